Context: an optimization exercise on an open-source flow, tuned for small area and a short achievable clock period. The choices shown serve that exercise and are no tape-out recipe. Where RTL was checked, it was by simulation tests only, not by an equivalence proof against the original. The runs stand in the order in which they began. Some may have run side by side, so a run need not build on the results above it, and the first need not be the original design. The series may have gaps, and a smaller design here may also do less where the tests do not look. Only the layout flow was run in runs 1 to 3; the RTL was not checked for function there. Power is estimated from default activity; no workload was simulated.

<file path="design.v">
module fulladder(
  input      a,  
  input      b,
  input     Pin,
  output     S,    
  output     Pout
  );
      assign Pout = ((a & b) | (a & Pin)) | (b & Pin);
      assign S =  (a ^ b) ^ Pin;
  endmodule
module fulladder4(
  input [3:0]   a,  
  input [3:0]   b,
  input         Pin,
  output [3:0]  S,    
  output        Pout
  );
    wire [2:0] P;
    fulladder a0 (
        .a(a[0]),
        .b(b[0]),
        .Pin(Pin),
        .S(S[0]),
        .Pout(P[0])
    );
        fulladder a1 (
        .a(a[1]),
        .b(b[1]),
        .Pin(P[0]),
        .S(S[1]),
        .Pout(P[1])
    );
        fulladder a2 (
        .a(a[2]),
        .b(b[2]),
        .Pin(P[1]),
        .S(S[2]),
        .Pout(P[2])
    );
        fulladder a3 (
        .a(a[3]),
        .b(b[3]),
        .Pin(P[2]),
        .S(S[3]),
        .Pout(Pout)
    );
  endmodule
module fulladder16(
    input [15:0]   a,  
    input [15:0]   b,
    input         Pin,
    output [15:0]  S,    
    output        Pout
);
        wire [2:0] P;
        fulladder4 a0 (
        .a(a[3:0]),
        .b(b[3:0]),
        .Pin(Pin),
        .S(S[3:0]),
        .Pout(P[0])
    );
        fulladder4 a1 (
        .a(a[7:4]),
        .b(b[7:4]),
        .Pin(P[0]),
        .S(S[7:4]),
        .Pout(P[1])
    );
        fulladder4 a2 (
        .a(a[11:8]),
        .b(b[11:8]),
        .Pin(P[1]),
        .S(S[11:8]),
        .Pout(P[2])
    );
        fulladder4 a3 (
        .a(a[15:12]),
        .b(b[15:12]),
        .Pin(P[2]),
        .S(S[15:12]),
        .Pout(Pout)
    );
  endmodule
  module fulladder32(
      input [31:0]  A,  
      input [31:0]  B,
      input         Pin,
      output [31:0] S,    
      output        Pout
  );
    wire P;
    fulladder16 a0 (
        .a(A[15:0]),
        .b(B[15:0]),
        .Pin(Pin),
        .S(S[15:0]),
        .Pout(P)
    );
        fulladder16 a1 (
        .a(A[31:16]),
        .b(B[31:16]),
        .Pin(P),
        .S(S[31:16]),
        .Pout(Pout)
    );
  endmodule
module alu_riscv(
    input [31:0] A,
    input [31:0] B,
    input [4:0] ALUOp,
    output reg Flag,
    output reg [31:0] Result
);
    wire [31:0] S;
    fulladder32 a0(
                .A(A), 
                .B(ALUOp[3] ? ~B + 1'b1 : B), 
                .Pin(0),
                .S(S),
                .Pout()
            );
    always @(*) begin
        case(ALUOp)
        5'b00000: begin Result = S; Flag = 0; end
        5'b01000: begin Result = S; Flag = 0; end
        5'b00001: begin 
            Result = A << B[4:0]; 
            Flag = 0; 
        end
        5'b00010: begin Result = $signed(A) <  $signed(B); Flag = 0; end
        5'b00011: begin Result = $unsigned(A) <  $unsigned(B); Flag = 0; end
        5'b00100: begin Result = A ^ B; Flag = 0; end
        5'b00101: begin Result = A >> B[4:0]; Flag = 0; end
        5'b01101: begin Result = $signed(A) >>> B[4:0]; Flag = 0; end
        5'b00110: begin Result = A | B; Flag = 0; end
        5'b00111: begin Result = A & B; Flag = 0; end
        5'b11000: begin Result = 0; Flag = A == B; end
        5'b11001: begin Result = 0; Flag = A != B; end
        5'b11100: begin Result = 0; Flag = $signed(A) <  $signed(B); end
        5'b11101: begin Result = 0; Flag = $signed(A) >=  $signed(B); end
        5'b11110: begin Result = 0; Flag = $unsigned(A) <  $unsigned(B); end
        5'b11111: begin Result = 0; Flag = $unsigned(A) >=  $unsigned(B); end
        default: begin Result = 0; Flag = 0; end
        endcase
    end 
endmodule
module decoder_riscv (
  input       [31:0]  fetched_instr_i,       
  output  reg [1:0]   ex_op_a_sel_o,         
  output  reg [2:0]   ex_op_b_sel_o,         
  output  reg [4:0]   alu_op_o,              
  output  reg         mem_req_o,             
  output  reg         mem_we_o,              
  output  reg [2:0]   mem_size_o,            
  output  reg         gpr_we_a_o,            
  output  reg         wb_src_sel_o,          
  output  reg         illegal_instr_o,       
  output  reg         branch_o,              
  output  reg         jal_o,                 
  output  reg         jalr_o               
);
    wire [1:0]opcode_d = fetched_instr_i[1:0];
    wire [4:0]opcode = fetched_instr_i[6:2];
    wire [2:0]func3 = fetched_instr_i[14:12];
    wire [6:0]func7 = fetched_instr_i[31:25];
    always @(*) begin
        illegal_instr_o = 0;
        ex_op_a_sel_o = 0;
        ex_op_b_sel_o = 0;
        alu_op_o = 0;
        mem_size_o = 0;
        mem_req_o = 0;
        mem_we_o = 0;
        gpr_we_a_o = 0;
        wb_src_sel_o = 0;
        branch_o = 0;
        jal_o = 0;
        jalr_o = 0;
        if(opcode_d != 2'b11)
            illegal_instr_o = 1;
        else begin
            case(opcode)  
            5'b01100:begin  
                if ((func7 == 7'h00) | ((func7 == 7'h20) & 
                    ((func3 == 3'b000) | (func3 == 3'b101)))) begin
                    ex_op_a_sel_o = 0;
                    ex_op_b_sel_o = 0;
                    alu_op_o = {func7[6:5], func3};
                    wb_src_sel_o = 0;
                    gpr_we_a_o = 1;
                end else begin 
                    illegal_instr_o = 1;
                end
            end
            5'b00100:begin  
                if ( ((func3 == 3'h1) & (func7 != 7'h00)) | 
                    ((func3 == 3'h5) & (func7 != 7'h00) & (func7 != 7'h20)) ) begin
                        illegal_instr_o = 1;
                end else begin
                    ex_op_a_sel_o = 0;
                    ex_op_b_sel_o = 1;
                    if(func3 == 3'h5) begin 
                        alu_op_o = {func7[6:5], func3};
                    end else begin 
                        alu_op_o = {2'b00, func3};
                    end
                    wb_src_sel_o = 0;
                    gpr_we_a_o = 1;
                end
            end
            5'b00000:begin  
                if((func3 <= 3'h5) & (func3 != 3'h3)) begin 
                    ex_op_a_sel_o = 0;
                    ex_op_b_sel_o = 1;
                    alu_op_o = 5'b00000;
                    mem_req_o = 1;
                    mem_size_o = func3;
                    wb_src_sel_o = 1;
                    gpr_we_a_o = 1;
                end else begin 
                    illegal_instr_o = 1;
                end                
            end
            5'b01000:begin  
                if(func3 <= 3'h2) begin 
                    ex_op_a_sel_o = 0;
                    ex_op_b_sel_o = 3;
                    alu_op_o = 5'b00000;
                    mem_req_o = 1;
                    mem_we_o = 1;
                    mem_size_o = func3;
                end else begin 
                    illegal_instr_o = 1;
                end    
            end
            5'b11000:begin  
                if((func3 != 3'h2) & (func3 != 3'h3)) begin                
                    branch_o = 1;
                    ex_op_a_sel_o = 0;
                    ex_op_b_sel_o = 0;
                    alu_op_o = {2'b11, func3};
                end else begin 
                    illegal_instr_o = 1;
                end
            end
            5'b11011:begin  
                jal_o = 1;
                ex_op_a_sel_o = 1;
                ex_op_b_sel_o = 4;
                alu_op_o = 5'b00000;
                wb_src_sel_o = 0;
                gpr_we_a_o = 1;            
            end
            5'b11001:begin  
                if(func3 == 3'h0) begin
                jalr_o = 1;
                ex_op_a_sel_o = 1;
                ex_op_b_sel_o = 4;
                alu_op_o = 5'b00000;
                wb_src_sel_o = 0;
                gpr_we_a_o = 1; 
                end else begin 
                    illegal_instr_o = 1;
                end
            end
            5'b01101:begin  
                ex_op_a_sel_o = 2;
                ex_op_b_sel_o = 2;
                alu_op_o = 5'b00000;
                wb_src_sel_o = 0;
                gpr_we_a_o = 1;
            end 
            5'b00101:begin  
                ex_op_a_sel_o = 1;
                ex_op_b_sel_o = 2;
                alu_op_o = 5'b00000;
                wb_src_sel_o = 0;
                gpr_we_a_o = 1;
            end
            5'b00011:begin  
                if(func3 != 0) begin
                    illegal_instr_o = 1;
                end else begin
                end
            end
            5'b11100: begin  
                if(!((fetched_instr_i[31:7] == 0) | 
                ((fetched_instr_i[31:20] == 1) & (fetched_instr_i[19:7] == 0)))) begin
                    illegal_instr_o = 1;
                end else begin 
                end
            end
            default: begin
                illegal_instr_o = 1;
                ex_op_a_sel_o = 0;
                ex_op_b_sel_o = 0;
                alu_op_o = 0;
                mem_req_o = 0;
                mem_we_o = 0;
                gpr_we_a_o = 0;
                wb_src_sel_o = 0;
                branch_o = 0;
                jal_o = 0;
                jalr_o = 0;
                mem_size_o = 0;
            end
            endcase
        end       
    end
endmodule
module rf_riscv(
        input           clk,
        input           WE,
        input [4:0]    A1,
        input [4:0]    A2,
        input [4:0]    A3,
        input   [31:0]    WD3,
        output  [31:0]    RD1,
        output  [31:0]    RD2
    );
    reg [31:0] REGS [0:31];
    assign RD1 = A1 == 5'b0 ? 32'b0 : REGS[A1];
    assign RD2 = A2 == 5'b0 ? 32'b0 : REGS[A2];
    always @ (posedge clk) begin
        if (WE && (A3 != 5'b0)) begin
            REGS[A3] <= WD3;
        end
    end 
endmodule
module PC (
    input               clk_i,
    input               rst_i,
    input       [31:0]  d_i,
    output  reg [31:0] addr_o
);
    always @(posedge clk_i) begin
        if(rst_i) addr_o <= 0;
        else addr_o <= d_i;
    end
endmodule
module riscv_core(
    input clk_i,
    input rst_i,
    input   [31:0] instr_i,
    input   [31:0] RD_i,
    output  WE_o,
    output  [31:0] WD_o,
    output  [31:0] instr_addr_o,
    output  [31:0] data_addr_o,
    output  [2:0] size_o
);     
    wire [1:0]   srcA;      
    wire [2:0]   srcB;       
    wire [4:0]   alu_op;                  
    wire         gpr_we_a;           
    wire         wb_src_sel;         
    wire         illegal_instr;     
    wire         branch;      
    wire         jal;             
    wire         jalr;  
    wire         mem_req;
    wire [31:0]  aluResult;
    wire         comp;
    decoder_riscv decoder (
        .fetched_instr_i  (instr_i),
        .ex_op_a_sel_o    (srcA),
        .ex_op_b_sel_o    (srcB),
        .alu_op_o         (alu_op),
        .mem_req_o        (mem_req),
        .mem_we_o         (WE_o),
        .mem_size_o       (size_o),
        .gpr_we_a_o       (gpr_we_a),
        .wb_src_sel_o     (wb_src_sel),
        .illegal_instr_o  (illegal_instr),
        .branch_o         (branch),
        .jal_o            (jal),
        .jalr_o           (jalr)
    );
    wire [31:0] ReadData1;
    wire [31:0] ReadData2;
    reg [31:0] WriteData;
    assign WD_o = ReadData2; 
    rf_riscv reg_file(
        .clk(clk_i),
        .WE(gpr_we_a),
        .A1(instr_i[19:15]),
        .A2(instr_i[24:20]),
        .A3(instr_i[11:7]),
        .WD3(WriteData),
        .RD1(ReadData1),
        .RD2(ReadData2)
    );
    wire [31:0] se_imm_I = {{20{instr_i[31]}}, instr_i[31:20]};
    wire [31:0] se_imm_U = {instr_i[31:12], {12{1'b0}}};
    wire [31:0] se_imm_S = {{20{instr_i[31]}}, instr_i[31:25], instr_i[11:7]};
    wire [31:0] se_imm_J = {{12{instr_i[31]}}, instr_i[19:12], instr_i[20], instr_i[30:21], 1'b0};
    wire [31:0] se_imm_B = {{19{instr_i[31]}}, instr_i[31], instr_i[7], instr_i[30:25], instr_i[11:8], 1'b0};
    reg [31:0] alu_A;
    reg [31:0] alu_B;
    always @(*) begin
           case(srcA) 
            0: alu_A <= ReadData1;
            1: alu_A <= instr_addr_o;
            2: alu_A <= 0;
            default: alu_A <= 0;
        endcase
        case(srcB) 
            0: alu_B <= ReadData2;
            1: alu_B <= se_imm_I;
            2: alu_B <= se_imm_U;
            3: alu_B <= se_imm_S;
            4: alu_B <= 4;
            default: alu_B <= 0;
        endcase
        case(wb_src_sel) 
            0: WriteData <= aluResult;
            1: WriteData <= RD_i;
        endcase
    end
    assign data_addr_o = aluResult;
    alu_riscv alu(
        .A(alu_A),
        .B(alu_B),
        .ALUOp(alu_op),
        .Flag(comp),
        .Result(aluResult)
    );
    wire [31:0] branchAddr;
    wire [31:0] immAddr;
    reg [31:0] branchImm;
    reg [31:0] branchOut;
    reg [31:0] nextAddr;
    wire jumpComp = (comp & branch) | jal;
    always @(*) begin
        case(branch)
            0: branchImm <= se_imm_J;
            1: branchImm <= se_imm_B;
        endcase
        case(jumpComp)
            0: branchOut <= 4;
            1: branchOut <= branchImm;
        endcase
        case(jalr)
            0: nextAddr <= branchAddr;
            1: nextAddr <= {immAddr[31:1], 1'b0};
        endcase
    end
    fulladder32 branchAddr_adder(
        .A(instr_addr_o),  
        .B(branchOut),
        .Pin(1'b0),
        .S(branchAddr) 
    );
    fulladder32 immAddr_adder(
        .A(ReadData1),  
        .B(se_imm_I),
        .Pin(1'b0),
        .S(immAddr) 
    );
    PC pc(
        .clk_i(clk_i),
        .rst_i(rst_i),
        .d_i(nextAddr),
        .addr_o(instr_addr_o)
    );
endmodule
</file>
<file path="constraint.sdc">
create_clock -name core_clock -period 26.0 [get_ports {clk_i}]
set_input_delay 5.2000 -clock core_clock [delete_from_list [all_inputs] [get_ports {clk_i}]]
set_output_delay 5.2000 -clock core_clock [all_outputs]
set_load 0.01 [all_outputs]
</file>
<file path="config.mk">
export PLATFORM = sky130hd
export DESIGN_NAME = riscv_core
export DESIGN_NICKNAME = riscv_core
export VERILOG_FILES = /design/flow/design.v
export SDC_FILE = /design/flow/constraint.sdc
export NUM_CORES = 4
export LEC_CHECK = 0
export CAP_MARGIN = 20
export CORE_MARGIN = 2
export CORE_UTILIZATION = 40
export PLACE_DENSITY = 0.6
export SETUP_SLACK_MARGIN = 0.8
export SLEW_MARGIN = 20
</file>
<file path="run.sh">
#!/bin/bash
# synth_recipe.tcl (not shown) runs the flow's synth.tcl, then flattens the netlist and writes it again
# the make line also repeats each setting of config.mk as NAME=value (left out here)
make -C /OpenROAD-flow-scripts/flow DESIGN_CONFIG=/design/flow/config.mk WORK_HOME=/design/flow/orfs CLKGATE_MAP_FILE= SYNTH_SCRIPT=/design/flow/synth_recipe.tcl finish
</file>
==> results.tsv, run 1 <==
metric	value	unit
sink of the worst hold path	pc.addr_o[31]$_SDFF_PP0_	
Post-Syn Area	61000	um2
status	timing/DRC/antenna clean	
Die Wd	394	um
R2R cell count	57	
Final Slew Violations	0	
initial antenna violation count	13	
Yosys cell types	106	
worst min-delay path class	register to register	
CP endpoint kind	output pin	
initial DRC count	7175	
CTS buffer count	110	
worst-skew pair later-pin latency	0.77	ns
CTS H-tree depth	3	
Initial Util	40.2	%
R2R Path End	pc.addr_o[31]$_SDFF_PP0_	
P_int	3470	uW
# nets final	5104	
Slowest-stage cell, CP	or4_4	
total power	5150	uW
Clk pwr share	30.8	%
I/O Pins	166	
fin crit share	95.8	%
Final Hold Slack	0.732	ns
Post-synth EDFFs	1024	
Reg power frac	41.9	%
root buf cell	clkbuf_16	
Num Clock Sinks	1055	
Sw Share	32.7	%
TNS Setup	0	ns
gr usage total	32.8	%
Post-synth ARST share	0	%
drt drc	0	
Port Buffers	164	
CP most frequent cell	fa_2	
total of max-cap violations	0	
core area	152000	um2
pwr dens	72.8	nW/um2
minimum clock period	24.91	ns
Via density	6.68	
worst vdd ir	0.0000658	V
NetSw	1680	uW
row count	143	
Syn Inst Count	4481	
full die area	156000	um2
slew at the pin closest to its max-slew limit	1.11	ns
layout cell share with drive strength beyond 1	22.2	%
WHS Path Cells	3	
total grt overflow	0	
first-pass GRT wire length	358	mm
final cell count without fillers	6982	
Layout area overhead	16.2	%
Slew HR	25.6	%
Worst Skew	0.0554	ns
TritonRoute pass-1 iters	6	
vias in the first global route	44500	
dpl cells	6758	
largest net degree at the start of global routing	101	
Setup violations, final	0	
final hold violations	0	
Die Y	394	um
synthesis warning total	6	
Max Fclk	40.1	MHz
Leak Pwr	0.0249	uW
element type at the critical path start	input pin	
type of the worst setup path	input pin to output pin	
HP Start	pc.addr_o[31]$_SDFF_PP0_	
Placer Congestion	1.01	
ANT nets after route	0	
Finished Core Util	46.7	%
combinational share of power	27.3	%
vias post-DR	46600	
crit path max fanout	5	
CTS max path bufs	3	
reg2reg setup slack	6.91	ns
Synth Register Bits	1055	
Post-DP HPWL	179	mm
Most used DFF post-synth	edfxtp_1	
Clock transition at path regs	0.06	ns
Req. time, crit path	20.80	ns
drt total wl	262	mm
DR WL/cell	37.5	um
crit path DAT	19.71	ns
Worst R2R Start	reg_file.REGS[29][0]$_DFFE_PP_	
Post-Synthesis Mean Instance Area	13.6	um2
TritonCTS clock tree	done	
RSZ-0062 raised after global routing	no	
post-synthesis sequential area ratio	51.5	%
CP peak stage delay	0.53	ns
==> registers in the layout, summed over array words and instances (netlist names) <==
| register | count |
|---|---|
| reg_file.REGS | 1024 |
| pc.addr_o | 31 |
==> placed cells by master (no fill, tap or decap), types with 116 or more instances in the layout <==
master / count
nor2_1: 198
buf_4: 405
edfxtp_1: 1024
a22oi_1: 210
mux4_2: 277
nand2_1: 248
clkdlybuf4s50_1: 149
o22ai_1: 116
mux2i_1: 605
a21oi_1: 129
==> stage by stage <==
step           setup WS [ns]  instance area (um2)
6_report                1.09                70800
5_1_grt                0.782                70800
4_1_cts                0.810                70700
3_5_place_dp          -0.236                67100
3_3_place_gp          -0.338                67100
2_1_floorplan          0.806                61200
==> synthesized netlist by cell type (8+ instances only) <==
cell type  number  area share (%)
o221ai_1       42            0.60
fa_1           89             2.9
nor2b_1        17            0.17
a32oi_1        10            0.14
edfxtp_1     1024              50
or2_2           9           0.092
o21ai_0        70            0.57
a2111oi_0      11            0.16
nand4_1        25            0.26
a22o_1         26            0.37
o32ai_1         8            0.11
a21oi_1       132             1.1
nand2b_1       16            0.16
o211ai_1       43            0.53
a211oi_1       39            0.48
a221o_1         9            0.15
nand3b_1        8           0.099
buf_2          79            0.65
nand2_1       249             1.5
and2_1         26            0.27
mux2_2         58             1.1
o22a_1         16            0.23
nor2_1        236             1.5
clkbuf_1      149            0.92
or4_1           8           0.099
and3_1         28            0.29
dfxtp_1        31             1.0
nor3_1         57            0.47
a221oi_1       27            0.39
inv_1          88            0.54
mux2i_1       605             9.9
a22oi_1       210             2.6
a31oi_1        56            0.57
buf_6          22            0.41
nor4_1         41            0.42
xnor2_1        36            0.52
o31ai_1        12            0.15
ha_1          101             2.1
mux4_2        277              10
buf_4          63            0.78
o22ai_1       117             1.2
or3_1           9           0.092
buf_1          39            0.24
nand3_1        87            0.71
==> cells by family after synthesis <==
family	count (synthesis)	share of synthesized area [%]
AOI/OAI and AO/OA	931	11.0
xor gates and xnor gates	38	0.546
adders and majority gates	190	5.00
buffers and inverters	459	3.84
DFF	1055	51.5
muxes	943	21.3
other	1	0.00615
and+or+nand+nor	864	6.88
==> what timing repair did <==
item | in CTS | in global routing
pin swaps | 22 | 36
endpoints found under the setup margin | 5 | 6
setup buffers | 3 | 5
resized for setup | 18 | 25
hold buffers | 0 | 0
==> how the worst max path moves through the flow <==
stage / startpoint / end / slack [ns] / cells after the start
3_3_place_gp: instr_i[6] / data_addr_o[30] / -0.34 / 49
6_report: instr_i[3] / data_addr_o[30] / 1.09 / 47
4_1_cts: instr_i[3] / data_addr_o[31] / 0.81 / 47
2_1_floorplan: instr_i[20] / data_addr_o[30] / 0.81 / 52
5_1_grt: instr_i[3] / data_addr_o[30] / 0.78 / 49
3_5_place_dp: instr_i[6] / data_addr_o[30] / -0.24 / 49
==> worst max-delay path: cells and delay by family <==
kind	cells	cell delay (ns)
buf+inv	6	0.83
simple gates	3	0.70
fa+ha+maj	31	11.41
compound gates	7	1.55
==> routing by layer <==
metal	global-route usage, %	vias to the layer above	wire length [um]
met2	50.5	3197	118000
met1	44.3	24100	100000
met4	15.1	10	14100
li1	-	18700	-
met5	0	-	67
met3	7.35	629	29700
==> power by group through the flow <==
stage               clock network [uW]  registers (uW)  logic [uW]
finish                            1590            2160        1410
global route                      1660            2160        1470
CTS                               1600            2160        1380
detailed placement                   0            2190        1370
global placement                     0            2190        1370
floorplan                            0            2190         699
==> final cells by class <==
| class | instances | area (um2) |
|---|---|---|
| Fill cell | 13600 | 80900 |
| Tap cell | 2030 | 2540 |
| Multi-Input combinational cell | 2999 | 28000 |
| Timing Repair Buffer | 584 | 4940 |
| Clock buffer | 136 | 2870 |
| Inverter | 98 | 375 |
| Clock inverter | 69 | 698 |
| Antenna cell | 11 | 27.5 |
| Sequential cell | 1055 | 31400 |
==> run 2: changes to the inputs <==
==> design.v (replaced) <==
module add32 (
    input  [31:0] a,
    input  [31:0] b,
    output [31:0] s
);
    assign s = a + b;
endmodule
module alu_riscv (
    input  [31:0] a,
    input  [31:0] b,
    input  [2:0]  f3,
    input         sub,       
    input         arith,     
    output reg [31:0] y,
    output        eq,
    output        lts,
    output        ltu
);
    wire [31:0] bx = b ^ {32{sub}};
    wire [32:0] sum1 = {a, 1'b1} + {bx, sub};
    wire [31:0] sum = sum1[32:1];
    wire [31:0] x = a ^ b;
    assign eq  = ~|x;
    assign ltu = (a[31] ^ b[31]) ? b[31] : sum[31];
    assign lts = (a[31] ^ b[31]) ? a[31] : sum[31];
    wire left = ~f3[2];
    reg  [31:0] a_rev, shr_rev;
    integer k;
    always @(*) begin
        for (k = 0; k < 32; k = k + 1) a_rev[k] = a[31-k];
    end
    wire [31:0] shin = left ? a_rev : a;
    wire fill = arith & a[31] & ~left;
    wire [32:0] shx = $signed({fill, shin}) >>> b[4:0];
    wire [31:0] shr = shx[31:0];
    always @(*) begin
        for (k = 0; k < 32; k = k + 1) shr_rev[k] = shr[31-k];
    end
    wire [31:0] shres = left ? shr_rev : shr;
    always @(*) begin
        case (f3)
            3'd0: y = sum;
            3'd1: y = shres;
            3'd2: y = {31'd0, lts};
            3'd3: y = {31'd0, ltu};
            3'd4: y = x;
            3'd5: y = shres;
            3'd6: y = a | b;
            default: y = a & b;
        endcase
    end
endmodule
module dec5 (
    input  [4:0]  a,
    output [31:0] y
);
    genvar g;
    generate for (g = 0; g < 32; g = g + 1) begin : g_dec
        assign y[g] = (a == g);
    end endgenerate
endmodule
module rdmux (
    input      [31:0]      sel,
    input      [31*32-1:0] d,
    output reg [31:0]      y
);
    integer k;
    always @(*) begin
        y = 32'd0;
        for (k = 1; k < 32; k = k + 1)
            y = y | ({32{sel[k]}} & d[(k-1)*32 +: 32]);
    end
endmodule
module pc_add (
    input  [31:0] pc,
    input  [31:0] imm,
    output [31:0] pc4,
    output [31:0] pcimm
);
    assign pc4   = {pc[31:2] + 30'd1, pc[1:0]};
    assign pcimm = pc + imm;
endmodule
module riscv_core(
    input clk_i,
    input rst_i,
    input   [31:0] instr_i,
    input   [31:0] RD_i,
    output  WE_o,
    output  [31:0] WD_o,
    output  [31:0] instr_addr_o,
    output  [31:0] data_addr_o,
    output  [2:0] size_o
);
    wire [6:0] opc  = instr_i[6:0];
    wire [2:0] f3   = instr_i[14:12];
    wire [6:0] f7   = instr_i[31:25];
    wire [4:0] rs1a = instr_i[19:15];
    wire [4:0] rs2a = instr_i[24:20];
    wire [4:0] rda  = instr_i[11:7];
    wire f7z  = (f7 == 7'h00);
    wire f7s  = (f7 == 7'h20);
    wire is_op    = (opc == 7'b0110011) & (f7z | (f7s & (f3 == 3'd0 | f3 == 3'd5)));
    wire is_opimm = (opc == 7'b0010011) & ~((f3 == 3'd1) & ~f7z) & ~((f3 == 3'd5) & ~f7z & ~f7s);
    wire is_load  = (opc == 7'b0000011) & (f3 != 3'd3) & (f3 != 3'd6) & (f3 != 3'd7);
    wire is_store = (opc == 7'b0100011) & ~f3[2] & ~(f3[1] & f3[0]);
    wire is_br    = (opc == 7'b1100011) & (f3[2:1] != 2'b01);
    wire is_jal   = (opc == 7'b1101111);
    wire is_jalr  = (opc == 7'b1100111) & (f3 == 3'd0);
    wire is_lui   = (opc == 7'b0110111);
    wire is_auipc = (opc == 7'b0010111);
    assign WE_o   = is_store;
    assign size_o = f3;
    wire [31:0] imm_i = {{20{instr_i[31]}}, instr_i[31:20]};
    reg  [31:0] regs [1:31];
    wire [31:0] dec1, dec2, decw;
    wire [31*32-1:0] regs_flat;
    wire [31:0] rs1, rs2;
    genvar g;
    dec5 u_dec1 (.a(rs1a), .y(dec1));
    dec5 u_dec2 (.a(rs2a), .y(dec2));
    dec5 u_decw (.a(rda),  .y(decw));
    generate for (g = 1; g < 32; g = g + 1) begin : g_flat
        assign regs_flat[(g-1)*32 +: 32] = regs[g];
    end endgenerate
    rdmux u_rd1 (.sel(dec1), .d(regs_flat), .y(rs1));
    rdmux u_rd2 (.sel(dec2), .d(regs_flat), .y(rs2));
    wire sel_s = ~instr_i[6] & instr_i[5];
    wire [31:0] imm_ls = {imm_i[31:5], sel_s ? instr_i[11:7] : instr_i[24:20]};
    wire [31:0] addr;
    add32 u_addr (.a(rs1), .b(imm_ls), .s(addr));
    assign data_addr_o = addr;
    assign WD_o = rs2;
    wire [31:0] opb = instr_i[5] ? rs2 : imm_i;
    wire sub = ~(f3 == 3'd0) | (instr_i[5] & (instr_i[30] | instr_i[6]));
    wire [31:0] alu;
    wire eq, lts, ltu;
    alu_riscv u_alu (.a(rs1), .b(opb), .f3(f3), .sub(sub), .arith(instr_i[30]),
                     .y(alu), .eq(eq), .lts(lts), .ltu(ltu));
    reg  [31:0] pc;
    assign instr_addr_o = pc;
    wire [31:0] imm_b = {{20{instr_i[31]}}, instr_i[7], instr_i[30:25], instr_i[11:8], 1'b0};
    wire [31:0] imm_j = {{12{instr_i[31]}}, instr_i[19:12], instr_i[20], instr_i[30:21], 1'b0};
    wire [31:0] imm_u = {instr_i[31:12], 12'd0};
    wire [31:0] imm_pc = ~instr_i[2] ? imm_b : (instr_i[3] ? imm_j : imm_u);
    wire [31:0] pc4, pcimm;
    pc_add u_pc (.pc(pc), .imm(imm_pc), .pc4(pc4), .pcimm(pcimm));
    reg taken;
    always @(*) begin
        case (f3)
            3'd0: taken = eq;
            3'd1: taken = ~eq;
            3'd4: taken = lts;
            3'd5: taken = ~lts;
            3'd6: taken = ltu;
            default: taken = ~ltu;
        endcase
    end
    wire [31:0] pc_next = is_jalr ? {addr[31:1], 1'b0} :
                          ((is_br & taken) | is_jal) ? pcimm : pc4;
    always @(posedge clk_i) begin
        if (rst_i) pc <= 32'd0;
        else       pc <= pc_next;
    end
    wire [31:0] wd = is_load ? RD_i :
                     is_lui ? imm_u :
                     is_auipc ? pcimm :
                     (is_jal | is_jalr) ? pc4 : alu;
    wire we = is_op | is_opimm | is_load | is_jal | is_jalr | is_lui | is_auipc;
    generate for (g = 1; g < 32; g = g + 1) begin : g_rf
        always @(posedge clk_i) begin
            if (we & decw[g]) regs[g] <= wd;
        end
    end endgenerate
endmodule
==> flow/run.sh (new file) <==
#!/bin/bash
# Layout flow: the standard flow (standard.sh), with the extra ORFS make
# variables listed in flow/extra.mk (one NAME=VALUE per line) added on the make
# command line, where they override the same settings from config.mk.
cd "$(dirname "$0")/.."
extra=$(grep -v '^#' flow/extra.mk | xargs)
echo "extra make variables: $extra" > run.log
bash standard.sh $extra finish > standard.log 2>&1
echo "standard.sh exit $?" >> run.log
==> flow/extra.mk (new file) <==
SETUP_SLACK_MARGIN=12
TNS_END_PERCENT=5
==> standard.sh (new file) <==
#!/bin/bash
# synth_recipe.tcl (not shown) runs the flow's synth.tcl, then flattens the netlist and writes it again
# the make line also repeats each setting of config.mk as NAME=value (left out here)
make -C /OpenROAD-flow-scripts/flow DESIGN_CONFIG=/design/flow/config.mk WORK_HOME=/design/flow/orfs CLKGATE_MAP_FILE= SYNTH_SCRIPT=/design/flow/synth_recipe.tcl "${@:-finish}"
--- a/config.mk
+++ b/config.mk
@@ -12,2 +12,3 @@
 export SETUP_SLACK_MARGIN = 0.8
 export SLEW_MARGIN = 20
+export SYNTH_HIERARCHICAL = 1
removed: run.sh
==> results.tsv, run 2 <==
metric	value	unit	change
most frequent cells in the layout	edfxtp_1, a22oi_1, nand2_1		was edfxtp_1, mux2i_1, buf_4
RSZ-0062 raised after global routing	yes		was no
met3 usage	10.9	%	was 7.35%
met2 Usage GRT	51.1	%	was 50.5%
Layout area overhead	18.4	%	was 16.2%
CP peak stage delay	0.79	ns	was 0.53 ns
core area	140000	um2	was 152000 um2
full die area	144000	um2	was 156000 um2
Req. time, crit path	20.80	ns	about the same
TNS Setup	0	ns	unchanged
ANT nets after route	0		unchanged
Slowest-stage cell, CP	nor2_4		was or4_4
crit path DAT	9.44	ns	was 19.71 ns
minimum clock period	14.64	ns	was 24.91 ns
drt total wl	259	mm	was 262 mm
reg2reg setup slack	19.05	ns	was 6.91 ns
kind of cell adding the most delay to the critical path	simple AND/OR/NAND/NOR gates		was adder cells
sink of the worst hold path	pc[0]$_SDFF_PP0_		was pc.addr_o[31]$_SDFF_PP0_
Post-Syn Area	56200	um2	was 61000 um2
grt met1 use	44.7	%	was 44.3%
final hold violations	0		unchanged
total of max-cap violations	0		unchanged
initial DRC count	8700		was 7175
element type at the critical path start	input pin		unchanged
TritonRoute pass-1 iters	7		was 6
slew at the pin closest to its max-slew limit	1.19	ns	was 1.11 ns
Via density	7.10		was 6.68
crit path max fanout	17		was 5
Post-Synthesis Mean Instance Area	12.0	um2	was 13.6 um2
final worst setup slack	11.36	ns	was 1.09 ns
Worst Skew	0.0413	ns	was 0.0554 ns
worst-skew pair later-pin latency	0.73	ns	was 0.77 ns
gr usage total	34.8	%	was 32.8%
GRT Max-Usage Layer	met2		unchanged
total power	4590	uW	was 5150 uW
root buf cell	clkbuf_16		unchanged
Syn Inst Count	4693		was 4481
Die Y	379	um	was 394 um
Final Slew Violations	0		unchanged
Buf/Inv on CP	4		was 6
max reg flops	992		was 1024
Num Clock Sinks	1024		was 1055
largest reg by FF count	regs		was reg_file.REGS
Slew HR	21.0	%	was 25.6%
first-pass GRT wire length	352	mm	was 358 mm
Port Buffers	165		was 164
drt drc	0		unchanged
hold_buf cts	0		unchanged
HP Start	pc[0]$_SDFF_PP0_		was pc.addr_o[31]$_SDFF_PP0_
DR WL/cell	37.6	um	was 37.5 um
vias in the first global route	45100		was 44500
# nets final	5141		was 5104
total grt overflow	0		unchanged
worst vdd ir	0.0000564	V	was 0.0000658 V
Placer Congestion	0.993		was 1.01
worst min-delay path class	register to register		unchanged
most common cell after layout, fill and taps aside	edfxtp_1		unchanged
CTS max path bufs	3		unchanged
fin crit share	56.3	%	was 95.8%
vias post-DR	49000		was 46600
Leak Pwr	0.0225	uW	was 0.0249 uW
TritonCTS clock tree	done		unchanged
synthesis warning total	10		was 6
crit-path cells	clkdlybuf4s50_1 > buf_4 > nand2_1 > nor2_4 > buf_4 > a22oi_1 > nand4_1 > or4_1 > clkdlybuf4s50_1		
Die Wd	379	um	was 394 um
number of fill cells	12500		was 13600
type of the worst setup path	input pin to output pin		unchanged
post-place setup slack	9.27	ns	was -0.236 ns
area post-placement	60600	um2	was 67100 um2
CP endpoint kind	output pin		unchanged
layout cell share with drive strength beyond 1	19.2	%	was 22.2%
I/O Pins	166		unchanged
Setup violations, final	0		unchanged
Finished Core Util	47.7	%	was 46.7%
Worst R2R Start	regs[2][4]$_DFFE_PP_		was reg_file.REGS[29][0]$_DFFE_PP_
Initial Util	40.3	%	was 40.2%
CTS H-tree depth	3		unchanged
initial antenna violation count	24		was 13
Post-DP HPWL	165	mm	was 179 mm
biggest regs	regs: 992 flops, pc: 32 flops		was reg_file.REGS: 1024 flops, pc.addr_o: 31 flops
row count	137		was 143
CTS buffer count	107		was 110
final instance area	66600	um2	was 70800 um2
pwr dens	69.0	nW/um2	was 72.8 nW/um2
Clock transition at path regs	0.06	ns	about the same
largest net degree at the start of global routing	64		was 101
R2R cell count	19		was 57
Max Fclk	68.3	MHz	was 40.1 MHz
status	timing/DRC/antenna clean		unchanged
R2R Path End	regs[24][30]$_DFFE_PP_		was pc.addr_o[31]$_SDFF_PP0_
WHS Path Cells	2		was 3
==> run 2: worst max-delay path by stage <==
stage / from / to / slack, ns / cells past startpoint
after floorplan: instr_i[19] / data_addr_o[31] / 12.00 / 16
after global placement: instr_i[19] / data_addr_o[31] / 9.27 / 17
after detailed placement: instr_i[19] / data_addr_o[18] / 9.27 / 16
after CTS: instr_i[15] / data_addr_o[31] / 11.61 / 17
after global routing: instr_i[18] / data_addr_o[18] / 11.50 / 19
final: instr_i[22] / WD_o[29] / 11.36 / 9
==> run 2: per-stage QoR <==
stage / std cells / hold WS, ns
floorplan: 4693 / 0.610
global placement: 6547 / 0.507
detailed placement: 6547 / 0.519
CTS: 6836 / 0.528
global route: 6880 / 0.588
finish: 6893 / 0.532
==> run 2: timing repair <==
item / CTS / global route
pin swaps: 74 / 51
buffers inserted: 84 / 38
cloned: 3 / 6
endpoints found under the setup margin: 64 / 62
resized for setup: 279 / 53
==> run 2: power breakdown <==
| group | switching [uW] | internal, uW |
|---|---|---|
| Clock | 687 | 858 |
| Sequential | 2.34 | 1900 |
| Combinational | 755 | 393 |
==> run 2: per-layer routing <==
| metal | part of all wire, % | vias up |
|---|---|---|
| met2 | 43 | 4227 |
| li1 | - | 19600 |
| met3 | 14 | 973 |
| met5 | 0.047 | - |
| met4 | 7.3 | 16 |
| met1 | 36 | 24100 |
==> run 2: tightest hold or removal path: cells and delay by family (launching register included) <==
family | cells | cell delay, ns
AO/OA/AOI/OAI | 2 | 0.14
flip-flops | 1 | 0.34
==> run 2: layout make-up <==
class / instances / area [um2] / share of cell area [%]
tap: 1876 / 2350 / 3.53
multi-input combinational: 3216 / 25500 / 38.3
timing repair buffer: 467 / 4430 / 6.65
clock buffer: 118 / 2720 / 4.08
clock inverter: 84 / 777 / 1.17
sequential: 1024 / 30400 / 45.7
inverter: 95 / 357 / 0.536
antenna: 13 / 32.5 / 0.0489
==> run 3: changes to the inputs <==
==> flow/extra.mk (replaced) <==
SETUP_SLACK_MARGIN=12
TNS_END_PERCENT=5
CTS_CLUSTER_SIZE=30
CTS_CLUSTER_DIAMETER=100
==> results.tsv, run 3 <==
metric	value	unit	change
synthesis warning total	10		unchanged
initial DRC count	8848		was 8700
TNS Setup	0	ns	unchanged
combinational share of power	29.3	%	was 25.0%
TritonRoute pass-1 iters	10		was 7
TritonCTS clock tree	done		unchanged
layout cell share with drive strength beyond 1	17.3	%	was 19.2%
Req. time, crit path	20.80	ns	about the same
max reg flops	992		unchanged
largest reg by FF count	regs		unchanged
worst min-delay path class	register to register		unchanged
total of max-cap violations	0		unchanged
P_int	2620	uW	was 3150 uW
full die area	144000	um2	unchanged
Max Fclk	68.8	MHz	was 68.3 MHz
Final Slew Violations	0		unchanged
gr usage total	34.3	%	was 34.8%
CTS max path bufs	3		unchanged
number of fill cells	12700		was 12500
NetSw	1290	uW	was 1440 uW
largest net degree at the start of global routing	64		unchanged
Leak Pwr	0.0213	uW	was 0.0225 uW
Syn Inst Count	4693		unchanged
Post-Syn Area	56200	um2	unchanged
CTS buffer count	43		was 107
Post-DP HPWL	165	mm	unchanged
Die Y	379	um	unchanged
R2R cell count	20		was 19
drt drc	0		unchanged
Post-Synthesis Mean Instance Area	12.0	um2	unchanged
post-place setup slack	9.27	ns	unchanged
hold_buf cts	0		unchanged
Sw Share	33.0	%	was 31.4%
CP endpoint kind	output pin		unchanged
DR WL/cell	37.8	um	was 37.6 um
# nets final	5062		was 5141
Reg power frac	48.5	%	was 41.4%
minimum clock period	14.54	ns	was 14.64 ns
RSZ-0062 raised after global routing	yes		unchanged
crit path DAT	9.34	ns	was 9.44 ns
most frequent cells in the layout	edfxtp_1, a22oi_1, nand2_1		unchanged
status	timing/DRC/antenna clean		unchanged
fin crit share	55.9	%	was 56.3%
Layout area overhead	14.1	%	was 18.4%
Num Clock Sinks	1024		unchanged
type of the worst setup path	input pin to output pin		unchanged
biggest regs	regs: 992 flops, pc: 32 flops		unchanged
WHS Path Cells	2		unchanged
first-pass GRT wire length	346	mm	was 352 mm
final hold violations	0		unchanged
CTS H-tree depth	2		was 3
Worst R2R Start	regs[2][4]$_DFFE_PP_		unchanged
core area	140000	um2	unchanged
most common cell after layout, fill and taps aside	edfxtp_1		unchanged
Setup violations, final	0		unchanged
element type at the critical path start	input pin		unchanged
HP Start	pc[0]$_SDFF_PP0_		unchanged
Via density	7.15		was 7.10
root buf cell	clkbuf_16		unchanged
row count	137		unchanged
Slew HR	17.8	%	was 21.0%
initial antenna violation count	27		was 24
vias in the first global route	44300		was 45100
drt total wl	254	mm	was 259 mm
crit path max fanout	22		was 17
sink of the worst hold path	pc[0]$_SDFF_PP0_		unchanged
total grt overflow	0		unchanged
reg2reg setup slack	19.00	ns	was 19.05 ns
I/O Pins	166		unchanged
Clock transition at path regs	0.10	ns	was 0.06 ns
worst-skew pair later-pin latency	0.71	ns	was 0.73 ns
Die Wd	379	um	unchanged
pwr dens	61.0	nW/um2	was 69.0 nW/um2
worst vdd ir	0.0000527	V	was 0.0000564 V
Initial Util	40.3	%	unchanged
final worst setup slack	11.46	ns	was 11.36 ns
slew at the pin closest to its max-slew limit	1.22	ns	was 1.19 ns
Worst Skew	0.0478	ns	was 0.0413 ns
R2R Path End	regs[1][0]$_DFFE_PP_		was regs[24][30]$_DFFE_PP_
Clk pwr share	22.2	%	was 33.6%
Placer Congestion	0.993		unchanged
ANT nets after route	0		unchanged
vias post-DR	48100		was 49000
Port Buffers	165		unchanged
==> run 3: final cells by class <==
type,count,area (um2),area share [%]
clock buffers,49,1120,1.74
multi-input cells,3216,25500,39.7
diodes,9,22.5,0.0351
clock inverters,12,185,0.289
inverters,95,357,0.556
well taps,1876,2350,3.66
flip-flops and latches,1024,30400,47.4
repair buffers,452,4220,6.57
==> run 3: power by group through the flow <==
stage          clock (uW)  sequential (uW)  combinational, uW
6_report              871             1900               1150
5_1_grt               924             1900               1190
4_1_cts               872             1900               1090
3_5_place_dp            0             1940               1020
3_3_place_gp            0             1940               1020
2_1_floorplan           0             1940                564
==> run 3: how the worst max path moves through the flow <==
stage | start | slack [ns] | end | depth (start not counted)
after floorplan | instr_i[19] | 12.00 | data_addr_o[31] | 16
after global placement | instr_i[19] | 9.27 | data_addr_o[31] | 17
after detailed placement | instr_i[19] | 9.27 | data_addr_o[18] | 16
after CTS | instr_i[16] | 11.66 | data_addr_o[28] | 18
after global routing | instr_i[17] | 11.53 | data_addr_o[31] | 18
final | instr_i[24] | 11.46 | WD_o[22] | 9
==> run 3: stage by stage <==
stage / instances / hold slack, ns / area (um2) / power, uW / utilization, %
2_1_floorplan: 4693 / 0.610 / 56300 / 2500 / -
3_3_place_gp: 6547 / 0.507 / 60600 / 2960 / 43.5
3_5_place_dp: 6547 / 0.519 / 60600 / 2960 / 43.5
4_1_cts: 6699 / 0.533 / 63700 / 3860 / 45.7
5_1_grt: 6724 / 0.593 / 64200 / 4010 / 46.0
6_report: 6733 / 0.538 / 64200 / 3920 / 46.0
==> run 3: repair_timing <==
action,CTS,global route
buffers inserted,89,22
setup endpoints to repair,64,62
cloned,2,3
pin swaps,87,63
resized for setup,281,60
==> run 3: routing by layer <==
metal | vias up | part of all wire (%) | GRT usage, %
met2 | 4053 | 43 | 50.7
met1 | 23800 | 36 | 44.0
met5 | - | 0.085 | 0.172
met3 | 879 | 14 | 10.6
li1 | 19400 | - | -
met4 | 30 | 7.0 | 20.2
==> run 3: worst max-delay path, cell delays in order <==
cell             delay, ns
clkdlybuf4s50_1       0.46
buf_4                 0.24
nand2_1               0.49
nor2_4                0.63
buf_4                 0.51
a22oi_1               0.14
nand3_1               0.21
or4_1                 0.65
clkdlybuf4s50_1       0.68
==> run 4: changes to the inputs <==
==> design.v (replaced) <==
module ks_nand2 (input a, input b, output y);
    assign y = ~(a & b);
endmodule
module ks_nor2 (input a, input b, output y);
    assign y = ~(a | b);
endmodule
module ks_xor2 (input a, input b, output y);
    assign y = a ^ b;
endmodule
module ks_xnor2 (input a, input b, output y);
    assign y = ~(a ^ b);
endmodule
module ks_inv (input a, output y);
    assign y = ~a;
endmodule
module ks_o21ai (input a1, input a2, input b1, output y);
    assign y = ~((a1 | a2) & b1);
endmodule
module ks_a21oi (input a1, input a2, input b1, output y);
    assign y = ~((a1 & a2) | b1);
endmodule
module add32 (
    input  [31:0] a,
    input  [31:0] b,
    output [31:0] s
);
    wire g1;
    wire t2;
    wire p3;
    wire g7;
    wire t8;
    wire p9;
    wire g13;
    wire t14;
    wire p15;
    wire g19;
    wire t20;
    wire p21;
    wire g25;
    wire t26;
    wire p27;
    wire g31;
    wire t32;
    wire p33;
    wire g37;
    wire t38;
    wire p39;
    wire g43;
    wire t44;
    wire p45;
    wire g49;
    wire t50;
    wire p51;
    wire g55;
    wire t56;
    wire p57;
    wire g61;
    wire t62;
    wire p63;
    wire g67;
    wire t68;
    wire p69;
    wire g73;
    wire t74;
    wire p75;
    wire g79;
    wire t80;
    wire p81;
    wire g85;
    wire t86;
    wire p87;
    wire g91;
    wire t92;
    wire p93;
    wire g97;
    wire t98;
    wire p99;
    wire g103;
    wire t104;
    wire p105;
    wire g109;
    wire t110;
    wire p111;
    wire g115;
    wire t116;
    wire p117;
    wire g121;
    wire t122;
    wire p123;
    wire g127;
    wire t128;
    wire p129;
    wire g133;
    wire t134;
    wire p135;
    wire g139;
    wire t140;
    wire p141;
    wire g145;
    wire t146;
    wire p147;
    wire g151;
    wire t152;
    wire p153;
    wire g157;
    wire t158;
    wire p159;
    wire g163;
    wire t164;
    wire p165;
    wire g169;
    wire t170;
    wire p171;
    wire g175;
    wire t176;
    wire p177;
    wire g181;
    wire t182;
    wire p183;
    wire g187;
    wire t188;
    wire p189;
    wire g193;
    wire g195;
    wire t197;
    wire g199;
    wire t201;
    wire g203;
    wire t205;
    wire g207;
    wire t209;
    wire g211;
    wire t213;
    wire g215;
    wire t217;
    wire g219;
    wire t221;
    wire g223;
    wire t225;
    wire g227;
    wire t229;
    wire g231;
    wire t233;
    wire g235;
    wire t237;
    wire g239;
    wire t241;
    wire g243;
    wire t245;
    wire g247;
    wire t249;
    wire g251;
    wire t253;
    wire g255;
    wire t257;
    wire g259;
    wire t261;
    wire g263;
    wire t265;
    wire g267;
    wire t269;
    wire g271;
    wire t273;
    wire g275;
    wire t277;
    wire g279;
    wire t281;
    wire g283;
    wire t285;
    wire g287;
    wire t289;
    wire g291;
    wire t293;
    wire g295;
    wire t297;
    wire g299;
    wire t301;
    wire g303;
    wire t305;
    wire g307;
    wire t309;
    wire g311;
    wire t313;
    wire g315;
    wire n316;
    wire g319;
    wire g321;
    wire t323;
    wire g325;
    wire t327;
    wire g329;
    wire t331;
    wire g333;
    wire t335;
    wire g337;
    wire t339;
    wire g341;
    wire t343;
    wire g345;
    wire t347;
    wire g349;
    wire t351;
    wire g353;
    wire t355;
    wire g357;
    wire t359;
    wire g361;
    wire t363;
    wire g365;
    wire t367;
    wire g369;
    wire t371;
    wire g373;
    wire t375;
    wire g377;
    wire t379;
    wire g381;
    wire t383;
    wire g385;
    wire t387;
    wire g389;
    wire t391;
    wire g393;
    wire t395;
    wire g397;
    wire t399;
    wire g401;
    wire t403;
    wire g405;
    wire t407;
    wire g409;
    wire t411;
    wire g413;
    wire t415;
    wire g417;
    wire t419;
    wire g421;
    wire t423;
    wire g425;
    wire t427;
    wire g429;
    wire t431;
    wire g433;
    wire g435;
    wire n436;
    wire g439;
    wire g441;
    wire g443;
    wire t445;
    wire g447;
    wire t449;
    wire g451;
    wire t453;
    wire g455;
    wire t457;
    wire g459;
    wire t461;
    wire g463;
    wire t465;
    wire g467;
    wire t469;
    wire g471;
    wire t473;
    wire g475;
    wire t477;
    wire g479;
    wire t481;
    wire g483;
    wire t485;
    wire g487;
    wire t489;
    wire g491;
    wire t493;
    wire g495;
    wire t497;
    wire g499;
    wire t501;
    wire g503;
    wire t505;
    wire g507;
    wire t509;
    wire g511;
    wire t513;
    wire g515;
    wire t517;
    wire g519;
    wire t521;
    wire g523;
    wire t525;
    wire g527;
    wire t529;
    wire g531;
    wire t533;
    wire g535;
    wire t537;
    wire g539;
    wire g541;
    wire g543;
    wire n544;
    wire g547;
    wire n548;
    wire g551;
    wire g553;
    wire g555;
    wire g557;
    wire g559;
    wire t561;
    wire g563;
    wire t565;
    wire g567;
    wire t569;
    wire g571;
    wire t573;
    wire g575;
    wire t577;
    wire g579;
    wire t581;
    wire g583;
    wire t585;
    wire g587;
    wire t589;
    wire g591;
    wire t593;
    wire g595;
    wire t597;
    wire g599;
    wire t601;
    wire g603;
    wire t605;
    wire g607;
    wire t609;
    wire g611;
    wire t613;
    wire g615;
    wire t617;
    wire g619;
    wire t621;
    wire g623;
    wire g625;
    wire g627;
    wire g629;
    wire g631;
    wire n632;
    wire g635;
    wire n636;
    wire g639;
    wire n640;
    wire g643;
    wire n644;
    wire g647;
    wire g649;
    wire g651;
    wire g653;
    wire g655;
    wire g657;
    wire g659;
    wire g661;
    ks_nand2 c4 (.a(a[0]), .b(b[0]), .y(g1));
    ks_nor2 c5 (.a(a[0]), .b(b[0]), .y(t2));
    ks_xor2 c6 (.a(a[0]), .b(b[0]), .y(p3));
    ks_nand2 c10 (.a(a[1]), .b(b[1]), .y(g7));
    ks_nor2 c11 (.a(a[1]), .b(b[1]), .y(t8));
    ks_xor2 c12 (.a(a[1]), .b(b[1]), .y(p9));
    ks_nand2 c16 (.a(a[2]), .b(b[2]), .y(g13));
    ks_nor2 c17 (.a(a[2]), .b(b[2]), .y(t14));
    ks_xor2 c18 (.a(a[2]), .b(b[2]), .y(p15));
    ks_nand2 c22 (.a(a[3]), .b(b[3]), .y(g19));
    ks_nor2 c23 (.a(a[3]), .b(b[3]), .y(t20));
    ks_xor2 c24 (.a(a[3]), .b(b[3]), .y(p21));
    ks_nand2 c28 (.a(a[4]), .b(b[4]), .y(g25));
    ks_nor2 c29 (.a(a[4]), .b(b[4]), .y(t26));
    ks_xor2 c30 (.a(a[4]), .b(b[4]), .y(p27));
    ks_nand2 c34 (.a(a[5]), .b(b[5]), .y(g31));
    ks_nor2 c35 (.a(a[5]), .b(b[5]), .y(t32));
    ks_xor2 c36 (.a(a[5]), .b(b[5]), .y(p33));
    ks_nand2 c40 (.a(a[6]), .b(b[6]), .y(g37));
    ks_nor2 c41 (.a(a[6]), .b(b[6]), .y(t38));
    ks_xor2 c42 (.a(a[6]), .b(b[6]), .y(p39));
    ks_nand2 c46 (.a(a[7]), .b(b[7]), .y(g43));
    ks_nor2 c47 (.a(a[7]), .b(b[7]), .y(t44));
    ks_xor2 c48 (.a(a[7]), .b(b[7]), .y(p45));
    ks_nand2 c52 (.a(a[8]), .b(b[8]), .y(g49));
    ks_nor2 c53 (.a(a[8]), .b(b[8]), .y(t50));
    ks_xor2 c54 (.a(a[8]), .b(b[8]), .y(p51));
    ks_nand2 c58 (.a(a[9]), .b(b[9]), .y(g55));
    ks_nor2 c59 (.a(a[9]), .b(b[9]), .y(t56));
    ks_xor2 c60 (.a(a[9]), .b(b[9]), .y(p57));
    ks_nand2 c64 (.a(a[10]), .b(b[10]), .y(g61));
    ks_nor2 c65 (.a(a[10]), .b(b[10]), .y(t62));
    ks_xor2 c66 (.a(a[10]), .b(b[10]), .y(p63));
    ks_nand2 c70 (.a(a[11]), .b(b[11]), .y(g67));
    ks_nor2 c71 (.a(a[11]), .b(b[11]), .y(t68));
    ks_xor2 c72 (.a(a[11]), .b(b[11]), .y(p69));
    ks_nand2 c76 (.a(a[12]), .b(b[12]), .y(g73));
    ks_nor2 c77 (.a(a[12]), .b(b[12]), .y(t74));
    ks_xor2 c78 (.a(a[12]), .b(b[12]), .y(p75));
    ks_nand2 c82 (.a(a[13]), .b(b[13]), .y(g79));
    ks_nor2 c83 (.a(a[13]), .b(b[13]), .y(t80));
    ks_xor2 c84 (.a(a[13]), .b(b[13]), .y(p81));
    ks_nand2 c88 (.a(a[14]), .b(b[14]), .y(g85));
    ks_nor2 c89 (.a(a[14]), .b(b[14]), .y(t86));
    ks_xor2 c90 (.a(a[14]), .b(b[14]), .y(p87));
    ks_nand2 c94 (.a(a[15]), .b(b[15]), .y(g91));
    ks_nor2 c95 (.a(a[15]), .b(b[15]), .y(t92));
    ks_xor2 c96 (.a(a[15]), .b(b[15]), .y(p93));
    ks_nand2 c100 (.a(a[16]), .b(b[16]), .y(g97));
    ks_nor2 c101 (.a(a[16]), .b(b[16]), .y(t98));
    ks_xor2 c102 (.a(a[16]), .b(b[16]), .y(p99));
    ks_nand2 c106 (.a(a[17]), .b(b[17]), .y(g103));
    ks_nor2 c107 (.a(a[17]), .b(b[17]), .y(t104));
    ks_xor2 c108 (.a(a[17]), .b(b[17]), .y(p105));
    ks_nand2 c112 (.a(a[18]), .b(b[18]), .y(g109));
    ks_nor2 c113 (.a(a[18]), .b(b[18]), .y(t110));
    ks_xor2 c114 (.a(a[18]), .b(b[18]), .y(p111));
    ks_nand2 c118 (.a(a[19]), .b(b[19]), .y(g115));
    ks_nor2 c119 (.a(a[19]), .b(b[19]), .y(t116));
    ks_xor2 c120 (.a(a[19]), .b(b[19]), .y(p117));
    ks_nand2 c124 (.a(a[20]), .b(b[20]), .y(g121));
    ks_nor2 c125 (.a(a[20]), .b(b[20]), .y(t122));
    ks_xor2 c126 (.a(a[20]), .b(b[20]), .y(p123));
    ks_nand2 c130 (.a(a[21]), .b(b[21]), .y(g127));
    ks_nor2 c131 (.a(a[21]), .b(b[21]), .y(t128));
    ks_xor2 c132 (.a(a[21]), .b(b[21]), .y(p129));
    ks_nand2 c136 (.a(a[22]), .b(b[22]), .y(g133));
    ks_nor2 c137 (.a(a[22]), .b(b[22]), .y(t134));
    ks_xor2 c138 (.a(a[22]), .b(b[22]), .y(p135));
    ks_nand2 c142 (.a(a[23]), .b(b[23]), .y(g139));
    ks_nor2 c143 (.a(a[23]), .b(b[23]), .y(t140));
    ks_xor2 c144 (.a(a[23]), .b(b[23]), .y(p141));
    ks_nand2 c148 (.a(a[24]), .b(b[24]), .y(g145));
    ks_nor2 c149 (.a(a[24]), .b(b[24]), .y(t146));
    ks_xor2 c150 (.a(a[24]), .b(b[24]), .y(p147));
    ks_nand2 c154 (.a(a[25]), .b(b[25]), .y(g151));
    ks_nor2 c155 (.a(a[25]), .b(b[25]), .y(t152));
    ks_xor2 c156 (.a(a[25]), .b(b[25]), .y(p153));
    ks_nand2 c160 (.a(a[26]), .b(b[26]), .y(g157));
    ks_nor2 c161 (.a(a[26]), .b(b[26]), .y(t158));
    ks_xor2 c162 (.a(a[26]), .b(b[26]), .y(p159));
    ks_nand2 c166 (.a(a[27]), .b(b[27]), .y(g163));
    ks_nor2 c167 (.a(a[27]), .b(b[27]), .y(t164));
    ks_xor2 c168 (.a(a[27]), .b(b[27]), .y(p165));
    ks_nand2 c172 (.a(a[28]), .b(b[28]), .y(g169));
    ks_nor2 c173 (.a(a[28]), .b(b[28]), .y(t170));
    ks_xor2 c174 (.a(a[28]), .b(b[28]), .y(p171));
    ks_nand2 c178 (.a(a[29]), .b(b[29]), .y(g175));
    ks_nor2 c179 (.a(a[29]), .b(b[29]), .y(t176));
    ks_xor2 c180 (.a(a[29]), .b(b[29]), .y(p177));
    ks_nand2 c184 (.a(a[30]), .b(b[30]), .y(g181));
    ks_nor2 c185 (.a(a[30]), .b(b[30]), .y(t182));
    ks_xor2 c186 (.a(a[30]), .b(b[30]), .y(p183));
    ks_nand2 c190 (.a(a[31]), .b(b[31]), .y(g187));
    ks_nor2 c191 (.a(a[31]), .b(b[31]), .y(t188));
    ks_xor2 c192 (.a(a[31]), .b(b[31]), .y(p189));
    ks_o21ai c194 (.a1(t8), .a2(g1), .b1(g7), .y(g193));
    ks_o21ai c196 (.a1(t14), .a2(g7), .b1(g13), .y(g195));
    ks_nor2 c198 (.a(t14), .b(t8), .y(t197));
    ks_o21ai c200 (.a1(t20), .a2(g13), .b1(g19), .y(g199));
    ks_nor2 c202 (.a(t20), .b(t14), .y(t201));
    ks_o21ai c204 (.a1(t26), .a2(g19), .b1(g25), .y(g203));
    ks_nor2 c206 (.a(t26), .b(t20), .y(t205));
    ks_o21ai c208 (.a1(t32), .a2(g25), .b1(g31), .y(g207));
    ks_nor2 c210 (.a(t32), .b(t26), .y(t209));
    ks_o21ai c212 (.a1(t38), .a2(g31), .b1(g37), .y(g211));
    ks_nor2 c214 (.a(t38), .b(t32), .y(t213));
    ks_o21ai c216 (.a1(t44), .a2(g37), .b1(g43), .y(g215));
    ks_nor2 c218 (.a(t44), .b(t38), .y(t217));
    ks_o21ai c220 (.a1(t50), .a2(g43), .b1(g49), .y(g219));
    ks_nor2 c222 (.a(t50), .b(t44), .y(t221));
    ks_o21ai c224 (.a1(t56), .a2(g49), .b1(g55), .y(g223));
    ks_nor2 c226 (.a(t56), .b(t50), .y(t225));
    ks_o21ai c228 (.a1(t62), .a2(g55), .b1(g61), .y(g227));
    ks_nor2 c230 (.a(t62), .b(t56), .y(t229));
    ks_o21ai c232 (.a1(t68), .a2(g61), .b1(g67), .y(g231));
    ks_nor2 c234 (.a(t68), .b(t62), .y(t233));
    ks_o21ai c236 (.a1(t74), .a2(g67), .b1(g73), .y(g235));
    ks_nor2 c238 (.a(t74), .b(t68), .y(t237));
    ks_o21ai c240 (.a1(t80), .a2(g73), .b1(g79), .y(g239));
    ks_nor2 c242 (.a(t80), .b(t74), .y(t241));
    ks_o21ai c244 (.a1(t86), .a2(g79), .b1(g85), .y(g243));
    ks_nor2 c246 (.a(t86), .b(t80), .y(t245));
    ks_o21ai c248 (.a1(t92), .a2(g85), .b1(g91), .y(g247));
    ks_nor2 c250 (.a(t92), .b(t86), .y(t249));
    ks_o21ai c252 (.a1(t98), .a2(g91), .b1(g97), .y(g251));
    ks_nor2 c254 (.a(t98), .b(t92), .y(t253));
    ks_o21ai c256 (.a1(t104), .a2(g97), .b1(g103), .y(g255));
    ks_nor2 c258 (.a(t104), .b(t98), .y(t257));
    ks_o21ai c260 (.a1(t110), .a2(g103), .b1(g109), .y(g259));
    ks_nor2 c262 (.a(t110), .b(t104), .y(t261));
    ks_o21ai c264 (.a1(t116), .a2(g109), .b1(g115), .y(g263));
    ks_nor2 c266 (.a(t116), .b(t110), .y(t265));
    ks_o21ai c268 (.a1(t122), .a2(g115), .b1(g121), .y(g267));
    ks_nor2 c270 (.a(t122), .b(t116), .y(t269));
    ks_o21ai c272 (.a1(t128), .a2(g121), .b1(g127), .y(g271));
    ks_nor2 c274 (.a(t128), .b(t122), .y(t273));
    ks_o21ai c276 (.a1(t134), .a2(g127), .b1(g133), .y(g275));
    ks_nor2 c278 (.a(t134), .b(t128), .y(t277));
    ks_o21ai c280 (.a1(t140), .a2(g133), .b1(g139), .y(g279));
    ks_nor2 c282 (.a(t140), .b(t134), .y(t281));
    ks_o21ai c284 (.a1(t146), .a2(g139), .b1(g145), .y(g283));
    ks_nor2 c286 (.a(t146), .b(t140), .y(t285));
    ks_o21ai c288 (.a1(t152), .a2(g145), .b1(g151), .y(g287));
    ks_nor2 c290 (.a(t152), .b(t146), .y(t289));
    ks_o21ai c292 (.a1(t158), .a2(g151), .b1(g157), .y(g291));
    ks_nor2 c294 (.a(t158), .b(t152), .y(t293));
    ks_o21ai c296 (.a1(t164), .a2(g157), .b1(g163), .y(g295));
    ks_nor2 c298 (.a(t164), .b(t158), .y(t297));
    ks_o21ai c300 (.a1(t170), .a2(g163), .b1(g169), .y(g299));
    ks_nor2 c302 (.a(t170), .b(t164), .y(t301));
    ks_o21ai c304 (.a1(t176), .a2(g169), .b1(g175), .y(g303));
    ks_nor2 c306 (.a(t176), .b(t170), .y(t305));
    ks_o21ai c308 (.a1(t182), .a2(g175), .b1(g181), .y(g307));
    ks_nor2 c310 (.a(t182), .b(t176), .y(t309));
    ks_o21ai c312 (.a1(t188), .a2(g181), .b1(g187), .y(g311));
    ks_nor2 c314 (.a(t188), .b(t182), .y(t313));
    ks_inv c317 (.a(g1), .y(n316));
    ks_a21oi c318 (.a1(t197), .a2(n316), .b1(g195), .y(g315));
    ks_a21oi c320 (.a1(t201), .a2(g193), .b1(g199), .y(g319));
    ks_a21oi c322 (.a1(t205), .a2(g195), .b1(g203), .y(g321));
    ks_nand2 c324 (.a(t205), .b(t197), .y(t323));
    ks_a21oi c326 (.a1(t209), .a2(g199), .b1(g207), .y(g325));
    ks_nand2 c328 (.a(t209), .b(t201), .y(t327));
    ks_a21oi c330 (.a1(t213), .a2(g203), .b1(g211), .y(g329));
    ks_nand2 c332 (.a(t213), .b(t205), .y(t331));
    ks_a21oi c334 (.a1(t217), .a2(g207), .b1(g215), .y(g333));
    ks_nand2 c336 (.a(t217), .b(t209), .y(t335));
    ks_a21oi c338 (.a1(t221), .a2(g211), .b1(g219), .y(g337));
    ks_nand2 c340 (.a(t221), .b(t213), .y(t339));
    ks_a21oi c342 (.a1(t225), .a2(g215), .b1(g223), .y(g341));
    ks_nand2 c344 (.a(t225), .b(t217), .y(t343));
    ks_a21oi c346 (.a1(t229), .a2(g219), .b1(g227), .y(g345));
    ks_nand2 c348 (.a(t229), .b(t221), .y(t347));
    ks_a21oi c350 (.a1(t233), .a2(g223), .b1(g231), .y(g349));
    ks_nand2 c352 (.a(t233), .b(t225), .y(t351));
    ks_a21oi c354 (.a1(t237), .a2(g227), .b1(g235), .y(g353));
    ks_nand2 c356 (.a(t237), .b(t229), .y(t355));
    ks_a21oi c358 (.a1(t241), .a2(g231), .b1(g239), .y(g357));
    ks_nand2 c360 (.a(t241), .b(t233), .y(t359));
    ks_a21oi c362 (.a1(t245), .a2(g235), .b1(g243), .y(g361));
    ks_nand2 c364 (.a(t245), .b(t237), .y(t363));
    ks_a21oi c366 (.a1(t249), .a2(g239), .b1(g247), .y(g365));
    ks_nand2 c368 (.a(t249), .b(t241), .y(t367));
    ks_a21oi c370 (.a1(t253), .a2(g243), .b1(g251), .y(g369));
    ks_nand2 c372 (.a(t253), .b(t245), .y(t371));
    ks_a21oi c374 (.a1(t257), .a2(g247), .b1(g255), .y(g373));
    ks_nand2 c376 (.a(t257), .b(t249), .y(t375));
    ks_a21oi c378 (.a1(t261), .a2(g251), .b1(g259), .y(g377));
    ks_nand2 c380 (.a(t261), .b(t253), .y(t379));
    ks_a21oi c382 (.a1(t265), .a2(g255), .b1(g263), .y(g381));
    ks_nand2 c384 (.a(t265), .b(t257), .y(t383));
    ks_a21oi c386 (.a1(t269), .a2(g259), .b1(g267), .y(g385));
    ks_nand2 c388 (.a(t269), .b(t261), .y(t387));
    ks_a21oi c390 (.a1(t273), .a2(g263), .b1(g271), .y(g389));
    ks_nand2 c392 (.a(t273), .b(t265), .y(t391));
    ks_a21oi c394 (.a1(t277), .a2(g267), .b1(g275), .y(g393));
    ks_nand2 c396 (.a(t277), .b(t269), .y(t395));
    ks_a21oi c398 (.a1(t281), .a2(g271), .b1(g279), .y(g397));
    ks_nand2 c400 (.a(t281), .b(t273), .y(t399));
    ks_a21oi c402 (.a1(t285), .a2(g275), .b1(g283), .y(g401));
    ks_nand2 c404 (.a(t285), .b(t277), .y(t403));
    ks_a21oi c406 (.a1(t289), .a2(g279), .b1(g287), .y(g405));
    ks_nand2 c408 (.a(t289), .b(t281), .y(t407));
    ks_a21oi c410 (.a1(t293), .a2(g283), .b1(g291), .y(g409));
    ks_nand2 c412 (.a(t293), .b(t285), .y(t411));
    ks_a21oi c414 (.a1(t297), .a2(g287), .b1(g295), .y(g413));
    ks_nand2 c416 (.a(t297), .b(t289), .y(t415));
    ks_a21oi c418 (.a1(t301), .a2(g291), .b1(g299), .y(g417));
    ks_nand2 c420 (.a(t301), .b(t293), .y(t419));
    ks_a21oi c422 (.a1(t305), .a2(g295), .b1(g303), .y(g421));
    ks_nand2 c424 (.a(t305), .b(t297), .y(t423));
    ks_a21oi c426 (.a1(t309), .a2(g299), .b1(g307), .y(g425));
    ks_nand2 c428 (.a(t309), .b(t301), .y(t427));
    ks_a21oi c430 (.a1(t313), .a2(g303), .b1(g311), .y(g429));
    ks_nand2 c432 (.a(t313), .b(t305), .y(t431));
    ks_o21ai c434 (.a1(t323), .a2(g1), .b1(g321), .y(g433));
    ks_inv c437 (.a(g193), .y(n436));
    ks_o21ai c438 (.a1(t327), .a2(n436), .b1(g325), .y(g435));
    ks_o21ai c440 (.a1(t331), .a2(g315), .b1(g329), .y(g439));
    ks_o21ai c442 (.a1(t335), .a2(g319), .b1(g333), .y(g441));
    ks_o21ai c444 (.a1(t339), .a2(g321), .b1(g337), .y(g443));
    ks_nor2 c446 (.a(t339), .b(t323), .y(t445));
    ks_o21ai c448 (.a1(t343), .a2(g325), .b1(g341), .y(g447));
    ks_nor2 c450 (.a(t343), .b(t327), .y(t449));
    ks_o21ai c452 (.a1(t347), .a2(g329), .b1(g345), .y(g451));
    ks_nor2 c454 (.a(t347), .b(t331), .y(t453));
    ks_o21ai c456 (.a1(t351), .a2(g333), .b1(g349), .y(g455));
    ks_nor2 c458 (.a(t351), .b(t335), .y(t457));
    ks_o21ai c460 (.a1(t355), .a2(g337), .b1(g353), .y(g459));
    ks_nor2 c462 (.a(t355), .b(t339), .y(t461));
    ks_o21ai c464 (.a1(t359), .a2(g341), .b1(g357), .y(g463));
    ks_nor2 c466 (.a(t359), .b(t343), .y(t465));
    ks_o21ai c468 (.a1(t363), .a2(g345), .b1(g361), .y(g467));
    ks_nor2 c470 (.a(t363), .b(t347), .y(t469));
    ks_o21ai c472 (.a1(t367), .a2(g349), .b1(g365), .y(g471));
    ks_nor2 c474 (.a(t367), .b(t351), .y(t473));
    ks_o21ai c476 (.a1(t371), .a2(g353), .b1(g369), .y(g475));
    ks_nor2 c478 (.a(t371), .b(t355), .y(t477));
    ks_o21ai c480 (.a1(t375), .a2(g357), .b1(g373), .y(g479));
    ks_nor2 c482 (.a(t375), .b(t359), .y(t481));
    ks_o21ai c484 (.a1(t379), .a2(g361), .b1(g377), .y(g483));
    ks_nor2 c486 (.a(t379), .b(t363), .y(t485));
    ks_o21ai c488 (.a1(t383), .a2(g365), .b1(g381), .y(g487));
    ks_nor2 c490 (.a(t383), .b(t367), .y(t489));
    ks_o21ai c492 (.a1(t387), .a2(g369), .b1(g385), .y(g491));
    ks_nor2 c494 (.a(t387), .b(t371), .y(t493));
    ks_o21ai c496 (.a1(t391), .a2(g373), .b1(g389), .y(g495));
    ks_nor2 c498 (.a(t391), .b(t375), .y(t497));
    ks_o21ai c500 (.a1(t395), .a2(g377), .b1(g393), .y(g499));
    ks_nor2 c502 (.a(t395), .b(t379), .y(t501));
    ks_o21ai c504 (.a1(t399), .a2(g381), .b1(g397), .y(g503));
    ks_nor2 c506 (.a(t399), .b(t383), .y(t505));
    ks_o21ai c508 (.a1(t403), .a2(g385), .b1(g401), .y(g507));
    ks_nor2 c510 (.a(t403), .b(t387), .y(t509));
    ks_o21ai c512 (.a1(t407), .a2(g389), .b1(g405), .y(g511));
    ks_nor2 c514 (.a(t407), .b(t391), .y(t513));
    ks_o21ai c516 (.a1(t411), .a2(g393), .b1(g409), .y(g515));
    ks_nor2 c518 (.a(t411), .b(t395), .y(t517));
    ks_o21ai c520 (.a1(t415), .a2(g397), .b1(g413), .y(g519));
    ks_nor2 c522 (.a(t415), .b(t399), .y(t521));
    ks_o21ai c524 (.a1(t419), .a2(g401), .b1(g417), .y(g523));
    ks_nor2 c526 (.a(t419), .b(t403), .y(t525));
    ks_o21ai c528 (.a1(t423), .a2(g405), .b1(g421), .y(g527));
    ks_nor2 c530 (.a(t423), .b(t407), .y(t529));
    ks_o21ai c532 (.a1(t427), .a2(g409), .b1(g425), .y(g531));
    ks_nor2 c534 (.a(t427), .b(t411), .y(t533));
    ks_o21ai c536 (.a1(t431), .a2(g413), .b1(g429), .y(g535));
    ks_nor2 c538 (.a(t431), .b(t415), .y(t537));
    ks_a21oi c540 (.a1(t445), .a2(n316), .b1(g443), .y(g539));
    ks_a21oi c542 (.a1(t449), .a2(g193), .b1(g447), .y(g541));
    ks_inv c545 (.a(g315), .y(n544));
    ks_a21oi c546 (.a1(t453), .a2(n544), .b1(g451), .y(g543));
    ks_inv c549 (.a(g319), .y(n548));
    ks_a21oi c550 (.a1(t457), .a2(n548), .b1(g455), .y(g547));
    ks_a21oi c552 (.a1(t461), .a2(g433), .b1(g459), .y(g551));
    ks_a21oi c554 (.a1(t465), .a2(g435), .b1(g463), .y(g553));
    ks_a21oi c556 (.a1(t469), .a2(g439), .b1(g467), .y(g555));
    ks_a21oi c558 (.a1(t473), .a2(g441), .b1(g471), .y(g557));
    ks_a21oi c560 (.a1(t477), .a2(g443), .b1(g475), .y(g559));
    ks_nand2 c562 (.a(t477), .b(t445), .y(t561));
    ks_a21oi c564 (.a1(t481), .a2(g447), .b1(g479), .y(g563));
    ks_nand2 c566 (.a(t481), .b(t449), .y(t565));
    ks_a21oi c568 (.a1(t485), .a2(g451), .b1(g483), .y(g567));
    ks_nand2 c570 (.a(t485), .b(t453), .y(t569));
    ks_a21oi c572 (.a1(t489), .a2(g455), .b1(g487), .y(g571));
    ks_nand2 c574 (.a(t489), .b(t457), .y(t573));
    ks_a21oi c576 (.a1(t493), .a2(g459), .b1(g491), .y(g575));
    ks_nand2 c578 (.a(t493), .b(t461), .y(t577));
    ks_a21oi c580 (.a1(t497), .a2(g463), .b1(g495), .y(g579));
    ks_nand2 c582 (.a(t497), .b(t465), .y(t581));
    ks_a21oi c584 (.a1(t501), .a2(g467), .b1(g499), .y(g583));
    ks_nand2 c586 (.a(t501), .b(t469), .y(t585));
    ks_a21oi c588 (.a1(t505), .a2(g471), .b1(g503), .y(g587));
    ks_nand2 c590 (.a(t505), .b(t473), .y(t589));
    ks_a21oi c592 (.a1(t509), .a2(g475), .b1(g507), .y(g591));
    ks_nand2 c594 (.a(t509), .b(t477), .y(t593));
    ks_a21oi c596 (.a1(t513), .a2(g479), .b1(g511), .y(g595));
    ks_nand2 c598 (.a(t513), .b(t481), .y(t597));
    ks_a21oi c600 (.a1(t517), .a2(g483), .b1(g515), .y(g599));
    ks_nand2 c602 (.a(t517), .b(t485), .y(t601));
    ks_a21oi c604 (.a1(t521), .a2(g487), .b1(g519), .y(g603));
    ks_nand2 c606 (.a(t521), .b(t489), .y(t605));
    ks_a21oi c608 (.a1(t525), .a2(g491), .b1(g523), .y(g607));
    ks_nand2 c610 (.a(t525), .b(t493), .y(t609));
    ks_a21oi c612 (.a1(t529), .a2(g495), .b1(g527), .y(g611));
    ks_nand2 c614 (.a(t529), .b(t497), .y(t613));
    ks_a21oi c616 (.a1(t533), .a2(g499), .b1(g531), .y(g615));
    ks_nand2 c618 (.a(t533), .b(t501), .y(t617));
    ks_a21oi c620 (.a1(t537), .a2(g503), .b1(g535), .y(g619));
    ks_nand2 c622 (.a(t537), .b(t505), .y(t621));
    ks_o21ai c624 (.a1(t561), .a2(g1), .b1(g559), .y(g623));
    ks_o21ai c626 (.a1(t565), .a2(n436), .b1(g563), .y(g625));
    ks_o21ai c628 (.a1(t569), .a2(g315), .b1(g567), .y(g627));
    ks_o21ai c630 (.a1(t573), .a2(g319), .b1(g571), .y(g629));
    ks_inv c633 (.a(g433), .y(n632));
    ks_o21ai c634 (.a1(t577), .a2(n632), .b1(g575), .y(g631));
    ks_inv c637 (.a(g435), .y(n636));
    ks_o21ai c638 (.a1(t581), .a2(n636), .b1(g579), .y(g635));
    ks_inv c641 (.a(g439), .y(n640));
    ks_o21ai c642 (.a1(t585), .a2(n640), .b1(g583), .y(g639));
    ks_inv c645 (.a(g441), .y(n644));
    ks_o21ai c646 (.a1(t589), .a2(n644), .b1(g587), .y(g643));
    ks_o21ai c648 (.a1(t593), .a2(g539), .b1(g591), .y(g647));
    ks_o21ai c650 (.a1(t597), .a2(g541), .b1(g595), .y(g649));
    ks_o21ai c652 (.a1(t601), .a2(g543), .b1(g599), .y(g651));
    ks_o21ai c654 (.a1(t605), .a2(g547), .b1(g603), .y(g653));
    ks_o21ai c656 (.a1(t609), .a2(g551), .b1(g607), .y(g655));
    ks_o21ai c658 (.a1(t613), .a2(g553), .b1(g611), .y(g657));
    ks_o21ai c660 (.a1(t617), .a2(g555), .b1(g615), .y(g659));
    ks_o21ai c662 (.a1(t621), .a2(g557), .b1(g619), .y(g661));
    ks_xnor2 c663 (.a(p9), .b(g1), .y(s[1]));
    ks_xor2 c664 (.a(p15), .b(g193), .y(s[2]));
    ks_xnor2 c665 (.a(p21), .b(g315), .y(s[3]));
    ks_xnor2 c666 (.a(p27), .b(g319), .y(s[4]));
    ks_xor2 c667 (.a(p33), .b(g433), .y(s[5]));
    ks_xor2 c668 (.a(p39), .b(g435), .y(s[6]));
    ks_xor2 c669 (.a(p45), .b(g439), .y(s[7]));
    ks_xor2 c670 (.a(p51), .b(g441), .y(s[8]));
    ks_xnor2 c671 (.a(p57), .b(g539), .y(s[9]));
    ks_xnor2 c672 (.a(p63), .b(g541), .y(s[10]));
    ks_xnor2 c673 (.a(p69), .b(g543), .y(s[11]));
    ks_xnor2 c674 (.a(p75), .b(g547), .y(s[12]));
    ks_xnor2 c675 (.a(p81), .b(g551), .y(s[13]));
    ks_xnor2 c676 (.a(p87), .b(g553), .y(s[14]));
    ks_xnor2 c677 (.a(p93), .b(g555), .y(s[15]));
    ks_xnor2 c678 (.a(p99), .b(g557), .y(s[16]));
    ks_xor2 c679 (.a(p105), .b(g623), .y(s[17]));
    ks_xor2 c680 (.a(p111), .b(g625), .y(s[18]));
    ks_xor2 c681 (.a(p117), .b(g627), .y(s[19]));
    ks_xor2 c682 (.a(p123), .b(g629), .y(s[20]));
    ks_xor2 c683 (.a(p129), .b(g631), .y(s[21]));
    ks_xor2 c684 (.a(p135), .b(g635), .y(s[22]));
    ks_xor2 c685 (.a(p141), .b(g639), .y(s[23]));
    ks_xor2 c686 (.a(p147), .b(g643), .y(s[24]));
    ks_xor2 c687 (.a(p153), .b(g647), .y(s[25]));
    ks_xor2 c688 (.a(p159), .b(g649), .y(s[26]));
    ks_xor2 c689 (.a(p165), .b(g651), .y(s[27]));
    ks_xor2 c690 (.a(p171), .b(g653), .y(s[28]));
    ks_xor2 c691 (.a(p177), .b(g655), .y(s[29]));
    ks_xor2 c692 (.a(p183), .b(g657), .y(s[30]));
    ks_xor2 c693 (.a(p189), .b(g659), .y(s[31]));
    assign s[0] = p3;
endmodule
module add32bk (
    input  [31:0] a,
    input  [31:0] b,
    input         ci,
    output [31:0] s
);
    wire g1;
    wire t2;
    wire p3;
    wire g7;
    wire t8;
    wire p9;
    wire g13;
    wire t14;
    wire p15;
    wire g19;
    wire t20;
    wire p21;
    wire g25;
    wire t26;
    wire p27;
    wire g31;
    wire t32;
    wire p33;
    wire g37;
    wire t38;
    wire p39;
    wire g43;
    wire t44;
    wire p45;
    wire g49;
    wire t50;
    wire p51;
    wire g55;
    wire t56;
    wire p57;
    wire g61;
    wire t62;
    wire p63;
    wire g67;
    wire t68;
    wire p69;
    wire g73;
    wire t74;
    wire p75;
    wire g79;
    wire t80;
    wire p81;
    wire g85;
    wire t86;
    wire p87;
    wire g91;
    wire t92;
    wire p93;
    wire g97;
    wire t98;
    wire p99;
    wire g103;
    wire t104;
    wire p105;
    wire g109;
    wire t110;
    wire p111;
    wire g115;
    wire t116;
    wire p117;
    wire g121;
    wire t122;
    wire p123;
    wire g127;
    wire t128;
    wire p129;
    wire g133;
    wire t134;
    wire p135;
    wire g139;
    wire t140;
    wire p141;
    wire g145;
    wire t146;
    wire p147;
    wire g151;
    wire t152;
    wire p153;
    wire g157;
    wire t158;
    wire p159;
    wire g163;
    wire t164;
    wire p165;
    wire g169;
    wire t170;
    wire p171;
    wire g175;
    wire t176;
    wire p177;
    wire g181;
    wire t182;
    wire p183;
    wire g187;
    wire t188;
    wire p189;
    wire g193;
    wire n194;
    wire g197;
    wire n198;
    wire g201;
    wire t203;
    wire g205;
    wire t207;
    wire g209;
    wire t211;
    wire g213;
    wire t215;
    wire g217;
    wire t219;
    wire g221;
    wire t223;
    wire g225;
    wire t227;
    wire g229;
    wire t231;
    wire g233;
    wire t235;
    wire g237;
    wire t239;
    wire g241;
    wire t243;
    wire g245;
    wire t247;
    wire g249;
    wire t251;
    wire g253;
    wire t255;
    wire g257;
    wire t259;
    wire g261;
    wire g263;
    wire t265;
    wire g267;
    wire t269;
    wire g271;
    wire t273;
    wire g275;
    wire t277;
    wire g279;
    wire t281;
    wire g283;
    wire t285;
    wire g287;
    wire t289;
    wire g291;
    wire g293;
    wire t295;
    wire g297;
    wire t299;
    wire g301;
    wire t303;
    wire g305;
    wire g307;
    wire t309;
    wire g311;
    wire g313;
    wire n314;
    wire g317;
    wire n318;
    wire g321;
    wire g323;
    wire g325;
    wire n326;
    wire g329;
    wire g331;
    wire g333;
    wire g335;
    wire g337;
    wire n338;
    wire g341;
    wire g343;
    wire n344;
    wire g347;
    wire g349;
    wire g351;
    wire g353;
    wire g355;
    wire n356;
    wire g359;
    wire g361;
    wire g363;
    wire g365;
    wire n366;
    wire g369;
    wire g371;
    wire g373;
    wire g375;
    wire n376;
    wire g379;
    ks_nand2 c4 (.a(a[0]), .b(b[0]), .y(g1));
    ks_nor2 c5 (.a(a[0]), .b(b[0]), .y(t2));
    ks_xor2 c6 (.a(a[0]), .b(b[0]), .y(p3));
    ks_nand2 c10 (.a(a[1]), .b(b[1]), .y(g7));
    ks_nor2 c11 (.a(a[1]), .b(b[1]), .y(t8));
    ks_xor2 c12 (.a(a[1]), .b(b[1]), .y(p9));
    ks_nand2 c16 (.a(a[2]), .b(b[2]), .y(g13));
    ks_nor2 c17 (.a(a[2]), .b(b[2]), .y(t14));
    ks_xor2 c18 (.a(a[2]), .b(b[2]), .y(p15));
    ks_nand2 c22 (.a(a[3]), .b(b[3]), .y(g19));
    ks_nor2 c23 (.a(a[3]), .b(b[3]), .y(t20));
    ks_xor2 c24 (.a(a[3]), .b(b[3]), .y(p21));
    ks_nand2 c28 (.a(a[4]), .b(b[4]), .y(g25));
    ks_nor2 c29 (.a(a[4]), .b(b[4]), .y(t26));
    ks_xor2 c30 (.a(a[4]), .b(b[4]), .y(p27));
    ks_nand2 c34 (.a(a[5]), .b(b[5]), .y(g31));
    ks_nor2 c35 (.a(a[5]), .b(b[5]), .y(t32));
    ks_xor2 c36 (.a(a[5]), .b(b[5]), .y(p33));
    ks_nand2 c40 (.a(a[6]), .b(b[6]), .y(g37));
    ks_nor2 c41 (.a(a[6]), .b(b[6]), .y(t38));
    ks_xor2 c42 (.a(a[6]), .b(b[6]), .y(p39));
    ks_nand2 c46 (.a(a[7]), .b(b[7]), .y(g43));
    ks_nor2 c47 (.a(a[7]), .b(b[7]), .y(t44));
    ks_xor2 c48 (.a(a[7]), .b(b[7]), .y(p45));
    ks_nand2 c52 (.a(a[8]), .b(b[8]), .y(g49));
    ks_nor2 c53 (.a(a[8]), .b(b[8]), .y(t50));
    ks_xor2 c54 (.a(a[8]), .b(b[8]), .y(p51));
    ks_nand2 c58 (.a(a[9]), .b(b[9]), .y(g55));
    ks_nor2 c59 (.a(a[9]), .b(b[9]), .y(t56));
    ks_xor2 c60 (.a(a[9]), .b(b[9]), .y(p57));
    ks_nand2 c64 (.a(a[10]), .b(b[10]), .y(g61));
    ks_nor2 c65 (.a(a[10]), .b(b[10]), .y(t62));
    ks_xor2 c66 (.a(a[10]), .b(b[10]), .y(p63));
    ks_nand2 c70 (.a(a[11]), .b(b[11]), .y(g67));
    ks_nor2 c71 (.a(a[11]), .b(b[11]), .y(t68));
    ks_xor2 c72 (.a(a[11]), .b(b[11]), .y(p69));
    ks_nand2 c76 (.a(a[12]), .b(b[12]), .y(g73));
    ks_nor2 c77 (.a(a[12]), .b(b[12]), .y(t74));
    ks_xor2 c78 (.a(a[12]), .b(b[12]), .y(p75));
    ks_nand2 c82 (.a(a[13]), .b(b[13]), .y(g79));
    ks_nor2 c83 (.a(a[13]), .b(b[13]), .y(t80));
    ks_xor2 c84 (.a(a[13]), .b(b[13]), .y(p81));
    ks_nand2 c88 (.a(a[14]), .b(b[14]), .y(g85));
    ks_nor2 c89 (.a(a[14]), .b(b[14]), .y(t86));
    ks_xor2 c90 (.a(a[14]), .b(b[14]), .y(p87));
    ks_nand2 c94 (.a(a[15]), .b(b[15]), .y(g91));
    ks_nor2 c95 (.a(a[15]), .b(b[15]), .y(t92));
    ks_xor2 c96 (.a(a[15]), .b(b[15]), .y(p93));
    ks_nand2 c100 (.a(a[16]), .b(b[16]), .y(g97));
    ks_nor2 c101 (.a(a[16]), .b(b[16]), .y(t98));
    ks_xor2 c102 (.a(a[16]), .b(b[16]), .y(p99));
    ks_nand2 c106 (.a(a[17]), .b(b[17]), .y(g103));
    ks_nor2 c107 (.a(a[17]), .b(b[17]), .y(t104));
    ks_xor2 c108 (.a(a[17]), .b(b[17]), .y(p105));
    ks_nand2 c112 (.a(a[18]), .b(b[18]), .y(g109));
    ks_nor2 c113 (.a(a[18]), .b(b[18]), .y(t110));
    ks_xor2 c114 (.a(a[18]), .b(b[18]), .y(p111));
    ks_nand2 c118 (.a(a[19]), .b(b[19]), .y(g115));
    ks_nor2 c119 (.a(a[19]), .b(b[19]), .y(t116));
    ks_xor2 c120 (.a(a[19]), .b(b[19]), .y(p117));
    ks_nand2 c124 (.a(a[20]), .b(b[20]), .y(g121));
    ks_nor2 c125 (.a(a[20]), .b(b[20]), .y(t122));
    ks_xor2 c126 (.a(a[20]), .b(b[20]), .y(p123));
    ks_nand2 c130 (.a(a[21]), .b(b[21]), .y(g127));
    ks_nor2 c131 (.a(a[21]), .b(b[21]), .y(t128));
    ks_xor2 c132 (.a(a[21]), .b(b[21]), .y(p129));
    ks_nand2 c136 (.a(a[22]), .b(b[22]), .y(g133));
    ks_nor2 c137 (.a(a[22]), .b(b[22]), .y(t134));
    ks_xor2 c138 (.a(a[22]), .b(b[22]), .y(p135));
    ks_nand2 c142 (.a(a[23]), .b(b[23]), .y(g139));
    ks_nor2 c143 (.a(a[23]), .b(b[23]), .y(t140));
    ks_xor2 c144 (.a(a[23]), .b(b[23]), .y(p141));
    ks_nand2 c148 (.a(a[24]), .b(b[24]), .y(g145));
    ks_nor2 c149 (.a(a[24]), .b(b[24]), .y(t146));
    ks_xor2 c150 (.a(a[24]), .b(b[24]), .y(p147));
    ks_nand2 c154 (.a(a[25]), .b(b[25]), .y(g151));
    ks_nor2 c155 (.a(a[25]), .b(b[25]), .y(t152));
    ks_xor2 c156 (.a(a[25]), .b(b[25]), .y(p153));
    ks_nand2 c160 (.a(a[26]), .b(b[26]), .y(g157));
    ks_nor2 c161 (.a(a[26]), .b(b[26]), .y(t158));
    ks_xor2 c162 (.a(a[26]), .b(b[26]), .y(p159));
    ks_nand2 c166 (.a(a[27]), .b(b[27]), .y(g163));
    ks_nor2 c167 (.a(a[27]), .b(b[27]), .y(t164));
    ks_xor2 c168 (.a(a[27]), .b(b[27]), .y(p165));
    ks_nand2 c172 (.a(a[28]), .b(b[28]), .y(g169));
    ks_nor2 c173 (.a(a[28]), .b(b[28]), .y(t170));
    ks_xor2 c174 (.a(a[28]), .b(b[28]), .y(p171));
    ks_nand2 c178 (.a(a[29]), .b(b[29]), .y(g175));
    ks_nor2 c179 (.a(a[29]), .b(b[29]), .y(t176));
    ks_xor2 c180 (.a(a[29]), .b(b[29]), .y(p177));
    ks_nand2 c184 (.a(a[30]), .b(b[30]), .y(g181));
    ks_nor2 c185 (.a(a[30]), .b(b[30]), .y(t182));
    ks_xor2 c186 (.a(a[30]), .b(b[30]), .y(p183));
    ks_nand2 c190 (.a(a[31]), .b(b[31]), .y(g187));
    ks_nor2 c191 (.a(a[31]), .b(b[31]), .y(t188));
    ks_xor2 c192 (.a(a[31]), .b(b[31]), .y(p189));
    ks_inv c195 (.a(ci), .y(n194));
    ks_o21ai c196 (.a1(t2), .a2(n194), .b1(g1), .y(g193));
    ks_inv c199 (.a(g193), .y(n198));
    ks_o21ai c200 (.a1(t8), .a2(n198), .b1(g7), .y(g197));
    ks_o21ai c202 (.a1(t20), .a2(g13), .b1(g19), .y(g201));
    ks_nor2 c204 (.a(t20), .b(t14), .y(t203));
    ks_o21ai c206 (.a1(t32), .a2(g25), .b1(g31), .y(g205));
    ks_nor2 c208 (.a(t32), .b(t26), .y(t207));
    ks_o21ai c210 (.a1(t44), .a2(g37), .b1(g43), .y(g209));
    ks_nor2 c212 (.a(t44), .b(t38), .y(t211));
    ks_o21ai c214 (.a1(t56), .a2(g49), .b1(g55), .y(g213));
    ks_nor2 c216 (.a(t56), .b(t50), .y(t215));
    ks_o21ai c218 (.a1(t68), .a2(g61), .b1(g67), .y(g217));
    ks_nor2 c220 (.a(t68), .b(t62), .y(t219));
    ks_o21ai c222 (.a1(t80), .a2(g73), .b1(g79), .y(g221));
    ks_nor2 c224 (.a(t80), .b(t74), .y(t223));
    ks_o21ai c226 (.a1(t92), .a2(g85), .b1(g91), .y(g225));
    ks_nor2 c228 (.a(t92), .b(t86), .y(t227));
    ks_o21ai c230 (.a1(t104), .a2(g97), .b1(g103), .y(g229));
    ks_nor2 c232 (.a(t104), .b(t98), .y(t231));
    ks_o21ai c234 (.a1(t116), .a2(g109), .b1(g115), .y(g233));
    ks_nor2 c236 (.a(t116), .b(t110), .y(t235));
    ks_o21ai c238 (.a1(t128), .a2(g121), .b1(g127), .y(g237));
    ks_nor2 c240 (.a(t128), .b(t122), .y(t239));
    ks_o21ai c242 (.a1(t140), .a2(g133), .b1(g139), .y(g241));
    ks_nor2 c244 (.a(t140), .b(t134), .y(t243));
    ks_o21ai c246 (.a1(t152), .a2(g145), .b1(g151), .y(g245));
    ks_nor2 c248 (.a(t152), .b(t146), .y(t247));
    ks_o21ai c250 (.a1(t164), .a2(g157), .b1(g163), .y(g249));
    ks_nor2 c252 (.a(t164), .b(t158), .y(t251));
    ks_o21ai c254 (.a1(t176), .a2(g169), .b1(g175), .y(g253));
    ks_nor2 c256 (.a(t176), .b(t170), .y(t255));
    ks_o21ai c258 (.a1(t188), .a2(g181), .b1(g187), .y(g257));
    ks_nor2 c260 (.a(t188), .b(t182), .y(t259));
    ks_a21oi c262 (.a1(t203), .a2(g197), .b1(g201), .y(g261));
    ks_a21oi c264 (.a1(t211), .a2(g205), .b1(g209), .y(g263));
    ks_nand2 c266 (.a(t211), .b(t207), .y(t265));
    ks_a21oi c268 (.a1(t219), .a2(g213), .b1(g217), .y(g267));
    ks_nand2 c270 (.a(t219), .b(t215), .y(t269));
    ks_a21oi c272 (.a1(t227), .a2(g221), .b1(g225), .y(g271));
    ks_nand2 c274 (.a(t227), .b(t223), .y(t273));
    ks_a21oi c276 (.a1(t235), .a2(g229), .b1(g233), .y(g275));
    ks_nand2 c278 (.a(t235), .b(t231), .y(t277));
    ks_a21oi c280 (.a1(t243), .a2(g237), .b1(g241), .y(g279));
    ks_nand2 c282 (.a(t243), .b(t239), .y(t281));
    ks_a21oi c284 (.a1(t251), .a2(g245), .b1(g249), .y(g283));
    ks_nand2 c286 (.a(t251), .b(t247), .y(t285));
    ks_a21oi c288 (.a1(t259), .a2(g253), .b1(g257), .y(g287));
    ks_nand2 c290 (.a(t259), .b(t255), .y(t289));
    ks_o21ai c292 (.a1(t265), .a2(g261), .b1(g263), .y(g291));
    ks_o21ai c294 (.a1(t273), .a2(g267), .b1(g271), .y(g293));
    ks_nor2 c296 (.a(t273), .b(t269), .y(t295));
    ks_o21ai c298 (.a1(t281), .a2(g275), .b1(g279), .y(g297));
    ks_nor2 c300 (.a(t281), .b(t277), .y(t299));
    ks_o21ai c302 (.a1(t289), .a2(g283), .b1(g287), .y(g301));
    ks_nor2 c304 (.a(t289), .b(t285), .y(t303));
    ks_a21oi c306 (.a1(t295), .a2(g291), .b1(g293), .y(g305));
    ks_a21oi c308 (.a1(t303), .a2(g297), .b1(g301), .y(g307));
    ks_nand2 c310 (.a(t303), .b(t299), .y(t309));
    ks_o21ai c312 (.a1(t309), .a2(g305), .b1(g307), .y(g311));
    ks_inv c315 (.a(g305), .y(n314));
    ks_a21oi c316 (.a1(t299), .a2(n314), .b1(g297), .y(g313));
    ks_inv c319 (.a(g291), .y(n318));
    ks_o21ai c320 (.a1(t269), .a2(n318), .b1(g267), .y(g317));
    ks_o21ai c322 (.a1(t277), .a2(g305), .b1(g275), .y(g321));
    ks_o21ai c324 (.a1(t285), .a2(g313), .b1(g283), .y(g323));
    ks_inv c327 (.a(g261), .y(n326));
    ks_a21oi c328 (.a1(t207), .a2(n326), .b1(g205), .y(g325));
    ks_a21oi c330 (.a1(t215), .a2(g291), .b1(g213), .y(g329));
    ks_a21oi c332 (.a1(t223), .a2(g317), .b1(g221), .y(g331));
    ks_a21oi c334 (.a1(t231), .a2(n314), .b1(g229), .y(g333));
    ks_a21oi c336 (.a1(t239), .a2(g321), .b1(g237), .y(g335));
    ks_inv c339 (.a(g313), .y(n338));
    ks_a21oi c340 (.a1(t247), .a2(n338), .b1(g245), .y(g337));
    ks_a21oi c342 (.a1(t255), .a2(g323), .b1(g253), .y(g341));
    ks_inv c345 (.a(g197), .y(n344));
    ks_o21ai c346 (.a1(t14), .a2(n344), .b1(g13), .y(g343));
    ks_o21ai c348 (.a1(t26), .a2(g261), .b1(g25), .y(g347));
    ks_o21ai c350 (.a1(t38), .a2(g325), .b1(g37), .y(g349));
    ks_o21ai c352 (.a1(t50), .a2(n318), .b1(g49), .y(g351));
    ks_o21ai c354 (.a1(t62), .a2(g329), .b1(g61), .y(g353));
    ks_inv c357 (.a(g317), .y(n356));
    ks_o21ai c358 (.a1(t74), .a2(n356), .b1(g73), .y(g355));
    ks_o21ai c360 (.a1(t86), .a2(g331), .b1(g85), .y(g359));
    ks_o21ai c362 (.a1(t98), .a2(g305), .b1(g97), .y(g361));
    ks_o21ai c364 (.a1(t110), .a2(g333), .b1(g109), .y(g363));
    ks_inv c367 (.a(g321), .y(n366));
    ks_o21ai c368 (.a1(t122), .a2(n366), .b1(g121), .y(g365));
    ks_o21ai c370 (.a1(t134), .a2(g335), .b1(g133), .y(g369));
    ks_o21ai c372 (.a1(t146), .a2(g313), .b1(g145), .y(g371));
    ks_o21ai c374 (.a1(t158), .a2(g337), .b1(g157), .y(g373));
    ks_inv c377 (.a(g323), .y(n376));
    ks_o21ai c378 (.a1(t170), .a2(n376), .b1(g169), .y(g375));
    ks_o21ai c380 (.a1(t182), .a2(g341), .b1(g181), .y(g379));
    ks_xor2 c381 (.a(p3), .b(ci), .y(s[0]));
    ks_xor2 c382 (.a(p9), .b(g193), .y(s[1]));
    ks_xor2 c383 (.a(p15), .b(g197), .y(s[2]));
    ks_xor2 c384 (.a(p21), .b(g343), .y(s[3]));
    ks_xnor2 c385 (.a(p27), .b(g261), .y(s[4]));
    ks_xor2 c386 (.a(p33), .b(g347), .y(s[5]));
    ks_xnor2 c387 (.a(p39), .b(g325), .y(s[6]));
    ks_xor2 c388 (.a(p45), .b(g349), .y(s[7]));
    ks_xor2 c389 (.a(p51), .b(g291), .y(s[8]));
    ks_xor2 c390 (.a(p57), .b(g351), .y(s[9]));
    ks_xnor2 c391 (.a(p63), .b(g329), .y(s[10]));
    ks_xor2 c392 (.a(p69), .b(g353), .y(s[11]));
    ks_xor2 c393 (.a(p75), .b(g317), .y(s[12]));
    ks_xor2 c394 (.a(p81), .b(g355), .y(s[13]));
    ks_xnor2 c395 (.a(p87), .b(g331), .y(s[14]));
    ks_xor2 c396 (.a(p93), .b(g359), .y(s[15]));
    ks_xnor2 c397 (.a(p99), .b(g305), .y(s[16]));
    ks_xor2 c398 (.a(p105), .b(g361), .y(s[17]));
    ks_xnor2 c399 (.a(p111), .b(g333), .y(s[18]));
    ks_xor2 c400 (.a(p117), .b(g363), .y(s[19]));
    ks_xor2 c401 (.a(p123), .b(g321), .y(s[20]));
    ks_xor2 c402 (.a(p129), .b(g365), .y(s[21]));
    ks_xnor2 c403 (.a(p135), .b(g335), .y(s[22]));
    ks_xor2 c404 (.a(p141), .b(g369), .y(s[23]));
    ks_xnor2 c405 (.a(p147), .b(g313), .y(s[24]));
    ks_xor2 c406 (.a(p153), .b(g371), .y(s[25]));
    ks_xnor2 c407 (.a(p159), .b(g337), .y(s[26]));
    ks_xor2 c408 (.a(p165), .b(g373), .y(s[27]));
    ks_xor2 c409 (.a(p171), .b(g323), .y(s[28]));
    ks_xor2 c410 (.a(p177), .b(g375), .y(s[29]));
    ks_xnor2 c411 (.a(p183), .b(g341), .y(s[30]));
    ks_xor2 c412 (.a(p189), .b(g379), .y(s[31]));
endmodule
module add32bkn (
    input  [31:0] a,
    input  [31:0] b,
    output [31:0] s
);
    wire g1;
    wire t2;
    wire p3;
    wire g7;
    wire t8;
    wire p9;
    wire g13;
    wire t14;
    wire p15;
    wire g19;
    wire t20;
    wire p21;
    wire g25;
    wire t26;
    wire p27;
    wire g31;
    wire t32;
    wire p33;
    wire g37;
    wire t38;
    wire p39;
    wire g43;
    wire t44;
    wire p45;
    wire g49;
    wire t50;
    wire p51;
    wire g55;
    wire t56;
    wire p57;
    wire g61;
    wire t62;
    wire p63;
    wire g67;
    wire t68;
    wire p69;
    wire g73;
    wire t74;
    wire p75;
    wire g79;
    wire t80;
    wire p81;
    wire g85;
    wire t86;
    wire p87;
    wire g91;
    wire t92;
    wire p93;
    wire g97;
    wire t98;
    wire p99;
    wire g103;
    wire t104;
    wire p105;
    wire g109;
    wire t110;
    wire p111;
    wire g115;
    wire t116;
    wire p117;
    wire g121;
    wire t122;
    wire p123;
    wire g127;
    wire t128;
    wire p129;
    wire g133;
    wire t134;
    wire p135;
    wire g139;
    wire t140;
    wire p141;
    wire g145;
    wire t146;
    wire p147;
    wire g151;
    wire t152;
    wire p153;
    wire g157;
    wire t158;
    wire p159;
    wire g163;
    wire t164;
    wire p165;
    wire g169;
    wire t170;
    wire p171;
    wire g175;
    wire t176;
    wire p177;
    wire g181;
    wire t182;
    wire p183;
    wire g187;
    wire t188;
    wire p189;
    wire g193;
    wire g195;
    wire t197;
    wire g199;
    wire t201;
    wire g203;
    wire t205;
    wire g207;
    wire t209;
    wire g211;
    wire t213;
    wire g215;
    wire t217;
    wire g219;
    wire t221;
    wire g223;
    wire t225;
    wire g227;
    wire t229;
    wire g231;
    wire t233;
    wire g235;
    wire t237;
    wire g239;
    wire t241;
    wire g243;
    wire t245;
    wire g247;
    wire t249;
    wire g251;
    wire t253;
    wire g255;
    wire g257;
    wire t259;
    wire g261;
    wire t263;
    wire g265;
    wire t267;
    wire g269;
    wire t271;
    wire g273;
    wire t275;
    wire g277;
    wire t279;
    wire g281;
    wire t283;
    wire g285;
    wire g287;
    wire t289;
    wire g291;
    wire t293;
    wire g295;
    wire t297;
    wire g299;
    wire g301;
    wire t303;
    wire g305;
    wire g307;
    wire n308;
    wire g311;
    wire n312;
    wire g315;
    wire g317;
    wire g319;
    wire n320;
    wire g323;
    wire g325;
    wire g327;
    wire g329;
    wire g331;
    wire n332;
    wire g335;
    wire g337;
    wire n338;
    wire g341;
    wire g343;
    wire g345;
    wire g347;
    wire g349;
    wire n350;
    wire g353;
    wire g355;
    wire g357;
    wire g359;
    wire n360;
    wire g363;
    wire g365;
    wire g367;
    wire g369;
    wire n370;
    wire g373;
    ks_nand2 c4 (.a(a[0]), .b(b[0]), .y(g1));
    ks_nor2 c5 (.a(a[0]), .b(b[0]), .y(t2));
    ks_xor2 c6 (.a(a[0]), .b(b[0]), .y(p3));
    ks_nand2 c10 (.a(a[1]), .b(b[1]), .y(g7));
    ks_nor2 c11 (.a(a[1]), .b(b[1]), .y(t8));
    ks_xor2 c12 (.a(a[1]), .b(b[1]), .y(p9));
    ks_nand2 c16 (.a(a[2]), .b(b[2]), .y(g13));
    ks_nor2 c17 (.a(a[2]), .b(b[2]), .y(t14));
    ks_xor2 c18 (.a(a[2]), .b(b[2]), .y(p15));
    ks_nand2 c22 (.a(a[3]), .b(b[3]), .y(g19));
    ks_nor2 c23 (.a(a[3]), .b(b[3]), .y(t20));
    ks_xor2 c24 (.a(a[3]), .b(b[3]), .y(p21));
    ks_nand2 c28 (.a(a[4]), .b(b[4]), .y(g25));
    ks_nor2 c29 (.a(a[4]), .b(b[4]), .y(t26));
    ks_xor2 c30 (.a(a[4]), .b(b[4]), .y(p27));
    ks_nand2 c34 (.a(a[5]), .b(b[5]), .y(g31));
    ks_nor2 c35 (.a(a[5]), .b(b[5]), .y(t32));
    ks_xor2 c36 (.a(a[5]), .b(b[5]), .y(p33));
    ks_nand2 c40 (.a(a[6]), .b(b[6]), .y(g37));
    ks_nor2 c41 (.a(a[6]), .b(b[6]), .y(t38));
    ks_xor2 c42 (.a(a[6]), .b(b[6]), .y(p39));
    ks_nand2 c46 (.a(a[7]), .b(b[7]), .y(g43));
    ks_nor2 c47 (.a(a[7]), .b(b[7]), .y(t44));
    ks_xor2 c48 (.a(a[7]), .b(b[7]), .y(p45));
    ks_nand2 c52 (.a(a[8]), .b(b[8]), .y(g49));
    ks_nor2 c53 (.a(a[8]), .b(b[8]), .y(t50));
    ks_xor2 c54 (.a(a[8]), .b(b[8]), .y(p51));
    ks_nand2 c58 (.a(a[9]), .b(b[9]), .y(g55));
    ks_nor2 c59 (.a(a[9]), .b(b[9]), .y(t56));
    ks_xor2 c60 (.a(a[9]), .b(b[9]), .y(p57));
    ks_nand2 c64 (.a(a[10]), .b(b[10]), .y(g61));
    ks_nor2 c65 (.a(a[10]), .b(b[10]), .y(t62));
    ks_xor2 c66 (.a(a[10]), .b(b[10]), .y(p63));
    ks_nand2 c70 (.a(a[11]), .b(b[11]), .y(g67));
    ks_nor2 c71 (.a(a[11]), .b(b[11]), .y(t68));
    ks_xor2 c72 (.a(a[11]), .b(b[11]), .y(p69));
    ks_nand2 c76 (.a(a[12]), .b(b[12]), .y(g73));
    ks_nor2 c77 (.a(a[12]), .b(b[12]), .y(t74));
    ks_xor2 c78 (.a(a[12]), .b(b[12]), .y(p75));
    ks_nand2 c82 (.a(a[13]), .b(b[13]), .y(g79));
    ks_nor2 c83 (.a(a[13]), .b(b[13]), .y(t80));
    ks_xor2 c84 (.a(a[13]), .b(b[13]), .y(p81));
    ks_nand2 c88 (.a(a[14]), .b(b[14]), .y(g85));
    ks_nor2 c89 (.a(a[14]), .b(b[14]), .y(t86));
    ks_xor2 c90 (.a(a[14]), .b(b[14]), .y(p87));
    ks_nand2 c94 (.a(a[15]), .b(b[15]), .y(g91));
    ks_nor2 c95 (.a(a[15]), .b(b[15]), .y(t92));
    ks_xor2 c96 (.a(a[15]), .b(b[15]), .y(p93));
    ks_nand2 c100 (.a(a[16]), .b(b[16]), .y(g97));
    ks_nor2 c101 (.a(a[16]), .b(b[16]), .y(t98));
    ks_xor2 c102 (.a(a[16]), .b(b[16]), .y(p99));
    ks_nand2 c106 (.a(a[17]), .b(b[17]), .y(g103));
    ks_nor2 c107 (.a(a[17]), .b(b[17]), .y(t104));
    ks_xor2 c108 (.a(a[17]), .b(b[17]), .y(p105));
    ks_nand2 c112 (.a(a[18]), .b(b[18]), .y(g109));
    ks_nor2 c113 (.a(a[18]), .b(b[18]), .y(t110));
    ks_xor2 c114 (.a(a[18]), .b(b[18]), .y(p111));
    ks_nand2 c118 (.a(a[19]), .b(b[19]), .y(g115));
    ks_nor2 c119 (.a(a[19]), .b(b[19]), .y(t116));
    ks_xor2 c120 (.a(a[19]), .b(b[19]), .y(p117));
    ks_nand2 c124 (.a(a[20]), .b(b[20]), .y(g121));
    ks_nor2 c125 (.a(a[20]), .b(b[20]), .y(t122));
    ks_xor2 c126 (.a(a[20]), .b(b[20]), .y(p123));
    ks_nand2 c130 (.a(a[21]), .b(b[21]), .y(g127));
    ks_nor2 c131 (.a(a[21]), .b(b[21]), .y(t128));
    ks_xor2 c132 (.a(a[21]), .b(b[21]), .y(p129));
    ks_nand2 c136 (.a(a[22]), .b(b[22]), .y(g133));
    ks_nor2 c137 (.a(a[22]), .b(b[22]), .y(t134));
    ks_xor2 c138 (.a(a[22]), .b(b[22]), .y(p135));
    ks_nand2 c142 (.a(a[23]), .b(b[23]), .y(g139));
    ks_nor2 c143 (.a(a[23]), .b(b[23]), .y(t140));
    ks_xor2 c144 (.a(a[23]), .b(b[23]), .y(p141));
    ks_nand2 c148 (.a(a[24]), .b(b[24]), .y(g145));
    ks_nor2 c149 (.a(a[24]), .b(b[24]), .y(t146));
    ks_xor2 c150 (.a(a[24]), .b(b[24]), .y(p147));
    ks_nand2 c154 (.a(a[25]), .b(b[25]), .y(g151));
    ks_nor2 c155 (.a(a[25]), .b(b[25]), .y(t152));
    ks_xor2 c156 (.a(a[25]), .b(b[25]), .y(p153));
    ks_nand2 c160 (.a(a[26]), .b(b[26]), .y(g157));
    ks_nor2 c161 (.a(a[26]), .b(b[26]), .y(t158));
    ks_xor2 c162 (.a(a[26]), .b(b[26]), .y(p159));
    ks_nand2 c166 (.a(a[27]), .b(b[27]), .y(g163));
    ks_nor2 c167 (.a(a[27]), .b(b[27]), .y(t164));
    ks_xor2 c168 (.a(a[27]), .b(b[27]), .y(p165));
    ks_nand2 c172 (.a(a[28]), .b(b[28]), .y(g169));
    ks_nor2 c173 (.a(a[28]), .b(b[28]), .y(t170));
    ks_xor2 c174 (.a(a[28]), .b(b[28]), .y(p171));
    ks_nand2 c178 (.a(a[29]), .b(b[29]), .y(g175));
    ks_nor2 c179 (.a(a[29]), .b(b[29]), .y(t176));
    ks_xor2 c180 (.a(a[29]), .b(b[29]), .y(p177));
    ks_nand2 c184 (.a(a[30]), .b(b[30]), .y(g181));
    ks_nor2 c185 (.a(a[30]), .b(b[30]), .y(t182));
    ks_xor2 c186 (.a(a[30]), .b(b[30]), .y(p183));
    ks_nand2 c190 (.a(a[31]), .b(b[31]), .y(g187));
    ks_nor2 c191 (.a(a[31]), .b(b[31]), .y(t188));
    ks_xor2 c192 (.a(a[31]), .b(b[31]), .y(p189));
    ks_o21ai c194 (.a1(t8), .a2(g1), .b1(g7), .y(g193));
    ks_o21ai c196 (.a1(t20), .a2(g13), .b1(g19), .y(g195));
    ks_nor2 c198 (.a(t20), .b(t14), .y(t197));
    ks_o21ai c200 (.a1(t32), .a2(g25), .b1(g31), .y(g199));
    ks_nor2 c202 (.a(t32), .b(t26), .y(t201));
    ks_o21ai c204 (.a1(t44), .a2(g37), .b1(g43), .y(g203));
    ks_nor2 c206 (.a(t44), .b(t38), .y(t205));
    ks_o21ai c208 (.a1(t56), .a2(g49), .b1(g55), .y(g207));
    ks_nor2 c210 (.a(t56), .b(t50), .y(t209));
    ks_o21ai c212 (.a1(t68), .a2(g61), .b1(g67), .y(g211));
    ks_nor2 c214 (.a(t68), .b(t62), .y(t213));
    ks_o21ai c216 (.a1(t80), .a2(g73), .b1(g79), .y(g215));
    ks_nor2 c218 (.a(t80), .b(t74), .y(t217));
    ks_o21ai c220 (.a1(t92), .a2(g85), .b1(g91), .y(g219));
    ks_nor2 c222 (.a(t92), .b(t86), .y(t221));
    ks_o21ai c224 (.a1(t104), .a2(g97), .b1(g103), .y(g223));
    ks_nor2 c226 (.a(t104), .b(t98), .y(t225));
    ks_o21ai c228 (.a1(t116), .a2(g109), .b1(g115), .y(g227));
    ks_nor2 c230 (.a(t116), .b(t110), .y(t229));
    ks_o21ai c232 (.a1(t128), .a2(g121), .b1(g127), .y(g231));
    ks_nor2 c234 (.a(t128), .b(t122), .y(t233));
    ks_o21ai c236 (.a1(t140), .a2(g133), .b1(g139), .y(g235));
    ks_nor2 c238 (.a(t140), .b(t134), .y(t237));
    ks_o21ai c240 (.a1(t152), .a2(g145), .b1(g151), .y(g239));
    ks_nor2 c242 (.a(t152), .b(t146), .y(t241));
    ks_o21ai c244 (.a1(t164), .a2(g157), .b1(g163), .y(g243));
    ks_nor2 c246 (.a(t164), .b(t158), .y(t245));
    ks_o21ai c248 (.a1(t176), .a2(g169), .b1(g175), .y(g247));
    ks_nor2 c250 (.a(t176), .b(t170), .y(t249));
    ks_o21ai c252 (.a1(t188), .a2(g181), .b1(g187), .y(g251));
    ks_nor2 c254 (.a(t188), .b(t182), .y(t253));
    ks_a21oi c256 (.a1(t197), .a2(g193), .b1(g195), .y(g255));
    ks_a21oi c258 (.a1(t205), .a2(g199), .b1(g203), .y(g257));
    ks_nand2 c260 (.a(t205), .b(t201), .y(t259));
    ks_a21oi c262 (.a1(t213), .a2(g207), .b1(g211), .y(g261));
    ks_nand2 c264 (.a(t213), .b(t209), .y(t263));
    ks_a21oi c266 (.a1(t221), .a2(g215), .b1(g219), .y(g265));
    ks_nand2 c268 (.a(t221), .b(t217), .y(t267));
    ks_a21oi c270 (.a1(t229), .a2(g223), .b1(g227), .y(g269));
    ks_nand2 c272 (.a(t229), .b(t225), .y(t271));
    ks_a21oi c274 (.a1(t237), .a2(g231), .b1(g235), .y(g273));
    ks_nand2 c276 (.a(t237), .b(t233), .y(t275));
    ks_a21oi c278 (.a1(t245), .a2(g239), .b1(g243), .y(g277));
    ks_nand2 c280 (.a(t245), .b(t241), .y(t279));
    ks_a21oi c282 (.a1(t253), .a2(g247), .b1(g251), .y(g281));
    ks_nand2 c284 (.a(t253), .b(t249), .y(t283));
    ks_o21ai c286 (.a1(t259), .a2(g255), .b1(g257), .y(g285));
    ks_o21ai c288 (.a1(t267), .a2(g261), .b1(g265), .y(g287));
    ks_nor2 c290 (.a(t267), .b(t263), .y(t289));
    ks_o21ai c292 (.a1(t275), .a2(g269), .b1(g273), .y(g291));
    ks_nor2 c294 (.a(t275), .b(t271), .y(t293));
    ks_o21ai c296 (.a1(t283), .a2(g277), .b1(g281), .y(g295));
    ks_nor2 c298 (.a(t283), .b(t279), .y(t297));
    ks_a21oi c300 (.a1(t289), .a2(g285), .b1(g287), .y(g299));
    ks_a21oi c302 (.a1(t297), .a2(g291), .b1(g295), .y(g301));
    ks_nand2 c304 (.a(t297), .b(t293), .y(t303));
    ks_o21ai c306 (.a1(t303), .a2(g299), .b1(g301), .y(g305));
    ks_inv c309 (.a(g299), .y(n308));
    ks_a21oi c310 (.a1(t293), .a2(n308), .b1(g291), .y(g307));
    ks_inv c313 (.a(g285), .y(n312));
    ks_o21ai c314 (.a1(t263), .a2(n312), .b1(g261), .y(g311));
    ks_o21ai c316 (.a1(t271), .a2(g299), .b1(g269), .y(g315));
    ks_o21ai c318 (.a1(t279), .a2(g307), .b1(g277), .y(g317));
    ks_inv c321 (.a(g255), .y(n320));
    ks_a21oi c322 (.a1(t201), .a2(n320), .b1(g199), .y(g319));
    ks_a21oi c324 (.a1(t209), .a2(g285), .b1(g207), .y(g323));
    ks_a21oi c326 (.a1(t217), .a2(g311), .b1(g215), .y(g325));
    ks_a21oi c328 (.a1(t225), .a2(n308), .b1(g223), .y(g327));
    ks_a21oi c330 (.a1(t233), .a2(g315), .b1(g231), .y(g329));
    ks_inv c333 (.a(g307), .y(n332));
    ks_a21oi c334 (.a1(t241), .a2(n332), .b1(g239), .y(g331));
    ks_a21oi c336 (.a1(t249), .a2(g317), .b1(g247), .y(g335));
    ks_inv c339 (.a(g193), .y(n338));
    ks_o21ai c340 (.a1(t14), .a2(n338), .b1(g13), .y(g337));
    ks_o21ai c342 (.a1(t26), .a2(g255), .b1(g25), .y(g341));
    ks_o21ai c344 (.a1(t38), .a2(g319), .b1(g37), .y(g343));
    ks_o21ai c346 (.a1(t50), .a2(n312), .b1(g49), .y(g345));
    ks_o21ai c348 (.a1(t62), .a2(g323), .b1(g61), .y(g347));
    ks_inv c351 (.a(g311), .y(n350));
    ks_o21ai c352 (.a1(t74), .a2(n350), .b1(g73), .y(g349));
    ks_o21ai c354 (.a1(t86), .a2(g325), .b1(g85), .y(g353));
    ks_o21ai c356 (.a1(t98), .a2(g299), .b1(g97), .y(g355));
    ks_o21ai c358 (.a1(t110), .a2(g327), .b1(g109), .y(g357));
    ks_inv c361 (.a(g315), .y(n360));
    ks_o21ai c362 (.a1(t122), .a2(n360), .b1(g121), .y(g359));
    ks_o21ai c364 (.a1(t134), .a2(g329), .b1(g133), .y(g363));
    ks_o21ai c366 (.a1(t146), .a2(g307), .b1(g145), .y(g365));
    ks_o21ai c368 (.a1(t158), .a2(g331), .b1(g157), .y(g367));
    ks_inv c371 (.a(g317), .y(n370));
    ks_o21ai c372 (.a1(t170), .a2(n370), .b1(g169), .y(g369));
    ks_o21ai c374 (.a1(t182), .a2(g335), .b1(g181), .y(g373));
    ks_xnor2 c375 (.a(p9), .b(g1), .y(s[1]));
    ks_xor2 c376 (.a(p15), .b(g193), .y(s[2]));
    ks_xor2 c377 (.a(p21), .b(g337), .y(s[3]));
    ks_xnor2 c378 (.a(p27), .b(g255), .y(s[4]));
    ks_xor2 c379 (.a(p33), .b(g341), .y(s[5]));
    ks_xnor2 c380 (.a(p39), .b(g319), .y(s[6]));
    ks_xor2 c381 (.a(p45), .b(g343), .y(s[7]));
    ks_xor2 c382 (.a(p51), .b(g285), .y(s[8]));
    ks_xor2 c383 (.a(p57), .b(g345), .y(s[9]));
    ks_xnor2 c384 (.a(p63), .b(g323), .y(s[10]));
    ks_xor2 c385 (.a(p69), .b(g347), .y(s[11]));
    ks_xor2 c386 (.a(p75), .b(g311), .y(s[12]));
    ks_xor2 c387 (.a(p81), .b(g349), .y(s[13]));
    ks_xnor2 c388 (.a(p87), .b(g325), .y(s[14]));
    ks_xor2 c389 (.a(p93), .b(g353), .y(s[15]));
    ks_xnor2 c390 (.a(p99), .b(g299), .y(s[16]));
    ks_xor2 c391 (.a(p105), .b(g355), .y(s[17]));
    ks_xnor2 c392 (.a(p111), .b(g327), .y(s[18]));
    ks_xor2 c393 (.a(p117), .b(g357), .y(s[19]));
    ks_xor2 c394 (.a(p123), .b(g315), .y(s[20]));
    ks_xor2 c395 (.a(p129), .b(g359), .y(s[21]));
    ks_xnor2 c396 (.a(p135), .b(g329), .y(s[22]));
    ks_xor2 c397 (.a(p141), .b(g363), .y(s[23]));
    ks_xnor2 c398 (.a(p147), .b(g307), .y(s[24]));
    ks_xor2 c399 (.a(p153), .b(g365), .y(s[25]));
    ks_xnor2 c400 (.a(p159), .b(g331), .y(s[26]));
    ks_xor2 c401 (.a(p165), .b(g367), .y(s[27]));
    ks_xor2 c402 (.a(p171), .b(g317), .y(s[28]));
    ks_xor2 c403 (.a(p177), .b(g369), .y(s[29]));
    ks_xnor2 c404 (.a(p183), .b(g335), .y(s[30]));
    ks_xor2 c405 (.a(p189), .b(g373), .y(s[31]));
    assign s[0] = p3;
endmodule
module alu_riscv (
    input  [31:0] a,
    input  [31:0] b,
    input  [2:0]  f3,
    input         sub,       
    input         arith,     
    output reg [31:0] y,
    output        eq,
    output        lts,
    output        ltu
);
    wire [31:0] bx = b ^ {32{sub}};
    wire [31:0] sum;
    add32bk u_add (.a(a), .b(bx), .ci(sub), .s(sum));
    wire [31:0] x = a ^ b;
    assign eq  = ~|x;
    assign ltu = (a[31] ^ b[31]) ? b[31] : sum[31];
    assign lts = (a[31] ^ b[31]) ? a[31] : sum[31];
    wire [31:0] shres_n;
    shifter u_sh (.a(a), .sh(b[4:0]), .left(~f3[2]), .arith(arith), .yn(shres_n));
    wire [31:0] shres = ~shres_n;
    always @(*) begin
        case (f3)
            3'd0: y = sum;
            3'd1: y = shres;
            3'd2: y = {31'd0, lts};
            3'd3: y = {31'd0, ltu};
            3'd4: y = x;
            3'd5: y = shres;
            3'd6: y = a | b;
            default: y = a & b;
        endcase
    end
endmodule
module sh_a222oi (input a1, input a2, input b1, input b2, input c1, input c2, output y);
    assign y = ~((a1 & a2) | (b1 & b2) | (c1 & c2));
endmodule
module shifter (
    input  [31:0] a,
    input  [4:0]  sh,
    input         left,
    input         arith,
    output [31:0] yn
);
    wire [31:0] d0 = a;         
    wire [31:0] d1, d2, d3, d4, d5;
    sh_stage #(.S(1),  .INV(0)) s0 (.d(d0), .amt(sh[0]), .left(left), .arith(arith), .q(d1));
    sh_stage #(.S(16), .INV(1)) s1 (.d(d1), .amt(sh[4]), .left(left), .arith(arith), .q(d2));
    sh_stage #(.S(2),  .INV(0)) s2 (.d(d2), .amt(sh[1]), .left(left), .arith(arith), .q(d3));
    sh_stage #(.S(8),  .INV(1)) s3 (.d(d3), .amt(sh[3]), .left(left), .arith(arith), .q(d4));
    sh_stage #(.S(4),  .INV(0)) s4 (.d(d4), .amt(sh[2]), .left(left), .arith(arith), .q(d5));
    assign yn = d5;
endmodule
module sh_stage #(parameter S = 1, parameter INV = 0) (
    input  [31:0] d,
    input         amt,
    input         left,
    input         arith,
    output [31:0] q
);
    wire n = ~amt;
    wire l = amt & left;
    wire r = amt & ~left;
    wire fill_r = INV ? (~arith | d[31]) : (arith & d[31]);
    wire fill_l = INV ? 1'b1 : 1'b0;
    genvar i;
    generate for (i = 0; i < 32; i = i + 1) begin : g_bit
        wire from_l = (i - S >= 0) ? d[(i - S >= 0) ? i - S : 0] : fill_l;
        wire from_r = (i + S <= 31) ? d[(i + S <= 31) ? i + S : 31] : fill_r;
        sh_a222oi c (.a1(n), .a2(d[i]), .b1(l), .b2(from_l), .c1(r), .c2(from_r), .y(q[i]));
    end endgenerate
endmodule
module dec5n (
    input  [4:0]  a,
    output [31:0] yn
);
    genvar g;
    generate for (g = 0; g < 32; g = g + 1) begin : g_dec
        assign yn[g] = ~(a == g);
    end endgenerate
endmodule
module rf_o22ai (input a1, input a2, input b1, input b2, output y);
    assign y = ~((a1 | a2) & (b1 | b2));
endmodule
module rf_o21ai (input a1, input a2, input b1, output y);
    assign y = ~((a1 | a2) & b1);
endmodule
module rf_nor2 (input a, input b, output y);
    assign y = ~(a | b);
endmodule
module rf_nand4 (input a, input b, input c, input d, output y);
    assign y = ~(a & b & c & d);
endmodule
module rf_or4 (input a, input b, input c, input d, output y);
    assign y = a | b | c | d;
endmodule
module rf_nor4 (input a, input b, input c, input d, output y);
    assign y = ~(a | b | c | d);
endmodule
module rdbit (
    input  [30:0] q,
    input  [31:0] seln,
    output        y
);
    wire [15:0] t;
    wire [3:0]  u;
    genvar p;
    generate for (p = 0; p < 15; p = p + 1) begin : g_pair
        rf_o22ai c (.a1(q[2*p]), .a2(seln[2*p+1]), .b1(q[2*p+1]), .b2(seln[2*p+2]), .y(t[p]));
    end endgenerate
    rf_o21ai c31 (.a1(q[30]), .a2(seln[31]), .b1(seln[0]), .y(t[15]));
    generate for (p = 0; p < 4; p = p + 1) begin : g_or
        rf_or4 c (.a(t[4*p]), .b(t[4*p+1]), .c(t[4*p+2]), .d(t[4*p+3]), .y(u[p]));
    end endgenerate
    rf_nor4 c_out (.a(u[0]), .b(u[1]), .c(u[2]), .d(u[3]), .y(y));
endmodule
module rdbit_fast (
    input  [30:0] q,
    input  [31:0] seln,
    output        y
);
    wire [15:0] t;
    wire [7:0]  u;
    wire [1:0]  v;
    genvar p;
    generate for (p = 0; p < 15; p = p + 1) begin : g_pair
        rf_o22ai c (.a1(q[2*p]), .a2(seln[2*p+1]), .b1(q[2*p+1]), .b2(seln[2*p+2]), .y(t[p]));
    end endgenerate
    rf_o21ai c31 (.a1(q[30]), .a2(seln[31]), .b1(seln[0]), .y(t[15]));
    generate for (p = 0; p < 8; p = p + 1) begin : g_nor
        rf_nor2 c (.a(t[2*p]), .b(t[2*p+1]), .y(u[p]));
    end endgenerate
    generate for (p = 0; p < 2; p = p + 1) begin : g_nand
        rf_nand4 c (.a(u[4*p]), .b(u[4*p+1]), .c(u[4*p+2]), .d(u[4*p+3]), .y(v[p]));
    end endgenerate
    rf_nor2 c_out (.a(v[0]), .b(v[1]), .y(y));
endmodule
module rdmux #(parameter FAST = 0) (
    input  [31:0]      seln,
    input  [31*32-1:0] d,
    output [31:0]      y
);
    genvar b, k;
    generate for (b = 0; b < 32; b = b + 1) begin : g_bit
        wire [30:0] q;
        for (k = 0; k < 31; k = k + 1) begin : g_q
            assign q[k] = d[k*32 + b];
        end
        if (FAST) begin : g_fast
            rdbit_fast u (.q(q), .seln(seln), .y(y[b]));
        end else begin : g_small
            rdbit u (.q(q), .seln(seln), .y(y[b]));
        end
    end endgenerate
endmodule
module pc_add (
    input  [31:0] pc,
    input  [31:0] imm,
    output [31:0] pc4,
    output [31:0] pcimm
);
    assign pc4   = {pc[31:2] + 30'd1, pc[1:0]};
    add32bkn u_add (.a(pc), .b(imm), .s(pcimm));
endmodule
module riscv_core(
    input clk_i,
    input rst_i,
    input   [31:0] instr_i,
    input   [31:0] RD_i,
    output  WE_o,
    output  [31:0] WD_o,
    output  [31:0] instr_addr_o,
    output  [31:0] data_addr_o,
    output  [2:0] size_o
);
    wire [6:0] opc  = instr_i[6:0];
    wire [2:0] f3   = instr_i[14:12];
    wire [6:0] f7   = instr_i[31:25];
    wire [4:0] rs1a = instr_i[19:15];
    wire [4:0] rs2a = instr_i[24:20];
    wire [4:0] rda  = instr_i[11:7];
    wire f7z  = (f7 == 7'h00);
    wire f7s  = (f7 == 7'h20);
    wire is_op    = (opc == 7'b0110011) & (f7z | (f7s & (f3 == 3'd0 | f3 == 3'd5)));
    wire is_opimm = (opc == 7'b0010011) & ~((f3 == 3'd1) & ~f7z) & ~((f3 == 3'd5) & ~f7z & ~f7s);
    wire is_load  = (opc == 7'b0000011) & (f3 != 3'd3) & (f3 != 3'd6) & (f3 != 3'd7);
    wire is_store = (opc == 7'b0100011) & ~f3[2] & ~(f3[1] & f3[0]);
    wire is_br    = (opc == 7'b1100011) & (f3[2:1] != 2'b01);
    wire is_jal   = (opc == 7'b1101111);
    wire is_jalr  = (opc == 7'b1100111) & (f3 == 3'd0);
    wire is_lui   = (opc == 7'b0110111);
    wire is_auipc = (opc == 7'b0010111);
    assign WE_o   = is_store;
    assign size_o = f3;
    wire [31:0] imm_i = {{20{instr_i[31]}}, instr_i[31:20]};
    reg  [31:0] regs [1:31];
    wire [31:0] dec1n, dec2n, decw;
    wire [31*32-1:0] regs_flat;
    wire [31:0] rs1, rs2;
    genvar g;
    dec5n u_dec1 (.a(rs1a), .yn(dec1n));
    dec5n u_dec2 (.a(rs2a), .yn(dec2n));
    generate for (g = 0; g < 32; g = g + 1) begin : g_decw
        assign decw[g] = (rda == g);
    end endgenerate
    generate for (g = 1; g < 32; g = g + 1) begin : g_flat
        assign regs_flat[(g-1)*32 +: 32] = regs[g];
    end endgenerate
    rdmux #(.FAST(1)) u_rd1 (.seln(dec1n), .d(regs_flat), .y(rs1));
    rdmux u_rd2 (.seln(dec2n), .d(regs_flat), .y(rs2));
    wire sel_s = ~instr_i[6] & instr_i[5];
    wire [31:0] imm_ls = {imm_i[31:5], sel_s ? instr_i[11:7] : instr_i[24:20]};
    wire [31:0] addr;
    add32 u_addr (.a(rs1), .b(imm_ls), .s(addr));
    assign data_addr_o = addr;
    assign WD_o = rs2;
    wire [31:0] opb = instr_i[5] ? rs2 : imm_i;
    wire sub = ~(f3 == 3'd0) | (instr_i[5] & (instr_i[30] | instr_i[6]));
    wire [31:0] alu;
    wire eq, lts, ltu;
    alu_riscv u_alu (.a(rs1), .b(opb), .f3(f3), .sub(sub), .arith(instr_i[30]),
                     .y(alu), .eq(eq), .lts(lts), .ltu(ltu));
    reg  [31:1] pc_q;
    wire [31:0] pc = {pc_q, 1'b0};
    assign instr_addr_o = pc;
    wire [31:0] imm_b = {{20{instr_i[31]}}, instr_i[7], instr_i[30:25], instr_i[11:8], 1'b0};
    wire [31:0] imm_j = {{12{instr_i[31]}}, instr_i[19:12], instr_i[20], instr_i[30:21], 1'b0};
    wire [31:0] imm_u = {instr_i[31:12], 12'd0};
    wire [31:0] imm_pc = ~instr_i[2] ? imm_b : (instr_i[3] ? imm_j : imm_u);
    wire [31:0] pc4, pcimm;
    pc_add u_pc (.pc(pc), .imm(imm_pc), .pc4(pc4), .pcimm(pcimm));
    reg taken;
    always @(*) begin
        case (f3)
            3'd0: taken = eq;
            3'd1: taken = ~eq;
            3'd4: taken = lts;
            3'd5: taken = ~lts;
            3'd6: taken = ltu;
            default: taken = ~ltu;
        endcase
    end
    wire [31:0] pc_next = is_jalr ? {addr[31:1], 1'b0} :
                          ((is_br & taken) | is_jal) ? pcimm : pc4;
    always @(posedge clk_i) begin
        if (rst_i) pc_q <= 31'd0;
        else       pc_q <= pc_next[31:1];
    end
    wire [31:0] wd = is_load ? RD_i :
                     is_lui ? imm_u :
                     is_auipc ? pcimm :
                     (is_jal | is_jalr) ? pc4 : alu;
    wire we = is_op | is_opimm | is_load | is_jal | is_jalr | is_lui | is_auipc;
    generate for (g = 1; g < 32; g = g + 1) begin : g_rf
        always @(posedge clk_i) begin
            if (we & decw[g]) regs[g] <= wd;
        end
    end endgenerate
endmodule
==> flow/run.sh (replaced) <==
#!/bin/bash
cd "$(dirname "$0")/.."
source flow/extra.sh
{
  printf 'through cts:\n'; printf '  %s\n' "${CTS_EXTRA[@]}"
  printf 'route and finish:\n'; printf '  %s\n' "${ROUTE_EXTRA[@]}"
} > run.log
bash standard.sh "${CTS_EXTRA[@]}" cts > standard_cts.log 2>&1
echo "standard.sh cts exit $?" >> run.log
bash standard.sh "${ROUTE_EXTRA[@]}" finish > standard_finish.log 2>&1
echo "standard.sh finish exit $?" >> run.log
==> flow/extra.sh (new file) <==
# Port buffers: buf_2 cells.
PORTS="BUFFER_PORTS_ARGS=-buffer_cell sky130_fd_sc_hd__buf_2"
# Through clock tree synthesis: timing repair aims for 12.2 ns of setup slack,
# working on the worst 5% of the failing endpoints.
CTS_EXTRA=(
  "SETUP_SLACK_MARGIN=12.2"
  "TNS_END_PERCENT=5"
  "$PORTS"
)
# After global routing: repair only up to 12 ns of setup slack.
ROUTE_EXTRA=(
  "SETUP_SLACK_MARGIN=12"
  "TNS_END_PERCENT=5"
  "$PORTS"
)
--- a/config.mk
+++ b/config.mk
@@ -8,6 +8,8 @@
 export CAP_MARGIN = 20
 export CORE_MARGIN = 2
-export CORE_UTILIZATION = 40
-export PLACE_DENSITY = 0.6
+export CORE_UTILIZATION = 50
+export CTS_CLUSTER_DIAMETER = 60
+export CTS_CLUSTER_SIZE = 20
+export PLACE_DENSITY = 0.65
 export SETUP_SLACK_MARGIN = 0.8
 export SLEW_MARGIN = 20
removed: flow/extra.mk
==> results.tsv, run 4 <==
metric	value	unit	change
Post-synth ARST share	0	%	
Worst Skew	0.0661	ns	was 0.0478 ns
most common cell after layout, fill and taps aside	edfxtp_1		unchanged
Max Fclk	69.4	MHz	was 68.8 MHz
total of max-cap violations	0		unchanged
DR top layer	met5		unchanged
Syn Inst Count	4553		was 4693
TritonCTS clock tree	done		unchanged
Post-synth EDFFs	992		
core area	105000	um2	was 140000 um2
Initial Util	50.2	%	was 40.3%
Leak Pwr	0.0214	uW	was 0.0213 uW
full die area	108000	um2	was 144000 um2
CTS buffer count	83		was 43
Post-Syn Area	52600	um2	was 56200 um2
final worst setup slack	11.59	ns	was 11.46 ns
I/O Pins	166		unchanged
post-place setup slack	10.95	ns	was 9.27 ns
gr usage total	40.2	%	was 34.3%
Die Wd	328	um	was 379 um
met3 wire length	35.4	mm	was 35.7 mm
TNS Setup	0	ns	unchanged
crit-path cells	buf_2 > nor3b_2 > nand2_1 > buf_4 > o22ai_1 > or4_1 > nor4_2 > buf_2		was clkdlybuf4s50_1 > buf_4 > nand2_1 > nor2_4 > buf_4 > a22oi_1 > nand3_1 > or4_1 > clkdlybuf4s50_1
Synth Register Bits	1023		
drt drc	0		unchanged
final hold violations	0		unchanged
most instantiated cells after synthesis	edfxtp_1, o22ai_1, nor2_1, nand2_1, o21ai_1		
Buf/Inv on CP	3		was 4
reg2reg setup slack	18.15	ns	was 19.00 ns
drt total wl	225	mm	was 254 mm
Post-DP HPWL	143	mm	was 165 mm
Slew HR	13.5	%	was 17.8%
Setup violations, final	0		unchanged
Clock transition at path regs	0.05	ns	was 0.10 ns
Final Hold Slack	0.663	ns	was 0.538 ns
status	timing/DRC/antenna clean		unchanged
initial antenna violation count	15		was 27
dpl cells	6225		was 6547
initial DRC count	10100		was 8848
first-pass GRT wire length	308	mm	was 346 mm
vias in the first global route	42000		was 44300
Most used DFF post-synth	edfxtp_1		
Layout area overhead	13.8	%	was 14.1%
most numerous cell in the Yosys netlist	edfxtp_1		
ANT nets after route	0		unchanged
post-synthesis sequential area ratio	57.8	%	
CP peak stage delay	1.10	ns	was 0.68 ns
row count	119		was 137
met1 wire length	77.3	mm	was 92.0 mm
most frequent cells in the layout	edfxtp_1, o22ai_1, nor2_1		was edfxtp_1, a22oi_1, nand2_1
worst min-delay path class	register to register		unchanged
CP endpoint kind	output pin		unchanged
Placer Congestion	1.04		was 0.993
type of the worst setup path	input pin to output pin		unchanged
DR WL/cell	35.2	um	was 37.8 um
Final Slew Violations	0		unchanged
layout cell share with drive strength beyond 1	15.0	%	was 17.3%
RSZ-0062 raised after global routing	yes		unchanged
CP most frequent cell	buf_2		
CTS max path bufs	3		unchanged
max reg flops	992		unchanged
wire length on met2	93.8	mm	was 109 mm
total grt overflow	0		unchanged
Yosys cell types	68		
area share of the largest cell type after synthesis	56.6	%	
vias post-DR	47400		was 48100
biggest regs	regs: 992 flops, pc_q: 31 flops		was regs: 992 flops, pc: 32 flops
synthesis warning total	9		was 10
largest reg by FF count	regs		unchanged
crit path max fanout	21		was 22
final cell count without fillers	6390		was 6733
Port Buffers	164		was 165
element type at the critical path start	input pin		unchanged
Die Y	328	um	was 379 um
TritonRoute pass-1 iters	22		was 10
minimum clock period	14.41	ns	was 14.54 ns
largest cells by area after synthesis	edfxtp_1, o22ai_1, nor2_1, xor2_1, a222oi_1		
CTS H-tree depth	3		was 2
# nets final	5062		unchanged
crit path DAT	9.21	ns	was 9.34 ns
Req. time, crit path	20.80	ns	about the same
Synth area leader	edfxtp_1		
kind of cell adding the most delay to the critical path	simple AND/OR/NAND/NOR gates		unchanged
fin crit share	55.4	%	was 55.9%
Num Clock Sinks	1023		was 1024
worst vdd ir	0.0000679	V	was 0.0000527 V
root buf cell	clkbuf_16		unchanged
Slowest-stage cell, CP	nor4_2		was clkdlybuf4s50_1
pwr dens	70.3	nW/um2	was 61.0 nW/um2
worst-skew pair later-pin latency	0.70	ns	was 0.71 ns
Post-Synthesis Mean Instance Area	11.6	um2	was 12.0 um2
largest net degree at the start of global routing	68		was 64
Via density	7.42		was 7.15
slew at the pin closest to its max-slew limit	1.29	ns	was 1.22 ns
## run 4: timing repair
action / in CTS / in global routing
gates resized for setup: 123 / 14
pin swaps: 22 / 6
buffers inserted: 8 / 1
gates cloned: 3 / 0
hold buffers: 0 / 0
endpoints found under the setup margin: 43 / 30
## run 4: worst paths after layout
check                                      startpoint                      to  cells after the start
worst max-delay path                      instr_i[24]                WD_o[27]                      8
worst min-delay path               pc_q[1]$_SDFF_PP0_      pc_q[1]$_SDFF_PP0_                      2
worst min register to register     pc_q[1]$_SDFF_PP0_      pc_q[1]$_SDFF_PP0_                      2
worst max register to register  regs[12][0]$_DFFE_PP_  regs[28][30]$_DFFE_PP_                     19
## run 4: logic make-up after synthesis
group	Yosys count	synth area share [%]
xor+xnor	252	4.19
mux	100	1.94
buf+inv	197	1.66
fa+ha+maj	65	1.55
simple gates	1242	11.6
other cells	6	0.0428
flops	1023	57.8
compound gates	1668	21.2
## run 4: layout make-up
cell class / instances / area, um2
Antenna cell: 5 / 12.5
Clock buffer: 87 / 2110
Clock inverter: 61 / 704
Fill cell: 8775 / 44900
Inverter: 105 / 394
Multi-Input combinational cell: 3364 / 21800
Sequential cell: 1023 / 30400
Tap cell: 1391 / 1740
Timing Repair Buffer: 354 / 2670
## run 4: routing by layer
| layer | global-route usage (%) | vias up |
|---|---|---|
| met5 | 0 | - |
| met4 | 26.2 | 10 |
| met3 | 13.2 | 815 |
| met2 | 57.8 | 4157 |
| met1 | 52.0 | 23000 |
| li1 | - | 19400 |
## run 4: worst reg2reg max path, delay by kind of cell (launching register included)
kind	cells	cell delay (ns)
flip-flops	1	0.37
AO/OA/AOI/OAI	9	3.12
multiplexers	2	0.54
AND/OR/NAND/NOR	8	3.40
## run 4: metrics by stage
stage / power, uW / utilization, % / instance area [um2]
2_1_floorplan: 2470 / - / 52700
3_3_place_gp: 2840 / 53.8 / 56400
3_5_place_dp: 2850 / 53.8 / 56400
4_1_cts: 4160 / 57.1 / 59800
5_1_grt: 4300 / 57.1 / 59900
6_report: 4210 / 57.1 / 59900
## run 4: modules after synthesis, one instance, submodules excluded, excerpt
module	flip-flops and latches	times used	cells
rf_o21ai	0	64	1
ks_xnor2	0	32	1
ks_nand2	0	147	1
rf_nor2	0	288	1
rf_or4	0	128	1
ks_a21oi	0	84	1
ks_inv	0	26	1
ks_o21ai	0	145	1
add32bkn	0	1	1
riscv_core	1023	1	1509
pc_add	0	1	83
rf_o22ai	0	960	1
ks_nor2	0	175	1
rf_nand4	0	64	1
alu_riscv	0	1	377
## run 4: power by group
group          switching [uW]  leakage [uW]  total (uW)  internal (uW)
sequential               2.80       0.00926        1900           1890
combinational             708        0.0108         995            287
clock                     657       0.00137        1320            664
total                    1370        0.0214        4210           2840
==> run 5: changes to the inputs <==
--- a/design.v
+++ b/design.v
@@ -1554,8 +1554,9 @@
     input  [31:0] a,
     input  [31:0] b,
-    input  [2:0]  f3,
+    input         left,      
     input         sub,       
     input         arith,     
-    output reg [31:0] y,
+    output [31:0] sum,
+    output [31:0] shres_n,   
     output        eq,
     output        lts,
@@ -1563,25 +1564,67 @@
 );
     wire [31:0] bx = b ^ {32{sub}};
-    wire [31:0] sum;
     add32bk u_add (.a(a), .b(bx), .ci(sub), .s(sum));
-    wire [31:0] x = a ^ b;
-    assign eq  = ~|x;
+    assign eq  = ~|sum;      
     assign ltu = (a[31] ^ b[31]) ? b[31] : sum[31];
     assign lts = (a[31] ^ b[31]) ? a[31] : sum[31];
-    wire [31:0] shres_n;
-    shifter u_sh (.a(a), .sh(b[4:0]), .left(~f3[2]), .arith(arith), .yn(shres_n));
-    wire [31:0] shres = ~shres_n;
-    always @(*) begin
-        case (f3)
-            3'd0: y = sum;
-            3'd1: y = shres;
-            3'd2: y = {31'd0, lts};
-            3'd3: y = {31'd0, ltu};
-            3'd4: y = x;
-            3'd5: y = shres;
-            3'd6: y = a | b;
-            default: y = a & b;
-        endcase
-    end
+    shifter u_sh (.a(a), .sh(b[4:0]), .left(left), .arith(arith), .yn(shres_n));
+endmodule
+module wb_logic (input a, input b, input s_xor, input s_or, input s_and_n, output l);
+    wire n, o, kn;
+    wb_nand2  c0 (.a(a), .b(b), .y(n));
+    wb_nor2   c1 (.a(a), .b(b), .y(o));
+    wb_a21oi  c2 (.a1(s_xor), .a2(n), .b1(s_or), .y(kn));
+    wb_o22ai  c3 (.a1(n), .a2(s_and_n), .b1(o), .b2(kn), .y(l));
+endmodule
+module wb_nand2 (input a, input b, output y);
+    assign y = ~(a & b);
+endmodule
+module wb_a21oi (input a1, input a2, input b1, output y);
+    assign y = ~((a1 & a2) | b1);
+endmodule
+module wb_o22ai (input a1, input a2, input b1, input b2, output y);
+    assign y = ~((a1 | a2) & (b1 | b2));
+endmodule
+module wb_nand3b (input a_n, input b, input c, output y);
+    assign y = ~(~a_n & b & c);
+endmodule
+module wb_nand4b (input a_n, input b, input c, input d, output y);
+    assign y = ~(~a_n & b & c & d);
+endmodule
+module wb_a2bb2oi (input a1_n, input a2_n, input b1, input b2, output y);
+    assign y = ~((~a1_n & ~a2_n) | (b1 & b2));
+endmodule
+module wb_nor2 (input a, input b, output y);
+    assign y = ~(a | b);
+endmodule
+module wb_bit #(parameter LO = 0, parameter BIT0 = 0) (
+    input  sum, input sh_n, input a, input b, input rd, input u, input pcimm, input pc4,
+    input  ext_n,
+    input  s_sum, input s_sh_n, input s_xor, input s_or, input s_and_n,
+    input  s_ld, input s_lui, input s_auipc, input s_link,
+    output y
+);
+    wire t0, t1, l, un;
+    wb_a2bb2oi c0 (.a1_n(s_sh_n), .a2_n(sh_n), .b1(s_sum), .b2(sum), .y(t0));
+    sh_a222oi  c1 (.a1(s_ld), .a2(rd), .b1(s_auipc), .b2(pcimm), .c1(s_link), .c2(pc4), .y(t1));
+    wb_logic   c2 (.a(a), .b(b), .s_xor(s_xor), .s_or(s_or), .s_and_n(s_and_n), .l(l));
+    generate
+        if (BIT0) begin : g_b0
+            wb_nand4b c3 (.a_n(l), .b(t0), .c(t1), .d(ext_n), .y(y));
+        end else if (LO) begin : g_lo
+            wb_nand3b c3 (.a_n(l), .b(t0), .c(t1), .y(y));
+        end else begin : g_hi
+            wb_nand2  c4 (.a(s_lui), .b(u), .y(un));
+            wb_nand4b c3 (.a_n(l), .b(t0), .c(t1), .d(un), .y(y));
+        end
+    endgenerate
+endmodule
+module pc_bit (
+    input rst, input s_jalr, input jalr_t, input s_tk, input tgt, input s_nx, input pc4,
+    output d
+);
+    wire t;
+    sh_a222oi c0 (.a1(s_jalr), .a2(jalr_t), .b1(s_tk), .b2(tgt), .c1(s_nx), .c2(pc4), .y(t));
+    wb_nor2   c1 (.a(rst), .b(t), .y(d));
 endmodule
 module sh_a222oi (input a1, input a2, input b1, input b2, input c1, input c2, output y);
@@ -1769,8 +1812,8 @@
     wire [31:0] opb = instr_i[5] ? rs2 : imm_i;
     wire sub = ~(f3 == 3'd0) | (instr_i[5] & (instr_i[30] | instr_i[6]));
-    wire [31:0] alu;
+    wire [31:0] sum, shres_n;
     wire eq, lts, ltu;
-    alu_riscv u_alu (.a(rs1), .b(opb), .f3(f3), .sub(sub), .arith(instr_i[30]),
-                     .y(alu), .eq(eq), .lts(lts), .ltu(ltu));
+    alu_riscv u_alu (.a(rs1), .b(opb), .left(~f3[2]), .sub(sub), .arith(instr_i[30]),
+                     .sum(sum), .shres_n(shres_n), .eq(eq), .lts(lts), .ltu(ltu));
     reg  [31:1] pc_q;
     wire [31:0] pc = {pc_q, 1'b0};
@@ -1793,14 +1836,33 @@
         endcase
     end
-    wire [31:0] pc_next = is_jalr ? {addr[31:1], 1'b0} :
-                          ((is_br & taken) | is_jal) ? pcimm : pc4;
+    wire jump = (is_br & taken) | is_jal;
+    wire s_jalr = is_jalr;
+    wire s_tk = ~is_jalr & jump;
+    wire s_nx = ~is_jalr & ~jump;
+    wire [31:1] pc_d;
+    generate for (g = 1; g < 32; g = g + 1) begin : g_pc
+        pc_bit u (.rst(rst_i), .s_jalr(s_jalr), .jalr_t(addr[g]), .s_tk(s_tk), .tgt(pcimm[g]),
+                  .s_nx(s_nx), .pc4(pc4[g]), .d(pc_d[g]));
+    end endgenerate
     always @(posedge clk_i) begin
-        if (rst_i) pc_q <= 31'd0;
-        else       pc_q <= pc_next[31:1];
+        pc_q <= pc_d;
     end
-    wire [31:0] wd = is_load ? RD_i :
-                     is_lui ? imm_u :
-                     is_auipc ? pcimm :
-                     (is_jal | is_jalr) ? pc4 : alu;
+    wire alu_op  = is_op | is_opimm;
+    wire s_sum   = alu_op & (f3 == 3'd0);
+    wire s_sh_n  = ~(alu_op & (f3[1:0] == 2'd1));
+    wire s_slt   = alu_op & (f3[2:1] == 2'd1);
+    wire s_xor   = alu_op & (f3 == 3'd4);
+    wire s_or    = alu_op & (f3 == 3'd6);
+    wire s_and_n = ~(alu_op & (f3 == 3'd7));
+    wire s_link  = is_jal | is_jalr;
+    wire slt_n   = ~(s_slt & (f3[0] ? ltu : lts));
+    wire [31:0] wd;
+    generate for (g = 0; g < 32; g = g + 1) begin : g_wb
+        wb_bit #(.LO(g < 12), .BIT0(g == 0)) u (
+            .sum(sum[g]), .sh_n(shres_n[g]), .a(rs1[g]), .b(opb[g]), .rd(RD_i[g]), .u(imm_u[g]),
+            .pcimm(pcimm[g]), .pc4(pc4[g]), .ext_n(slt_n),
+            .s_sum(s_sum), .s_sh_n(s_sh_n), .s_xor(s_xor), .s_or(s_or), .s_and_n(s_and_n),
+            .s_ld(is_load), .s_lui(is_lui), .s_auipc(is_auipc), .s_link(s_link), .y(wd[g]));
+    end endgenerate
     wire we = is_op | is_opimm | is_load | is_jal | is_jalr | is_lui | is_auipc;
     generate for (g = 1; g < 32; g = g + 1) begin : g_rf
--- a/config.mk
+++ b/config.mk
@@ -9,6 +9,6 @@
 export CORE_MARGIN = 2
 export CORE_UTILIZATION = 50
-export CTS_CLUSTER_DIAMETER = 60
-export CTS_CLUSTER_SIZE = 20
+export CTS_CLUSTER_DIAMETER = 70
+export CTS_CLUSTER_SIZE = 26
 export PLACE_DENSITY = 0.65
 export SETUP_SLACK_MARGIN = 0.8
==> results.tsv, run 5 <==
metric	value	unit	change
total grt overflow	0		unchanged
Most used DFF post-synth	edfxtp_1		unchanged
Worst Skew	0.0686	ns	was 0.0661 ns
status	timing/DRC/antenna clean		unchanged
Setup violations, final	0		unchanged
RSZ-0062 raised after global routing	yes		unchanged
Num Clock Sinks	1023		unchanged
Post-Synthesis Mean Instance Area	11.9	um2	was 11.6 um2
Port Buffers	164		unchanged
vias in the first global route	40900		was 42000
element type at the critical path start	input pin		unchanged
post-synthesis sequential area ratio	59.8	%	was 57.8%
Post-DP HPWL	139	mm	was 143 mm
minimum clock period	14.16	ns	was 14.41 ns
Placer Congestion	1.01		was 1.04
core area	101000	um2	was 105000 um2
Post-synth ARST share	0	%	unchanged
fin crit share	54.5	%	was 55.4%
footprint of the multi-input gates	21000	um2	was 21800 um2
Syn Inst Count	4283		was 4553
GRT Max-Usage Layer	met2		unchanged
pwr dens	63.2	nW/um2	was 70.3 nW/um2
ANT nets after route	0		unchanged
most instantiated cells after synthesis	edfxtp_1, o22ai_1, nor2_1, nand2_1, a222oi_1		was edfxtp_1, o22ai_1, nor2_1, nand2_1, o21ai_1
Finished Core Util	57.5	%	was 57.1%
Die Wd	323	um	was 328 um
layout cell share with drive strength beyond 1	18.0	%	was 15.0%
met2 Usage GRT	59.5	%	was 57.8%
Via density	7.52		was 7.42
initial antenna violation count	9		was 15
Post-synth EDFFs	992		unchanged
root buf cell	clkbuf_16		unchanged
first-pass GRT wire length	299	mm	was 308 mm
Yosys cell types	58		was 68
crit path max fanout	25		was 21
total of max-cap violations	0		unchanged
# nets final	4777		was 5062
TritonRoute pass-1 iters	14		was 22
Req. time, crit path	20.80	ns	about the same
grt met1 use	52.1	%	was 52.0%
TritonCTS clock tree	done		unchanged
row count	117		was 119
Slew HR	14.6	%	was 13.5%
biggest regs	regs: 992 flops, pc_q: 31 flops		unchanged
full die area	104000	um2	was 108000 um2
Layout area overhead	14.5	%	was 13.8%
most frequent cells in the layout	o22ai_1, edfxtp_1, nor2_1		was edfxtp_1, o22ai_1, nor2_1
initial DRC count	9555		was 10100
I/O Pins	166		unchanged
Max Fclk	70.6	MHz	was 69.4 MHz
worst vdd ir	0.0000793	V	was 0.0000679 V
worst-skew pair later-pin latency	0.74	ns	was 0.70 ns
Final Slew Violations	0		unchanged
Post-Syn Area	50900	um2	was 52600 um2
gr usage total	40.2	%	about the same
largest reg by FF count	regs		unchanged
reg2reg setup slack	17.41	ns	was 18.15 ns
Clock transition at path regs	0.07	ns	was 0.05 ns
largest cells by area after synthesis	edfxtp_1, o22ai_1, a222oi_1, nor2_1, xor2_1		was edfxtp_1, o22ai_1, nor2_1, xor2_1, a222oi_1
largest net degree at the start of global routing	68		unchanged
area share of the largest cell type after synthesis	58.5	%	was 56.6%
DR WL/cell	35.8	um	was 35.2 um
TNS Setup	0	ns	unchanged
max reg flops	992		unchanged
vias post-DR	46100		was 47400
Synth area leader	edfxtp_1		unchanged
CP endpoint kind	output pin		unchanged
CTS max path bufs	3		unchanged
met3 usage	14.1	%	was 13.2%
type of the worst setup path	input pin to output pin		unchanged
number of fill cells	8366		was 8775
final hold violations	0		unchanged
Initial Util	50.2	%	about the same
synthesis warning total	8		was 9
register area	30400	um2	unchanged
Synth Register Bits	1023		unchanged
worst min-delay path class	register to register		unchanged
slew at the pin closest to its max-slew limit	1.28	ns	was 1.29 ns
drt drc	0		unchanged
drt total wl	220	mm	was 225 mm
crit path DAT	8.96	ns	was 9.21 ns
Leak Pwr	0.0203	uW	was 0.0214 uW
CTS H-tree depth	2		was 3
Die Y	323	um	was 328 um
CTS buffer count	60		was 83
-- run 5: modules after synthesis (local to each module, per instance), excerpt --
module	flip-flops and latches	cell area (um2)	copies in the design
rf_or4	0	7.51	128
ks_xor2	0	8.76	158
rf_nand4	0	6.26	64
wb_a21oi	0	8.76	32
ks_a21oi	0	8.76	84
add32	0	7.51	1
wb_nand4b	0	8.76	21
pc_add	0	581	1
-- run 5: per-layer routing --
metal  wire [um]  vias to the layer above
li1            -                    18800
met1       76500                    22500
met2       93400                     4035
met3       34600                      789
met4       15100                       12
met5          97                        -
-- run 5: logic make-up (layout without fill, tap and decap cells) --
group                      after synthesis  after routing  synth area share (%)
AOI/OAI and AO/OA                     1603           1603                  22.0
and+or+nand+nor                       1308           1308                  12.7
DFF                                   1023           1023                  59.8
xor gates and xnor gates               252            252                  4.34
buffers and inverters                   77            517                 0.802
muxes                                   13             13                 0.283
other                                    6             48                0.0443
adders and majority gates                1              1                0.0246
-- run 5: through the flow --
step	instances	hold WS [ns]	cell area (um2)	power [uW]	setup WS (ns)
after global placement	5983	0.670	54800	2540	11.20
after floorplan	4314	0.665	51000	2270	12.58
after CTS	6095	0.703	57600	3630	12.09
after global routing	6123	0.758	58200	3770	11.93
final	6133	0.733	58300	3680	11.84
after detailed placement	5985	0.686	54900	2540	11.16
-- run 5: path summary, 6_finish.rpt --
| kind | start | endpoint | cells past startpoint |
|---|---|---|---|
| max reg2reg | regs[28][0]$_DFFE_PP_ | pc_q[15]$_DFF_P_ | 29 |
| max | instr_i[23] | WD_o[14] | 8 |
| min | pc_q[1]$_DFF_P_ | pc_q[1]$_DFF_P_ | 2 |
| min reg2reg | pc_q[1]$_DFF_P_ | pc_q[1]$_DFF_P_ | 2 |
-- run 5: worst max-delay path, cell delays in order --
cell and delay [ns]:
buf_2 0.50, and3b_1 0.29, nand2_1 0.36, buf_4 0.54, o22ai_1 0.16, or4_1 0.74, nor4_2 0.87, buf_2 0.28
-- run 5: what timing repair did --
action | 4_1_cts | 5_1_grt
setup endpoints to repair | 40 | 32
hold buffers | 0 | 0
gates resized for setup | 132 | 91
pin swaps | 19 | 37
setup buffers | 3 | 21
gates cloned | 1 | 6
-- run 5: cell type report --
| cell class | count | area share, % |
|---|---|---|
| multi-input combinational | 3214 | 36.0 |
| antenna | 11 | 0.0472 |
| clock inverter | 41 | 1.01 |
| inverter | 40 | 0.258 |
| timing repair buffer | 371 | 4.95 |
| clock buffer | 65 | 2.61 |
| tap | 1368 | 2.94 |
| sequential | 1023 | 52.2 |
-- run 5: report_power, final --
group | total, uW | internal, uW | switching (uW)
logic | 793 | 254 | 540
clock network | 1100 | 494 | 610
registers | 1790 | 1780 | 3.16
total | 3680 | 2530 | 1150
==> run 6: changes to the inputs <==
--- a/design.v
+++ b/design.v
@@ -1803,5 +1803,5 @@
     end endgenerate
     rdmux #(.FAST(1)) u_rd1 (.seln(dec1n), .d(regs_flat), .y(rs1));
-    rdmux u_rd2 (.seln(dec2n), .d(regs_flat), .y(rs2));
+    rdmux #(.FAST(1)) u_rd2 (.seln(dec2n), .d(regs_flat), .y(rs2));
     wire sel_s = ~instr_i[6] & instr_i[5];
     wire [31:0] imm_ls = {imm_i[31:5], sel_s ? instr_i[11:7] : instr_i[24:20]};
==> results.tsv, run 6 <==
metric	value	unit	change
status	timing/DRC/antenna clean		unchanged
Sw Share	31.4	%	was 31.3%
crit path max fanout	16		was 25
type of the worst setup path	input pin to output pin		unchanged
worst-skew pair later-pin latency	0.72	ns	was 0.74 ns
Most used DFF post-synth	edfxtp_1		unchanged
crit-path cells	buf_4 > and3b_2 > nand2_4 > buf_12 > o22ai_1 > nor2_1 > nand4_1 > nor2_2 > buf_6 > nor2_1 > nor2_2 > nand2_2 > o21ai_1 > a21oi_2 > xnor2_1 > buf_2		was buf_2 > and3b_1 > nand2_1 > buf_4 > o22ai_1 > or4_1 > nor4_2 > buf_2
CTS buffer count	55		was 60
max reg flops	992		unchanged
Setup violations, final	0		unchanged
Post-Syn Area	51000	um2	was 50900 um2
Max Fclk	70.9	MHz	was 70.6 MHz
mux share of post-synthesis cell area	0.282	%	was 0.283%
XOR/XNOR Fraction of Synth Area	4.33	%	was 4.34%
Post-synth EDFFs	992		unchanged
DR WL/cell	33.9	um	was 35.8 um
area share of the largest cell type after synthesis	58.4	%	was 58.5%
largest cells by area after synthesis	edfxtp_1, o22ai_1, nor2_1, a222oi_1, xor2_1		was edfxtp_1, o22ai_1, a222oi_1, nor2_1, xor2_1
Synth area leader	edfxtp_1		unchanged
# nets final	4955		was 4777
Post-DP HPWL	131	mm	was 139 mm
Num Clock Sinks	1023		unchanged
hold_buf cts	0		unchanged
full die area	105000	um2	was 104000 um2
Synth Register Bits	1023		unchanged
final cell count without fillers	6297		was 6133
most frequent cells in the layout	o22ai_1, edfxtp_1, nor2_1		unchanged
most instantiated cells after synthesis	edfxtp_1, o22ai_1, nor2_1, nand2_1, a222oi_1		unchanged
first-pass GRT wire length	290	mm	was 299 mm
CTS H-tree depth	2		unchanged
layout cell share with drive strength beyond 1	15.8	%	was 18.0%
Initial Util	50.3	%	was 50.2%
CP peak stage delay	0.51	ns	was 0.87 ns
TritonCTS clock tree	done		unchanged
Final Slew Violations	0		unchanged
Placer Congestion	0.992		was 1.01
Post-Synthesis Mean Instance Area	11.4	um2	was 11.9 um2
total grt overflow	0		unchanged
Die Wd	323	um	about the same
P_int	2490	uW	was 2530 uW
worst min-delay path class	register to register		unchanged
root buf cell	clkbuf_16		unchanged
gr usage total	38.9	%	was 40.2%
Port Buffers	164		unchanged
Simple-Gate Fraction of Synth Area	12.9	%	was 12.7%
Via density	7.31		was 7.52
RSZ-0062 raised after global routing	yes		unchanged
Compound-Gate Fraction of Synth Area	22.0	%	about the same
row count	117		unchanged
Yosys cell types	58		unchanged
number of fill cells	8374		was 8366
dpl cells	6171		was 5985
Die Y	323	um	about the same
CP endpoint kind	output pin		unchanged
reg2reg setup slack	18.23	ns	was 17.41 ns
initial DRC count	9476		was 9555
Post-Synth Adder-Cell Area	0.0245	%	was 0.0246%
drt total wl	213	mm	was 220 mm
vias post-DR	46000		was 46100
largest net degree at the start of global routing	68		unchanged
Worst Skew	0.0392	ns	was 0.0686 ns
TritonRoute pass-1 iters	20		was 14
TNS Setup	0	ns	unchanged
Layout area overhead	13.7	%	was 14.5%
Reg power frac	49.3	%	was 48.5%
core area	101000	um2	about the same
worst vdd ir	0.0000784	V	was 0.0000793 V
synthesis warning total	8		unchanged
fin crit share	54.2	%	was 54.5%
post-place setup slack	11.34	ns	was 11.16 ns
I/O Pins	166		unchanged
Leak Pwr	0.0202	uW	was 0.0203 uW
vias in the first global route	41400		was 40900
Syn Inst Count	4475		was 4283
post-synthesis sequential area ratio	59.6	%	was 59.8%
pwr dens	62.4	nW/um2	was 63.2 nW/um2
initial antenna violation count	15		was 9
largest family of logic cells by synthesized area	compound AO/OA/AOI/OAI gates		unchanged
Slew HR	27.3	%	was 14.6%
Post-synth ARST share	0	%	unchanged
largest reg by FF count	regs		unchanged
slew at the pin closest to its max-slew limit	1.09	ns	was 1.28 ns
crit path DAT	8.90	ns	was 8.96 ns
final worst setup slack	11.90	ns	was 11.84 ns
total of max-cap violations	0		unchanged
drt drc	0		unchanged
minimum clock period	14.10	ns	was 14.16 ns
CTS max path bufs	3		unchanged
Clk pwr share	28.3	%	was 30.0%
element type at the critical path start	input pin		unchanged
ANT nets after route	0		unchanged
Finished Core Util	57.2	%	was 57.5%
final hold violations	0		unchanged
Req. time, crit path	20.80	ns	about the same
Clock transition at path regs	0.10	ns	was 0.07 ns
biggest regs	regs: 992 flops, pc_q: 31 flops		unchanged
NetSw	1140	uW	was 1150 uW
Slowest-stage cell, CP	nand4_1		was nor4_2
combinational share of power	22.4	%	was 21.5%
==> run 6: changes by cell type after synthesis <==
cell,change
nand4_1,+64
nor2_1,+288
nor4_2,-32
or4_1,-128
==> run 6: per-module statistics from Yosys (local to each module, per instance), a selection <==
module      copies in the design  flops+latches  cells inside
wb_a21oi                      32              0             1
rf_o22ai                     960              0             1
wb_nand2                      52              0             1
riscv_core                     1           1023          1257
wb_nand3b                     11              0             1
ks_inv                        26              0             1
ks_xnor2                      32              0             1
==> run 6: what timing repair did <==
item | 4_1_cts | 5_1_grt
hold endpoints to repair | 0 | 0
pin swaps | 21 | 24
setup buffers | 3 | 12
resized for setup | 154 | 57
cloned | 4 | 8
endpoints found under the setup margin | 30 | 24
==> run 6: area by class of cell <==
type	instances	area, um2	area share, %
clock buffers	60	1420	2.44
multi-input cells	3406	20900	36.1
clock inverters	32	453	0.781
repair buffers	362	2930	5.06
diodes	6	15.0	0.0259
inverters	40	150	0.259
flip-flops and latches	1023	30400	52.4
well taps	1368	1710	2.95
==> run 6: path summary, 6_finish.rpt <==
path,startpoint,to,depth (start not counted)
max,instr_i[18],data_addr_o[16],16
min,pc_q[1]$_DFF_P_,pc_q[1]$_DFF_P_,2
max reg2reg,regs[21][3]$_DFFE_PP_,pc_q[14]$_DFF_P_,27
min reg2reg,pc_q[1]$_DFF_P_,pc_q[1]$_DFF_P_,2
==> run 6: metrics by stage <==
stage	cell area, um2	hold WS [ns]	power, uW
floorplan	51100	0.665	2270
global placement	54900	0.700	2560
detailed placement	54900	0.711	2560
CTS	57500	0.722	3580
global route	58000	0.771	3720
finish	58000	0.731	3620
==> run 6: critical path, delay by kind of cell <==
kind / cells / cell delay (ns)
simple gates: 8 / 1.98
buf+inv: 4 / 0.82
xor+xnor: 1 / 0.39
compound gates: 3 / 0.44
==> run 6: power groups by stage <==
stage / combinational, uW / sequential [uW] / clock [uW]
floorplan: 448 / 1820 / 0
global placement: 735 / 1820 / 0
detailed placement: 737 / 1820 / 0
CTS: 761 / 1790 / 1030
global route: 845 / 1790 / 1090
finish: 813 / 1790 / 1020
==> run 6: kinds of logic after synthesis <==
family          count (synthesis)
compound gates               1603
simple gates                 1500
xor+xnor                      252
other cells                     6
fa+ha+maj                       1
flops                        1023
mux                            13
buf+inv                        77
==> run 6: routing by layer <==
layer / GRT usage [%] / part of all wire [%] / vias up
li1: - / - / 19100
met4: 20.7 / 6.2 / 14
met5: 0.648 / 0.075 / -
met2: 56.6 / 43 / 3934
met1: 52.4 / 36 / 22300
met3: 11.9 / 15 / 669
==> run 7: changes to the inputs <==
--- a/config.mk
+++ b/config.mk
@@ -8,8 +8,8 @@
 export CAP_MARGIN = 20
 export CORE_MARGIN = 2
-export CORE_UTILIZATION = 50
+export CORE_UTILIZATION = 55
 export CTS_CLUSTER_DIAMETER = 70
 export CTS_CLUSTER_SIZE = 26
-export PLACE_DENSITY = 0.65
+export PLACE_DENSITY = 0.7
 export SETUP_SLACK_MARGIN = 0.8
 export SLEW_MARGIN = 20
==> results.tsv, run 7 <==
metric	value	unit	change
Max Fclk	70.9	MHz	about the same
TNS Setup	0	ns	unchanged
Worst R2R Start	regs[19][3]$_DFFE_PP_		was regs[21][3]$_DFFE_PP_
hold_buf cts	0		unchanged
slew at the pin closest to its max-slew limit	1.10	ns	was 1.09 ns
Num Clock Sinks	1023		unchanged
Synth area leader	edfxtp_1		unchanged
CP endpoint kind	output pin		unchanged
worst min-delay path class	register to register		unchanged
Post-Syn Area	51000	um2	unchanged
Clock transition at path regs	0.08	ns	was 0.10 ns
crit path DAT	8.90	ns	about the same
Slew HR	26.8	%	was 27.3%
Die Wd	309	um	was 323 um
DR WL/cell	33.4	um	was 33.9 um
layout cell share with drive strength beyond 1	15.2	%	was 15.8%
Req. time, crit path	20.80	ns	about the same
post-synthesis sequential area ratio	59.6	%	unchanged
TritonRoute pass-1 iters	19		was 20
largest reg by FF count	regs		unchanged
initial antenna violation count	17		was 15
Setup violations, final	0		unchanged
worst vdd ir	0.0000630	V	was 0.0000784 V
Worst Skew	0.0566	ns	was 0.0392 ns
Post-synth EDFFs	992		unchanged
status	timing/DRC/antenna clean		unchanged
worst-skew pair later-pin latency	0.73	ns	was 0.72 ns
core area	91800	um2	was 101000 um2
Die Y	309	um	was 323 um
area share of the largest cell type after synthesis	58.4	%	unchanged
ANT nets after route	0		unchanged
post-place setup slack	11.47	ns	was 11.34 ns
largest cells by area after synthesis	edfxtp_1, o22ai_1, nor2_1, a222oi_1, xor2_1		unchanged
Most used DFF post-synth	edfxtp_1		unchanged
Post-synth ARST share	0	%	unchanged
most frequent cells in the layout	o22ai_1, edfxtp_1, nor2_1		unchanged
row count	111		was 117
CTS H-tree depth	2		unchanged
first-pass GRT wire length	281	mm	was 290 mm
TritonCTS clock tree	done		unchanged
max reg flops	992		unchanged
initial DRC count	11200		was 9476
Post-Synthesis Mean Instance Area	11.4	um2	unchanged
drt total wl	206	mm	was 213 mm
Final Slew Violations	0		unchanged
# nets final	4956		was 4955
number of fill cells	7229		was 8374
full die area	95200	um2	was 105000 um2
CTS buffer count	55		unchanged
type of the worst setup path	input pin to output pin		unchanged
vias post-DR	46200		was 46000
Syn Inst Count	4475		unchanged
R2R Path End	pc_q[10]$_DFF_P_		was pc_q[14]$_DFF_P_
gr usage total	41.1	%	was 38.9%
Initial Util	55.6	%	was 50.3%
synthesis warning total	8		unchanged
RSZ-0062 raised after global routing	yes		unchanged
Setup crit start	instr_i[16]		was instr_i[18]
drt drc	0		unchanged
Yosys cell types	58		unchanged
final hold violations	0		unchanged
R2R cell count	28		was 27
total grt overflow	0		unchanged
Leak Pwr	0.0197	uW	was 0.0202 uW
element type at the critical path start	input pin		unchanged
total of max-cap violations	0		unchanged
vias in the first global route	41100		was 41400
crit path to	data_addr_o[29]		was data_addr_o[16]
Port Buffers	164		unchanged
largest net degree at the start of global routing	68		unchanged
final worst setup slack	11.90	ns	about the same
reg2reg setup slack	18.33	ns	was 18.23 ns
CTS max path bufs	3		unchanged
biggest regs	regs: 992 flops, pc_q: 31 flops		unchanged
Post-DP HPWL	128	mm	was 131 mm
fin crit share	54.2	%	about the same
WHS Path Cells	3		was 2
Layout area overhead	12.9	%	was 13.7%
Via density	7.48		was 7.31
root buf cell	clkbuf_16		unchanged
crit path max fanout	32		was 16
pwr dens	62.3	nW/um2	was 62.4 nW/um2
minimum clock period	14.10	ns	about the same
Placer Congestion	1.04		was 0.992
most instantiated cells after synthesis	edfxtp_1, o22ai_1, nor2_1, nand2_1, a222oi_1		unchanged
Synth Register Bits	1023		unchanged
I/O Pins	166		unchanged
[run 7: logic make-up after synthesis]
kind of cell / Yosys count / share of synthesized area, %
buffers and inverters: 77 / 0.800
xor gates and xnor gates: 252 / 4.33
other: 6 / 0.0442
DFF: 1023 / 59.6
and+or+nand+nor: 1500 / 12.9
AOI/OAI and AO/OA: 1603 / 22.0
muxes: 13 / 0.282
adders and majority gates: 1 / 0.0245
[run 7: repair_timing]
action | in CTS | in global routing
pin swaps | 23 | 23
endpoints found under the setup margin | 29 | 26
resized for setup | 130 | 66
setup buffers | 8 | 13
gates cloned | 0 | 5
[run 7: how the worst min path moves through the flow]
stage / startpoint / endpoint / slack (ns)
after floorplan: pc_q[2]$_DFF_P_ / pc_q[2]$_DFF_P_ / 0.66
after global placement: pc_q[1]$_DFF_P_ / pc_q[1]$_DFF_P_ / 0.69
final: pc_q[2]$_DFF_P_ / pc_q[2]$_DFF_P_ / 0.75
after CTS: pc_q[2]$_DFF_P_ / pc_q[2]$_DFF_P_ / 0.74
after global routing: pc_q[2]$_DFF_P_ / pc_q[2]$_DFF_P_ / 0.79
after detailed placement: pc_q[1]$_DFF_P_ / pc_q[1]$_DFF_P_ / 0.71
[run 7: layer usage]
| metal | routed length [um] | up-vias | GRT usage, % |
|---|---|---|---|
| met5 | 259 | - | 1.47 |
| met3 | 33500 | 760 | 12.9 |
| met2 | 88000 | 4137 | 60.4 |
| met1 | 71200 | 22100 | 54.5 |
| li1 | - | 19100 | - |
| met4 | 13200 | 12 | 22.5 |
[run 7: modules after synthesis (local to each module, per instance), a selection]
module      cells  times used  cell area, um2  flip-flops and latches
rf_nor2         1         576            3.75                       0
ks_inv          1          26            3.75                       0
rf_nand4        1         128            6.26                       0
wb_a2bb2oi      1          32            15.0                       0
sh_a222oi       1         223            10.0                       0
ks_nand2        1         147            3.75                       0
ks_a21oi        1          84            8.76                       0
[run 7: worst max-delay path, stage by stage]
cell,delay (ns)
buf_2,0.28
nor2b_4,0.13
nand2_1,0.12
buf_8,0.32
o22ai_1,0.17
nor2_1,0.19
nand4_1,0.45
nor2_1,0.25
buf_4,0.29
nor2_1,0.12
nor2_1,0.27
nand2_1,0.15
nor2_1,0.22
nand2_1,0.08
o21ai_1,0.15
xor2_1,0.29
buf_2,0.19
[run 7: final cells by class]
class                      instances  area [um2]  area share, %
antenna                            9        22.5         0.0391
clock buffer                      57        1410           2.44
clock inverter                    30         434          0.754
inverter                          40         150          0.261
multi-input combinational       3406       20800           36.2
sequential                      1023       30400           52.8
tap                             1243        1560           2.70
timing repair buffer             363        2790           4.84
[run 7: metrics by stage]
| step | util (%) | std cells | hold slack (ns) | total power (uW) | instance area [um2] |
|---|---|---|---|---|---|
| global route | 62.7 | 6164 | 0.792 | 3660 | 57600 |
| finish | 62.7 | 6171 | 0.746 | 3590 | 57600 |
| global placement | 59.6 | 6049 | 0.691 | 2530 | 54700 |
| detailed placement | 59.6 | 6049 | 0.707 | 2530 | 54700 |
| floorplan | - | 4506 | 0.665 | 2270 | 51100 |
| CTS | 62.2 | 6144 | 0.736 | 3530 | 57100 |
[run 7: power breakdown]
part           total (uW)  internal (uW)  switching (uW)
Sequential           1790           1780            2.55
Combinational         778            243             535
Clock                1030            446             581

-- re-timing with driven ports --
No port has a modelled driver above. Below, the same layouts with a new extraction and two added sets of constraints. Step 1 (the two cells are an assumption about what drives the block):
set clk [get_ports {clk_i}]
set_driving_cell -lib_cell sky130_fd_sc_hd__clkbuf_16 $clk
set_driving_cell -lib_cell sky130_fd_sc_hd__buf_2 [delete_from_list [all_inputs] $clk]
Step 2 adds t to the input delays and takes it off the output delays; t is the mean of the earliest and latest rising clock arrival at the registers after step 1. Input paths then give back, and output paths get back, about the clock's delay inside the block. Three values: ideal ports, drivers, drivers and shift; two values: the first two.
run | t, ns | slack for setup (ns) | worst register clock-pin slew, ns | pins driven straight from the clock port
run 1 | 0.825 | 1.090 / 1.056 / 0.437 | 0.07 / 0.07 | 1
run 2 | 0.780 | 11.364 / 11.308 / 11.308 | 0.08 / 0.08 | 1
run 3 | 0.763 | 11.462 / 11.388 / 11.388 | 0.12 / 0.12 | 1
run 4 | 0.743 | 11.590 / 11.561 / 11.523 | 0.08 / 0.08 | 1
run 5 | 0.781 | 11.838 / 11.810 / 11.174 | 0.11 / 0.11 | 1
run 6 | 0.766 | 11.903 / 11.876 / 11.876 | 0.10 / 0.10 | 1
run 7 | 0.778 | 11.899 / 11.877 / 11.877 | 0.10 / 0.10 | 1
After both steps setup and hold are still met in every run listed. The setup slack of run 5, which loses most, moves by -0.028 ns with the drivers and by -0.664 ns with both steps.
